Source: an optimization exercise on an open RTL-to-GDS flow (aim: small area and few clock cycles). Production flows keep margins and buffers that such runs may drop. Where RTL was checked, it was by simulation tests only, not by an equivalence proof against the original. The runs stand in the order in which they began. Some may have run side by side, so a run need not build on the results above it, and the first need not be the original design. Some runs may be left out. An edit can pass the tests and still lose a function that they never use. No functional check of the RTL was part of runs 1 to 8, 13, 14 and 18.

==> flow/design.v <==
`timescale 1ns/10ps
module ELA(clk, rst, ready, in_data, data_rd, req, wen, addr, data_wr, done);
	input				clk;
	input				rst;
	input				ready;
	input		[7:0]	in_data;
	input		[7:0]	data_rd;
	output				req;
	output				wen;
	output		[12:0]	addr;
	output		[7:0]	data_wr;
	output	reg			done;
reg				mode;		 
reg		[1:0]	ph;
reg		[6:0]	cnt;
reg		[4:0]	n;
reg				fin;
reg		[7:0]	U0, U1, U2;	 
reg		[7:0]	D0, D1;		 
wire	[6:0]	cnt_inc = cnt + 7'd1;
wire			cnt_last = (cnt == 7'd127);
assign req     = ~mode & ~done & cnt_last & (ph != 2'd3);
assign wen     = ~done & (mode ? (ph != 2'd0) : (ph != 2'd3));
assign addr    = {n + {4'd0, ph[1]}, ph[0], ph[0] ? cnt : cnt_inc};
wire	[8:0]	e1 = {1'b0, U0} - {1'b0, data_rd};
wire	[8:0]	e2 = {1'b0, U1} - {1'b0, D1};
wire	[8:0]	e3 = {1'b0, U2} - {1'b0, D0};
wire	[7:0]	d1 = e1[8] ? -e1[7:0] : e1[7:0];
wire	[7:0]	d2 = e2[8] ? -e2[7:0] : e2[7:0];
wire	[7:0]	d3 = e3[8] ? -e3[7:0] : e3[7:0];
wire	[8:0]	s1 = U0 + data_rd;
wire	[8:0]	s2 = U1 + D1;
wire	[8:0]	s3 = U2 + D0;
wire	[10:0]	st = s1 + s3 + {s2, 1'b0};
wire			edge_x = (cnt == 7'd0) | cnt_last;
reg		[7:0]	res;
always @(*) begin
	if (edge_x)
		res = s2[8:1];
	else if (d1 == d2 && d2 == d3)
		res = st[10:3];
	else if (d1 <= d3)
		res = (d2 <= d1) ? s2[8:1] : s1[8:1];
	else
		res = (d2 <= d3) ? s2[8:1] : s3[8:1];
end
assign data_wr = ~mode ? in_data : (ph[1] ? D1 : res);
always @(posedge clk) begin
	if (mode && ph == 2'd0) begin
		U0 <= U1;
		U1 <= U2;
		U2 <= data_rd;
	end
	if (mode && ph == 2'd1) begin
		D0 <= D1;
		D1 <= data_rd;
	end
end
always @(posedge clk or posedge rst) begin
	if (rst) begin
		mode <= 1'b0;
		ph   <= 2'd3;
		cnt  <= 7'd127;
		n    <= 5'd0;
		fin  <= 1'b0;
		done <= 1'b0;
	end
	else if (!done) begin
		if (!mode) begin
			if (ph == 2'd3) begin
				if (ready)
					ph <= 2'd0;
			end
			else begin
				cnt <= cnt_inc;
				if (cnt == 7'd126) begin
					if (ph == 2'd0)
						ph <= 2'd1;
					else begin
						mode <= 1'b1;
						ph   <= 2'd0;
					end
				end
			end
		end
		else begin
			case (ph)
			2'd0: ph <= 2'd1;
			2'd1: begin
				if (fin) begin
					fin <= 1'b0;
					if (n == 5'd30)
						done <= 1'b1;
					else begin
						mode <= 1'b0;
						n    <= n + 5'd1;
					end
				end
				else
					ph <= 2'd2;
			end
			default: begin
				ph  <= 2'd0;
				cnt <= cnt_inc;
				if (cnt == 7'd126)
					fin <= 1'b1;
			end
			endcase
		end
	end
end
endmodule
==> flow/run.sh <==
#!/bin/bash
# synth_recipe.tcl (not shown) runs the flow's synth.tcl, then flattens the netlist and writes it again
# the make line also repeats each setting of config.mk as NAME=value (left out here)
make -C /OpenROAD-flow-scripts/flow DESIGN_CONFIG=/design/flow/config.mk WORK_HOME=/design/flow/orfs CLKGATE_MAP_FILE= SYNTH_SCRIPT=/design/flow/synth_recipe.tcl finish
==> flow/config.mk <==
export PLATFORM = sky130hd
export DESIGN_NAME = ELA
export DESIGN_NICKNAME = ELA
export VERILOG_FILES = /design/flow/design.v
export SDC_FILE = /design/flow/constraint.sdc
export NUM_CORES = 4
export LEC_CHECK = 0
export CAP_MARGIN = 20
export CORE_MARGIN = 2
export CORE_UTILIZATION = 40
export SLEW_MARGIN = 20
==> flow/constraint.sdc <==
create_clock -name core_clock -period 10.0 [get_ports {clk}]
set_input_delay 2.0000 -clock core_clock [delete_from_list [all_inputs] [get_ports {clk}]]
set_output_delay 2.0000 -clock core_clock [all_outputs]
set_load 0.01 [all_outputs]
==> run_summary.xml, run 1 <==
<?xml version="1.0" encoding="UTF-8"?>
<metrics>
  <group name="cts">
    <metric name="tritoncts_clock_tree" unit="">built</metric>
    <metric name="clock_path_buffers" unit="">2</metric>
    <metric name="cts_resized" unit="">0</metric>
    <metric name="post_cts.repair.setup_buffers" unit="">0</metric>
    <metric name="cts-htree-levels" unit="">3</metric>
    <metric name="cts-buffers-inserted" unit="">9</metric>
    <metric name="clkSinkCount" unit="">57</metric>
    <metric name="ctsRootBufferMaster" unit="">sky130_fd_sc_hd__clkbuf_16</metric>
    <metric name="clk_pin_slew" unit="ps">50</metric>
    <metric name="cts.hold.buffers_added" unit="">0</metric>
    <metric name="clk-insertion-delay-late" unit="ps">330</metric>
  </group>
  <group name="sta">
    <metric name="final_cycle_utilization_of_the_critical_path" unit="">0.9351</metric>
    <metric name="tightestPinTransition" unit="ps">1025</metric>
    <metric name="fin_tns_setup" unit="ps">0</metric>
    <metric name="setup_viol" unit="">0</metric>
    <metric name="post-route-worst-setup-slack" unit="ps">649.1</metric>
    <metric name="timing.fmax" unit="GHz">0.1069</metric>
    <metric name="finalClockSkew" unit="ps">5.794</metric>
    <metric name="min_period" unit="ps">9351</metric>
    <metric name="slew_viol_final" unit="">0</metric>
    <metric name="finalHoldViolations" unit="">0</metric>
    <metric name="slew_headroom" unit="">0.3167</metric>
    <metric name="grt_setup_unrepaired" unit="">no</metric>
  </group>
  <group name="layout">
    <metric name="num_antenna_cells" unit="">0</metric>
    <metric name="layout.cells.most_common" unit="">sky130_fd_sc_hd__ha_1</metric>
    <metric name="layout_common_cells" unit="">sky130_fd_sc_hd__ha_1, sky130_fd_sc_hd__inv_1, sky130_fd_sc_hd__nor2_1</metric>
    <metric name="area_growth_syn_to_layout" unit="%">14.17</metric>
    <metric name="drive_gt1_frac" unit="">0.06640</metric>
    <metric name="layout.core_utilization" unit="">0.4694</metric>
    <metric name="final_net_count" unit="">870</metric>
  </group>
  <group name="synth">
    <metric name="syn_area_per_cell" unit="µm²">8.820</metric>
    <metric name="synth_async_sr_flop_share" unit="">0.2982</metric>
    <metric name="yosys.cell_types.count" unit="">68</metric>
    <metric name="syn-instance-count" unit="">714</metric>
    <metric name="ys_warn_count" unit="">1</metric>
    <metric name="synth-main-ff-cell" unit="">sky130_fd_sc_hd__edfxtp_1</metric>
    <metric name="yosys_register_bits" unit="">57</metric>
    <metric name="synth_top_area_frac" unit="">0.1907</metric>
    <metric name="yosysSeqAreaShare" unit="">0.2601</metric>
    <metric name="synth.area.top_cells" unit="">sky130_fd_sc_hd__edfxtp_1, sky130_fd_sc_hd__ha_1, sky130_fd_sc_hd__xnor2_1</metric>
    <metric name="yosysTopAreaCell" unit="">sky130_fd_sc_hd__edfxtp_1</metric>
    <metric name="netlist_area" unit="mm²">0.006297</metric>
    <metric name="syn-num-nets" unit="">836</metric>
    <metric name="synth-edff-count" unit="">40</metric>
  </group>
  <group name="detailed_routing">
    <metric name="drtPass1Iterations" unit="">5</metric>
    <metric name="wire_per_inst" unit="µm">17.41</metric>
    <metric name="route.final.wire_length" unit="mm">16.78</metric>
    <metric name="avgViaCountPerCell" unit="">5.425</metric>
    <metric name="initialDrtViolationCount" unit="">286</metric>
    <metric name="drc_errors" unit="">0</metric>
    <metric name="via_count" unit="">5230</metric>
    <metric name="remaining_antenna_violation_count" unit="">0</metric>
  </group>
  <group name="die">
    <metric name="floorplan.initialDensity" unit="">0.4112</metric>
    <metric name="fp.dieArea" unit="mm²">0.01676</metric>
    <metric name="rows" unit="">45</metric>
    <metric name="num_io_pins" unit="">43</metric>
    <metric name="fp.dieW" unit="µm">129.5</metric>
    <metric name="core_region_area" unit="mm²">0.01531</metric>
    <metric name="die_y" unit="µm">129.5</metric>
  </group>
  <group name="worst_hold_path">
    <metric name="worstHoldEndpoint" unit="">U0[7]</metric>
    <metric name="hold_class" unit="">reg2reg</metric>
    <metric name="hold_path_startpoint" unit="">U1[7]</metric>
    <metric name="hold_depth" unit="">0</metric>
  </group>
  <group name="run_status">
    <metric name="outcome" unit="">timing/DRC/antenna clean</metric>
  </group>
  <group name="worst_setup_path">
    <metric name="critical_path_depth" unit="">18</metric>
    <metric name="crit_required" unit="ps">8000</metric>
    <metric name="worst-r2r-setup-slack" unit="ps">7290</metric>
    <metric name="setup.worst_path.class" unit="">in2out</metric>
    <metric name="critPathMaxFanout" unit="">7</metric>
    <metric name="crit_path_start_kind" unit="">input pin</metric>
    <metric name="cp.arrival" unit="ps">7350</metric>
    <metric name="worst_path_largest_cell_delay" unit="ps">530</metric>
    <metric name="r2r_cells" unit="">2</metric>
    <metric name="critical-path-top-delay-family" unit="">simple AND/OR/NAND/NOR gates</metric>
    <metric name="worst_r2r_startpoint" unit="">mode</metric>
    <metric name="endpoint_kind" unit="">output pin</metric>
    <metric name="critical_path_cell_list" unit="">clkdlybuf4s50_1 &gt; ha_1 &gt; fa_1 &gt; nand2b_1 &gt; a211oi_1 &gt; mux2_2 &gt; or4_1 &gt; o21ai_0 &gt; or2_2 &gt; inv_1 &gt; ha_1 &gt; nand4_1 &gt; or2_2 &gt; or3_1 &gt; and2_4 &gt; a221oi_1 &gt; a21o_1 &gt; clkdlybuf4s50_1</metric>
    <metric name="cp_slowest_cell" unit="">sky130_fd_sc_hd__clkdlybuf4s50_1</metric>
    <metric name="worst_reg2reg_endpoint" unit="">D1[4]</metric>
    <metric name="worst-path-buf-inv" unit="">3</metric>
  </group>
  <group name="placement">
    <metric name="io_buffer_count" unit="">42</metric>
    <metric name="gp_routability_congestion" unit="">0.9635</metric>
    <metric name="dpl.hpwl" unit="mm">13.52</metric>
    <metric name="dpl_worst_slack" unit="ps">639.4</metric>
  </group>
  <group name="global_route">
    <metric name="groute.usage.overall" unit="">0.2055</metric>
    <metric name="grt-ovfl-total" unit="">0</metric>
    <metric name="grt_antenna_before_repair" unit="">0</metric>
    <metric name="grt_max_degree" unit="">27</metric>
    <metric name="vias_in_the_first_global_route" unit="">5160</metric>
    <metric name="grt_first_pass_wirelength" unit="mm">26.58</metric>
  </group>
  <group name="flow_run">
    <metric name="timing.max_cap.violations" unit="">0</metric>
  </group>
</metrics>
## cell usage after synthesis, drive strengths merged (11+ instances only)
cell type  number
nand2          39
xor2           23
nor2           66
nand3          16
xnor2          49
nor3           21
inv            80
nor2b          12
nand2b         16
o21ai          27
fa             14
a21oi          48
edfxtp         40
ha             89
o21bai         11
clkbuf         14
## state kept, by name, summed over array words and instances, names as in the netlist
signal and flops:
D0 8, D1 8, U0 8, U1 8, U2 8, cnt 7, done 1, fin 1
mode 1, n 5, ph 2
## per-layer routing
| metal | part of all wire | wire length [µm] | GRT usage |
|---|---|---|---|
| met1 | 0.46 | 7687 | 0.2724 |
| met2 | 0.48 | 8106 | 0.3557 |
| met3 | 0.042 | 711 | 0.02395 |
| met4 | 0.017 | 279 | 0.05693 |
| met5 | 0 | 0 | 0 |
## cells by family (layout without fill, tap and decap cells)
logic type                 after synthesis  count (layout)  share of synthesized area
AOI/OAI and AO/OA                      159             159                     0.1711
xor gates and xnor gates                72              72                     0.1001
adders and majority gates              103             103                     0.2213
buffers and inverters                  103             142                    0.06636
DFF                                     57              57                     0.2601
muxes                                   11              11                    0.01868
and+or+nand+nor                        209             209                     0.1623
## area by class of cell
cell class                 instances  area (µm²)
clock inverter                     4       25.02
tap                              211       264.0
clock buffer                      12       267.8
fill                            1483        8125
timing repair buffer              46       450.4
sequential                        57        1638
inverter                          80       300.3
multi-input combinational        554        4244
## how the worst max path moves through the flow
stage | end | startpoint | slack (ps)
floorplan | data_wr[1] | data_rd[0] | 2060
global route | data_wr[1] | data_rd[0] | 320
detailed placement | data_wr[1] | data_rd[0] | 640
finish | data_wr[1] | data_rd[0] | 650
global placement | data_wr[1] | data_rd[0] | 740
CTS | data_wr[1] | data_rd[0] | 630
## stage by stage
step,area (µm²),std cells,hold slack (ps)
6_report,7189,964,497.4
5_1_grt,7189,964,522.4
4_1_cts,7189,964,505.5
3_5_place_dp,6897,948,483.5
3_3_place_gp,6897,948,479.8
2_1_floorplan,6297,714,454.3
Power of run 1 is not shown: the default activity estimate is doubtful for this run.
==> run 2: changes to the inputs <==
--- a/flow/design.v
+++ b/flow/design.v
@@ -12,36 +12,39 @@
 	output	reg			done;
 reg				mode;		 
-reg		[1:0]	ph;
+reg		[1:0]	ph;			 
 reg		[6:0]	cnt;
 reg		[4:0]	n;
 reg				fin;
-reg		[7:0]	U0, U1, U2;	 
-reg		[7:0]	D0, D1;		 
+reg		[7:0]	U0, U1, U2;
+reg		[7:0]	D0, D1;
+reg		[7:0]	best_d;		 
+reg		[7:0]	best_v;		 
+reg				is3;		 
+reg				eq;			 
+reg		[10:0]	tot;		 
 wire	[6:0]	cnt_inc = cnt + 7'd1;
 wire			cnt_last = (cnt == 7'd127);
+wire			edge_x = (cnt == 7'd0) | cnt_last;
 assign req     = ~mode & ~done & cnt_last & (ph != 2'd3);
 assign wen     = ~done & (mode ? (ph != 2'd0) : (ph != 2'd3));
 assign addr    = {n + {4'd0, ph[1]}, ph[0], ph[0] ? cnt : cnt_inc};
-wire	[8:0]	e1 = {1'b0, U0} - {1'b0, data_rd};
-wire	[8:0]	e2 = {1'b0, U1} - {1'b0, D1};
-wire	[8:0]	e3 = {1'b0, U2} - {1'b0, D0};
-wire	[7:0]	d1 = e1[8] ? -e1[7:0] : e1[7:0];
-wire	[7:0]	d2 = e2[8] ? -e2[7:0] : e2[7:0];
-wire	[7:0]	d3 = e3[8] ? -e3[7:0] : e3[7:0];
-wire	[8:0]	s1 = U0 + data_rd;
-wire	[8:0]	s2 = U1 + D1;
-wire	[8:0]	s3 = U2 + D0;
-wire	[10:0]	st = s1 + s3 + {s2, 1'b0};
-wire			edge_x = (cnt == 7'd0) | cnt_last;
+wire	[7:0]	opa = ph[1] ? U2 : (ph[0] ? U0 : D0);
+wire	[7:0]	opb = ph[1] ? D1 : data_rd;
+wire	[8:0]	e   = {1'b0, opa} - {1'b0, opb};
+wire	[7:0]	d   = e[8] ? -e[7:0] : e[7:0];
+wire	[8:0]	s   = opa + opb;
+wire			lt  = d < best_d;
+wire			eqd = d == best_d;
+wire	[10:0]	tsum = tot + {2'b00, s};
 reg		[7:0]	res;
 always @(*) begin
 	if (edge_x)
-		res = s2[8:1];
-	else if (d1 == d2 && d2 == d3)
-		res = st[10:3];
-	else if (d1 <= d3)
-		res = (d2 <= d1) ? s2[8:1] : s1[8:1];
+		res = best_v;
+	else if (eq & eqd)
+		res = tsum[10:3];
+	else if (lt | (eqd & is3))
+		res = s[8:1];
 	else
-		res = (d2 <= d3) ? s2[8:1] : s3[8:1];
+		res = best_v;
 end
 assign data_wr = ~mode ? in_data : (ph[1] ? D1 : res);
@@ -56,4 +59,13 @@
 		D1 <= data_rd;
 	end
+end
+always @(posedge clk) begin
+	if (ph[1] || (!edge_x && lt)) begin
+		best_d <= d;
+		best_v <= s[8:1];
+		is3    <= ~ph[1];
+	end
+	eq  <= eqd;
+	tot <= ph[1] ? {1'b0, s, 1'b0} : tsum;
 end
 always @(posedge clk or posedge rst) begin
@@ -101,8 +113,11 @@
 			end
 			default: begin
-				ph  <= 2'd0;
 				cnt <= cnt_inc;
-				if (cnt == 7'd126)
+				if (cnt == 7'd126) begin
 					fin <= 1'b1;
+					ph  <= 2'd1;
+				end
+				else
+					ph <= 2'd0;
 			end
 			endcase
==> run 2 against run 1 <==
Net effect: still clean; die area down 16%; first-iteration DRC count up 5.9%; count of clock-buffer cells in the layout up 2; via count down 26%; sequential share of layout area up 16 points; flip-flop and latch count up 29; critical path type unchanged.
==> run_summary.xml, run 2 <==
<?xml version="1.0" encoding="UTF-8"?>
<metrics>
  <group name="cts">
    <metric name="ctsRootBufferMaster" unit="">sky130_fd_sc_hd__clkbuf_16</metric>
    <metric name="cts-htree-levels" unit="">3</metric>
    <metric name="clk_pin_slew" unit="ps">60</metric>
    <metric name="post_cts.repair.setup_buffers" unit="">0</metric>
    <metric name="cts-buffers-inserted" unit="">9</metric>
    <metric name="clk-insertion-delay-late" unit="ps">350</metric>
    <metric name="tritoncts_clock_tree" unit="">built</metric>
    <metric name="clock_path_buffers" unit="">2</metric>
    <metric name="cts.hold.buffers_added" unit="">0</metric>
    <metric name="clkSinkCount" unit="">86</metric>
    <metric name="cts_resized" unit="">0</metric>
  </group>
  <group name="detailed_routing">
    <metric name="via_count" unit="">3874</metric>
    <metric name="wl_met1" unit="mm">5.378</metric>
    <metric name="drc_errors" unit="">0</metric>
    <metric name="met3_routed_wl" unit="µm">515</metric>
    <metric name="avgViaCountPerCell" unit="">5.321</metric>
    <metric name="route.top_layer_used" unit="">met4</metric>
    <metric name="wire_per_inst" unit="µm">16.21</metric>
    <metric name="remaining_antenna_violation_count" unit="">0</metric>
    <metric name="initialDrtViolationCount" unit="">303</metric>
    <metric name="routed-wl-met2" unit="mm">5.678</metric>
    <metric name="route.final.wire_length" unit="mm">11.80</metric>
    <metric name="drtPass1Iterations" unit="">5</metric>
  </group>
  <group name="layout">
    <metric name="area_growth_syn_to_layout" unit="%">15.73</metric>
    <metric name="layout_common_cells" unit="">sky130_fd_sc_hd__edfxtp_1, sky130_fd_sc_hd__nand2_1, sky130_fd_sc_hd__clkdlybuf4s50_1</metric>
    <metric name="largest_register_ff_count" unit="">11</metric>
    <metric name="num_antenna_cells" unit="">0</metric>
    <metric name="final_cell_count_no_fill" unit="">728</metric>
    <metric name="layout.cells.most_common" unit="">sky130_fd_sc_hd__edfxtp_1</metric>
    <metric name="max_flop_register" unit="">tot</metric>
    <metric name="drive_gt1_frac" unit="">0.07014</metric>
    <metric name="final_net_count" unit="">614</metric>
  </group>
  <group name="global_route">
    <metric name="grt_max_degree" unit="">30</metric>
    <metric name="grt-ovfl-total" unit="">0</metric>
    <metric name="grt_antenna_before_repair" unit="">0</metric>
    <metric name="vias_in_the_first_global_route" unit="">3786</metric>
    <metric name="grt_first_pass_wirelength" unit="mm">19.33</metric>
    <metric name="groute.usage.overall" unit="">0.1749</metric>
  </group>
  <group name="synth">
    <metric name="netlist_area" unit="mm²">0.005259</metric>
    <metric name="syn-num-nets" unit="">578</metric>
    <metric name="synth_async_sr_flop_share" unit="">0.1977</metric>
    <metric name="yosysSeqAreaShare" unit="">0.4542</metric>
    <metric name="yosysTopAreaCell" unit="">sky130_fd_sc_hd__edfxtp_1</metric>
    <metric name="syn_area_per_cell" unit="µm²">10.21</metric>
    <metric name="synth_top_area_frac" unit="">0.3255</metric>
    <metric name="yosys.cell_types.count" unit="">55</metric>
    <metric name="synth-edff-count" unit="">57</metric>
    <metric name="yosys_register_bits" unit="">86</metric>
    <metric name="syn-instance-count" unit="">515</metric>
    <metric name="yosys-top-cells-count" unit="">sky130_fd_sc_hd__edfxtp_1, sky130_fd_sc_hd__nand2_1, sky130_fd_sc_hd__ha_1</metric>
    <metric name="synth.area.top_cells" unit="">sky130_fd_sc_hd__edfxtp_1, sky130_fd_sc_hd__ha_1, sky130_fd_sc_hd__xnor2_1</metric>
    <metric name="synth-main-ff-cell" unit="">sky130_fd_sc_hd__edfxtp_1</metric>
    <metric name="synthMostInstantiatedCell" unit="">sky130_fd_sc_hd__edfxtp_1</metric>
    <metric name="ys_warn_count" unit="">1</metric>
  </group>
  <group name="run_status">
    <metric name="outcome" unit="">timing/DRC/antenna clean</metric>
  </group>
  <group name="placement">
    <metric name="gp_routability_congestion" unit="">0.8544</metric>
    <metric name="dpl.hpwl" unit="mm">8.832</metric>
    <metric name="io_buffer_count" unit="">42</metric>
    <metric name="post-place-cells" unit="">712</metric>
  </group>
  <group name="worst_setup_path">
    <metric name="crit_required" unit="ps">8000</metric>
    <metric name="crit_path_start_kind" unit="">input pin</metric>
    <metric name="endpoint_kind" unit="">output pin</metric>
    <metric name="cp.arrival" unit="ps">6920</metric>
    <metric name="critPathMaxFanout" unit="">11</metric>
    <metric name="setup.worst_path.class" unit="">in2out</metric>
  </group>
  <group name="sta">
    <metric name="finalHoldViolations" unit="">0</metric>
    <metric name="slew_headroom" unit="">0.4262</metric>
    <metric name="grt_setup_unrepaired" unit="">no</metric>
    <metric name="tightestPinTransition" unit="ps">839.0</metric>
    <metric name="fin_tns_setup" unit="ps">0</metric>
    <metric name="slew_viol_final" unit="">0</metric>
    <metric name="final_cycle_utilization_of_the_critical_path" unit="">0.8916</metric>
    <metric name="finalClockSkew" unit="ps">8.563</metric>
    <metric name="timing.fmax" unit="GHz">0.1122</metric>
    <metric name="min_period" unit="ps">8916</metric>
    <metric name="setup_viol" unit="">0</metric>
  </group>
  <group name="die">
    <metric name="core_region_area" unit="mm²">0.01272</metric>
    <metric name="rows" unit="">41</metric>
    <metric name="num_io_pins" unit="">43</metric>
    <metric name="floorplan.initialDensity" unit="">0.4134</metric>
    <metric name="die_y" unit="µm">118.7</metric>
    <metric name="fp.dieW" unit="µm">118.7</metric>
    <metric name="fp.dieArea" unit="mm²">0.01408</metric>
  </group>
  <group name="worst_hold_path">
    <metric name="hold_class" unit="">reg2reg</metric>
  </group>
  <group name="flow_run">
    <metric name="timing.max_cap.violations" unit="">0</metric>
  </group>
</metrics>
run 2: cell types whose count changed in the layout (fill, tap and decap cells not counted), moves of 15 or more:
cell and change:
sky130_fd_sc_hd__a21oi_1 -26, sky130_fd_sc_hd__edfxtp_1 +17, sky130_fd_sc_hd__ha_1 -48, sky130_fd_sc_hd__inv_1 -41, sky130_fd_sc_hd__nand2_1 +15, sky130_fd_sc_hd__nor2_1 -37
sky130_fd_sc_hd__nor3_1 -17, sky130_fd_sc_hd__xnor2_1 -21
run 2: cell type report:
type | instances | area, µm²
Timing Repair Buffer | 46 | 450.4
Fill cell | 1233 | 6636
Sequential cell | 86 | 2389
Multi-Input combinational cell | 369 | 2631
Clock buffer | 14 | 244.0
Inverter | 39 | 146.4
Tap cell | 172 | 215.2
Clock inverter | 2 | 10.01
run 2: routing by layer:
layer  up-vias  global-route usage
met1      1854              0.2195
met2        83              0.2902
li1       1922                   -
met3        15             0.03958
met5         -                   0
met4         0             0.07217
run 2: final timing paths:
check                            from          to  slack (ps)  cells after the start
max reg2reg                     ph[1]   best_v[5]        5050                     14
min in group asynchronous         rst        n[0]        2050                      2
max in group asynchronous         rst         fin        7520                      2
min reg2reg                     U1[3]       U0[3]         420                      0
max                        data_rd[0]  data_wr[3]        1080                     20
min                             U1[3]       U0[3]         420                      0
run 2: kinds of logic (layout without fill, tap and decap cells):
| logic type | after synthesis | after routing | share of synthesized area |
|---|---|---|---|
| mux | 20 | 20 | 0.03973 |
| buf+inv | 60 | 101 | 0.04592 |
| compound gates | 126 | 126 | 0.1561 |
| xor+xnor | 42 | 42 | 0.07352 |
| flops | 86 | 86 | 0.4542 |
| simple gates | 137 | 137 | 0.1216 |
| fa+ha+maj | 44 | 44 | 0.1090 |
run 2: per-stage QoR:
step	util	setup WS, ps	instance area, µm²	hold slack (ps)
floorplan	-	2434	5259	400.3
global placement	0.4584	1134	5832	400.5
detailed placement	0.4584	1094	5832	404.5
CTS	0.4784	1084	6086	418.5
global route	0.4784	576.5	6086	422.7
finish	0.4784	1084	6086	417.1
run 2: worst max-delay path, stage by stage:
cell and delay [ps]:
sky130_fd_sc_hd__clkdlybuf4s50_1 430, sky130_fd_sc_hd__inv_1 60, sky130_fd_sc_hd__o21ai_0 90, sky130_fd_sc_hd__ha_1 250, sky130_fd_sc_hd__fa_1 400, sky130_fd_sc_hd__or3_4 400
sky130_fd_sc_hd__and3_4 200, sky130_fd_sc_hd__xnor2_4 150, sky130_fd_sc_hd__nand2_1 60, sky130_fd_sc_hd__or2_1 240, sky130_fd_sc_hd__o31ai_2 240, sky130_fd_sc_hd__xnor2_1 120
sky130_fd_sc_hd__ha_1 300, sky130_fd_sc_hd__nand4_1 120, sky130_fd_sc_hd__a21o_1 190, sky130_fd_sc_hd__a22o_1 360, sky130_fd_sc_hd__o21ai_0 340, sky130_fd_sc_hd__nand2_1 90
sky130_fd_sc_hd__a31oi_1 270, sky130_fd_sc_hd__clkdlybuf4s50_1 600
Power of run 2 is not shown: the default activity estimate is doubtful for this run.
==> run 3: changes to the inputs <==
==> flow/design.v (replaced) <==
`timescale 1ns/10ps
module ELA(clk, rst, ready, in_data, data_rd, req, wen, addr, data_wr, done);
	input				clk;
	input				rst;
	input				ready;
	input		[7:0]	in_data;
	input		[7:0]	data_rd;
	output				req;
	output				wen;
	output		[12:0]	addr;
	output		[7:0]	data_wr;
	output				done;
reg				mode;
reg		[1:0]	ph;
reg		[6:0]	cnt;
reg		[4:0]	n;
reg		[7:0]	U0, U1, U2;
reg		[7:0]	D0, D1;
reg		[7:0]	best_d;		 
reg		[7:0]	best_v;		 
reg				is3;		 
reg				eq;			 
reg		[10:0]	tot;		 
function [8:0] add8;			 
	input	[7:0]	a;
	input	[7:0]	b;
	input			ci;
	integer			k;
	reg				c;
	begin
		c = ci;
		for (k = 0; k < 8; k = k + 1) begin
			add8[k] = a[k] ^ b[k] ^ c;
			c = (a[k] & b[k]) | (c & (a[k] ^ b[k]));
		end
		add8[8] = c;
	end
endfunction
function [7:0] inc8;			 
	input	[7:0]	a;
	input			ci;
	integer			k;
	reg				c;
	begin
		c = ci;
		for (k = 0; k < 8; k = k + 1) begin
			inc8[k] = a[k] ^ c;
			c = a[k] & c;
		end
	end
endfunction
function [10:0] add11;			 
	input	[10:0]	a;
	input	[10:0]	b;
	integer			k;
	reg				c;
	begin
		c = 1'b0;
		for (k = 0; k < 11; k = k + 1) begin
			add11[k] = a[k] ^ b[k] ^ c;
			c = (a[k] & b[k]) | (c & (a[k] ^ b[k]));
		end
	end
endfunction
wire	[7:0]	cnt_i8 = inc8({1'b0, cnt}, 1'b1);
wire	[6:0]	cnt_inc = cnt_i8[6:0];
wire	[7:0]	row_i8 = inc8({3'b000, n}, ph[1]);
wire			cnt_last = (cnt == 7'd127);
wire			cnt_end = (cnt == 7'd126);
wire			edge_x = (cnt == 7'd0) | cnt_last;
assign done    = mode & ph[1] & ph[0];
assign req     = ~mode & ph[1] & cnt_last;
assign wen     = (ph != 2'd0) & ~done;
assign addr    = {row_i8[4:0], ph[0], ph[0] ? cnt : cnt_inc};
wire	[7:0]	opa = ph[1] ? U2 : (ph[0] ? U0 : D0);
wire	[7:0]	opb = ph[1] ? D1 : data_rd;
wire	[8:0]	e   = add8(opa, ~opb, 1'b1);		 
wire	[7:0]	d   = inc8(e[7:0] ^ {8{~e[8]}}, ~e[8]);
wire	[8:0]	s   = add8(opa, opb, 1'b0);
wire	[8:0]	cmp = add8(d, ~best_d, 1'b1);		 
wire			lt  = ~cmp[8];
wire			eqd = ~|cmp[7:0];
wire	[10:0]	tsum = add11(tot, {2'b00, s});
reg		[7:0]	res;
always @(*) begin
	if (edge_x)
		res = best_v;
	else if (eq & eqd)
		res = tsum[10:3];
	else if (lt | (eqd & is3))
		res = s[8:1];
	else
		res = best_v;
end
assign data_wr = ph[1] ? (mode ? D1 : in_data) : res;
always @(posedge clk) begin
	if (mode && ph == 2'd0) begin
		U0 <= U1;
		U1 <= U2;
		U2 <= data_rd;
	end
	if (mode && ph == 2'd1) begin
		D0 <= D1;
		D1 <= data_rd;
	end
end
always @(posedge clk) begin
	if (ph[1] || (!edge_x && lt)) begin
		best_d <= d;
		best_v <= s[8:1];
		is3    <= ~ph[1];
	end
	eq  <= eqd;
	tot <= ph[1] ? {1'b0, s, 1'b0} : tsum;
end
always @(posedge clk or posedge rst) begin
	if (rst) begin
		mode <= 1'b0;
		ph   <= 2'd0;
		cnt  <= 7'd127;
		n    <= 5'd31;
	end
	else if (!mode) begin
		case (ph)
		2'd0: if (ready) ph <= 2'd2;
		2'd1: if (n == 5'd30) begin
				mode <= 1'b1;
				ph   <= 2'd3;
			end
			else
				ph <= 2'd3;
		default: begin
			cnt <= cnt_inc;
			if (cnt_end) begin
				if (!ph[0])
					ph <= 2'd3;
				else begin
					mode <= 1'b1;
					ph   <= 2'd0;
					n    <= row_i8[4:0];
				end
			end
		end
		endcase
	end
	else begin
		case (ph)
		2'd0: ph <= 2'd1;
		2'd1: ph <= 2'd2;
		2'd2: begin
			cnt <= cnt_inc;
			if (cnt_end) begin
				mode <= 1'b0;
				ph   <= 2'd1;
			end
			else
				ph <= 2'd0;
		end
		default: ;
		endcase
	end
end
endmodule
==> run 3 against run 2 <==
Net effect: sequential share of layout area down 1.2 points; global-route usage is 0.23 points higher; synthesized cell count is 23% lower; now fails the layout checks on negative setup slack; via count fell by 17%; worst hold slack gained 1.1 ps; die area down 6.6%.
==> run_summary.xml, run 3 <==
<?xml version="1.0" encoding="UTF-8"?>
<metrics>
  <group name="sta">
    <metric name="finalHoldViolations" unit="">0</metric>
    <metric name="grt_setup_unrepaired" unit="">yes</metric>
    <metric name="hold-worst-slack" unit="ps">418.3</metric>
    <metric name="timing.fmax" unit="GHz">0.09186</metric>
    <metric name="post-route-worst-setup-slack" unit="ps">-886.2</metric>
    <metric name="min_period" unit="ps">10890</metric>
    <metric name="slew_viol_final" unit="">0</metric>
    <metric name="finalClockSkew" unit="ps">6.867</metric>
    <metric name="final_cycle_utilization_of_the_critical_path" unit="">1.089</metric>
    <metric name="slew_headroom" unit="">0.4248</metric>
    <metric name="tightestPinTransition" unit="ps">862.8</metric>
    <metric name="setup_viol" unit="">8</metric>
  </group>
  <group name="placement">
    <metric name="dpl.hpwl" unit="mm">7.919</metric>
    <metric name="io_buffer_count" unit="">42</metric>
    <metric name="gp_routability_congestion" unit="">0.8548</metric>
    <metric name="post-place-cells" unit="">597</metric>
  </group>
  <group name="run_status">
    <metric name="outcome" unit="">complete, but fails checks</metric>
    <metric name="so_faults" unit="">negative setup slack</metric>
  </group>
  <group name="synth">
    <metric name="yosys_register_bits" unit="">84</metric>
    <metric name="synthMostInstantiatedCell" unit="">sky130_fd_sc_hd__edfxtp_1</metric>
    <metric name="yosysSeqAreaShare" unit="">0.4780</metric>
    <metric name="synth-main-ff-cell" unit="">sky130_fd_sc_hd__edfxtp_1</metric>
    <metric name="synth-edff-count" unit="">57</metric>
    <metric name="syn-num-nets" unit="">470</metric>
    <metric name="synth.area.top_cells" unit="">sky130_fd_sc_hd__edfxtp_1, sky130_fd_sc_hd__fa_1, sky130_fd_sc_hd__dfstp_2</metric>
    <metric name="yosysTopAreaCell" unit="">sky130_fd_sc_hd__edfxtp_1</metric>
    <metric name="yosys-top-cells-count" unit="">sky130_fd_sc_hd__edfxtp_1, sky130_fd_sc_hd__inv_1, sky130_fd_sc_hd__nand2_1</metric>
    <metric name="synth_async_sr_flop_share" unit="">0.1786</metric>
    <metric name="netlist_area" unit="mm²">0.004900</metric>
    <metric name="ys_warn_count" unit="">1</metric>
    <metric name="syn-instance-count" unit="">397</metric>
    <metric name="yosys.cell_types.count" unit="">46</metric>
    <metric name="synth_top_area_frac" unit="">0.3493</metric>
    <metric name="syn_area_per_cell" unit="µm²">12.34</metric>
  </group>
  <group name="worst_setup_path">
    <metric name="crit_path_start_kind" unit="">input pin</metric>
    <metric name="critPathMaxFanout" unit="">4</metric>
    <metric name="worst_path_most_repeated_cell" unit="">sky130_fd_sc_hd__fa_2</metric>
    <metric name="worst_path_largest_cell_delay" unit="ps">400</metric>
    <metric name="crit_required" unit="ps">8000</metric>
    <metric name="setup.worst_path.class" unit="">in2out</metric>
    <metric name="cp_slowest_cell" unit="">sky130_fd_sc_hd__fa_2</metric>
    <metric name="endpoint_kind" unit="">output pin</metric>
    <metric name="cp.arrival" unit="ps">8890</metric>
  </group>
  <group name="layout">
    <metric name="max_flop_register" unit="">tot</metric>
    <metric name="num_antenna_cells" unit="">0</metric>
    <metric name="layout.cells.most_common" unit="">sky130_fd_sc_hd__edfxtp_1</metric>
    <metric name="largest_register_ff_count" unit="">11</metric>
    <metric name="final_net_count" unit="">544</metric>
    <metric name="final_cell_count_no_fill" unit="">623</metric>
    <metric name="layout_common_cells" unit="">sky130_fd_sc_hd__edfxtp_1, sky130_fd_sc_hd__inv_1, sky130_fd_sc_hd__clkdlybuf4s50_1, sky130_fd_sc_hd__buf_4, sky130_fd_sc_hd__nand2_1</metric>
    <metric name="area_growth_syn_to_layout" unit="%">25.56</metric>
    <metric name="drive_gt1_frac" unit="">0.2878</metric>
  </group>
  <group name="worst_hold_path">
    <metric name="hold_class" unit="">reg2reg</metric>
  </group>
  <group name="cts">
    <metric name="tritoncts_clock_tree" unit="">built</metric>
    <metric name="clock_path_buffers" unit="">2</metric>
    <metric name="clk_pin_slew" unit="ps">60</metric>
    <metric name="clkSinkCount" unit="">84</metric>
    <metric name="cts.hold.buffers_added" unit="">0</metric>
    <metric name="cts-buffers-inserted" unit="">9</metric>
    <metric name="cts-htree-levels" unit="">3</metric>
    <metric name="clk-insertion-delay-late" unit="ps">350</metric>
    <metric name="ctsRootBufferMaster" unit="">sky130_fd_sc_hd__clkbuf_16</metric>
  </group>
  <group name="die">
    <metric name="fp.dieArea" unit="mm²">0.01315</metric>
    <metric name="fp.dieW" unit="µm">114.7</metric>
    <metric name="core_region_area" unit="mm²">0.01196</metric>
    <metric name="num_io_pins" unit="">43</metric>
    <metric name="die_y" unit="µm">114.7</metric>
    <metric name="floorplan.initialDensity" unit="">0.4096</metric>
    <metric name="rows" unit="">40</metric>
  </group>
  <group name="detailed_routing">
    <metric name="drc_errors" unit="">0</metric>
    <metric name="route.final.wire_length" unit="mm">10.77</metric>
    <metric name="initialDrtViolationCount" unit="">145</metric>
    <metric name="wire_per_inst" unit="µm">17.28</metric>
    <metric name="avgViaCountPerCell" unit="">5.167</metric>
    <metric name="via_count" unit="">3219</metric>
    <metric name="drtPass1Iterations" unit="">5</metric>
    <metric name="remaining_antenna_violation_count" unit="">0</metric>
  </group>
  <group name="global_route">
    <metric name="grt_first_pass_wirelength" unit="mm">17.39</metric>
    <metric name="groute.usage.overall" unit="">0.1772</metric>
    <metric name="busiest_layer" unit="">met2</metric>
    <metric name="gr-usage-met3" unit="">0.02965</metric>
    <metric name="grt_antenna_before_repair" unit="">0</metric>
    <metric name="grtUsageMet2" unit="">0.2852</metric>
    <metric name="grt_max_degree" unit="">41</metric>
    <metric name="vias_in_the_first_global_route" unit="">3286</metric>
    <metric name="grt-ovfl-total" unit="">0</metric>
    <metric name="global_route.usage.met1" unit="">0.2380</metric>
  </group>
  <group name="flow_run">
    <metric name="timing.max_cap.violations" unit="">0</metric>
  </group>
</metrics>
[run 3: path summary, 6_finish.rpt]
path,start,to,slack [ps],cells past startpoint
setup / recovery,data_rd[0],data_wr[7],-890,35
hold / removal,U1[4],U0[4],420,0
setup reg to reg,ph[0],best_v[0],2720,32
hold reg to reg,U1[4],U0[4],420,0
max in group asynchronous,rst,ph[1],7530,2
min in group asynchronous,rst,ph[1],2030,2
[run 3: worst max-delay path: cells and delay by family]
kind                     cells  cell delay (ps)
XOR/XNOR                     1              150
adder cells (fa/ha/maj)     16             4940
AO/OA/AOI/OAI                3              530
multiplexers                 1              160
buffers and inverters       12              880
AND/OR/NAND/NOR              2              210
[run 3: logic make-up (layout without fill, tap and decap cells)]
family                     Yosys count  after routing  synth area share
and+or+nand+nor                     58             58           0.05720
DFF                                 84             84            0.4780
muxes                               45             45           0.09627
AOI/OAI and AO/OA                   66             66           0.09755
adders and majority gates           54             54            0.1823
xor gates and xnor gates            15             15           0.02681
buffers and inverters               75            154           0.06180
[run 3: final cells by class]
type	instances	area, µm²
Clock buffer	9	225.2
Clock inverter	7	66.31
Fill cell	1039	5809
Inverter	56	210.2
Multi-Input combinational cell	238	2411
Sequential cell	84	2344
Tap cell	147	183.9
Timing Repair Buffer	82	711.9
[run 3: metrics by stage]
step           TNS (ps)  setup slack (ps)  instance area, µm²    util
6_report          -6731            -886.2                6152  0.5143
5_1_grt           -8595             -1117                6152  0.5143
4_1_cts           -6396            -869.6                6110  0.5108
3_5_place_dp     -14030             -1806                5707  0.4771
3_3_place_gp     -13250             -1710                5705  0.4770
2_1_floorplan     -3630            -480.8                4975       -
[run 3: timing repair]
action                                  CTS  global route
pin swaps                                13             2
endpoints found under the setup margin    8             8
setup buffers                             9             2
resized for setup                        60             6
[run 3: layer usage]
layer / wire (µm) / part of all wire
met5: 0 / 0
met4: 211 / 0.020
met2: 5251 / 0.49
met1: 4908 / 0.46
met3: 397 / 0.037
Power of run 3 is not shown: the default activity estimate is doubtful for this run.
==> run 4: changes to the inputs <==
--- a/flow/config.mk
+++ b/flow/config.mk
@@ -9,3 +9,6 @@
 export CORE_MARGIN = 2
 export CORE_UTILIZATION = 40
+export CTS_BUF_LIST = sky130_fd_sc_hd__clkbuf_8
+export CTS_CLUSTER_DIAMETER = 500
+export CTS_CLUSTER_SIZE = 100
 export SLEW_MARGIN = 20
==> run 4 against run 3 <==
Net effect: the layout still fails its checks (negative setup slack); wire length shrank 0.56%; clock skew grew 3.6 ps; setup slack improved by 54 ps; design area is 1.7% lower; sequential share of layout area is 0.66 points higher; non-clock buffer count unchanged; critical endpoint is now data_wr[1].
==> run_summary.xml, run 4 <==
<?xml version="1.0" encoding="UTF-8"?>
<metrics>
  <group name="global_route">
    <metric name="grt_first_pass_wirelength" unit="mm">17.24</metric>
    <metric name="groute.usage.overall" unit="">0.1765</metric>
    <metric name="vias_in_the_first_global_route" unit="">3266</metric>
    <metric name="grt_antenna_before_repair" unit="">0</metric>
    <metric name="grt-ovfl-total" unit="">0</metric>
    <metric name="grt_max_degree" unit="">41</metric>
  </group>
  <group name="worst_setup_path">
    <metric name="crit_required" unit="ps">8000</metric>
    <metric name="r2r_cells" unit="">32</metric>
    <metric name="worst_path_largest_cell_delay" unit="ps">400</metric>
    <metric name="worst_reg2reg_endpoint" unit="">best_v[0]</metric>
    <metric name="worst_r2r_startpoint" unit="">ph[0]</metric>
    <metric name="cp.arrival" unit="ps">8830</metric>
    <metric name="endpoint_kind" unit="">output pin</metric>
    <metric name="critPathMaxFanout" unit="">4</metric>
    <metric name="worst-r2r-setup-slack" unit="ps">2750</metric>
    <metric name="crit_path_start_kind" unit="">input pin</metric>
    <metric name="worst_path_most_repeated_cell" unit="">sky130_fd_sc_hd__fa_2</metric>
    <metric name="setup.worst_path.class" unit="">in2out</metric>
    <metric name="cp_slowest_cell" unit="">sky130_fd_sc_hd__fa_1</metric>
  </group>
  <group name="flow_run">
    <metric name="timing.max_cap.violations" unit="">0</metric>
  </group>
  <group name="layout">
    <metric name="largest_register_ff_count" unit="">11</metric>
    <metric name="layout.cells.most_common" unit="">sky130_fd_sc_hd__edfxtp_1</metric>
    <metric name="final_net_count" unit="">544</metric>
    <metric name="max_flop_register" unit="">tot</metric>
    <metric name="area_growth_syn_to_layout" unit="%">23.42</metric>
    <metric name="num_antenna_cells" unit="">0</metric>
    <metric name="layout_common_cells" unit="">sky130_fd_sc_hd__edfxtp_1, sky130_fd_sc_hd__inv_1, sky130_fd_sc_hd__clkdlybuf4s50_1</metric>
    <metric name="drive_gt1_frac" unit="">0.2857</metric>
    <metric name="layout.core_utilization" unit="">0.5055</metric>
    <metric name="final_cell_count_no_fill" unit="">623</metric>
  </group>
  <group name="synth">
    <metric name="synth_async_sr_flop_share" unit="">0.1786</metric>
    <metric name="ys_warn_count" unit="">1</metric>
    <metric name="synth-main-ff-cell" unit="">sky130_fd_sc_hd__edfxtp_1</metric>
    <metric name="syn_area_per_cell" unit="µm²">12.34</metric>
    <metric name="netlist_area" unit="mm²">0.004900</metric>
    <metric name="synth.area.top_cells" unit="">sky130_fd_sc_hd__edfxtp_1, sky130_fd_sc_hd__fa_1, sky130_fd_sc_hd__dfstp_2</metric>
    <metric name="synthMostInstantiatedCell" unit="">sky130_fd_sc_hd__edfxtp_1</metric>
    <metric name="synth_top_area_frac" unit="">0.3493</metric>
    <metric name="yosys-top-cells-count" unit="">sky130_fd_sc_hd__edfxtp_1, sky130_fd_sc_hd__inv_1, sky130_fd_sc_hd__nand2_1</metric>
    <metric name="yosysTopAreaCell" unit="">sky130_fd_sc_hd__edfxtp_1</metric>
    <metric name="syn-instance-count" unit="">397</metric>
    <metric name="yosys.cell_types.count" unit="">46</metric>
    <metric name="synth-edff-count" unit="">57</metric>
    <metric name="syn-num-nets" unit="">470</metric>
    <metric name="yosysSeqAreaShare" unit="">0.4780</metric>
    <metric name="yosys_register_bits" unit="">84</metric>
  </group>
  <group name="placement">
    <metric name="dpl.hpwl" unit="mm">7.919</metric>
    <metric name="gp_routability_congestion" unit="">0.8548</metric>
    <metric name="post-place-cells" unit="">597</metric>
    <metric name="io_buffer_count" unit="">42</metric>
  </group>
  <group name="sta">
    <metric name="slew_viol_final" unit="">0</metric>
    <metric name="post-route-worst-setup-slack" unit="ps">-831.9</metric>
    <metric name="grt_setup_unrepaired" unit="">yes</metric>
    <metric name="setup_viol" unit="">8</metric>
    <metric name="min_period" unit="ps">10830</metric>
    <metric name="finalClockSkew" unit="ps">10.45</metric>
    <metric name="final_cycle_utilization_of_the_critical_path" unit="">1.083</metric>
    <metric name="finalHoldViolations" unit="">0</metric>
    <metric name="hold-worst-slack" unit="ps">424.7</metric>
    <metric name="fin_tns_setup" unit="ps">-6341</metric>
    <metric name="slew_headroom" unit="">0.4274</metric>
    <metric name="tightestPinTransition" unit="ps">859.0</metric>
    <metric name="timing.fmax" unit="GHz">0.09232</metric>
  </group>
  <group name="worst_hold_path">
    <metric name="hold_path_startpoint" unit="">U1[4]</metric>
    <metric name="hold_depth" unit="">0</metric>
    <metric name="hold_class" unit="">reg2reg</metric>
    <metric name="worstHoldEndpoint" unit="">U0[4]</metric>
  </group>
  <group name="detailed_routing">
    <metric name="drc_errors" unit="">0</metric>
    <metric name="avgViaCountPerCell" unit="">5.133</metric>
    <metric name="wire_per_inst" unit="µm">17.19</metric>
    <metric name="via_count" unit="">3198</metric>
    <metric name="route.final.wire_length" unit="mm">10.71</metric>
    <metric name="initialDrtViolationCount" unit="">142</metric>
    <metric name="remaining_antenna_violation_count" unit="">0</metric>
    <metric name="drtPass1Iterations" unit="">4</metric>
  </group>
  <group name="run_status">
    <metric name="outcome" unit="">complete, but fails checks</metric>
    <metric name="so_faults" unit="">negative setup slack</metric>
  </group>
  <group name="cts">
    <metric name="ctsRootBufferMaster" unit="">sky130_fd_sc_hd__clkbuf_8</metric>
    <metric name="tritoncts_clock_tree" unit="">built</metric>
    <metric name="clk_pin_slew" unit="ps">90</metric>
    <metric name="cts-htree-levels" unit="">3</metric>
    <metric name="clkSinkCount" unit="">84</metric>
    <metric name="clk-insertion-delay-late" unit="ps">380</metric>
    <metric name="cts.hold.buffers_added" unit="">0</metric>
    <metric name="cts-buffers-inserted" unit="">9</metric>
    <metric name="clock_path_buffers" unit="">2</metric>
  </group>
  <group name="die">
    <metric name="die_y" unit="µm">114.7</metric>
    <metric name="fp.dieArea" unit="mm²">0.01315</metric>
    <metric name="num_io_pins" unit="">43</metric>
    <metric name="floorplan.initialDensity" unit="">0.4096</metric>
    <metric name="fp.dieW" unit="µm">114.7</metric>
    <metric name="rows" unit="">40</metric>
    <metric name="core_region_area" unit="mm²">0.01196</metric>
  </group>
</metrics>
run 4: cell counts after synthesis:
No cell type changed its count.
run 4: logic make-up (layout without fill, tap and decap cells):
group / after synthesis / after routing / synth area share
buffers and inverters: 75 / 154 / 0.06180
adder cells (fa/ha/maj): 54 / 54 / 0.1823
XOR/XNOR: 15 / 15 / 0.02681
flip-flops: 84 / 84 / 0.4780
multiplexers: 45 / 45 / 0.09627
AND/OR/NAND/NOR: 58 / 58 / 0.05720
AO/OA/AOI/OAI: 66 / 66 / 0.09755
run 4: metal layers:
layer  share of wire  track usage
met5               0            0
met4           0.023      0.07642
met3           0.040      0.03123
met2            0.48       0.2828
met1            0.46       0.2359
run 4: critical path, delay by kind of cell:
kind,cells,cell delay [ps]
multiplexers,1,160
XOR/XNOR,1,160
buffers and inverters,12,860
AO/OA/AOI/OAI,3,550
AND/OR/NAND/NOR,2,210
adder cells (fa/ha/maj),16,4900
run 4: worst max-delay path by stage:
| stage | slack [ps] | startpoint | to |
|---|---|---|---|
| final | -830 | data_rd[0] | data_wr[1] |
| after global placement | -1710 | data_rd[0] | data_wr[7] |
| after floorplan | -480 | data_rd[0] | data_wr[2] |
| after global routing | -1100 | data_rd[0] | data_wr[5] |
| after detailed placement | -1810 | data_rd[0] | data_wr[7] |
| after CTS | -840 | data_rd[0] | data_wr[2] |
run 4: final cells by class:
class | count | area (µm²)
sequential | 84 | 2344
clock inverter | 7 | 66.31
timing repair buffer | 82 | 715.7
tap | 147 | 183.9
inverter | 56 | 210.2
clock buffer | 9 | 123.9
fill | 1049 | 5914
multi-input combinational | 238 | 2404
run 4: per-stage QoR:
step,setup WS (ps),area (µm²)
2_1_floorplan,-480.8,4975
3_3_place_gp,-1710,5705
3_5_place_dp,-1806,5707
4_1_cts,-836.3,6018
5_1_grt,-1101,6047
6_report,-831.9,6047
run 4: what timing repair did:
action                                  in CTS  in global routing
gates cloned                                 0                  0
pin swaps                                   10                  1
endpoints found under the setup margin       8                  8
resized for setup                           60                  6
setup buffers                                9                  1
Power of run 4 is not shown: the default activity estimate is doubtful for this run.
==> run 5: changes to the inputs <==
--- a/flow/design.v
+++ b/flow/design.v
@@ -17,5 +17,6 @@
 reg		[7:0]	U0, U1, U2;
 reg		[7:0]	D0, D1;
-reg		[7:0]	best_d;		 
+reg		[7:0]	best_q;		 
+reg				best_c;
 reg		[7:0]	best_v;		 
 reg				is3;		 
@@ -75,10 +76,13 @@
 wire	[7:0]	opa = ph[1] ? U2 : (ph[0] ? U0 : D0);
 wire	[7:0]	opb = ph[1] ? D1 : data_rd;
-wire	[8:0]	e   = add8(opa, ~opb, 1'b1);		 
-wire	[7:0]	d   = inc8(e[7:0] ^ {8{~e[8]}}, ~e[8]);
+wire	[8:0]	t   = add8(opa, ~opb, 1'b0);
+wire			c   = t[8];
+wire	[7:0]	q   = t[7:0] ^ {8{~c}};
 wire	[8:0]	s   = add8(opa, opb, 1'b0);
-wire	[8:0]	cmp = add8(d, ~best_d, 1'b1);		 
-wire			lt  = ~cmp[8];
-wire			eqd = ~|cmp[7:0];
+wire	[8:0]	y   = add8(q, ~best_q, c);
+wire			y1s = &y[7:0];
+wire			y0s = ~|y[7:0];
+wire			lt  = best_c ? ~y[8] : (~y[8] & ~y1s);
+wire			eqd = best_c ? (y[8] & y0s) : (~y[8] & y1s);
 wire	[10:0]	tsum = add11(tot, {2'b00, s});
 reg		[7:0]	res;
@@ -107,5 +111,6 @@
 always @(posedge clk) begin
 	if (ph[1] || (!edge_x && lt)) begin
-		best_d <= d;
+		best_q <= q;
+		best_c <= c;
 		best_v <= s[8:1];
 		is3    <= ~ph[1];
--- a/flow/config.mk
+++ b/flow/config.mk
@@ -9,6 +9,3 @@
 export CORE_MARGIN = 2
 export CORE_UTILIZATION = 40
-export CTS_BUF_LIST = sky130_fd_sc_hd__clkbuf_8
-export CTS_CLUSTER_DIAMETER = 500
-export CTS_CLUSTER_SIZE = 100
 export SLEW_MARGIN = 20
==> run 5 against run 4 <==
Net effect: still fails the layout checks on negative setup slack; first-iteration DRC count decreased by 2.1%; sequential share of layout area decreased by 0.19 points; final cell count decreased by 4.0%; largest cell class is now sequential cells; die area decreased by 2.7%; count of clock-buffer cells in the layout increased by 5; design area increased by 1.8%; setup slack improved by 99 ps.
==> run_summary.xml, run 5 <==
<?xml version="1.0" encoding="UTF-8"?>
<metrics>
  <group name="synth">
    <metric name="synth_top_area_frac" unit="">0.3657</metric>
    <metric name="yosysTopAreaCell" unit="">sky130_fd_sc_hd__edfxtp_1</metric>
    <metric name="synth.area.top_cells" unit="">sky130_fd_sc_hd__edfxtp_1, sky130_fd_sc_hd__fa_1, sky130_fd_sc_hd__dfstp_2</metric>
    <metric name="netlist_area" unit="mm²">0.004762</metric>
    <metric name="synth-main-ff-cell" unit="">sky130_fd_sc_hd__edfxtp_1</metric>
    <metric name="syn-num-nets" unit="">434</metric>
    <metric name="yosysSeqAreaShare" unit="">0.4982</metric>
    <metric name="synthMostInstantiatedCell" unit="">sky130_fd_sc_hd__edfxtp_1</metric>
    <metric name="syn-instance-count" unit="">368</metric>
    <metric name="yosys_register_bits" unit="">85</metric>
    <metric name="ys_warn_count" unit="">1</metric>
    <metric name="synth-edff-count" unit="">58</metric>
    <metric name="syn_area_per_cell" unit="µm²">12.94</metric>
    <metric name="synth_async_sr_flop_share" unit="">0.1765</metric>
    <metric name="yosys.cell_types.count" unit="">48</metric>
    <metric name="yosys-top-cells-count" unit="">sky130_fd_sc_hd__edfxtp_1, sky130_fd_sc_hd__inv_1, sky130_fd_sc_hd__mux2i_1</metric>
  </group>
  <group name="cts">
    <metric name="clkSinkCount" unit="">85</metric>
    <metric name="cts-buffers-inserted" unit="">9</metric>
    <metric name="cts-htree-levels" unit="">3</metric>
    <metric name="ctsRootBufferMaster" unit="">sky130_fd_sc_hd__clkbuf_16</metric>
    <metric name="clk-insertion-delay-late" unit="ps">330</metric>
    <metric name="clk_pin_slew" unit="ps">60</metric>
    <metric name="clock_path_buffers" unit="">2</metric>
    <metric name="tritoncts_clock_tree" unit="">built</metric>
  </group>
  <group name="worst_setup_path">
    <metric name="critical_path_depth" unit="">30</metric>
    <metric name="r2r_cells" unit="">27</metric>
    <metric name="cp.arrival" unit="ps">8730</metric>
    <metric name="critical-path-top-delay-family" unit="">adder cells</metric>
    <metric name="endpoint_kind" unit="">output pin</metric>
    <metric name="setup.worst_path.class" unit="">in2out</metric>
    <metric name="worst_path_largest_cell_delay" unit="ps">490</metric>
    <metric name="worst_r2r_startpoint" unit="">ph[0]</metric>
    <metric name="crit_path_start_kind" unit="">input pin</metric>
    <metric name="worst_reg2reg_endpoint" unit="">best_v[0]</metric>
    <metric name="worst-r2r-setup-slack" unit="ps">2370</metric>
    <metric name="worst_path_most_repeated_cell" unit="">sky130_fd_sc_hd__fa_2</metric>
    <metric name="worstSetupStartpoint" unit="">data_rd[0]</metric>
    <metric name="cp_slowest_cell" unit="">sky130_fd_sc_hd__fa_1</metric>
    <metric name="worst-path-buf-inv" unit="">8</metric>
    <metric name="worst_setup_path_endpoint" unit="">data_wr[4]</metric>
    <metric name="crit_required" unit="ps">8000</metric>
    <metric name="critPathMaxFanout" unit="">5</metric>
  </group>
  <group name="detailed_routing">
    <metric name="route.final.wire_length" unit="mm">10.04</metric>
    <metric name="avgViaCountPerCell" unit="">5.018</metric>
    <metric name="wire_per_inst" unit="µm">16.79</metric>
    <metric name="initialDrtViolationCount" unit="">139</metric>
    <metric name="via_count" unit="">3001</metric>
    <metric name="drc_errors" unit="">0</metric>
    <metric name="remaining_antenna_violation_count" unit="">0</metric>
    <metric name="drtPass1Iterations" unit="">15</metric>
  </group>
  <group name="global_route">
    <metric name="grt_max_degree" unit="">25</metric>
    <metric name="groute.usage.overall" unit="">0.1720</metric>
    <metric name="grt_first_pass_wirelength" unit="mm">16.84</metric>
    <metric name="vias_in_the_first_global_route" unit="">3184</metric>
    <metric name="grt-ovfl-total" unit="">0</metric>
    <metric name="grt_antenna_before_repair" unit="">0</metric>
  </group>
  <group name="sta">
    <metric name="timing.fmax" unit="GHz">0.09317</metric>
    <metric name="hold-worst-slack" unit="ps">420.0</metric>
    <metric name="grt_setup_unrepaired" unit="">yes</metric>
    <metric name="post-route-worst-setup-slack" unit="ps">-733.1</metric>
    <metric name="slew_headroom" unit="">0.3372</metric>
    <metric name="final_cycle_utilization_of_the_critical_path" unit="">1.073</metric>
    <metric name="fin_tns_setup" unit="ps">-5565</metric>
    <metric name="min_period" unit="ps">10730</metric>
    <metric name="tightestPinTransition" unit="ps">994.2</metric>
    <metric name="setup_viol" unit="">8</metric>
    <metric name="finalHoldViolations" unit="">0</metric>
    <metric name="finalClockSkew" unit="ps">4.331</metric>
    <metric name="slew_viol_final" unit="">0</metric>
  </group>
  <group name="die">
    <metric name="fp.dieArea" unit="mm²">0.01279</metric>
    <metric name="floorplan.initialDensity" unit="">0.4135</metric>
    <metric name="die_y" unit="µm">113.1</metric>
    <metric name="num_io_pins" unit="">43</metric>
    <metric name="core_region_area" unit="mm²">0.01152</metric>
    <metric name="fp.dieW" unit="µm">113.1</metric>
    <metric name="rows" unit="">39</metric>
  </group>
  <group name="flow_run">
    <metric name="timing.max_cap.violations" unit="">0</metric>
  </group>
  <group name="layout">
    <metric name="multi_input_combinational_cell_area" unit="mm²">0.002332</metric>
    <metric name="final_net_count" unit="">516</metric>
    <metric name="final_area" unit="mm²">0.006155</metric>
    <metric name="layout.cells.most_common" unit="">sky130_fd_sc_hd__edfxtp_1</metric>
    <metric name="fillCellCount" unit="">988</metric>
    <metric name="ff_latch_area" unit="mm²">0.002374</metric>
    <metric name="layout_common_cells" unit="">sky130_fd_sc_hd__edfxtp_1, sky130_fd_sc_hd__inv_1, sky130_fd_sc_hd__buf_4</metric>
    <metric name="area_growth_syn_to_layout" unit="%">29.24</metric>
    <metric name="max_flop_register" unit="">tot</metric>
    <metric name="largest_register_ff_count" unit="">11</metric>
    <metric name="num_antenna_cells" unit="">0</metric>
    <metric name="drive_gt1_frac" unit="">0.3143</metric>
  </group>
  <group name="placement">
    <metric name="gp_routability_congestion" unit="">0.8578</metric>
    <metric name="dpl.hpwl" unit="mm">7.272</metric>
    <metric name="dpl-instance-area" unit="mm²">0.005634</metric>
    <metric name="io_buffer_count" unit="">42</metric>
  </group>
  <group name="worst_hold_path">
    <metric name="hold_depth" unit="">0</metric>
    <metric name="hold_class" unit="">reg2reg</metric>
  </group>
  <group name="run_status">
    <metric name="so_faults" unit="">negative setup slack</metric>
    <metric name="outcome" unit="">complete, but fails checks</metric>
  </group>
</metrics>
-- run 5: routing by layer --
layer,routed length [µm],part of all wire,vias up,GRT usage
met5,0,0,-,0
met1,4824,0.48,1489,0.2394
met2,4734,0.47,49,0.2683
li1,-,-,1447,-
met3,256,0.026,16,0.02892
met4,223,0.022,0,0.07236
-- run 5: logic make-up (layout without fill, tap and decap cells) --
kind of cell	after synthesis	count (layout)	share of synthesized area
muxes	50	50	0.1127
DFF	85	85	0.4982
AOI/OAI and AO/OA	44	44	0.06175
buffers and inverters	60	147	0.04913
adders and majority gates	47	47	0.1692
and+or+nand+nor	66	66	0.07804
xor gates and xnor gates	16	16	0.03101
-- run 5: stage by stage --
stage	instances	setup slack, ps	utilization
after floorplan	368	-388.3	-
after global placement	568	-1488	0.4892
after detailed placement	568	-1568	0.4892
after CTS	594	-987.4	0.5287
after global routing	598	-1010	0.5344
final	598	-733.1	0.5344
-- run 5: worst min-delay path by stage --
| stage | slack [ps] | to | start |
|---|---|---|---|
| global placement | 400 | U0[3] | U1[3] |
| global route | 430 | U0[5] | U1[5] |
| CTS | 420 | U0[5] | U1[5] |
| detailed placement | 410 | U0[5] | U1[5] |
| finish | 420 | U0[0] | U1[0] |
| floorplan | 400 | U0[0] | U1[0] |
-- run 5: cell type report --
type,count,share of cell area
Clock inverter,2,0.005692
Multi-Input combinational cell,223,0.3789
Clock buffer,14,0.04818
Sequential cell,85,0.3856
Tap cell,143,0.02907
Timing Repair Buffer,84,0.1238
Inverter,47,0.02866
-- run 5: worst register-to-register path, cell delays in order, from the launching register on --
cell and delay [ps]:
sky130_fd_sc_hd__dfrtp_1 390, sky130_fd_sc_hd__mux2i_1 220, sky130_fd_sc_hd__o21ai_0 140, sky130_fd_sc_hd__ha_2 220, sky130_fd_sc_hd__fa_2 360, sky130_fd_sc_hd__fa_2 370, sky130_fd_sc_hd__fa_2 340, sky130_fd_sc_hd__fa_2 350
sky130_fd_sc_hd__fa_2 350, sky130_fd_sc_hd__inv_2 60, sky130_fd_sc_hd__fa_2 210, sky130_fd_sc_hd__fa_2 240, sky130_fd_sc_hd__xor2_2 200, sky130_fd_sc_hd__inv_2 50, sky130_fd_sc_hd__fa_2 350, sky130_fd_sc_hd__fa_2 380
sky130_fd_sc_hd__fa_2 370, sky130_fd_sc_hd__fa_2 340, sky130_fd_sc_hd__inv_2 70, sky130_fd_sc_hd__fa_2 200, sky130_fd_sc_hd__fa_2 200, sky130_fd_sc_hd__inv_2 40, sky130_fd_sc_hd__fa_1 490, sky130_fd_sc_hd__and4bb_2 280
sky130_fd_sc_hd__buf_4 140, sky130_fd_sc_hd__a31oi_1 240, sky130_fd_sc_hd__buf_4 170, sky130_fd_sc_hd__a31o_2 510
-- run 5: repair_timing --
action / in CTS / in global routing
gates resized for setup: 51 / 12
setup endpoints to repair: 8 / 8
buffers inserted: 10 / 5
pin swaps: 21 / 20
hold buffers: 0 / 0
Power of run 5 is not shown: the default activity estimate is doubtful for this run.
==> run 6: changes to the inputs <==
==> flow/design.v (replaced) <==
`timescale 1ns/10ps
module ELA(clk, rst, ready, in_data, data_rd, req, wen, addr, data_wr, done);
	input				clk;
	input				rst;
	input				ready;
	input		[7:0]	in_data;
	input		[7:0]	data_rd;
	output				req;
	output				wen;
	output		[12:0]	addr;
	output		[7:0]	data_wr;
	output				done;
reg				mode;
reg		[1:0]	ph;
reg		[6:0]	cnt;
reg		[4:0]	n;
reg				fin;
reg		[7:0]	UA, UB;			 
reg		[7:0]	R0, R1, R2;		 
reg		[7:0]	best_q;			 
reg				best_c;
reg		[7:0]	best_v;			 
reg				eq;				 
reg		[8:0]	tot;			 
function [8:0] add8;			 
	input	[7:0]	a;
	input	[7:0]	b;
	input			ci;
	integer			k;
	reg				c;
	begin
		c = ci;
		for (k = 0; k < 8; k = k + 1) begin
			add8[k] = a[k] ^ b[k] ^ c;
			c = (a[k] & b[k]) | (c & (a[k] ^ b[k]));
		end
		add8[8] = c;
	end
endfunction
function [9:0] add9;			 
	input	[8:0]	a;
	input	[8:0]	b;
	integer			k;
	reg				c;
	begin
		c = 1'b0;
		for (k = 0; k < 9; k = k + 1) begin
			add9[k] = a[k] ^ b[k] ^ c;
			c = (a[k] & b[k]) | (c & (a[k] ^ b[k]));
		end
		add9[9] = c;
	end
endfunction
function [7:0] inc8;			 
	input	[7:0]	a;
	input			ci;
	integer			k;
	reg				c;
	begin
		c = ci;
		for (k = 0; k < 8; k = k + 1) begin
			inc8[k] = a[k] ^ c;
			c = a[k] & c;
		end
	end
endfunction
wire	[7:0]	cnt_i8 = inc8({1'b0, cnt}, 1'b1);
wire	[6:0]	cnt_inc = cnt_i8[6:0];
wire	[7:0]	row_i8 = inc8({3'b000, n}, ph[1]);
wire			cnt_hi = &cnt[6:1];
wire			cnt_last = cnt_hi & cnt[0];		 
wire			cnt_126 = cnt_hi & ~cnt[0];
wire			cnt_125 = (cnt == 7'd125);
wire			edge_x = (cnt == 7'd0) | cnt_last;
assign done    = mode & ph[1] & ph[0];
assign req     = ~mode & ph[1] & cnt_hi & (cnt[0] ^ ph[0]);
assign wen     = (ph != 2'd0) & ~done;
assign addr    = {row_i8[4:0], ph[0], ph[0] ? cnt : cnt_inc};
wire	[7:0]	opa = (ph == 2'd0) ? data_rd : UA;
wire	[7:0]	opb = R0;
wire	[8:0]	t   = add8(opa, ~opb, 1'b0);
wire			c   = t[8];
wire	[7:0]	q   = t[7:0] ^ {8{~c}};
wire	[8:0]	s   = add8(opa, opb, 1'b0);
wire	[8:0]	y   = add8(q, ~best_q, c);
wire			y1s = &y[7:0];
wire			y0s = ~|y[7:0];
wire			lt  = best_c ? ~y[8] : (~y[8] & ~y1s);
wire			eqd = best_c ? (y[8] & y0s) : (~y[8] & y1s);
wire	[9:0]	ts  = add9(tot, s);
wire			tie = eq & eqd & ~edge_x;
wire	[7:0]	res = tie ? ts[9:2] : ((edge_x | lt | eqd) ? s[8:1] : best_v);
assign data_wr = ph[1] ? (mode ? R2 : in_data) : res;
always @(posedge clk) begin
	if (ph == 2'd0) begin
		UA <= UB;
		UB <= data_rd;
	end
	if (ph == 2'd1) begin
		R0 <= data_rd;
		R1 <= R0;
		R2 <= R1;
	end
	else begin
		R0 <= R1;
		R1 <= R2;
		R2 <= R0;
	end
end
always @(posedge clk) begin
	if (ph[1] || lt) begin
		best_q <= q;
		best_c <= c;
		best_v <= s[8:1];
	end
	eq  <= eqd;
	tot <= ph[1] ? s : ts[9:1];
end
always @(posedge clk or posedge rst) begin
	if (rst) begin
		mode <= 1'b0;
		ph   <= 2'd0;
		cnt  <= 7'd127;
		n    <= 5'd31;
		fin  <= 1'b0;
	end
	else if (!mode) begin
		case (ph)
		2'd0: if (ready) ph <= 2'd2;
		2'd2: begin
			if (cnt_126)
				ph <= 2'd3;
			else
				cnt <= cnt_inc;
		end
		2'd3: begin
			cnt <= cnt_inc;
			if (cnt_125) begin
				mode <= 1'b1;
				ph   <= 2'd1;
				n    <= row_i8[4:0];
				fin  <= 1'b1;
			end
		end
		default: ;
		endcase
	end
	else begin
		case (ph)
		2'd0: ph <= 2'd1;
		2'd1: begin
			if (fin && cnt_last) begin
				fin <= 1'b0;
				cnt <= 7'd126;
				if (n == 5'd30)
					ph <= 2'd3;
				else begin
					mode <= 1'b0;
					ph   <= 2'd3;
				end
			end
			else
				ph <= 2'd2;
		end
		2'd2: begin
			cnt <= cnt_inc;
			ph  <= 2'd0;
			if (cnt_126)
				fin <= ~fin;
		end
		default: ;
		endcase
	end
end
endmodule
==> run 6 against run 5 <==
Net effect: core utilization shrank 2.3 points; via count grew 2.5%; wire length shrank 3.8%; design area shrank 5.1%; die area shrank 1.3%; synthesized cell count grew 6.3%; register-to-register slack gained 280 ps; sequential share of layout area shrank 2.8 points; fmax shrank 0.54%; setup slack lost 58 ps; clock skew grew 0.64 ps; the layout still fails its checks (negative setup slack).
==> run_summary.xml, run 6 <==
<?xml version="1.0" encoding="UTF-8"?>
<metrics>
  <group name="run_status">
    <metric name="outcome" unit="">complete, but fails checks</metric>
    <metric name="so_faults" unit="">negative setup slack</metric>
  </group>
  <group name="die">
    <metric name="num_io_pins" unit="">43</metric>
    <metric name="fp.dieArea" unit="mm²">0.01262</metric>
    <metric name="die_y" unit="µm">112.4</metric>
    <metric name="floorplan.initialDensity" unit="">0.4112</metric>
    <metric name="fp.dieW" unit="µm">112.4</metric>
    <metric name="rows" unit="">39</metric>
    <metric name="core_region_area" unit="mm²">0.01142</metric>
  </group>
  <group name="worst_setup_path">
    <metric name="crit_required" unit="ps">8000</metric>
    <metric name="cp_slowest_cell" unit="">sky130_fd_sc_hd__fa_2</metric>
    <metric name="crit_path_start_kind" unit="">input pin</metric>
    <metric name="worst_path_most_repeated_cell" unit="">sky130_fd_sc_hd__fa_2</metric>
    <metric name="critPathMaxFanout" unit="">4</metric>
    <metric name="worst_path_largest_cell_delay" unit="ps">440</metric>
    <metric name="cp.arrival" unit="ps">8790</metric>
    <metric name="setup.worst_path.class" unit="">in2out</metric>
    <metric name="endpoint_kind" unit="">output pin</metric>
  </group>
  <group name="sta">
    <metric name="grt_setup_unrepaired" unit="">yes</metric>
    <metric name="slew_viol_final" unit="">0</metric>
    <metric name="setup_viol" unit="">8</metric>
    <metric name="post-route-worst-setup-slack" unit="ps">-791.4</metric>
    <metric name="min_period" unit="ps">10790</metric>
    <metric name="final_cycle_utilization_of_the_critical_path" unit="">1.079</metric>
    <metric name="timing.fmax" unit="GHz">0.09267</metric>
    <metric name="finalHoldViolations" unit="">0</metric>
    <metric name="slew_headroom" unit="">0.4820</metric>
    <metric name="hold-worst-slack" unit="ps">417.4</metric>
    <metric name="finalClockSkew" unit="ps">4.972</metric>
    <metric name="tightestPinTransition" unit="ps">777.0</metric>
  </group>
  <group name="layout">
    <metric name="fillCellCount" unit="">1051</metric>
    <metric name="max_flop_register" unit="">tot</metric>
    <metric name="area_growth_syn_to_layout" unit="%">24.38</metric>
    <metric name="layout_common_cells" unit="">sky130_fd_sc_hd__inv_1, sky130_fd_sc_hd__dfxtp_1, sky130_fd_sc_hd__edfxtp_1, sky130_fd_sc_hd__mux2_2, sky130_fd_sc_hd__clkdlybuf4s50_1</metric>
    <metric name="final_cell_count_no_fill" unit="">609</metric>
    <metric name="multi_input_combinational_cell_area" unit="mm²">0.002462</metric>
    <metric name="final_area" unit="mm²">0.005841</metric>
    <metric name="ff_latch_area" unit="mm²">0.002087</metric>
    <metric name="largest_register_ff_count" unit="">9</metric>
    <metric name="final_net_count" unit="">526</metric>
    <metric name="layout.core_utilization" unit="">0.5115</metric>
    <metric name="num_antenna_cells" unit="">0</metric>
    <metric name="drive_gt1_frac" unit="">0.3133</metric>
    <metric name="layout.cells.most_common" unit="">sky130_fd_sc_hd__inv_1</metric>
  </group>
  <group name="global_route">
    <metric name="vias_in_the_first_global_route" unit="">3141</metric>
    <metric name="groute.usage.overall" unit="">0.1657</metric>
    <metric name="grt-ovfl-total" unit="">0</metric>
    <metric name="grt_antenna_before_repair" unit="">0</metric>
    <metric name="grt_max_degree" unit="">31</metric>
    <metric name="grt_first_pass_wirelength" unit="mm">16.15</metric>
  </group>
  <group name="synth">
    <metric name="synthMostInstantiatedCell" unit="">sky130_fd_sc_hd__inv_1</metric>
    <metric name="yosysSeqAreaShare" unit="">0.4444</metric>
    <metric name="syn_area_per_cell" unit="µm²">12.01</metric>
    <metric name="synth_async_sr_flop_share" unit="">0.1928</metric>
    <metric name="syn-num-nets" unit="">456</metric>
    <metric name="synth-edff-count" unit="">33</metric>
    <metric name="netlist_area" unit="mm²">0.004696</metric>
    <metric name="yosys_register_bits" unit="">83</metric>
    <metric name="syn-instance-count" unit="">391</metric>
    <metric name="synth_top_area_frac" unit="">0.2110</metric>
    <metric name="synth.area.top_cells" unit="">sky130_fd_sc_hd__edfxtp_1, sky130_fd_sc_hd__dfxtp_1, sky130_fd_sc_hd__fa_1</metric>
    <metric name="synth-main-ff-cell" unit="">sky130_fd_sc_hd__dfxtp_1</metric>
    <metric name="yosys.cell_types.count" unit="">59</metric>
    <metric name="yosys-top-cells-count" unit="">sky130_fd_sc_hd__inv_1, sky130_fd_sc_hd__mux2_2, sky130_fd_sc_hd__dfxtp_1</metric>
    <metric name="ys_warn_count" unit="">1</metric>
    <metric name="yosysTopAreaCell" unit="">sky130_fd_sc_hd__edfxtp_1</metric>
  </group>
  <group name="detailed_routing">
    <metric name="drtPass1Iterations" unit="">4</metric>
    <metric name="remaining_antenna_violation_count" unit="">0</metric>
    <metric name="via_count" unit="">3076</metric>
    <metric name="wire_per_inst" unit="µm">15.86</metric>
    <metric name="drc_errors" unit="">0</metric>
    <metric name="initialDrtViolationCount" unit="">153</metric>
    <metric name="avgViaCountPerCell" unit="">5.051</metric>
    <metric name="route.final.wire_length" unit="mm">9.657</metric>
  </group>
  <group name="placement">
    <metric name="gp_routability_congestion" unit="">0.7755</metric>
    <metric name="io_buffer_count" unit="">42</metric>
    <metric name="dpl-instance-area" unit="mm²">0.005512</metric>
    <metric name="post-place-cells" unit="">586</metric>
    <metric name="dpl.hpwl" unit="mm">6.986</metric>
  </group>
  <group name="cts">
    <metric name="clkSinkCount" unit="">83</metric>
    <metric name="clock_path_buffers" unit="">2</metric>
    <metric name="cts-htree-levels" unit="">3</metric>
    <metric name="clk_pin_slew" unit="ps">60</metric>
    <metric name="clk-insertion-delay-late" unit="ps">340</metric>
    <metric name="ctsRootBufferMaster" unit="">sky130_fd_sc_hd__clkbuf_16</metric>
    <metric name="cts-buffers-inserted" unit="">9</metric>
    <metric name="tritoncts_clock_tree" unit="">built</metric>
  </group>
  <group name="worst_hold_path">
    <metric name="hold_class" unit="">reg2reg</metric>
  </group>
  <group name="flow_run">
    <metric name="timing.max_cap.violations" unit="">0</metric>
  </group>
</metrics>
-- run 6: cell types whose count changed after synthesis, moves of 6 or more --
| cell | before | now |
|---|---|---|
| sky130_fd_sc_hd__mux2_2 | 19 | 36 |
| sky130_fd_sc_hd__nand2_1 | 22 | 28 |
| sky130_fd_sc_hd__a21oi_1 | 8 | 20 |
| sky130_fd_sc_hd__a22o_1 | 0 | 7 |
| sky130_fd_sc_hd__edfxtp_1 | 58 | 33 |
| sky130_fd_sc_hd__dfxtp_1 | 12 | 34 |
| sky130_fd_sc_hd__mux2i_1 | 30 | 18 |
| sky130_fd_sc_hd__a221oi_1 | 7 | 0 |
| sky130_fd_sc_hd__o21ai_0 | 16 | 6 |
-- run 6: layout make-up --
class                   count  share of cell area
repair buffers             74              0.1123
flip-flops and latches     83              0.3573
multi-input cells         248              0.4216
clock buffers              13             0.04284
inverters                  45             0.02892
clock inverters             3            0.006427
well taps                 143             0.03063
-- run 6: worst max-delay path: cells and delay by family --
kind,cells,cell delay [ps]
adder cells (fa/ha/maj),15,4660
buffers and inverters,9,760
AO/OA/AOI/OAI,3,520
AND/OR/NAND/NOR,2,500
XOR/XNOR,1,180
multiplexers,1,150
-- run 6: worst paths after layout --
| check | from | to | slack [ps] | depth (start not counted) |
|---|---|---|---|---|
| worst max-delay path | data_rd[0] | data_wr[7] | -790 | 31 |
| worst min-delay path | UB[6] | UA[6] | 420 | 0 |
| worst max register to register | ph[0] | best_v[7] | 2650 | 27 |
| worst min register to register | UB[6] | UA[6] | 420 | 0 |
| max in group asynchronous | rst | mode | 7540 | 2 |
| min in group asynchronous | rst | ph[1] | 2050 | 2 |
-- run 6: layer usage --
metal | share of wire | track usage | vias to the layer above
met5 | 0 | 0 | -
met4 | 0.015 | 0.05610 | 0
met3 | 0.027 | 0.03564 | 11
met2 | 0.46 | 0.2514 | 38
met1 | 0.50 | 0.2373 | 1523
li1 | - | - | 1504
-- run 6: what timing repair did --
item,4_1_cts,5_1_grt
gates resized for setup,46,5
cloned,0,0
setup endpoints to repair,8,8
endpoints found under the hold margin,0,0
hold buffers,0,0
pin swaps,27,20
setup buffers,6,1
-- run 6: logic make-up after synthesis --
| family | synth area share |
|---|---|
| muxes | 0.1271 |
| adders and majority gates | 0.1689 |
| buffers and inverters | 0.05329 |
| xor gates and xnor gates | 0.02771 |
| and+or+nand+nor | 0.1018 |
| DFF | 0.4444 |
| AOI/OAI and AO/OA | 0.07674 |
-- run 6: per-stage QoR --
stage	TNS [ps]	worst slack, ps
2_1_floorplan	-5008	-646.9
3_5_place_dp	-13310	-1689
6_report	-6252	-791.4
5_1_grt	-8252	-1050
4_1_cts	-9165	-1156
3_3_place_gp	-12490	-1587
Power of run 6 is not shown: the default activity estimate is doubtful for this run.
==> run 7: changes to the inputs <==
--- a/flow/config.mk
+++ b/flow/config.mk
@@ -9,3 +9,6 @@
 export CORE_MARGIN = 2
 export CORE_UTILIZATION = 40
+export CTS_BUF_LIST = sky130_fd_sc_hd__clkbuf_8
+export CTS_CLUSTER_DIAMETER = 500
+export CTS_CLUSTER_SIZE = 100
 export SLEW_MARGIN = 20
==> run 7 against run 6 <==
Net effect: the layout still fails its checks (negative setup slack); critical endpoint unchanged; setup slack better by 14 ps; flip-flop and latch count stayed put; die area stayed put; non-clock buffer count stayed put; critical path depth stayed put; clock skew is 2.5 ps higher; core utilization is 0.89 points lower; synthesized cell count stayed put; via count is 1.8% lower.
==> run_summary.xml, run 7 <==
<?xml version="1.0" encoding="UTF-8"?>
<metrics>
  <group name="detailed_routing">
    <metric name="initialDrtViolationCount" unit="">123</metric>
    <metric name="via_count" unit="">3022</metric>
    <metric name="remaining_antenna_violation_count" unit="">0</metric>
    <metric name="drtPass1Iterations" unit="">4</metric>
    <metric name="avgViaCountPerCell" unit="">4.962</metric>
    <metric name="wire_per_inst" unit="µm">15.71</metric>
    <metric name="route.final.wire_length" unit="mm">9.569</metric>
    <metric name="drc_errors" unit="">0</metric>
  </group>
  <group name="synth">
    <metric name="synth-main-ff-cell" unit="">sky130_fd_sc_hd__dfxtp_1</metric>
    <metric name="synth-edff-count" unit="">33</metric>
    <metric name="yosysTopAreaCell" unit="">sky130_fd_sc_hd__edfxtp_1</metric>
    <metric name="synth.area.top_cells" unit="">sky130_fd_sc_hd__edfxtp_1, sky130_fd_sc_hd__dfxtp_1, sky130_fd_sc_hd__fa_1</metric>
    <metric name="synthMostInstantiatedCell" unit="">sky130_fd_sc_hd__inv_1</metric>
    <metric name="synth_async_sr_flop_share" unit="">0.1928</metric>
    <metric name="ys_warn_count" unit="">1</metric>
    <metric name="netlist_area" unit="mm²">0.004696</metric>
    <metric name="yosysSeqAreaShare" unit="">0.4444</metric>
    <metric name="syn-instance-count" unit="">391</metric>
    <metric name="syn-num-nets" unit="">456</metric>
    <metric name="yosys.cell_types.count" unit="">59</metric>
    <metric name="yosys-top-cells-count" unit="">sky130_fd_sc_hd__inv_1, sky130_fd_sc_hd__mux2_2, sky130_fd_sc_hd__dfxtp_1</metric>
    <metric name="yosys_register_bits" unit="">83</metric>
    <metric name="synth_top_area_frac" unit="">0.2110</metric>
    <metric name="syn_area_per_cell" unit="µm²">12.01</metric>
  </group>
  <group name="global_route">
    <metric name="grt-ovfl-total" unit="">0</metric>
    <metric name="grt_antenna_before_repair" unit="">0</metric>
    <metric name="grt_first_pass_wirelength" unit="mm">16.08</metric>
    <metric name="vias_in_the_first_global_route" unit="">3119</metric>
    <metric name="groute.usage.overall" unit="">0.1650</metric>
    <metric name="grt_max_degree" unit="">31</metric>
  </group>
  <group name="sta">
    <metric name="min_period" unit="ps">10780</metric>
    <metric name="final_cycle_utilization_of_the_critical_path" unit="">1.078</metric>
    <metric name="setup_viol" unit="">8</metric>
    <metric name="tightestPinTransition" unit="ps">767.9</metric>
    <metric name="slew_headroom" unit="">0.4881</metric>
    <metric name="timing.fmax" unit="GHz">0.09278</metric>
    <metric name="slew_viol_final" unit="">0</metric>
    <metric name="finalClockSkew" unit="ps">7.436</metric>
    <metric name="finalHoldViolations" unit="">0</metric>
    <metric name="grt_setup_unrepaired" unit="">yes</metric>
    <metric name="post-route-worst-setup-slack" unit="ps">-777.6</metric>
  </group>
  <group name="layout">
    <metric name="layout.core_utilization" unit="">0.5026</metric>
    <metric name="area_growth_syn_to_layout" unit="%">22.22</metric>
    <metric name="max_flop_register" unit="">tot</metric>
    <metric name="final_net_count" unit="">526</metric>
    <metric name="num_antenna_cells" unit="">0</metric>
    <metric name="drive_gt1_frac" unit="">0.3133</metric>
    <metric name="layout.cells.most_common" unit="">sky130_fd_sc_hd__inv_1</metric>
    <metric name="layout_common_cells" unit="">sky130_fd_sc_hd__inv_1, sky130_fd_sc_hd__dfxtp_1, sky130_fd_sc_hd__edfxtp_1, sky130_fd_sc_hd__mux2_2, sky130_fd_sc_hd__clkdlybuf4s50_1</metric>
    <metric name="largest_register_ff_count" unit="">9</metric>
  </group>
  <group name="cts">
    <metric name="clkSinkCount" unit="">83</metric>
    <metric name="tritoncts_clock_tree" unit="">built</metric>
    <metric name="cts.hold.buffers_added" unit="">0</metric>
    <metric name="clk-insertion-delay-late" unit="ps">360</metric>
    <metric name="ctsRootBufferMaster" unit="">sky130_fd_sc_hd__clkbuf_8</metric>
    <metric name="cts-buffers-inserted" unit="">9</metric>
    <metric name="clk_pin_slew" unit="ps">80</metric>
    <metric name="cts-htree-levels" unit="">3</metric>
    <metric name="clock_path_buffers" unit="">2</metric>
  </group>
  <group name="placement">
    <metric name="dpl.hpwl" unit="mm">6.986</metric>
    <metric name="io_buffer_count" unit="">42</metric>
    <metric name="gp_routability_congestion" unit="">0.7755</metric>
  </group>
  <group name="flow_run">
    <metric name="timing.max_cap.violations" unit="">0</metric>
  </group>
  <group name="die">
    <metric name="fp.dieArea" unit="mm²">0.01262</metric>
    <metric name="fp.dieW" unit="µm">112.4</metric>
    <metric name="rows" unit="">39</metric>
    <metric name="num_io_pins" unit="">43</metric>
    <metric name="die_y" unit="µm">112.4</metric>
    <metric name="core_region_area" unit="mm²">0.01142</metric>
    <metric name="floorplan.initialDensity" unit="">0.4112</metric>
  </group>
  <group name="run_status">
    <metric name="so_faults" unit="">negative setup slack</metric>
    <metric name="outcome" unit="">complete, but fails checks</metric>
  </group>
  <group name="worst_setup_path">
    <metric name="crit_required" unit="ps">8000</metric>
    <metric name="cp_slowest_cell" unit="">sky130_fd_sc_hd__fa_2</metric>
    <metric name="setup.worst_path.class" unit="">in2out</metric>
    <metric name="critPathMaxFanout" unit="">4</metric>
    <metric name="crit_path_start_kind" unit="">input pin</metric>
    <metric name="endpoint_kind" unit="">output pin</metric>
    <metric name="worst_path_largest_cell_delay" unit="ps">440</metric>
    <metric name="worst_path_most_repeated_cell" unit="">sky130_fd_sc_hd__fa_2</metric>
    <metric name="cp.arrival" unit="ps">8780</metric>
  </group>
  <group name="worst_hold_path">
    <metric name="hold_class" unit="">reg2reg</metric>
  </group>
</metrics>
run 7: changes by cell type in the layout (fill, tap and decap cells not counted), sizes merged:
| cell | change |
|---|---|
| clkbuf | -3 |
| inv | +3 |
run 7: worst paths after layout:
path                         endpoint  cells after the start  slack (ps)        from
min in group asynchronous        mode                      2        2020         rst
min reg2reg                     UA[6]                      0         420       UB[6]
max in group asynchronous       ph[0]                      2        7570         rst
max reg2reg                 best_v[2]                     27        2670       ph[0]
min                             UA[6]                      0         420       UB[6]
max                        data_wr[7]                     31        -780  data_rd[0]
run 7: cell families after synthesis:
group | after synthesis | share of synthesized area
AOI/OAI and AO/OA | 52 | 0.07674
buffers and inverters | 60 | 0.05329
adders and majority gates | 46 | 0.1689
and+or+nand+nor | 81 | 0.1018
xor gates and xnor gates | 14 | 0.02771
muxes | 55 | 0.1271
DFF | 83 | 0.4444
run 7: timing repair:
action | in CTS | in global routing
setup buffers | 5 | 2
setup endpoints to repair | 8 | 8
pin swaps | 27 | 20
gates resized for setup | 46 | 5
run 7: per-layer routing:
layer	part of all wire	GRT usage	vias up
met5	0	0	-
li1	-	-	1488
met4	0.013	0.05854	0
met2	0.45	0.2450	32
met1	0.51	0.2409	1492
met3	0.024	0.03402	10
run 7: cell type report:
type,instances,area [µm²]
fillers,1069,5679
flip-flops and latches,83,2087
repair buffers,74,655.6
clock buffers,10,137.6
multi-input cells,248,2462
clock inverters,6,48.80
inverters,45,168.9
well taps,143,178.9
run 7: worst max-delay path: cells and delay by family:
| kind | cells | cell delay, ps |
|---|---|---|
| xor+xnor | 1 | 180 |
| fa+ha+maj | 15 | 4640 |
| compound gates | 3 | 520 |
| mux | 1 | 150 |
| simple gates | 2 | 500 |
| buf+inv | 9 | 770 |
run 7: metrics by stage:
stage | worst slack [ps] | TNS [ps] | cell area [µm²] | hold WS (ps) | cells
after floorplan | -646.9 | -5008 | 4791 | 400.3 | 391
after detailed placement | -1689 | -13310 | 5512 | 405.2 | 586
final | -777.6 | -6139 | 5739 | 422.8 | 609
after CTS | -1146 | -9088 | 5724 | 424.9 | 607
after global routing | -1034 | -8123 | 5739 | 446.7 | 609
after global placement | -1587 | -12490 | 5512 | 402.3 | 586
Power of run 7 is not shown: the default activity estimate is doubtful for this run.
==> run 8: changes to the inputs <==
--- a/flow/design.v
+++ b/flow/design.v
@@ -22,5 +22,5 @@
 reg		[7:0]	best_v;			 
 reg				eq;				 
-reg		[8:0]	tot;			 
+reg		[10:0]	tot;			 
 function [8:0] add8;			 
 	input	[7:0]	a;
@@ -38,16 +38,15 @@
 	end
 endfunction
-function [9:0] add9;			 
-	input	[8:0]	a;
-	input	[8:0]	b;
+function [10:0] add11;			 
+	input	[10:0]	a;
+	input	[10:0]	b;
 	integer			k;
 	reg				c;
 	begin
 		c = 1'b0;
-		for (k = 0; k < 9; k = k + 1) begin
-			add9[k] = a[k] ^ b[k] ^ c;
+		for (k = 0; k < 11; k = k + 1) begin
+			add11[k] = a[k] ^ b[k] ^ c;
 			c = (a[k] & b[k]) | (c & (a[k] ^ b[k]));
 		end
-		add9[9] = c;
 	end
 endfunction
@@ -77,5 +76,5 @@
 assign wen     = (ph != 2'd0) & ~done;
 assign addr    = {row_i8[4:0], ph[0], ph[0] ? cnt : cnt_inc};
-wire	[7:0]	opa = (ph == 2'd0) ? data_rd : UA;
+wire	[7:0]	opa = (ph == 2'd0) ? UA : UB;
 wire	[7:0]	opb = R0;
 wire	[8:0]	t   = add8(opa, ~opb, 1'b0);
@@ -88,8 +87,8 @@
 wire			lt  = best_c ? ~y[8] : (~y[8] & ~y1s);
 wire			eqd = best_c ? (y[8] & y0s) : (~y[8] & y1s);
-wire	[9:0]	ts  = add9(tot, s);
+wire	[10:0]	ts  = add11(tot, {2'b00, s});
 wire			tie = eq & eqd & ~edge_x;
-wire	[7:0]	res = tie ? ts[9:2] : ((edge_x | lt | eqd) ? s[8:1] : best_v);
-assign data_wr = ph[1] ? (mode ? R2 : in_data) : res;
+wire	[7:0]	res = tie ? ts[10:3] : ((~edge_x & lt) ? s[8:1] : best_v);
+assign data_wr = ph[1] ? (mode ? R0 : in_data) : res;
 always @(posedge clk) begin
 	if (ph == 2'd0) begin
@@ -98,6 +97,6 @@
 	end
 	if (ph == 2'd1) begin
-		R0 <= data_rd;
-		R1 <= R0;
+		R0 <= R2;
+		R1 <= data_rd;
 		R2 <= R1;
 	end
@@ -109,5 +108,5 @@
 end
 always @(posedge clk) begin
-	if (ph[1] || lt) begin
+	if (ph[1] || (!edge_x && lt)) begin
 		best_q <= q;
 		best_c <= c;
@@ -115,5 +114,5 @@
 	end
 	eq  <= eqd;
-	tot <= ph[1] ? s : ts[9:1];
+	tot <= ph[1] ? {1'b0, s, 1'b0} : ts;
 end
 always @(posedge clk or posedge rst) begin
--- a/flow/config.mk
+++ b/flow/config.mk
@@ -9,6 +9,3 @@
 export CORE_MARGIN = 2
 export CORE_UTILIZATION = 40
-export CTS_BUF_LIST = sky130_fd_sc_hd__clkbuf_8
-export CTS_CLUSTER_DIAMETER = 500
-export CTS_CLUSTER_SIZE = 100
 export SLEW_MARGIN = 20
==> run 8 against run 7 <==
Net effect: setup slack improved by 740 ps; first-iteration DRC count increased by 28%; still fails the layout checks on negative setup slack; die area down 0.46%; final cell count shrank 3.0%; via count is 0.36% higher; count of clock-buffer cells in the layout is 1 lower; largest cell class unchanged; design area barely moved.
==> run_summary.xml, run 8 <==
<?xml version="1.0" encoding="UTF-8"?>
<metrics>
  <group name="run_status">
    <metric name="outcome" unit="">complete, but fails checks</metric>
    <metric name="so_faults" unit="">negative setup slack</metric>
  </group>
  <group name="layout">
    <metric name="layout.cells.most_common" unit="">sky130_fd_sc_hd__inv_1</metric>
    <metric name="final_net_count" unit="">510</metric>
    <metric name="multi_input_combinational_cell_area" unit="mm²">0.002396</metric>
    <metric name="max_flop_register" unit="">tot</metric>
    <metric name="area_growth_syn_to_layout" unit="%">22.70</metric>
    <metric name="largest_register_ff_count" unit="">11</metric>
    <metric name="fillCellCount" unit="">1047</metric>
    <metric name="num_antenna_cells" unit="">0</metric>
    <metric name="final_cell_count_no_fill" unit="">591</metric>
    <metric name="final_area" unit="mm²">0.005734</metric>
    <metric name="ff_latch_area" unit="mm²">0.002127</metric>
    <metric name="layout_common_cells" unit="">sky130_fd_sc_hd__inv_1, sky130_fd_sc_hd__mux2_2, sky130_fd_sc_hd__dfxtp_1</metric>
    <metric name="drive_gt1_frac" unit="">0.2924</metric>
  </group>
  <group name="detailed_routing">
    <metric name="avgViaCountPerCell" unit="">5.132</metric>
    <metric name="via_count" unit="">3033</metric>
    <metric name="remaining_antenna_violation_count" unit="">0</metric>
    <metric name="drtPass1Iterations" unit="">4</metric>
    <metric name="wire_per_inst" unit="µm">15.85</metric>
    <metric name="route.final.wire_length" unit="mm">9.369</metric>
    <metric name="initialDrtViolationCount" unit="">157</metric>
    <metric name="drc_errors" unit="">0</metric>
  </group>
  <group name="worst_setup_path">
    <metric name="cp_slowest_cell" unit="">sky130_fd_sc_hd__or4b_1</metric>
    <metric name="critPathMaxFanout" unit="">4</metric>
    <metric name="worst_path_largest_cell_delay" unit="ps">490</metric>
    <metric name="crit_required" unit="ps">8000</metric>
    <metric name="endpoint_kind" unit="">output pin</metric>
    <metric name="worst_path_most_repeated_cell" unit="">sky130_fd_sc_hd__fa_2</metric>
    <metric name="cp.arrival" unit="ps">8040</metric>
    <metric name="crit_path_start_kind" unit="">flip-flop</metric>
    <metric name="setup.worst_path.class" unit="">reg2out</metric>
    <metric name="worst-r2r-setup-slack" unit="ps">2210</metric>
  </group>
  <group name="cts">
    <metric name="cts-htree-levels" unit="">3</metric>
    <metric name="clock_path_buffers" unit="">2</metric>
    <metric name="cts-buffers-inserted" unit="">9</metric>
    <metric name="ctsRootBufferMaster" unit="">sky130_fd_sc_hd__clkbuf_16</metric>
    <metric name="cts.hold.buffers_added" unit="">0</metric>
    <metric name="clk_pin_slew" unit="ps">60</metric>
    <metric name="clkSinkCount" unit="">85</metric>
    <metric name="tritoncts_clock_tree" unit="">built</metric>
    <metric name="clk-insertion-delay-late" unit="ps">340</metric>
  </group>
  <group name="synth">
    <metric name="yosys.area_share.simple" unit="">0.08353</metric>
    <metric name="synthMostInstantiatedCell" unit="">sky130_fd_sc_hd__inv_1</metric>
    <metric name="syn-instance-count" unit="">392</metric>
    <metric name="synth_compound_gate_area_share" unit="">0.07764</metric>
    <metric name="muxShareOfSynthArea" unit="">0.1282</metric>
    <metric name="yosysTopAreaCell" unit="">sky130_fd_sc_hd__edfxtp_1</metric>
    <metric name="netlist_area" unit="mm²">0.004673</metric>
    <metric name="synth_xor_xnor_area_share" unit="">0.02624</metric>
    <metric name="syn_area_per_cell" unit="µm²">11.92</metric>
    <metric name="synth_async_sr_flop_share" unit="">0.1882</metric>
    <metric name="synth_top_family_by_area" unit="">adder cells</metric>
    <metric name="synth_top_area_frac" unit="">0.2120</metric>
    <metric name="yosysSeqAreaShare" unit="">0.4552</metric>
    <metric name="ys_warn_count" unit="">1</metric>
    <metric name="synth-main-ff-cell" unit="">sky130_fd_sc_hd__dfxtp_1</metric>
    <metric name="syn-num-nets" unit="">459</metric>
    <metric name="synth.area.top_cells" unit="">sky130_fd_sc_hd__edfxtp_1, sky130_fd_sc_hd__dfxtp_1, sky130_fd_sc_hd__fa_1</metric>
    <metric name="yosys-top-cells-count" unit="">sky130_fd_sc_hd__inv_1, sky130_fd_sc_hd__mux2_2, sky130_fd_sc_hd__dfxtp_1</metric>
    <metric name="adder_cell_area_share_of_the_yosys_netlist" unit="">0.1751</metric>
    <metric name="synth-edff-count" unit="">33</metric>
    <metric name="yosys_register_bits" unit="">85</metric>
    <metric name="yosys.cell_types.count" unit="">52</metric>
  </group>
  <group name="global_route">
    <metric name="grt_first_pass_wirelength" unit="mm">15.75</metric>
    <metric name="groute.usage.overall" unit="">0.1594</metric>
    <metric name="grt_max_degree" unit="">33</metric>
    <metric name="grt_antenna_before_repair" unit="">0</metric>
    <metric name="grt-ovfl-total" unit="">0</metric>
    <metric name="vias_in_the_first_global_route" unit="">3153</metric>
  </group>
  <group name="die">
    <metric name="fp.dieW" unit="µm">112.1</metric>
    <metric name="floorplan.initialDensity" unit="">0.4093</metric>
    <metric name="core_region_area" unit="mm²">0.01142</metric>
    <metric name="num_io_pins" unit="">43</metric>
    <metric name="fp.dieArea" unit="mm²">0.01256</metric>
    <metric name="die_y" unit="µm">112.1</metric>
    <metric name="rows" unit="">39</metric>
  </group>
  <group name="sta">
    <metric name="finalHoldViolations" unit="">0</metric>
    <metric name="hold-worst-slack" unit="ps">447.4</metric>
    <metric name="final_cycle_utilization_of_the_critical_path" unit="">1.004</metric>
    <metric name="finalClockSkew" unit="ps">9.815</metric>
    <metric name="post-route-worst-setup-slack" unit="ps">-35.91</metric>
    <metric name="grt_setup_unrepaired" unit="">yes</metric>
    <metric name="timing.fmax" unit="GHz">0.09964</metric>
    <metric name="tightestPinTransition" unit="ps">850.5</metric>
    <metric name="min_period" unit="ps">10040</metric>
    <metric name="setup_viol" unit="">7</metric>
    <metric name="slew_headroom" unit="">0.4330</metric>
    <metric name="slew_viol_final" unit="">0</metric>
  </group>
  <group name="placement">
    <metric name="gp_routability_congestion" unit="">0.8201</metric>
    <metric name="dpl.hpwl" unit="mm">6.953</metric>
    <metric name="io_buffer_count" unit="">42</metric>
    <metric name="dpl-instance-area" unit="mm²">0.005356</metric>
    <metric name="post-place-cells" unit="">568</metric>
    <metric name="dpl_worst_slack" unit="ps">8.971</metric>
  </group>
  <group name="flow_run">
    <metric name="timing.max_cap.violations" unit="">0</metric>
  </group>
  <group name="worst_hold_path">
    <metric name="hold_class" unit="">reg2reg</metric>
  </group>
</metrics>
==> run 8: final timing paths <==
| path | end | cells past startpoint | from |
|---|---|---|---|
| max | data_wr[2] | 31 | ph[1] |
| min | UA[5] | 0 | UB[5] |
| max reg2reg | best_q[0] | 27 | ph[1] |
| min reg2reg | UA[5] | 0 | UB[5] |
| max in group asynchronous | ph[1] | 2 | rst |
| min in group asynchronous | mode | 2 | rst |
==> run 8: stage by stage <==
step / TNS [ps] / utilization
2_1_floorplan: -4.640 / -
3_3_place_gp: 0 / 0.4691
3_5_place_dp: 0 / 0.4691
4_1_cts: -1364 / 0.5007
5_1_grt: -2040 / 0.5022
6_report: -191.4 / 0.5022
==> run 8: kinds of logic (layout without fill, tap and decap cells) <==
logic type / count (synthesis) / after routing
multiplexers: 55 / 55
flip-flops: 85 / 85
AND/OR/NAND/NOR: 70 / 70
buffers and inverters: 66 / 122
XOR/XNOR: 14 / 14
adder cells (fa/ha/maj): 48 / 48
AO/OA/AOI/OAI: 54 / 54
==> run 8: worst max-delay path, delay by kind of cell (launching register included) <==
| family | cells | cell delay [ps] |
|---|---|---|
| flip-flops | 1 | 360 |
| AO/OA/AOI/OAI | 3 | 530 |
| buffers and inverters | 8 | 800 |
| multiplexers | 1 | 220 |
| adder cells (fa/ha/maj) | 16 | 4680 |
| AND/OR/NAND/NOR | 2 | 940 |
| XOR/XNOR | 1 | 180 |
==> run 8: what timing repair did <==
item                                    CTS  global route
pin swaps                                 4             3
endpoints found under the setup margin    8             8
resized for setup                        35             0
setup buffers                             5             2
hold endpoints to repair                  0             0
==> run 8: area by class of cell <==
cell class,instances,share of cell area
multi-input combinational,241,0.4178
sequential,85,0.3709
timing repair buffer,57,0.08728
clock buffer,9,0.03928
inverter,49,0.03229
tap,143,0.03120
clock inverter,7,0.02117
==> run 8: routing by layer <==
metal | up-vias | wire length, µm | global-route usage
li1 | 1453 | - | -
met1 | 1509 | 4439 | 0.2200
met2 | 58 | 4449 | 0.2502
met3 | 13 | 264 | 0.02430
met4 | 0 | 216 | 0.07236
met5 | - | 0 | 0
Power of run 8 is not shown: the default activity estimate is doubtful for this run.
==> run 9: changes to the inputs <==
--- a/flow/design.v
+++ b/flow/design.v
@@ -76,5 +76,5 @@
 assign wen     = (ph != 2'd0) & ~done;
 assign addr    = {row_i8[4:0], ph[0], ph[0] ? cnt : cnt_inc};
-wire	[7:0]	opa = (ph == 2'd0) ? UA : UB;
+wire	[7:0]	opa = UA;
 wire	[7:0]	opb = R0;
 wire	[8:0]	t   = add8(opa, ~opb, 1'b0);
@@ -92,7 +92,9 @@
 assign data_wr = ph[1] ? (mode ? R0 : in_data) : res;
 always @(posedge clk) begin
-	if (ph == 2'd0) begin
+	if (ph == 2'd0)
+		UA <= data_rd;
+	else if (ph == 2'd2) begin
 		UA <= UB;
-		UB <= data_rd;
+		UB <= UA;
 	end
 	if (ph == 2'd1) begin
--- a/flow/config.mk
+++ b/flow/config.mk
@@ -9,3 +9,6 @@
 export CORE_MARGIN = 2
 export CORE_UTILIZATION = 40
+export CTS_BUF_LIST = sky130_fd_sc_hd__clkbuf_8
+export CTS_CLUSTER_DIAMETER = 500
+export CTS_CLUSTER_SIZE = 100
 export SLEW_MARGIN = 20
==> run 9 against run 8 <==
Net effect: the run now finishes clean; synthesized cell count down 1.5%; non-clock buffer count is 3 higher; via count decreased by 2.0%; area after synthesis is essentially flat; flip-flop and latch count unchanged; clock skew grew 4.3 ps; design area shrank 3.1%; core utilization fell by 1.5 points; critical path depth fell by 4; worst hold slack better by 18 ps; count of clock-buffer cells in the layout unchanged; sequential share of layout area up 1.2 points.
==> run_summary.xml, run 9 <==
<?xml version="1.0" encoding="UTF-8"?>
<metrics>
  <group name="worst_setup_path">
    <metric name="cp.arrival" unit="ps">7770</metric>
    <metric name="cp_slowest_cell" unit="">sky130_fd_sc_hd__or4b_4</metric>
    <metric name="setup.worst_path.class" unit="">reg2out</metric>
    <metric name="critical_path_depth" unit="">27</metric>
    <metric name="worst_path_largest_cell_delay" unit="ps">500</metric>
    <metric name="worst-r2r-setup-slack" unit="ps">2610</metric>
    <metric name="critPathMaxFanout" unit="">5</metric>
    <metric name="endpoint_kind" unit="">output pin</metric>
    <metric name="worst_reg2reg_endpoint" unit="">best_q[4]</metric>
    <metric name="r2r_cells" unit="">25</metric>
    <metric name="worst-path-buf-inv" unit="">6</metric>
    <metric name="worst_r2r_startpoint" unit="">UA[0]</metric>
    <metric name="worst_setup_path_endpoint" unit="">data_wr[6]</metric>
    <metric name="critical-path-top-delay-family" unit="">adder cells</metric>
    <metric name="worstSetupStartpoint" unit="">UA[0]</metric>
    <metric name="crit_path_start_kind" unit="">flip-flop</metric>
    <metric name="worst_path_most_repeated_cell" unit="">sky130_fd_sc_hd__fa_2</metric>
    <metric name="crit_required" unit="ps">8000</metric>
  </group>
  <group name="sta">
    <metric name="hold-worst-slack" unit="ps">465.1</metric>
    <metric name="min_period" unit="ps">9768</metric>
    <metric name="finalClockSkew" unit="ps">14.07</metric>
    <metric name="tightestPinTransition" unit="ps">869.6</metric>
    <metric name="timing.fmax" unit="GHz">0.1024</metric>
    <metric name="slew_viol_final" unit="">0</metric>
    <metric name="finalHoldViolations" unit="">0</metric>
    <metric name="setup_viol" unit="">0</metric>
    <metric name="grt_setup_unrepaired" unit="">yes</metric>
    <metric name="slew_headroom" unit="">0.4202</metric>
    <metric name="final_cycle_utilization_of_the_critical_path" unit="">0.9768</metric>
  </group>
  <group name="layout">
    <metric name="num_antenna_cells" unit="">0</metric>
    <metric name="largest_register_ff_count" unit="">11</metric>
    <metric name="layout.cells.most_common" unit="">sky130_fd_sc_hd__inv_1</metric>
    <metric name="drive_gt1_frac" unit="">0.2944</metric>
    <metric name="layout_common_cells" unit="">sky130_fd_sc_hd__inv_1, sky130_fd_sc_hd__mux2_2, sky130_fd_sc_hd__dfxtp_1</metric>
    <metric name="max_flop_register" unit="">tot</metric>
    <metric name="final_net_count" unit="">507</metric>
    <metric name="area_growth_syn_to_layout" unit="%">19.02</metric>
    <metric name="fillCellCount" unit="">1089</metric>
  </group>
  <group name="synth">
    <metric name="syn-num-nets" unit="">453</metric>
    <metric name="yosys_register_bits" unit="">85</metric>
    <metric name="synth_async_sr_flop_share" unit="">0.1882</metric>
    <metric name="yosys-top-cells-count" unit="">sky130_fd_sc_hd__inv_1, sky130_fd_sc_hd__mux2_2, sky130_fd_sc_hd__dfxtp_1</metric>
    <metric name="synth.area.top_cells" unit="">sky130_fd_sc_hd__edfxtp_1, sky130_fd_sc_hd__dfxtp_1, sky130_fd_sc_hd__fa_1</metric>
    <metric name="synth-main-ff-cell" unit="">sky130_fd_sc_hd__dfxtp_1</metric>
    <metric name="synthMostInstantiatedCell" unit="">sky130_fd_sc_hd__inv_1</metric>
    <metric name="netlist_area" unit="mm²">0.004671</metric>
    <metric name="ys_warn_count" unit="">1</metric>
    <metric name="yosys.cell_types.count" unit="">50</metric>
    <metric name="yosysSeqAreaShare" unit="">0.4554</metric>
    <metric name="syn-instance-count" unit="">386</metric>
    <metric name="yosysTopAreaCell" unit="">sky130_fd_sc_hd__edfxtp_1</metric>
    <metric name="synth_top_area_frac" unit="">0.2122</metric>
    <metric name="syn_area_per_cell" unit="µm²">12.10</metric>
    <metric name="synth-edff-count" unit="">33</metric>
  </group>
  <group name="die">
    <metric name="core_region_area" unit="mm²">0.01142</metric>
    <metric name="fp.dieArea" unit="mm²">0.01256</metric>
    <metric name="fp.dieW" unit="µm">112.1</metric>
    <metric name="die_y" unit="µm">112.1</metric>
    <metric name="num_io_pins" unit="">43</metric>
    <metric name="rows" unit="">39</metric>
    <metric name="floorplan.initialDensity" unit="">0.4091</metric>
  </group>
  <group name="cts">
    <metric name="clkSinkCount" unit="">85</metric>
    <metric name="tritoncts_clock_tree" unit="">built</metric>
    <metric name="cts-buffers-inserted" unit="">9</metric>
    <metric name="clock_path_buffers" unit="">2</metric>
    <metric name="cts-htree-levels" unit="">3</metric>
    <metric name="clk-insertion-delay-late" unit="ps">370</metric>
    <metric name="clk_pin_slew" unit="ps">90</metric>
    <metric name="ctsRootBufferMaster" unit="">sky130_fd_sc_hd__clkbuf_8</metric>
  </group>
  <group name="global_route">
    <metric name="grt_antenna_before_repair" unit="">0</metric>
    <metric name="grt_max_degree" unit="">27</metric>
    <metric name="grt-ovfl-total" unit="">0</metric>
    <metric name="vias_in_the_first_global_route" unit="">3147</metric>
    <metric name="groute.usage.overall" unit="">0.1620</metric>
    <metric name="grt_first_pass_wirelength" unit="mm">15.87</metric>
  </group>
  <group name="detailed_routing">
    <metric name="wire_per_inst" unit="µm">16.11</metric>
    <metric name="drc_errors" unit="">0</metric>
    <metric name="initialDrtViolationCount" unit="">119</metric>
    <metric name="route.final.wire_length" unit="mm">9.474</metric>
    <metric name="via_count" unit="">2973</metric>
    <metric name="drtPass1Iterations" unit="">4</metric>
    <metric name="remaining_antenna_violation_count" unit="">0</metric>
    <metric name="avgViaCountPerCell" unit="">5.056</metric>
  </group>
  <group name="placement">
    <metric name="gp_routability_congestion" unit="">0.8072</metric>
    <metric name="dpl.hpwl" unit="mm">7.115</metric>
    <metric name="io_buffer_count" unit="">42</metric>
  </group>
  <group name="flow_run">
    <metric name="timing.max_cap.violations" unit="">0</metric>
  </group>
  <group name="run_status">
    <metric name="outcome" unit="">timing/DRC/antenna clean</metric>
  </group>
  <group name="worst_hold_path">
    <metric name="hold_class" unit="">reg2reg</metric>
  </group>
</metrics>
-- run 9: cells by family (layout without fill, tap and decap cells) --
kind of cell	Yosys count	count (layout)	synth area share
DFF	85	85	0.4554
buffers and inverters	66	125	0.05545
and+or+nand+nor	61	61	0.07367
AOI/OAI and AO/OA	57	57	0.08412
muxes	55	55	0.1299
adders and majority gates	48	48	0.1752
xor gates and xnor gates	14	14	0.02625
-- run 9: per-stage QoR --
| stage | setup TNS [ps] | util | cell area, µm² | worst slack, ps | cells |
|---|---|---|---|---|---|
| 2_1_floorplan | 0 | - | 4671 | 165.5 | 386 |
| 3_3_place_gp | -62.43 | 0.4609 | 5263 | -62.43 | 563 |
| 3_5_place_dp | -895.4 | 0.4609 | 5263 | -204.5 | 563 |
| 4_1_cts | 0 | 0.4822 | 5507 | 34.65 | 583 |
| 5_1_grt | -180.6 | 0.4869 | 5559 | -73.01 | 588 |
| 6_report | 0 | 0.4869 | 5559 | 231.6 | 588 |
-- run 9: layout make-up --
type                            instances  area [µm²]  area share
Tap cell                              143       178.9     0.03219
Sequential cell                        85        2128      0.3828
Clock buffer                            9       123.9     0.02228
Clock inverter                          7       73.82     0.01328
Timing Repair Buffer                   60       519.2     0.09341
Multi-Input combinational cell        235        2351      0.4229
Inverter                               49       183.9     0.03309
-- run 9: how the worst min path moves through the flow --
stage,startpoint,endpoint,depth (start not counted)
final,R1[4],R2[4],2
after CTS,R1[4],R2[4],2
after detailed placement,R1[4],R2[4],2
after global routing,R1[5],R2[5],2
after global placement,R1[3],R2[3],2
after floorplan,R1[4],R2[4],2
-- run 9: per-layer routing --
metal / GRT usage / part of all wire / vias to the layer above
met1: 0.2039 / 0.45 / 1474
met3: 0.04050 / 0.037 / 13
met4: 0.05285 / 0.017 / 0
met5: 0 / 0 / -
met2: 0.2760 / 0.49 / 47
li1: - / - / 1439
-- run 9: timing repair --
item	4_1_cts	5_1_grt
setup endpoints to repair	8	8
buffers inserted	4	5
hold buffers	0	0
pin swaps	3	12
resized for setup	15	32
-- run 9: worst register-to-register path, cell delays in order (launching register included) --
cell and delay (ps):
sky130_fd_sc_hd__edfxtp_1 400, sky130_fd_sc_hd__ha_2 190, sky130_fd_sc_hd__fa_2 340, sky130_fd_sc_hd__fa_2 350
sky130_fd_sc_hd__fa_2 350, sky130_fd_sc_hd__fa_2 340, sky130_fd_sc_hd__fa_1 350, sky130_fd_sc_hd__inv_1 80
sky130_fd_sc_hd__fa_2 170, sky130_fd_sc_hd__inv_1 50, sky130_fd_sc_hd__fa_2 420, sky130_fd_sc_hd__buf_4 210
sky130_fd_sc_hd__a21oi_2 180, sky130_fd_sc_hd__fa_2 230, sky130_fd_sc_hd__fa_2 210, sky130_fd_sc_hd__fa_2 210
sky130_fd_sc_hd__fa_2 200, sky130_fd_sc_hd__inv_2 40, sky130_fd_sc_hd__fa_2 390, sky130_fd_sc_hd__fa_2 400
sky130_fd_sc_hd__fa_1 550, sky130_fd_sc_hd__nor4bb_1 340, sky130_fd_sc_hd__a31oi_1 140, sky130_fd_sc_hd__nand3_1 150
sky130_fd_sc_hd__buf_4 210, sky130_fd_sc_hd__nand2_1 480
Testbench counts for the RTL of run 9, summed over its fixed seeds: cycles 258,016.
Power of run 9 is not shown: the default activity estimate is doubtful for this run.
==> run 10: changes to the inputs <==
==> flow/flow/run.sh (new file) <==
#!/bin/bash
# The standard layout (standard.sh, standard synthesis included), with
# the port buffers made from the smallest buffer cell instead of the one
# buffer_ports picks by default.  Each tool's output goes to orfs/logs; this
# script's own output goes to flow_standard.log.
set -euo pipefail
cd "$(dirname "$0")/.."
bash standard.sh "BUFFER_PORTS_ARGS=-buffer_cell sky130_fd_sc_hd__buf_1" finish > flow_standard.log 2>&1
==> flow/standard.sh (new file) <==
#!/bin/bash
# synth_recipe.tcl (not shown) runs the flow's synth.tcl, then flattens the netlist and writes it again
# the make line also repeats each setting of config.mk as NAME=value (left out here)
make -C /OpenROAD-flow-scripts/flow DESIGN_CONFIG=/design/flow/config.mk WORK_HOME=/design/flow/orfs CLKGATE_MAP_FILE= SYNTH_SCRIPT=/design/flow/synth_recipe.tcl "${@:-finish}"
removed: flow/run.sh
==> run 10 against run 9 <==
Net effect: first-iteration DRC count decreased by 37%; synthesized cell count unchanged; clock skew increased by 1.9 ps; design area decreased by 6.3%; sequential share of layout area increased by 2.6 points; core utilization decreased by 3.1 points; worst hold slack got worse by 12 ps; final cell count decreased by 2.0%; die area unchanged; fmax increased by 0.71%; setup slack improved by 68 ps; critical path depth decreased by 1; critical path type unchanged.
==> run_summary.xml, run 10 <==
<?xml version="1.0" encoding="UTF-8"?>
<metrics>
  <group name="synth">
    <metric name="synth.area.top_cells" unit="">sky130_fd_sc_hd__edfxtp_1, sky130_fd_sc_hd__dfxtp_1, sky130_fd_sc_hd__fa_1</metric>
    <metric name="synth_async_sr_flop_share" unit="">0.1882</metric>
    <metric name="yosysTopAreaCell" unit="">sky130_fd_sc_hd__edfxtp_1</metric>
    <metric name="synth-edff-count" unit="">33</metric>
    <metric name="syn_area_per_cell" unit="µm²">12.10</metric>
    <metric name="syn-num-nets" unit="">453</metric>
    <metric name="yosys.cell_types.count" unit="">50</metric>
    <metric name="yosys-top-cells-count" unit="">sky130_fd_sc_hd__inv_1, sky130_fd_sc_hd__mux2_2, sky130_fd_sc_hd__dfxtp_1</metric>
    <metric name="synth_top_area_frac" unit="">0.2122</metric>
    <metric name="syn-instance-count" unit="">386</metric>
    <metric name="yosys_register_bits" unit="">85</metric>
    <metric name="netlist_area" unit="mm²">0.004671</metric>
    <metric name="synth-main-ff-cell" unit="">sky130_fd_sc_hd__dfxtp_1</metric>
    <metric name="ys_warn_count" unit="">1</metric>
    <metric name="synthMostInstantiatedCell" unit="">sky130_fd_sc_hd__inv_1</metric>
    <metric name="yosysSeqAreaShare" unit="">0.4554</metric>
  </group>
  <group name="global_route">
    <metric name="grt-ovfl-total" unit="">0</metric>
    <metric name="busiest_layer" unit="">met2</metric>
    <metric name="grtUsageMet2" unit="">0.2853</metric>
    <metric name="vias_in_the_first_global_route" unit="">3132</metric>
    <metric name="grt_first_pass_wirelength" unit="mm">15.90</metric>
    <metric name="grt_antenna_before_repair" unit="">0</metric>
    <metric name="grt_max_degree" unit="">37</metric>
    <metric name="gr-usage-met3" unit="">0.04428</metric>
    <metric name="global_route.usage.met1" unit="">0.2058</metric>
    <metric name="groute.usage.overall" unit="">0.1644</metric>
  </group>
  <group name="sta">
    <metric name="timing.fmax" unit="GHz">0.1031</metric>
    <metric name="setup_viol" unit="">0</metric>
    <metric name="hold-worst-slack" unit="ps">453.0</metric>
    <metric name="fin_tns_setup" unit="ps">0</metric>
    <metric name="tightestPinTransition" unit="ps">850.5</metric>
    <metric name="finalClockSkew" unit="ps">15.94</metric>
    <metric name="min_period" unit="ps">9700</metric>
    <metric name="final_cycle_utilization_of_the_critical_path" unit="">0.9700</metric>
    <metric name="slew_viol_final" unit="">0</metric>
    <metric name="grt_setup_unrepaired" unit="">no</metric>
    <metric name="finalHoldViolations" unit="">0</metric>
    <metric name="slew_headroom" unit="">0.4283</metric>
  </group>
  <group name="layout">
    <metric name="area_growth_syn_to_layout" unit="%">11.52</metric>
    <metric name="num_antenna_cells" unit="">0</metric>
    <metric name="ff_latch_area" unit="mm²">0.002128</metric>
    <metric name="largest_register_ff_count" unit="">11</metric>
    <metric name="layout_common_cells" unit="">sky130_fd_sc_hd__inv_1, sky130_fd_sc_hd__mux2_2, sky130_fd_sc_hd__buf_1</metric>
    <metric name="layout.cells.most_common" unit="">sky130_fd_sc_hd__inv_1</metric>
    <metric name="layout.core_utilization" unit="">0.4562</metric>
    <metric name="final_net_count" unit="">495</metric>
    <metric name="fillCellCount" unit="">1110</metric>
    <metric name="multi_input_combinational_cell_area" unit="mm²">0.002336</metric>
    <metric name="drive_gt1_frac" unit="">0.2379</metric>
    <metric name="max_flop_register" unit="">tot</metric>
  </group>
  <group name="cts">
    <metric name="clock_path_buffers" unit="">2</metric>
    <metric name="cts-htree-levels" unit="">3</metric>
    <metric name="clkSinkCount" unit="">85</metric>
    <metric name="tritoncts_clock_tree" unit="">built</metric>
    <metric name="ctsRootBufferMaster" unit="">sky130_fd_sc_hd__clkbuf_8</metric>
    <metric name="clk_pin_slew" unit="ps">90</metric>
    <metric name="clk-insertion-delay-late" unit="ps">370</metric>
    <metric name="cts.hold.buffers_added" unit="">0</metric>
    <metric name="cts-buffers-inserted" unit="">9</metric>
  </group>
  <group name="placement">
    <metric name="dpl.hpwl" unit="mm">7.222</metric>
    <metric name="io_buffer_count" unit="">42</metric>
    <metric name="gp_routability_congestion" unit="">0.8027</metric>
  </group>
  <group name="die">
    <metric name="die_y" unit="µm">112.1</metric>
    <metric name="floorplan.initialDensity" unit="">0.4091</metric>
    <metric name="rows" unit="">39</metric>
    <metric name="num_io_pins" unit="">43</metric>
    <metric name="fp.dieArea" unit="mm²">0.01256</metric>
    <metric name="fp.dieW" unit="µm">112.1</metric>
    <metric name="core_region_area" unit="mm²">0.01142</metric>
  </group>
  <group name="worst_setup_path">
    <metric name="crit_required" unit="ps">8000</metric>
    <metric name="setup.worst_path.class" unit="">reg2out</metric>
    <metric name="crit_path_start_kind" unit="">flip-flop</metric>
    <metric name="endpoint_kind" unit="">output pin</metric>
    <metric name="r2r_cells" unit="">25</metric>
    <metric name="cp.arrival" unit="ps">7700</metric>
    <metric name="critPathMaxFanout" unit="">8</metric>
  </group>
  <group name="detailed_routing">
    <metric name="drtPass1Iterations" unit="">4</metric>
    <metric name="drc_errors" unit="">0</metric>
    <metric name="via_count" unit="">2940</metric>
    <metric name="initialDrtViolationCount" unit="">75</metric>
    <metric name="remaining_antenna_violation_count" unit="">0</metric>
    <metric name="avgViaCountPerCell" unit="">5.104</metric>
    <metric name="route.final.wire_length" unit="mm">9.619</metric>
    <metric name="wire_per_inst" unit="µm">16.70</metric>
  </group>
  <group name="worst_hold_path">
    <metric name="hold_class" unit="">reg2reg</metric>
    <metric name="hold_depth" unit="">2</metric>
  </group>
  <group name="flow_run">
    <metric name="timing.max_cap.violations" unit="">0</metric>
  </group>
  <group name="run_status">
    <metric name="outcome" unit="">timing/DRC/antenna clean</metric>
  </group>
</metrics>
[run 10: changes by cell type in the layout (fill, tap and decap cells not counted), sizes merged]
cell           previous run  this run
buf                      20        47
clkinvlp                  1         0
clkbuf                   14        10
inv                      51        52
clkdlybuf4s50            34         0
dlygate4sd2               1         0
[run 10: worst max-delay path, stage by stage, from the launching register on]
cell	delay, ps
sky130_fd_sc_hd__edfxtp_1	410
sky130_fd_sc_hd__ha_2	210
sky130_fd_sc_hd__fa_2	340
sky130_fd_sc_hd__fa_2	340
sky130_fd_sc_hd__fa_2	350
sky130_fd_sc_hd__fa_2	350
sky130_fd_sc_hd__fa_1	360
sky130_fd_sc_hd__inv_1	70
sky130_fd_sc_hd__fa_1	170
sky130_fd_sc_hd__inv_1	60
sky130_fd_sc_hd__fa_2	400
sky130_fd_sc_hd__xnor2_2	200
sky130_fd_sc_hd__inv_1	70
sky130_fd_sc_hd__fa_2	340
sky130_fd_sc_hd__fa_2	340
sky130_fd_sc_hd__fa_2	350
sky130_fd_sc_hd__fa_2	360
sky130_fd_sc_hd__inv_2	70
sky130_fd_sc_hd__fa_2	200
sky130_fd_sc_hd__fa_2	200
sky130_fd_sc_hd__fa_1	410
sky130_fd_sc_hd__or4b_4	520
sky130_fd_sc_hd__nor4_4	350
sky130_fd_sc_hd__o2111ai_4	160
sky130_fd_sc_hd__and2_4	230
sky130_fd_sc_hd__a221o_1	310
sky130_fd_sc_hd__clkbuf_2	130
[run 10: cell type report]
cell class / instances / share of cell area
clock inverter: 7 / 0.01033
inverter: 49 / 0.03531
clock buffer: 9 / 0.02378
timing repair buffer: 48 / 0.03915
tap: 143 / 0.03435
sequential: 85 / 0.4086
multi-input combinational: 235 / 0.4485
[run 10: repair_timing]
action	in CTS	in global routing
setup endpoints to repair	8	8
pin swaps	2	9
buffers inserted	1	1
endpoints found under the hold margin	0	0
resized for setup	4	15
[run 10: final timing paths]
check	start	to	slack (ps)
setup / recovery	UA[0]	data_wr[7]	300
hold / removal	R1[0]	R2[0]	450
setup reg to reg	UA[0]	best_q[3]	2630
hold reg to reg	R1[0]	R2[0]	450
max in group asynchronous	rst	mode	7930
min in group asynchronous	rst	ph[1]	1670
[run 10: cells by family (layout without fill, tap and decap cells)]
kind of cell | after synthesis | in the layout | share of synthesized area
fa+ha+maj | 48 | 48 | 0.1752
buf+inv | 66 | 113 | 0.05545
compound gates | 57 | 57 | 0.08412
xor+xnor | 14 | 14 | 0.02625
mux | 55 | 55 | 0.1299
flops | 85 | 85 | 0.4554
simple gates | 61 | 61 | 0.07367
[run 10: metrics by stage]
step / setup WS, ps / cells / cell area [µm²]
after floorplan: 165.5 / 386 / 4671
after global placement: 300.2 / 558 / 4962
after detailed placement: 70.43 / 558 / 4962
after CTS: 22.62 / 575 / 5162
after global routing: 23.89 / 576 / 5209
final: 300.1 / 576 / 5209
[run 10: routing by layer]
| metal | wire (µm) | part of all wire |
|---|---|---|
| met5 | 0 | 0 |
| met4 | 99 | 0.010 |
| met3 | 361 | 0.038 |
| met2 | 4776 | 0.50 |
| met1 | 4382 | 0.46 |
Power of run 10 is not shown: the default activity estimate is doubtful for this run.
==> run 11: changes to the inputs <==
--- a/flow/design.v
+++ b/flow/design.v
@@ -22,5 +22,5 @@
 reg		[7:0]	best_v;			 
 reg				eq;				 
-reg		[10:0]	tot;			 
+reg		[9:0]	tot;			 
 function [8:0] add8;			 
 	input	[7:0]	a;
@@ -38,13 +38,14 @@
 	end
 endfunction
-function [10:0] add11;			 
-	input	[10:0]	a;
-	input	[10:0]	b;
+function [9:0] add10;			 
+	input	[9:0]	a;
+	input	[9:0]	b;
+	input			ci;
 	integer			k;
 	reg				c;
 	begin
-		c = 1'b0;
-		for (k = 0; k < 11; k = k + 1) begin
-			add11[k] = a[k] ^ b[k] ^ c;
+		c = ci;
+		for (k = 0; k < 10; k = k + 1) begin
+			add10[k] = a[k] ^ b[k] ^ c;
 			c = (a[k] & b[k]) | (c & (a[k] ^ b[k]));
 		end
@@ -87,7 +88,7 @@
 wire			lt  = best_c ? ~y[8] : (~y[8] & ~y1s);
 wire			eqd = best_c ? (y[8] & y0s) : (~y[8] & y1s);
-wire	[10:0]	ts  = add11(tot, {2'b00, s});
+wire	[9:0]	ts  = add10(tot, {2'b00, s[8:1]}, ph[0] & s[0]);
 wire			tie = eq & eqd & ~edge_x;
-wire	[7:0]	res = tie ? ts[10:3] : ((~edge_x & lt) ? s[8:1] : best_v);
+wire	[7:0]	res = tie ? ts[9:2] : ((~edge_x & lt) ? s[8:1] : best_v);
 assign data_wr = ph[1] ? (mode ? R0 : in_data) : res;
 always @(posedge clk) begin
@@ -116,5 +117,5 @@
 	end
 	eq  <= eqd;
-	tot <= ph[1] ? {1'b0, s, 1'b0} : ts;
+	tot <= ph[1] ? {1'b0, s} : ts;
 end
 always @(posedge clk or posedge rst) begin
@@ -166,5 +167,8 @@
 		2'd2: begin
 			cnt <= cnt_inc;
-			ph  <= 2'd0;
+			if (cnt_126 && !fin)
+				ph <= 2'd1;
+			else
+				ph <= 2'd0;
 			if (cnt_126)
 				fin <= ~fin;
==> flow/flow/run.sh (replaced) <==
#!/bin/bash
# The standard layout (standard.sh, standard synthesis included) with
# two changes that only affect buffering:
#  - the port buffers use the smallest buffer cell instead of the one
#    buffer_ports picks by default;
#  - clock tree synthesis inserts no dummy loads.
# Each tool's output goes to orfs/logs; this script's own output goes to
# flow_standard.log.
set -euo pipefail
cd "$(dirname "$0")/.."
bash standard.sh \
  "BUFFER_PORTS_ARGS=-buffer_cell sky130_fd_sc_hd__buf_1" \
  "CTS_ARGS=-sink_clustering_enable -repair_clock_nets -dont_use_dummy_load -buf_list sky130_fd_sc_hd__clkbuf_8 -sink_clustering_size 100 -sink_clustering_max_diameter 500" \
  finish > flow_standard.log 2>&1
==> run 11 against run 10 <==
Net effect: still clean; via count up 1.3%; wire length down 4.7%; worst hold slack better by 9.6 ps; design area down 0.65%; synthesized cell count up 4.4%; first-iteration DRC count up 95%; core utilization down 0.49 points; die area up 0.67%; critical path type unchanged.
==> run_summary.xml, run 11 <==
<?xml version="1.0" encoding="UTF-8"?>
<metrics>
  <group name="synth">
    <metric name="synthMostInstantiatedCell" unit="">sky130_fd_sc_hd__inv_1</metric>
    <metric name="synth_top_area_frac" unit="">0.2107</metric>
    <metric name="yosys.cell_types.count" unit="">53</metric>
    <metric name="syn-instance-count" unit="">403</metric>
    <metric name="synth-main-ff-cell" unit="">sky130_fd_sc_hd__dfxtp_1</metric>
    <metric name="syn-num-nets" unit="">469</metric>
    <metric name="synth_async_sr_flop_share" unit="">0.1905</metric>
    <metric name="synth-edff-count" unit="">33</metric>
    <metric name="yosysTopAreaCell" unit="">sky130_fd_sc_hd__edfxtp_1</metric>
    <metric name="syn_area_per_cell" unit="µm²">11.67</metric>
    <metric name="yosys-top-cells-count" unit="">sky130_fd_sc_hd__inv_1, sky130_fd_sc_hd__dfxtp_1, sky130_fd_sc_hd__mux2_2</metric>
    <metric name="netlist_area" unit="mm²">0.004703</metric>
    <metric name="yosysSeqAreaShare" unit="">0.4480</metric>
    <metric name="synth.area.top_cells" unit="">sky130_fd_sc_hd__edfxtp_1, sky130_fd_sc_hd__dfxtp_1, sky130_fd_sc_hd__fa_1</metric>
    <metric name="ys_warn_count" unit="">1</metric>
    <metric name="yosys_register_bits" unit="">84</metric>
  </group>
  <group name="layout">
    <metric name="drive_gt1_frac" unit="">0.1919</metric>
    <metric name="layout.cells.most_common" unit="">sky130_fd_sc_hd__inv_1</metric>
    <metric name="final_cell_count_no_fill" unit="">586</metric>
    <metric name="num_antenna_cells" unit="">0</metric>
    <metric name="max_flop_register" unit="">tot</metric>
    <metric name="largest_register_ff_count" unit="">10</metric>
    <metric name="final_area" unit="mm²">0.005175</metric>
    <metric name="final_net_count" unit="">511</metric>
    <metric name="fillCellCount" unit="">1065</metric>
    <metric name="layout_common_cells" unit="">sky130_fd_sc_hd__inv_1, sky130_fd_sc_hd__buf_1, sky130_fd_sc_hd__dfxtp_1, sky130_fd_sc_hd__mux2_2, sky130_fd_sc_hd__edfxtp_1</metric>
    <metric name="area_growth_syn_to_layout" unit="%">10.03</metric>
  </group>
  <group name="global_route">
    <metric name="vias_in_the_first_global_route" unit="">3013</metric>
    <metric name="grt_first_pass_wirelength" unit="mm">15.04</metric>
    <metric name="grt_max_degree" unit="">37</metric>
    <metric name="grt-ovfl-total" unit="">0</metric>
    <metric name="groute.usage.overall" unit="">0.1530</metric>
    <metric name="grt_antenna_before_repair" unit="">0</metric>
  </group>
  <group name="sta">
    <metric name="finalClockSkew" unit="ps">18.66</metric>
    <metric name="grt_setup_unrepaired" unit="">no</metric>
    <metric name="setup_viol" unit="">0</metric>
    <metric name="post-route-worst-setup-slack" unit="ps">329.4</metric>
    <metric name="finalHoldViolations" unit="">0</metric>
    <metric name="slew_headroom" unit="">0.4268</metric>
    <metric name="fin_tns_setup" unit="ps">0</metric>
    <metric name="final_cycle_utilization_of_the_critical_path" unit="">0.9671</metric>
    <metric name="tightestPinTransition" unit="ps">859.8</metric>
    <metric name="slew_viol_final" unit="">0</metric>
    <metric name="timing.fmax" unit="GHz">0.1034</metric>
    <metric name="min_period" unit="ps">9671</metric>
  </group>
  <group name="placement">
    <metric name="dpl-instance-area" unit="mm²">0.004969</metric>
    <metric name="dpl_worst_slack" unit="ps">160.4</metric>
    <metric name="gp_routability_congestion" unit="">0.7947</metric>
    <metric name="dpl.hpwl" unit="mm">6.871</metric>
    <metric name="io_buffer_count" unit="">42</metric>
    <metric name="post-place-cells" unit="">573</metric>
  </group>
  <group name="worst_setup_path">
    <metric name="worst_r2r_startpoint" unit="">UA[0]</metric>
    <metric name="r2r_cells" unit="">25</metric>
    <metric name="worst_reg2reg_endpoint" unit="">best_q[7]</metric>
    <metric name="endpoint_kind" unit="">output pin</metric>
    <metric name="critPathMaxFanout" unit="">13</metric>
    <metric name="worst-r2r-setup-slack" unit="ps">2600</metric>
    <metric name="crit_path_start_kind" unit="">flip-flop</metric>
    <metric name="crit_required" unit="ps">8000</metric>
    <metric name="setup.worst_path.class" unit="">reg2out</metric>
    <metric name="cp.arrival" unit="ps">7670</metric>
  </group>
  <group name="die">
    <metric name="num_io_pins" unit="">43</metric>
    <metric name="fp.dieW" unit="µm">112.4</metric>
    <metric name="core_region_area" unit="mm²">0.01147</metric>
    <metric name="rows" unit="">39</metric>
    <metric name="floorplan.initialDensity" unit="">0.4101</metric>
    <metric name="die_y" unit="µm">112.4</metric>
    <metric name="fp.dieArea" unit="mm²">0.01264</metric>
  </group>
  <group name="worst_hold_path">
    <metric name="hold_class" unit="">reg2reg</metric>
    <metric name="hold_path_startpoint" unit="">R1[5]</metric>
    <metric name="hold_depth" unit="">2</metric>
    <metric name="worstHoldEndpoint" unit="">R2[5]</metric>
  </group>
  <group name="detailed_routing">
    <metric name="avgViaCountPerCell" unit="">5.084</metric>
    <metric name="via_count" unit="">2979</metric>
    <metric name="drtPass1Iterations" unit="">4</metric>
    <metric name="route.final.wire_length" unit="mm">9.167</metric>
    <metric name="wire_per_inst" unit="µm">15.64</metric>
    <metric name="remaining_antenna_violation_count" unit="">0</metric>
    <metric name="drc_errors" unit="">0</metric>
    <metric name="initialDrtViolationCount" unit="">146</metric>
  </group>
  <group name="cts">
    <metric name="clk_pin_slew" unit="ps">80</metric>
    <metric name="tritoncts_clock_tree" unit="">built</metric>
    <metric name="clock_path_buffers" unit="">2</metric>
    <metric name="cts.hold.buffers_added" unit="">0</metric>
    <metric name="clkSinkCount" unit="">84</metric>
    <metric name="ctsRootBufferMaster" unit="">sky130_fd_sc_hd__clkbuf_8</metric>
    <metric name="cts-htree-levels" unit="">3</metric>
    <metric name="cts-buffers-inserted" unit="">9</metric>
    <metric name="clk-insertion-delay-late" unit="ps">360</metric>
  </group>
  <group name="flow_run">
    <metric name="timing.max_cap.violations" unit="">0</metric>
  </group>
  <group name="run_status">
    <metric name="outcome" unit="">timing/DRC/antenna clean</metric>
  </group>
</metrics>
run 11: cell types whose count changed after synthesis, sizes merged, moves of 4 or more:
cell    change
mux2       -11
nor2       +16
o22ai       -5
a21boi      -4
a21oi       +5
mux2i       +8
a211oi      +6
nand2       -4
o22a        -5
buf         +4
o21ai       +6
run 11: cell families (layout without fill, tap and decap cells):
family | Yosys count | after routing | share of synthesized area
AOI/OAI and AO/OA | 60 | 60 | 0.08247
xor gates and xnor gates | 14 | 14 | 0.02607
adders and majority gates | 47 | 47 | 0.1713
buffers and inverters | 67 | 107 | 0.05985
DFF | 84 | 84 | 0.4480
muxes | 52 | 52 | 0.1197
and+or+nand+nor | 79 | 79 | 0.09258
run 11: how the worst max path moves through the flow:
stage	endpoint	slack, ps	cells after the start	startpoint
after global routing	data_wr[3]	20	27	UA[0]
after global placement	data_wr[3]	350	26	UA[0]
after detailed placement	data_wr[3]	160	26	UA[0]
after floorplan	data_wr[1]	500	27	UA[0]
final	data_wr[3]	330	27	UA[0]
after CTS	data_wr[3]	30	28	R0[0]
run 11: layer usage:
metal | vias to the layer above | share of wire | routed length (µm) | track usage
met5 | - | 0 | 0 | 0
met4 | 0 | 0.016 | 146 | 0.06098
met3 | 12 | 0.032 | 293 | 0.02862
met2 | 47 | 0.47 | 4317 | 0.2390
met1 | 1455 | 0.48 | 4409 | 0.2120
li1 | 1465 | - | - | -
run 11: repair_timing:
item	in CTS	in global routing
setup endpoints to repair	8	8
resized for setup	3	10
setup buffers	2	2
pin swaps	2	6
run 11: per-stage QoR:
stage / hold slack [ps] / util
2_1_floorplan: 424.4 / -
3_3_place_gp: 434.8 / 0.4333
3_5_place_dp: 444.8 / 0.4333
4_1_cts: 470.7 / 0.4476
5_1_grt: 486.5 / 0.4513
6_report: 462.6 / 0.4513
run 11: layout make-up:
type | count | area (µm²) | share of cell area
multi-input cells | 252 | 2352 | 0.4545
flip-flops and latches | 84 | 2108 | 0.4074
repair buffers | 50 | 231.5 | 0.04473
inverters | 48 | 180.2 | 0.03482
well taps | 143 | 178.9 | 0.03457
clock buffers | 9 | 123.9 | 0.02394
run 11: worst max-delay path, cell delays in order (launching register included):
cell and delay [ps]:
sky130_fd_sc_hd__edfxtp_1 400, sky130_fd_sc_hd__ha_1 230, sky130_fd_sc_hd__fa_2 340, sky130_fd_sc_hd__fa_1 390, sky130_fd_sc_hd__fa_1 400, sky130_fd_sc_hd__fa_2 350
sky130_fd_sc_hd__fa_1 360, sky130_fd_sc_hd__inv_1 70, sky130_fd_sc_hd__fa_1 160, sky130_fd_sc_hd__inv_1 50, sky130_fd_sc_hd__fa_2 370, sky130_fd_sc_hd__xnor2_2 180
sky130_fd_sc_hd__inv_1 70, sky130_fd_sc_hd__fa_1 380, sky130_fd_sc_hd__fa_2 360, sky130_fd_sc_hd__fa_2 360, sky130_fd_sc_hd__fa_1 400, sky130_fd_sc_hd__inv_1 90
sky130_fd_sc_hd__fa_2 210, sky130_fd_sc_hd__fa_2 210, sky130_fd_sc_hd__fa_1 430, sky130_fd_sc_hd__or4b_4 540, sky130_fd_sc_hd__nor4_4 160, sky130_fd_sc_hd__o2111a_2 240
sky130_fd_sc_hd__buf_12 140, sky130_fd_sc_hd__a21oi_1 80, sky130_fd_sc_hd__o2bb2ai_1 180, sky130_fd_sc_hd__buf_2 170
Testbench counts for the RTL of run 11, summed over its fixed seeds: cycles 257,520.
Power of run 11 is not shown: the default activity estimate is doubtful for this run.
==> run 12: changes to the inputs <==
--- a/flow/design.v
+++ b/flow/design.v
@@ -17,10 +17,10 @@
 reg				fin;
 reg		[7:0]	UA, UB;			 
-reg		[7:0]	R0, R1, R2;		 
+reg		[7:0]	R0, R1, R2, R3;	 
 reg		[7:0]	best_q;			 
 reg				best_c;
 reg		[7:0]	best_v;			 
 reg				eq;				 
-reg		[9:0]	tot;			 
+reg		[10:0]	tot;			 
 function [8:0] add8;			 
 	input	[7:0]	a;
@@ -38,7 +38,7 @@
 	end
 endfunction
-function [9:0] add10;			 
-	input	[9:0]	a;
-	input	[9:0]	b;
+function [10:0] add11;			 
+	input	[10:0]	a;
+	input	[10:0]	b;
 	input			ci;
 	integer			k;
@@ -46,6 +46,6 @@
 	begin
 		c = ci;
-		for (k = 0; k < 10; k = k + 1) begin
-			add10[k] = a[k] ^ b[k] ^ c;
+		for (k = 0; k < 11; k = k + 1) begin
+			add11[k] = a[k] ^ b[k] ^ c;
 			c = (a[k] & b[k]) | (c & (a[k] ^ b[k]));
 		end
@@ -88,28 +88,18 @@
 wire			lt  = best_c ? ~y[8] : (~y[8] & ~y1s);
 wire			eqd = best_c ? (y[8] & y0s) : (~y[8] & y1s);
-wire	[9:0]	ts  = add10(tot, {2'b00, s[8:1]}, ph[0] & s[0]);
+wire	[10:0]	ts  = add11(tot, {2'b00, s}, ph[0] & s[0]);
 wire			tie = eq & eqd & ~edge_x;
-wire	[7:0]	res = tie ? ts[9:2] : ((~edge_x & lt) ? s[8:1] : best_v);
-assign data_wr = ph[1] ? (mode ? R0 : in_data) : res;
+wire	[7:0]	res = tie ? ts[10:3] : ((~edge_x & lt) ? s[8:1] : best_v);
+assign data_wr = ph[1] ? (mode ? R3 : in_data) : res;
 always @(posedge clk) begin
-	if (ph == 2'd0)
-		UA <= data_rd;
-	else if (ph == 2'd2) begin
-		UA <= UB;
-		UB <= UA;
-	end
-	if (ph == 2'd1) begin
-		R0 <= R2;
-		R1 <= data_rd;
-		R2 <= R1;
-	end
-	else begin
-		R0 <= R1;
-		R1 <= R2;
-		R2 <= R0;
-	end
+	UA <= (ph == 2'd0) ? data_rd : UB;
+	UB <= UA;
+	R0 <= (ph == 2'd1) ? data_rd : R3;
+	R1 <= R0;
+	R2 <= R1;
+	R3 <= R2;
 end
 always @(posedge clk) begin
-	if (ph[1] || (!edge_x && lt)) begin
+	if (ph[1] || lt || eqd || edge_x) begin
 		best_q <= q;
 		best_c <= c;
@@ -117,5 +107,5 @@
 	end
 	eq  <= eqd;
-	tot <= ph[1] ? {1'b0, s} : ts;
+	tot <= ph[1] ? {3'b000, s[8:1]} : {ts[9:0], 1'b0};
 end
 always @(posedge clk or posedge rst) begin
@@ -167,8 +157,5 @@
 		2'd2: begin
 			cnt <= cnt_inc;
-			if (cnt_126 && !fin)
-				ph <= 2'd1;
-			else
-				ph <= 2'd0;
+			ph  <= 2'd0;
 			if (cnt_126)
 				fin <= ~fin;
==> run 12 against run 11 <==
Net effect: still clean; core utilization rose by 0.84 points; flip-flop and latch count is 9 higher; sequential share of layout area is 1.6 points higher; fmax decreased by 0.75%; via count fell by 2.1%; synthesized cell count down 4.0%; area after synthesis decreased by 3.9%; clock skew rose by 5.7 ps; worst hold slack got worse by 130 ps; final cell count decreased by 3.1%; wire length increased by 2.8%; critical endpoint is now data_wr[1]; largest cell class unchanged.
==> run_summary.xml, run 12 <==
<?xml version="1.0" encoding="UTF-8"?>
<metrics>
  <group name="global_route">
    <metric name="grt-ovfl-total" unit="">0</metric>
    <metric name="grt_first_pass_wirelength" unit="mm">15.12</metric>
    <metric name="grt_antenna_before_repair" unit="">0</metric>
    <metric name="vias_in_the_first_global_route" unit="">2951</metric>
    <metric name="grt_max_degree" unit="">25</metric>
    <metric name="groute.usage.overall" unit="">0.1692</metric>
  </group>
  <group name="detailed_routing">
    <metric name="remaining_antenna_violation_count" unit="">0</metric>
    <metric name="avgViaCountPerCell" unit="">5.134</metric>
    <metric name="via_count" unit="">2916</metric>
    <metric name="route.final.wire_length" unit="mm">9.428</metric>
    <metric name="drtPass1Iterations" unit="">4</metric>
    <metric name="drc_errors" unit="">0</metric>
    <metric name="initialDrtViolationCount" unit="">197</metric>
    <metric name="wire_per_inst" unit="µm">16.60</metric>
  </group>
  <group name="worst_setup_path">
    <metric name="worstSetupStartpoint" unit="">R0[0]</metric>
    <metric name="cp_slowest_cell" unit="">sky130_fd_sc_hd__or4_4</metric>
    <metric name="worst_r2r_startpoint" unit="">R0[0]</metric>
    <metric name="worst_path_most_repeated_cell" unit="">sky130_fd_sc_hd__fa_2</metric>
    <metric name="worst_path_largest_cell_delay" unit="ps">560</metric>
    <metric name="critPathMaxFanout" unit="">6</metric>
    <metric name="endpoint_kind" unit="">output pin</metric>
    <metric name="cp.arrival" unit="ps">7740</metric>
    <metric name="crit_path_start_kind" unit="">flip-flop</metric>
    <metric name="crit_required" unit="ps">8000</metric>
    <metric name="setup.worst_path.class" unit="">reg2out</metric>
  </group>
  <group name="sta">
    <metric name="slew_viol_final" unit="">0</metric>
    <metric name="grt_setup_unrepaired" unit="">yes</metric>
    <metric name="final_cycle_utilization_of_the_critical_path" unit="">0.9744</metric>
    <metric name="setup_viol" unit="">0</metric>
    <metric name="finalClockSkew" unit="ps">24.36</metric>
    <metric name="min_period" unit="ps">9744</metric>
    <metric name="finalHoldViolations" unit="">0</metric>
    <metric name="post-route-worst-setup-slack" unit="ps">255.9</metric>
    <metric name="slew_headroom" unit="">0.2914</metric>
    <metric name="timing.fmax" unit="GHz">0.1026</metric>
    <metric name="tightestPinTransition" unit="ps">1063</metric>
    <metric name="fin_tns_setup" unit="ps">0</metric>
  </group>
  <group name="flow_run">
    <metric name="timing.max_cap.violations" unit="">0</metric>
  </group>
  <group name="synth">
    <metric name="yosysSeqAreaShare" unit="">0.4705</metric>
    <metric name="yosys.area_share.simple" unit="">0.08497</metric>
    <metric name="yosys-top-cells-count" unit="">sky130_fd_sc_hd__dfxtp_1, sky130_fd_sc_hd__inv_1, sky130_fd_sc_hd__fa_1</metric>
    <metric name="muxShareOfSynthArea" unit="">0.08608</metric>
    <metric name="synth_async_sr_flop_share" unit="">0.1720</metric>
    <metric name="yosys.cell_types.count" unit="">47</metric>
    <metric name="ys_warn_count" unit="">1</metric>
    <metric name="synth-edff-count" unit="">17</metric>
    <metric name="syn-instance-count" unit="">387</metric>
    <metric name="syn-num-nets" unit="">454</metric>
    <metric name="netlist_area" unit="mm²">0.004521</metric>
    <metric name="syn_area_per_cell" unit="µm²">11.68</metric>
    <metric name="synth_xor_xnor_area_share" unit="">0.02878</metric>
    <metric name="synthMostInstantiatedCell" unit="">sky130_fd_sc_hd__dfxtp_1</metric>
    <metric name="synth-main-ff-cell" unit="">sky130_fd_sc_hd__dfxtp_1</metric>
    <metric name="yosys_register_bits" unit="">93</metric>
    <metric name="synth_compound_gate_area_share" unit="">0.08635</metric>
    <metric name="adder_cell_area_share_of_the_yosys_netlist" unit="">0.1827</metric>
    <metric name="synth_top_area_frac" unit="">0.2657</metric>
    <metric name="yosysTopAreaCell" unit="">sky130_fd_sc_hd__dfxtp_1</metric>
    <metric name="synth_top_family_by_area" unit="">adder cells</metric>
    <metric name="synth.area.top_cells" unit="">sky130_fd_sc_hd__dfxtp_1, sky130_fd_sc_hd__fa_1, sky130_fd_sc_hd__edfxtp_1</metric>
  </group>
  <group name="die">
    <metric name="num_io_pins" unit="">43</metric>
    <metric name="core_region_area" unit="mm²">0.01094</metric>
    <metric name="die_y" unit="µm">110.3</metric>
    <metric name="fp.dieW" unit="µm">110.3</metric>
    <metric name="fp.dieArea" unit="mm²">0.01217</metric>
    <metric name="rows" unit="">38</metric>
    <metric name="floorplan.initialDensity" unit="">0.4134</metric>
  </group>
  <group name="layout">
    <metric name="layout.cells.most_common" unit="">sky130_fd_sc_hd__dfxtp_1</metric>
    <metric name="area_growth_syn_to_layout" unit="%">11.21</metric>
    <metric name="largest_register_ff_count" unit="">11</metric>
    <metric name="final_net_count" unit="">497</metric>
    <metric name="num_antenna_cells" unit="">0</metric>
    <metric name="layout_common_cells" unit="">sky130_fd_sc_hd__dfxtp_1, sky130_fd_sc_hd__inv_1, sky130_fd_sc_hd__buf_1</metric>
    <metric name="max_flop_register" unit="">tot</metric>
    <metric name="layout.core_utilization" unit="">0.4597</metric>
    <metric name="drive_gt1_frac" unit="">0.1939</metric>
    <metric name="final_cell_count_no_fill" unit="">568</metric>
    <metric name="fillCellCount" unit="">1048</metric>
  </group>
  <group name="placement">
    <metric name="gp_routability_congestion" unit="">0.7771</metric>
    <metric name="dpl.hpwl" unit="mm">6.753</metric>
    <metric name="post-place-cells" unit="">559</metric>
    <metric name="io_buffer_count" unit="">42</metric>
    <metric name="dpl_worst_slack" unit="ps">131.3</metric>
  </group>
  <group name="cts">
    <metric name="cts-buffers-inserted" unit="">9</metric>
    <metric name="clk-insertion-delay-late" unit="ps">370</metric>
    <metric name="ctsRootBufferMaster" unit="">sky130_fd_sc_hd__clkbuf_8</metric>
    <metric name="tritoncts_clock_tree" unit="">built</metric>
    <metric name="cts-htree-levels" unit="">3</metric>
    <metric name="clkSinkCount" unit="">93</metric>
    <metric name="clk_pin_slew" unit="ps">80</metric>
    <metric name="cts.hold.buffers_added" unit="">0</metric>
    <metric name="clock_path_buffers" unit="">2</metric>
  </group>
  <group name="worst_hold_path">
    <metric name="hold_path_startpoint" unit="">R2[7]</metric>
    <metric name="hold_class" unit="">reg2reg</metric>
  </group>
  <group name="run_status">
    <metric name="outcome" unit="">timing/DRC/antenna clean</metric>
  </group>
</metrics>
run 12: final timing paths:
| kind | end | slack, ps | depth (start not counted) |
|---|---|---|---|
| worst max-delay path | data_wr[1] | 260 | 29 |
| worst min-delay path | R3[7] | 330 | 0 |
| worst max register to register | best_q[1] | 2840 | 26 |
| worst min register to register | R3[7] | 330 | 0 |
| max in group asynchronous | fin | 7900 | 2 |
| min in group asynchronous | mode | 1690 | 2 |
run 12: worst max-delay path: cells and delay by family, from the launching register on:
family	cells	cell delay (ps)
and+or+nand+nor	2	700
DFF	1	350
xor gates and xnor gates	1	170
adders and majority gates	15	4800
buffers and inverters	8	740
AOI/OAI and AO/OA	3	630
run 12: stage by stage:
stage	hold slack (ps)	cell area, µm²
final	334.0	5027
after global routing	338.6	5027
after CTS	335.2	4964
after detailed placement	313.5	4820
after global placement	310.2	4820
after floorplan	309.6	4521
run 12: cells by family after synthesis:
kind of cell | count (synthesis)
fa+ha+maj | 48
xor+xnor | 14
buf+inv | 69
flops | 93
mux | 36
compound gates | 55
simple gates | 72
run 12: timing repair:
| item | in CTS | in global routing |
|---|---|---|
| buffers inserted | 0 | 0 |
| endpoints found under the hold margin | 0 | 0 |
| setup endpoints to repair | 8 | 8 |
| resized for setup | 7 | 24 |
| pin swaps | 1 | 11 |
run 12: area by class of cell:
| class | instances | area (µm²) | share of cell area |
|---|---|---|---|
| Timing Repair Buffer | 47 | 197.7 | 0.03932 |
| Tap cell | 140 | 175.2 | 0.03484 |
| Inverter | 54 | 202.7 | 0.04032 |
| Multi-Input combinational cell | 225 | 2197 | 0.4370 |
| Sequential cell | 93 | 2131 | 0.4238 |
| Clock buffer | 9 | 123.9 | 0.02464 |
run 12: per-layer routing:
layer / track usage / routed length (µm) / part of all wire
met5: 0 / 0 / 0
met4: 0.05089 / 157 / 0.017
met3: 0.04409 / 482 / 0.051
met2: 0.2778 / 4420 / 0.47
met1: 0.2200 / 4367 / 0.46
Testbench counts for the RTL of run 12, summed over its fixed seeds: cycles 258,016.
Power of run 12 is not shown: the default activity estimate is doubtful for this run.
==> run 13: changes to the inputs <==
--- a/flow/design.v
+++ b/flow/design.v
@@ -90,5 +90,5 @@
 wire	[10:0]	ts  = add11(tot, {2'b00, s}, ph[0] & s[0]);
 wire			tie = eq & eqd & ~edge_x;
-wire	[7:0]	res = tie ? ts[10:3] : ((~edge_x & lt) ? s[8:1] : best_v);
+wire	[7:0]	res = tie ? ts[10:3] : ((edge_x ? cnt[0] : lt) ? s[8:1] : best_v);
 assign data_wr = ph[1] ? (mode ? R3 : in_data) : res;
 always @(posedge clk) begin
@@ -157,5 +157,5 @@
 		2'd2: begin
 			cnt <= cnt_inc;
-			ph  <= 2'd0;
+			ph  <= (cnt_126 && !fin) ? 2'd1 : 2'd0;
 			if (cnt_126)
 				fin <= ~fin;
==> run 13 against run 12 <==
Net effect: critical path depth did not move; area after synthesis rose by 2.2%; fmax rose by 0.77%; first-iteration DRC count fell by 44%; global-route usage fell by 0.68 points; sequential share of layout area fell by 0.92 points; final cell count rose by 2.3%; core utilization fell by 0.66 points; non-clock buffer count rose by 3; worst hold slack got worse by 4.7 ps; clock skew rose by 4.9 ps; die area rose by 2.1%; largest cell class unchanged.
==> run_summary.xml, run 13 <==
<?xml version="1.0" encoding="UTF-8"?>
<metrics>
  <group name="worst_setup_path">
    <metric name="worst-r2r-setup-slack" unit="ps">2550</metric>
    <metric name="setup.worst_path.class" unit="">reg2out</metric>
    <metric name="cp_slowest_cell" unit="">sky130_fd_sc_hd__fa_1</metric>
    <metric name="critPathMaxFanout" unit="">5</metric>
    <metric name="cp.arrival" unit="ps">7670</metric>
    <metric name="worst_path_most_repeated_cell" unit="">sky130_fd_sc_hd__fa_1</metric>
    <metric name="crit_path_start_kind" unit="">flip-flop</metric>
    <metric name="crit_required" unit="ps">8000</metric>
    <metric name="endpoint_kind" unit="">output pin</metric>
    <metric name="worst_path_largest_cell_delay" unit="ps">440</metric>
  </group>
  <group name="layout">
    <metric name="max_flop_register" unit="">tot</metric>
    <metric name="largest_register_ff_count" unit="">11</metric>
    <metric name="final_net_count" unit="">507</metric>
    <metric name="fillCellCount" unit="">1070</metric>
    <metric name="multi_input_combinational_cell_area" unit="mm²">0.002283</metric>
    <metric name="layout_common_cells" unit="">sky130_fd_sc_hd__dfxtp_1, sky130_fd_sc_hd__inv_1, sky130_fd_sc_hd__buf_1</metric>
    <metric name="num_antenna_cells" unit="">0</metric>
    <metric name="ff_latch_area" unit="mm²">0.002127</metric>
    <metric name="layout.cells.most_common" unit="">sky130_fd_sc_hd__dfxtp_1</metric>
    <metric name="area_growth_syn_to_layout" unit="%">11.05</metric>
    <metric name="drive_gt1_frac" unit="">0.1918</metric>
  </group>
  <group name="synth">
    <metric name="yosysTopAreaCell" unit="">sky130_fd_sc_hd__dfxtp_1</metric>
    <metric name="yosysSeqAreaShare" unit="">0.4605</metric>
    <metric name="syn-instance-count" unit="">395</metric>
    <metric name="synth_async_sr_flop_share" unit="">0.1720</metric>
    <metric name="synthMostInstantiatedCell" unit="">sky130_fd_sc_hd__dfxtp_1</metric>
    <metric name="syn_area_per_cell" unit="µm²">11.69</metric>
    <metric name="yosys.cell_types.count" unit="">60</metric>
    <metric name="synth-main-ff-cell" unit="">sky130_fd_sc_hd__dfxtp_1</metric>
    <metric name="yosys-top-cells-count" unit="">sky130_fd_sc_hd__dfxtp_1, sky130_fd_sc_hd__inv_1, sky130_fd_sc_hd__fa_1</metric>
    <metric name="synth-edff-count" unit="">17</metric>
    <metric name="ys_warn_count" unit="">1</metric>
    <metric name="synth_top_area_frac" unit="">0.2600</metric>
    <metric name="netlist_area" unit="mm²">0.004619</metric>
    <metric name="synth.area.top_cells" unit="">sky130_fd_sc_hd__dfxtp_1, sky130_fd_sc_hd__fa_1, sky130_fd_sc_hd__edfxtp_1</metric>
    <metric name="syn-num-nets" unit="">462</metric>
    <metric name="yosys_register_bits" unit="">93</metric>
  </group>
  <group name="sta">
    <metric name="slew_headroom" unit="">0.4566</metric>
    <metric name="fin_tns_setup" unit="ps">0</metric>
    <metric name="setup_viol" unit="">0</metric>
    <metric name="timing.fmax" unit="GHz">0.1034</metric>
    <metric name="slew_viol_final" unit="">0</metric>
    <metric name="min_period" unit="ps">9669</metric>
    <metric name="grt_setup_unrepaired" unit="">no</metric>
    <metric name="final_cycle_utilization_of_the_critical_path" unit="">0.9669</metric>
    <metric name="finalHoldViolations" unit="">0</metric>
    <metric name="tightestPinTransition" unit="ps">815.2</metric>
    <metric name="finalClockSkew" unit="ps">29.23</metric>
  </group>
  <group name="placement">
    <metric name="io_buffer_count" unit="">42</metric>
    <metric name="dpl.hpwl" unit="mm">7.094</metric>
    <metric name="gp_routability_congestion" unit="">0.8827</metric>
  </group>
  <group name="global_route">
    <metric name="groute.usage.overall" unit="">0.1624</metric>
    <metric name="grt-ovfl-total" unit="">0</metric>
    <metric name="grt_antenna_before_repair" unit="">0</metric>
    <metric name="grt_first_pass_wirelength" unit="mm">15.56</metric>
    <metric name="grt_max_degree" unit="">29</metric>
    <metric name="vias_in_the_first_global_route" unit="">3060</metric>
  </group>
  <group name="die">
    <metric name="rows" unit="">39</metric>
    <metric name="core_region_area" unit="mm²">0.01132</metric>
    <metric name="die_y" unit="µm">111.5</metric>
    <metric name="fp.dieArea" unit="mm²">0.01242</metric>
    <metric name="num_io_pins" unit="">43</metric>
    <metric name="floorplan.initialDensity" unit="">0.4080</metric>
    <metric name="fp.dieW" unit="µm">111.5</metric>
  </group>
  <group name="worst_hold_path">
    <metric name="hold_class" unit="">reg2reg</metric>
  </group>
  <group name="cts">
    <metric name="clk_pin_slew" unit="ps">70</metric>
    <metric name="clk-insertion-delay-late" unit="ps">370</metric>
    <metric name="tritoncts_clock_tree" unit="">built</metric>
    <metric name="clkSinkCount" unit="">93</metric>
    <metric name="ctsRootBufferMaster" unit="">sky130_fd_sc_hd__clkbuf_8</metric>
    <metric name="cts-htree-levels" unit="">3</metric>
    <metric name="cts-buffers-inserted" unit="">9</metric>
    <metric name="clock_path_buffers" unit="">2</metric>
  </group>
  <group name="detailed_routing">
    <metric name="drtPass1Iterations" unit="">5</metric>
    <metric name="drc_errors" unit="">0</metric>
    <metric name="route.final.wire_length" unit="mm">9.681</metric>
    <metric name="wire_per_inst" unit="µm">16.66</metric>
    <metric name="initialDrtViolationCount" unit="">111</metric>
    <metric name="avgViaCountPerCell" unit="">5.040</metric>
    <metric name="remaining_antenna_violation_count" unit="">0</metric>
    <metric name="via_count" unit="">2928</metric>
  </group>
  <group name="flow_run">
    <metric name="timing.max_cap.violations" unit="">0</metric>
  </group>
  <group name="run_status">
    <metric name="outcome" unit="">timing/DRC/antenna clean</metric>
  </group>
</metrics>
-- run 13: changes by cell type after synthesis, sizes merged, moves of 4 or more --
| cell | previous run | this run |
|---|---|---|
| o31ai | 2 | 6 |
| o22ai | 8 | 2 |
| or2 | 0 | 5 |
| nand2 | 24 | 20 |
| a221o | 8 | 0 |
| mux2 | 23 | 28 |
| o211ai | 0 | 7 |
| a21oi | 18 | 11 |
| inv | 54 | 48 |
-- run 13: logic make-up (layout without fill, tap and decap cells) --
group / after synthesis / after routing / share of synthesized area
flip-flops: 93 / 93 / 0.4605
AND/OR/NAND/NOR: 79 / 79 / 0.09372
buffers and inverters: 64 / 107 / 0.05688
AO/OA/AOI/OAI: 55 / 55 / 0.08342
adder cells (fa/ha/maj): 48 / 48 / 0.1788
multiplexers: 42 / 42 / 0.09859
XOR/XNOR: 14 / 14 / 0.02817
-- run 13: timing repair --
item                       CTS  global route
setup buffers                0             4
setup endpoints to repair    3             8
hold buffers                 0             0
pin swaps                    0             4
gates resized for setup      2            12
-- run 13: layer usage --
layer  up-vias  part of all wire  track usage
li1       1425                 -            -
met1      1418              0.45       0.2063
met2        70              0.49       0.2683
met3        15             0.044      0.03484
met4         0             0.020      0.07160
met5         -                 0            0
-- run 13: metrics by stage --
step	std cells	area [µm²]	setup WS [ps]	hold WS, ps	utilization
finish	581	5130	330.9	329.3	0.4531
global route	581	5130	27.29	336.3	0.4531
CTS	576	5034	25.53	331.9	0.4446
detailed placement	567	4896	271.9	312.1	0.4325
global placement	567	4896	485.6	311.1	0.4325
floorplan	395	4619	731.1	309.6	-
-- run 13: cell type report --
| class | count | share of cell area |
|---|---|---|
| Clock buffer | 9 | 0.02415 |
| Inverter | 48 | 0.03512 |
| Multi-Input combinational cell | 238 | 0.4451 |
| Sequential cell | 93 | 0.4146 |
| Tap cell | 143 | 0.03488 |
| Timing Repair Buffer | 50 | 0.04610 |
-- run 13: worst max-delay path, delay by kind of cell (launching register included) --
kind | cells | cell delay [ps]
adders and majority gates | 15 | 5020
buffers and inverters | 7 | 680
and+or+nand+nor | 3 | 670
AOI/OAI and AO/OA | 3 | 420
DFF | 1 | 350
xor gates and xnor gates | 1 | 180
-- run 13: worst paths after layout --
check                       from          to  cells past startpoint
setup reg to reg           R0[0]   best_q[3]                     26
hold / removal             R1[7]       R2[7]                      0
min in group asynchronous    rst        mode                      2
max in group asynchronous    rst       ph[0]                      2
hold reg to reg            R1[7]       R2[7]                      0
setup / recovery           R0[0]  data_wr[7]                     29
Power of run 13 is not shown: default switching activity piles up to over one toggle a cycle in this logic, so the estimate is an artifact.
==> run 14: changes to the inputs <==
--- a/flow/config.mk
+++ b/flow/config.mk
@@ -8,5 +8,5 @@
 export CAP_MARGIN = 20
 export CORE_MARGIN = 2
-export CORE_UTILIZATION = 40
+export CORE_UTILIZATION = 60
 export CTS_BUF_LIST = sky130_fd_sc_hd__clkbuf_8
 export CTS_CLUSTER_DIAMETER = 500
==> run 14 against run 13 <==
Net effect: worst hold slack worse by 14 ps; final cell count is 8.1% lower; register-to-register slack worse by 180 ps; global-route usage is 7.4 points higher; via count is 0.58% higher; core utilization is 23 points higher; count of clock-buffer cells in the layout stayed put; first-iteration DRC count is 15% higher; critical endpoint is now data_wr[3]; largest cell class unchanged.
==> run_summary.xml, run 14 <==
<?xml version="1.0" encoding="UTF-8"?>
<metrics>
  <group name="run_status">
    <metric name="outcome" unit="">timing/DRC/antenna clean</metric>
  </group>
  <group name="synth">
    <metric name="yosys-top-cells-count" unit="">sky130_fd_sc_hd__dfxtp_1, sky130_fd_sc_hd__inv_1, sky130_fd_sc_hd__fa_1</metric>
    <metric name="synth_async_sr_flop_share" unit="">0.1720</metric>
    <metric name="ys_warn_count" unit="">1</metric>
    <metric name="synthMostInstantiatedCell" unit="">sky130_fd_sc_hd__dfxtp_1</metric>
    <metric name="netlist_area" unit="mm²">0.004619</metric>
    <metric name="synth_top_area_frac" unit="">0.2600</metric>
    <metric name="synth.area.top_cells" unit="">sky130_fd_sc_hd__dfxtp_1, sky130_fd_sc_hd__fa_1, sky130_fd_sc_hd__edfxtp_1</metric>
    <metric name="yosysSeqAreaShare" unit="">0.4605</metric>
    <metric name="yosys_register_bits" unit="">93</metric>
    <metric name="synth-main-ff-cell" unit="">sky130_fd_sc_hd__dfxtp_1</metric>
    <metric name="synth-edff-count" unit="">17</metric>
    <metric name="syn-instance-count" unit="">395</metric>
    <metric name="yosys.cell_types.count" unit="">60</metric>
    <metric name="syn-num-nets" unit="">462</metric>
    <metric name="syn_area_per_cell" unit="µm²">11.69</metric>
    <metric name="yosysTopAreaCell" unit="">sky130_fd_sc_hd__dfxtp_1</metric>
  </group>
  <group name="layout">
    <metric name="largest_register_ff_count" unit="">11</metric>
    <metric name="layout.cells.most_common" unit="">sky130_fd_sc_hd__dfxtp_1</metric>
    <metric name="fillCellCount" unit="">586</metric>
    <metric name="max_flop_register" unit="">tot</metric>
    <metric name="final_area" unit="mm²">0.005030</metric>
    <metric name="final_net_count" unit="">504</metric>
    <metric name="drive_gt1_frac" unit="">0.1908</metric>
    <metric name="layout_common_cells" unit="">sky130_fd_sc_hd__dfxtp_1, sky130_fd_sc_hd__inv_1, sky130_fd_sc_hd__buf_1</metric>
    <metric name="num_antenna_cells" unit="">0</metric>
    <metric name="area_growth_syn_to_layout" unit="%">8.884</metric>
    <metric name="layout.core_utilization" unit="">0.6825</metric>
  </group>
  <group name="die">
    <metric name="num_io_pins" unit="">43</metric>
    <metric name="fp.dieArea" unit="mm²">0.008417</metric>
    <metric name="rows" unit="">31</metric>
    <metric name="die_y" unit="µm">91.75</metric>
    <metric name="floorplan.initialDensity" unit="">0.6268</metric>
    <metric name="fp.dieW" unit="µm">91.75</metric>
    <metric name="core_region_area" unit="mm²">0.007370</metric>
  </group>
  <group name="cts">
    <metric name="ctsRootBufferMaster" unit="">sky130_fd_sc_hd__clkbuf_8</metric>
    <metric name="cts.hold.buffers_added" unit="">0</metric>
    <metric name="clk_pin_slew" unit="ps">100</metric>
    <metric name="clkSinkCount" unit="">93</metric>
    <metric name="clock_path_buffers" unit="">2</metric>
    <metric name="tritoncts_clock_tree" unit="">built</metric>
    <metric name="cts-buffers-inserted" unit="">9</metric>
    <metric name="clk-insertion-delay-late" unit="ps">370</metric>
    <metric name="cts-htree-levels" unit="">3</metric>
  </group>
  <group name="global_route">
    <metric name="grt_first_pass_wirelength" unit="mm">14.94</metric>
    <metric name="grt_max_degree" unit="">29</metric>
    <metric name="groute.usage.overall" unit="">0.2367</metric>
    <metric name="grt-ovfl-total" unit="">0</metric>
    <metric name="grt_antenna_before_repair" unit="">0</metric>
    <metric name="vias_in_the_first_global_route" unit="">2903</metric>
  </group>
  <group name="worst_setup_path">
    <metric name="worst-r2r-setup-slack" unit="ps">2370</metric>
    <metric name="worst_path_largest_cell_delay" unit="ps">470</metric>
    <metric name="endpoint_kind" unit="">output pin</metric>
    <metric name="cp_slowest_cell" unit="">sky130_fd_sc_hd__fa_1</metric>
    <metric name="setup.worst_path.class" unit="">reg2out</metric>
    <metric name="crit_required" unit="ps">8000</metric>
    <metric name="critPathMaxFanout" unit="">8</metric>
    <metric name="worst_path_most_repeated_cell" unit="">sky130_fd_sc_hd__fa_1</metric>
    <metric name="crit_path_start_kind" unit="">flip-flop</metric>
    <metric name="cp.arrival" unit="ps">7790</metric>
  </group>
  <group name="sta">
    <metric name="tightestPinTransition" unit="ps">1010</metric>
    <metric name="grt_setup_unrepaired" unit="">no</metric>
    <metric name="fin_tns_setup" unit="ps">0</metric>
    <metric name="finalClockSkew" unit="ps">39.13</metric>
    <metric name="timing.fmax" unit="GHz">0.1022</metric>
    <metric name="hold-worst-slack" unit="ps">315.2</metric>
    <metric name="slew_viol_final" unit="">0</metric>
    <metric name="min_period" unit="ps">9785</metric>
    <metric name="finalHoldViolations" unit="">0</metric>
    <metric name="final_cycle_utilization_of_the_critical_path" unit="">0.9785</metric>
    <metric name="setup_viol" unit="">0</metric>
    <metric name="slew_headroom" unit="">0.3249</metric>
  </group>
  <group name="detailed_routing">
    <metric name="route.final.wire_length" unit="mm">9.244</metric>
    <metric name="via_count" unit="">2945</metric>
    <metric name="wire_per_inst" unit="µm">17.31</metric>
    <metric name="drc_errors" unit="">0</metric>
    <metric name="remaining_antenna_violation_count" unit="">0</metric>
    <metric name="avgViaCountPerCell" unit="">5.515</metric>
    <metric name="initialDrtViolationCount" unit="">128</metric>
    <metric name="drtPass1Iterations" unit="">5</metric>
  </group>
  <group name="placement">
    <metric name="dpl.hpwl" unit="mm">6.757</metric>
    <metric name="io_buffer_count" unit="">42</metric>
    <metric name="dpl-instance-area" unit="mm²">0.004833</metric>
    <metric name="gp_routability_congestion" unit="">0.8505</metric>
  </group>
  <group name="worst_hold_path">
    <metric name="hold_class" unit="">reg2reg</metric>
  </group>
  <group name="flow_run">
    <metric name="timing.max_cap.violations" unit="">0</metric>
  </group>
</metrics>
run 14: cell count changes in the layout (fill, tap and decap cells not counted), sizes merged:
cell / delta
clkbuf: -1
buf: -2
run 14: cell type report:
class | instances | area [µm²] | share of cell area
clock buffer | 9 | 123.9 | 0.02463
inverter | 48 | 180.2 | 0.03582
multi-input combinational | 238 | 2275 | 0.4522
sequential | 93 | 2128 | 0.4231
tap | 99 | 123.9 | 0.02463
timing repair buffer | 47 | 198.9 | 0.03955
run 14: metal layers:
metal	track usage	share of wire	wire, µm	vias up
li1	-	-	-	1419
met1	0.3441	0.47	4364	1441
met4	0.06219	0.014	134	0
met2	0.3597	0.46	4231	73
met5	0	0	0	-
met3	0.05670	0.055	513	12
run 14: worst paths after layout:
| path | from | end | cells after the start |
|---|---|---|---|
| min in group asynchronous | rst | mode | 2 |
| worst min-delay path | R1[3] | R2[3] | 0 |
| worst min register to register | R1[3] | R2[3] | 0 |
| worst max-delay path | R0[0] | data_wr[3] | 28 |
| max in group asynchronous | rst | fin | 2 |
| worst max register to register | R0[0] | best_v[6] | 24 |
run 14: repair_timing:
action / CTS / global route
hold endpoints to repair: 0 / 0
setup buffers: 1 / 2
pin swaps: 4 / 3
setup endpoints to repair: 8 / 8
gates resized for setup: 7 / 8
gates cloned: 0 / 0
run 14: metrics by stage:
| stage | setup slack, ps | cells |
|---|---|---|
| detailed placement | 249.0 | 522 |
| global route | 14.93 | 534 |
| CTS | 51.43 | 532 |
| global placement | 498.5 | 522 |
| floorplan | 731.1 | 395 |
| finish | 214.9 | 534 |
run 14: cells by family (layout without fill, tap and decap cells):
logic type	count (synthesis)	after routing	share of synthesized area
AOI/OAI and AO/OA	55	55	0.08342
xor gates and xnor gates	14	14	0.02817
adders and majority gates	48	48	0.1788
buffers and inverters	64	104	0.05688
DFF	93	93	0.4605
muxes	42	42	0.09859
and+or+nand+nor	79	79	0.09372
run 14: worst max-delay path: cells and delay by family, from the launching register on:
kind	cells	cell delay [ps]
AND/OR/NAND/NOR	4	1040
adder cells (fa/ha/maj)	15	5150
AO/OA/AOI/OAI	2	230
buffers and inverters	6	480
flip-flops	1	350
XOR/XNOR	1	160
Power of run 14 is left out for the same reason.
==> run 15: changes to the inputs <==
--- a/flow/design.v
+++ b/flow/design.v
@@ -90,5 +90,5 @@
 wire	[10:0]	ts  = add11(tot, {2'b00, s}, ph[0] & s[0]);
 wire			tie = eq & eqd & ~edge_x;
-wire	[7:0]	res = tie ? ts[10:3] : ((edge_x ? cnt[0] : lt) ? s[8:1] : best_v);
+wire	[7:0]	res = tie ? ts[10:3] : ((~edge_x & lt) ? s[8:1] : best_v);
 assign data_wr = ph[1] ? (mode ? R3 : in_data) : res;
 always @(posedge clk) begin
@@ -157,5 +157,5 @@
 		2'd2: begin
 			cnt <= cnt_inc;
-			ph  <= (cnt_126 && !fin) ? 2'd1 : 2'd0;
+			ph  <= 2'd0;
 			if (cnt_126)
 				fin <= ~fin;
--- a/flow/config.mk
+++ b/flow/config.mk
@@ -8,7 +8,8 @@
 export CAP_MARGIN = 20
 export CORE_MARGIN = 2
-export CORE_UTILIZATION = 60
+export CORE_UTILIZATION = 75
 export CTS_BUF_LIST = sky130_fd_sc_hd__clkbuf_8
 export CTS_CLUSTER_DIAMETER = 500
 export CTS_CLUSTER_SIZE = 100
+export PLACE_DENSITY = 0.85
 export SLEW_MARGIN = 20
==> run 15 against run 14 <==
Net effect: via count increased by 2.9%; synthesized cell count decreased by 2.0%; worst hold slack got worse by 4.1 ps; still clean; critical endpoint is now data_wr[0]; flip-flop and latch count unchanged; largest cell class unchanged; clock skew decreased by 11 ps.
==> run_summary.xml, run 15 <==
<?xml version="1.0" encoding="UTF-8"?>
<metrics>
  <group name="run_status">
    <metric name="outcome" unit="">timing/DRC/antenna clean</metric>
  </group>
  <group name="die">
    <metric name="core_region_area" unit="mm²">0.005886</metric>
    <metric name="rows" unit="">28</metric>
    <metric name="floorplan.initialDensity" unit="">0.7681</metric>
    <metric name="fp.dieW" unit="µm">81.64</metric>
    <metric name="num_io_pins" unit="">43</metric>
    <metric name="fp.dieArea" unit="mm²">0.006664</metric>
    <metric name="die_y" unit="µm">81.64</metric>
  </group>
  <group name="cts">
    <metric name="cts-htree-levels" unit="">3</metric>
    <metric name="clock_path_buffers" unit="">2</metric>
    <metric name="clk_pin_slew" unit="ps">80</metric>
    <metric name="cts-buffers-inserted" unit="">9</metric>
    <metric name="clk-insertion-delay-late" unit="ps">350</metric>
    <metric name="tritoncts_clock_tree" unit="">built</metric>
    <metric name="clkSinkCount" unit="">93</metric>
    <metric name="ctsRootBufferMaster" unit="">sky130_fd_sc_hd__clkbuf_8</metric>
    <metric name="cts.hold.buffers_added" unit="">0</metric>
  </group>
  <group name="worst_setup_path">
    <metric name="cp_slowest_cell" unit="">sky130_fd_sc_hd__or4_4</metric>
    <metric name="worst_reg2reg_endpoint" unit="">best_v[1]</metric>
    <metric name="crit_required" unit="ps">8000</metric>
    <metric name="cp.arrival" unit="ps">7920</metric>
    <metric name="worst_r2r_startpoint" unit="">R0[0]</metric>
    <metric name="worst-r2r-setup-slack" unit="ps">2610</metric>
    <metric name="worst_path_most_repeated_cell" unit="">sky130_fd_sc_hd__fa_2</metric>
    <metric name="r2r_cells" unit="">26</metric>
    <metric name="critPathMaxFanout" unit="">8</metric>
    <metric name="setup.worst_path.class" unit="">reg2out</metric>
    <metric name="worst_path_largest_cell_delay" unit="ps">580</metric>
    <metric name="endpoint_kind" unit="">output pin</metric>
    <metric name="crit_path_start_kind" unit="">flip-flop</metric>
  </group>
  <group name="sta">
    <metric name="finalClockSkew" unit="ps">28.12</metric>
    <metric name="setup_viol" unit="">0</metric>
    <metric name="final_cycle_utilization_of_the_critical_path" unit="">0.9916</metric>
    <metric name="slew_viol_final" unit="">0</metric>
    <metric name="slew_headroom" unit="">0.3457</metric>
    <metric name="fin_tns_setup" unit="ps">0</metric>
    <metric name="timing.fmax" unit="GHz">0.1008</metric>
    <metric name="min_period" unit="ps">9916</metric>
    <metric name="tightestPinTransition" unit="ps">981.4</metric>
    <metric name="finalHoldViolations" unit="">0</metric>
    <metric name="post-route-worst-setup-slack" unit="ps">84.11</metric>
  </group>
  <group name="worst_hold_path">
    <metric name="hold_depth" unit="">0</metric>
    <metric name="worstHoldEndpoint" unit="">R2[2]</metric>
    <metric name="hold_path_startpoint" unit="">R1[2]</metric>
    <metric name="hold_class" unit="">reg2reg</metric>
  </group>
  <group name="synth">
    <metric name="synth.area.top_cells" unit="">sky130_fd_sc_hd__dfxtp_1, sky130_fd_sc_hd__fa_1, sky130_fd_sc_hd__edfxtp_1</metric>
    <metric name="muxShareOfSynthArea" unit="">0.08608</metric>
    <metric name="synth_async_sr_flop_share" unit="">0.1720</metric>
    <metric name="syn-num-nets" unit="">454</metric>
    <metric name="synth_compound_gate_area_share" unit="">0.08635</metric>
    <metric name="syn_area_per_cell" unit="µm²">11.68</metric>
    <metric name="ys_warn_count" unit="">1</metric>
    <metric name="adder_cell_area_share_of_the_yosys_netlist" unit="">0.1827</metric>
    <metric name="synth_top_family_by_area" unit="">adder cells</metric>
    <metric name="yosys-top-cells-count" unit="">sky130_fd_sc_hd__dfxtp_1, sky130_fd_sc_hd__inv_1, sky130_fd_sc_hd__fa_1</metric>
    <metric name="synth_xor_xnor_area_share" unit="">0.02878</metric>
    <metric name="syn-instance-count" unit="">387</metric>
    <metric name="yosys.area_share.simple" unit="">0.08497</metric>
    <metric name="netlist_area" unit="mm²">0.004521</metric>
    <metric name="synth-main-ff-cell" unit="">sky130_fd_sc_hd__dfxtp_1</metric>
    <metric name="yosys_register_bits" unit="">93</metric>
    <metric name="yosysSeqAreaShare" unit="">0.4705</metric>
    <metric name="synth-edff-count" unit="">17</metric>
    <metric name="yosys.cell_types.count" unit="">47</metric>
    <metric name="synth_top_area_frac" unit="">0.2657</metric>
    <metric name="yosysTopAreaCell" unit="">sky130_fd_sc_hd__dfxtp_1</metric>
    <metric name="synthMostInstantiatedCell" unit="">sky130_fd_sc_hd__dfxtp_1</metric>
  </group>
  <group name="detailed_routing">
    <metric name="initialDrtViolationCount" unit="">245</metric>
    <metric name="avgViaCountPerCell" unit="">6.024</metric>
    <metric name="remaining_antenna_violation_count" unit="">0</metric>
    <metric name="wire_per_inst" unit="µm">19.10</metric>
    <metric name="route.final.wire_length" unit="mm">9.606</metric>
    <metric name="via_count" unit="">3030</metric>
    <metric name="drc_errors" unit="">0</metric>
    <metric name="drtPass1Iterations" unit="">5</metric>
  </group>
  <group name="placement">
    <metric name="gp_routability_congestion" unit="">0.8599</metric>
    <metric name="io_buffer_count" unit="">42</metric>
    <metric name="post-place-cells" unit="">492</metric>
    <metric name="dpl.hpwl" unit="mm">6.582</metric>
    <metric name="dpl_worst_slack" unit="ps">96.87</metric>
  </group>
  <group name="layout">
    <metric name="area_growth_syn_to_layout" unit="%">8.912</metric>
    <metric name="max_flop_register" unit="">tot</metric>
    <metric name="final_net_count" unit="">497</metric>
    <metric name="fillCellCount" unit="">340</metric>
    <metric name="ff_latch_area" unit="mm²">0.002128</metric>
    <metric name="layout.cells.most_common" unit="">sky130_fd_sc_hd__dfxtp_1</metric>
    <metric name="final_cell_count_no_fill" unit="">503</metric>
    <metric name="num_antenna_cells" unit="">0</metric>
    <metric name="multi_input_combinational_cell_area" unit="mm²">0.002175</metric>
    <metric name="drive_gt1_frac" unit="">0.1729</metric>
    <metric name="largest_register_ff_count" unit="">11</metric>
    <metric name="layout_common_cells" unit="">sky130_fd_sc_hd__dfxtp_1, sky130_fd_sc_hd__inv_1, sky130_fd_sc_hd__buf_1</metric>
  </group>
  <group name="flow_run">
    <metric name="timing.max_cap.violations" unit="">0</metric>
  </group>
  <group name="global_route">
    <metric name="grt_first_pass_wirelength" unit="mm">14.76</metric>
    <metric name="grt-ovfl-total" unit="">0</metric>
    <metric name="grt_max_degree" unit="">28</metric>
    <metric name="groute.usage.overall" unit="">0.3057</metric>
    <metric name="grt_antenna_before_repair" unit="">0</metric>
    <metric name="vias_in_the_first_global_route" unit="">2973</metric>
  </group>
</metrics>
[run 15: changes by cell type after synthesis, sizes merged, moves of 4 or more]
| cell | before | now |
|---|---|---|
| inv | 48 | 54 |
| mux2 | 28 | 23 |
| nand2 | 20 | 24 |
| o211ai | 7 | 0 |
| o31ai | 6 | 2 |
| or2 | 5 | 0 |
| a221o | 0 | 8 |
| o22ai | 2 | 8 |
| a21oi | 11 | 18 |
[run 15: what timing repair did]
item / 4_1_cts / 5_1_grt
buffers inserted: 0 / 2
resized for setup: 7 / 14
setup endpoints to repair: 8 / 8
endpoints found under the hold margin: 0 / 0
pin swaps: 2 / 13
[run 15: final cells by class]
class,count,area share
multi-input combinational,225,0.4417
timing repair buffer,47,0.04066
inverter,54,0.04117
sequential,93,0.4323
tap,75,0.01906
clock buffer,9,0.02516
[run 15: metal layers]
layer  up-vias  track usage  wire, µm
li1       1381            -         -
met2       136       0.4836      4746
met3        19      0.07473       633
met5         -            0         0
met1      1494       0.4104      3995
met4         0       0.1217       231
[run 15: worst max-delay path by stage]
| stage | startpoint | to | cells after the start |
|---|---|---|---|
| 3_3_place_gp | R0[0] | data_wr[0] | 29 |
| 4_1_cts | R0[0] | data_wr[0] | 29 |
| 6_report | R0[0] | data_wr[0] | 29 |
| 5_1_grt | R0[0] | data_wr[0] | 29 |
| 2_1_floorplan | R0[0] | data_wr[0] | 28 |
| 3_5_place_dp | R0[0] | data_wr[0] | 29 |
[run 15: logic make-up (layout without fill, tap and decap cells)]
| logic type | Yosys count | count (layout) |
|---|---|---|
| AOI/OAI and AO/OA | 55 | 55 |
| buffers and inverters | 69 | 110 |
| muxes | 36 | 36 |
| xor gates and xnor gates | 14 | 14 |
| adders and majority gates | 48 | 48 |
| DFF | 93 | 93 |
| and+or+nand+nor | 72 | 72 |
[run 15: per-stage QoR]
stage	instance area, µm²	utilization	hold slack, ps
2_1_floorplan	4521	-	309.6
3_3_place_gp	4723	0.8025	310.1
3_5_place_dp	4723	0.8025	312.1
4_1_cts	4880	0.8291	318.7
5_1_grt	4923	0.8365	324.0
6_report	4923	0.8365	311.1
[run 15: critical path: cells and delay by family (launching register included)]
family / cells / cell delay, ps
XOR/XNOR: 1 / 210
adder cells (fa/ha/maj): 15 / 4860
buffers and inverters: 8 / 760
flip-flops: 1 / 340
AO/OA/AOI/OAI: 3 / 670
AND/OR/NAND/NOR: 2 / 730
Testbench counts for the RTL of run 15, summed over its fixed seeds: cycles 258,016.
Power of run 15 is not shown: the default activity estimate is doubtful for this run.
==> run 16: changes to the inputs <==
--- a/flow/config.mk
+++ b/flow/config.mk
@@ -8,8 +8,7 @@
 export CAP_MARGIN = 20
 export CORE_MARGIN = 2
-export CORE_UTILIZATION = 75
+export CORE_UTILIZATION = 60
 export CTS_BUF_LIST = sky130_fd_sc_hd__clkbuf_8
 export CTS_CLUSTER_DIAMETER = 500
 export CTS_CLUSTER_SIZE = 100
-export PLACE_DENSITY = 0.85
 export SLEW_MARGIN = 20
==> run 16 against run 15 <==
Net effect: via count decreased by 5.8%; flip-flop and latch count stayed put; critical path depth is the same; non-clock buffer count is 1 lower; sequential share of layout area shrank 0.24 points; final cell count increased by 4.6%; highest routed layer unchanged; critical endpoint is now data_wr[7]; critical path type unchanged; worst hold slack improved by 20 ps.
==> run_summary.xml, run 16 <==
<?xml version="1.0" encoding="UTF-8"?>
<metrics>
  <group name="run_status">
    <metric name="outcome" unit="">timing/DRC/antenna clean</metric>
  </group>
  <group name="die">
    <metric name="floorplan.initialDensity" unit="">0.6199</metric>
    <metric name="fp.dieArea" unit="mm²">0.008245</metric>
    <metric name="die_y" unit="µm">90.80</metric>
    <metric name="rows" unit="">31</metric>
    <metric name="core_region_area" unit="mm²">0.007292</metric>
    <metric name="fp.dieW" unit="µm">90.80</metric>
    <metric name="num_io_pins" unit="">43</metric>
  </group>
  <group name="worst_setup_path">
    <metric name="setup.worst_path.class" unit="">reg2out</metric>
    <metric name="crit_required" unit="ps">8000</metric>
    <metric name="endpoint_kind" unit="">output pin</metric>
    <metric name="cp.arrival" unit="ps">7750</metric>
    <metric name="worst_reg2reg_endpoint" unit="">best_q[6]</metric>
    <metric name="worst_path_most_repeated_cell" unit="">sky130_fd_sc_hd__fa_2</metric>
    <metric name="cp_slowest_cell" unit="">sky130_fd_sc_hd__or4_4</metric>
    <metric name="worstSetupStartpoint" unit="">R0[0]</metric>
    <metric name="r2r_cells" unit="">26</metric>
    <metric name="critPathMaxFanout" unit="">8</metric>
    <metric name="worst_path_largest_cell_delay" unit="ps">580</metric>
    <metric name="worst_r2r_startpoint" unit="">R0[0]</metric>
    <metric name="crit_path_start_kind" unit="">flip-flop</metric>
    <metric name="worst-r2r-setup-slack" unit="ps">2770</metric>
    <metric name="worst_setup_path_endpoint" unit="">data_wr[7]</metric>
  </group>
  <group name="synth">
    <metric name="synthMostInstantiatedCell" unit="">sky130_fd_sc_hd__dfxtp_1</metric>
    <metric name="syn_area_per_cell" unit="µm²">11.68</metric>
    <metric name="synth.area.top_cells" unit="">sky130_fd_sc_hd__dfxtp_1, sky130_fd_sc_hd__fa_1, sky130_fd_sc_hd__edfxtp_1</metric>
    <metric name="yosys-top-cells-count" unit="">sky130_fd_sc_hd__dfxtp_1, sky130_fd_sc_hd__inv_1, sky130_fd_sc_hd__fa_1</metric>
    <metric name="synth-main-ff-cell" unit="">sky130_fd_sc_hd__dfxtp_1</metric>
    <metric name="yosysTopAreaCell" unit="">sky130_fd_sc_hd__dfxtp_1</metric>
    <metric name="synth-edff-count" unit="">17</metric>
    <metric name="netlist_area" unit="mm²">0.004521</metric>
    <metric name="yosys_register_bits" unit="">93</metric>
    <metric name="syn-num-nets" unit="">454</metric>
    <metric name="ys_warn_count" unit="">1</metric>
    <metric name="synth_async_sr_flop_share" unit="">0.1720</metric>
    <metric name="yosysSeqAreaShare" unit="">0.4705</metric>
    <metric name="yosys.cell_types.count" unit="">47</metric>
    <metric name="syn-instance-count" unit="">387</metric>
    <metric name="synth_top_area_frac" unit="">0.2657</metric>
  </group>
  <group name="global_route">
    <metric name="grt_max_degree" unit="">28</metric>
    <metric name="vias_in_the_first_global_route" unit="">2788</metric>
    <metric name="grt-ovfl-total" unit="">0</metric>
    <metric name="grt_first_pass_wirelength" unit="mm">14.66</metric>
    <metric name="groute.usage.overall" unit="">0.2343</metric>
    <metric name="grt_antenna_before_repair" unit="">0</metric>
  </group>
  <group name="layout">
    <metric name="final_area" unit="mm²">0.004951</metric>
    <metric name="final_net_count" unit="">496</metric>
    <metric name="area_growth_syn_to_layout" unit="%">9.521</metric>
    <metric name="max_flop_register" unit="">tot</metric>
    <metric name="largest_register_ff_count" unit="">11</metric>
    <metric name="drive_gt1_frac" unit="">0.1756</metric>
    <metric name="layout.cells.most_common" unit="">sky130_fd_sc_hd__dfxtp_1</metric>
    <metric name="layout_common_cells" unit="">sky130_fd_sc_hd__dfxtp_1, sky130_fd_sc_hd__inv_1, sky130_fd_sc_hd__buf_1</metric>
    <metric name="num_antenna_cells" unit="">0</metric>
  </group>
  <group name="sta">
    <metric name="final_cycle_utilization_of_the_critical_path" unit="">0.9754</metric>
    <metric name="timing.fmax" unit="GHz">0.1025</metric>
    <metric name="finalClockSkew" unit="ps">37.79</metric>
    <metric name="slew_headroom" unit="">0.3532</metric>
    <metric name="slew_viol_final" unit="">0</metric>
    <metric name="finalHoldViolations" unit="">0</metric>
    <metric name="setup_viol" unit="">0</metric>
    <metric name="min_period" unit="ps">9754</metric>
    <metric name="tightestPinTransition" unit="ps">970.3</metric>
  </group>
  <group name="detailed_routing">
    <metric name="drc_errors" unit="">0</metric>
    <metric name="wire_per_inst" unit="µm">17.17</metric>
    <metric name="route.final.wire_length" unit="mm">9.032</metric>
    <metric name="drtPass1Iterations" unit="">4</metric>
    <metric name="remaining_antenna_violation_count" unit="">0</metric>
    <metric name="via_count" unit="">2853</metric>
    <metric name="avgViaCountPerCell" unit="">5.424</metric>
    <metric name="initialDrtViolationCount" unit="">130</metric>
  </group>
  <group name="cts">
    <metric name="tritoncts_clock_tree" unit="">built</metric>
    <metric name="cts-buffers-inserted" unit="">9</metric>
    <metric name="ctsRootBufferMaster" unit="">sky130_fd_sc_hd__clkbuf_8</metric>
    <metric name="clk_pin_slew" unit="ps">80</metric>
    <metric name="clk-insertion-delay-late" unit="ps">380</metric>
    <metric name="clkSinkCount" unit="">93</metric>
    <metric name="cts.hold.buffers_added" unit="">0</metric>
    <metric name="clock_path_buffers" unit="">2</metric>
    <metric name="cts-htree-levels" unit="">3</metric>
  </group>
  <group name="flow_run">
    <metric name="timing.max_cap.violations" unit="">0</metric>
  </group>
  <group name="placement">
    <metric name="dpl-instance-area" unit="mm²">0.004753</metric>
    <metric name="io_buffer_count" unit="">42</metric>
    <metric name="gp_routability_congestion" unit="">0.8707</metric>
    <metric name="dpl.hpwl" unit="mm">6.577</metric>
  </group>
  <group name="worst_hold_path">
    <metric name="hold_class" unit="">reg2reg</metric>
    <metric name="hold_depth" unit="">0</metric>
  </group>
</metrics>
[run 16: cell count changes in the layout (fill, tap and decap cells not counted)]
| cell | previous run | this run |
|---|---|---|
| sky130_fd_sc_hd__fa_1 | 18 | 16 |
| sky130_fd_sc_hd__fa_2 | 12 | 14 |
| sky130_fd_sc_hd__buf_4 | 4 | 3 |
[run 16: worst max-delay path: cells and delay by family, from the launching register on]
| kind | cells | cell delay (ps) |
|---|---|---|
| simple gates | 2 | 690 |
| buf+inv | 8 | 720 |
| compound gates | 3 | 610 |
| xor+xnor | 1 | 210 |
| flops | 1 | 340 |
| fa+ha+maj | 15 | 4790 |
[run 16: metal layers]
| layer | vias to the layer above | GRT usage | wire [µm] |
|---|---|---|---|
| li1 | 1379 | - | - |
| met5 | - | 0 | 0 |
| met3 | 14 | 0.04174 | 195 |
| met4 | 0 | 0.07576 | 153 |
| met1 | 1431 | 0.3417 | 4466 |
| met2 | 29 | 0.3588 | 4217 |
[run 16: timing repair]
| action | in CTS | in global routing |
|---|---|---|
| gates resized for setup | 6 | 17 |
| setup endpoints to repair | 8 | 8 |
| pin swaps | 1 | 11 |
| buffers inserted | 0 | 1 |
[run 16: worst min-delay path by stage]
stage | startpoint | slack [ps] | end
2_1_floorplan | R1[0] | 310 | R2[0]
4_1_cts | R2[2] | 330 | R3[2]
5_1_grt | R2[2] | 340 | R3[2]
6_report | R2[0] | 330 | R3[0]
3_3_place_gp | R2[2] | 310 | R3[2]
3_5_place_dp | R2[2] | 310 | R3[2]
[run 16: kinds of logic (layout without fill, tap and decap cells)]
| kind of cell | after synthesis | count (layout) | share of synthesized area |
|---|---|---|---|
| flops | 93 | 93 | 0.4705 |
| xor+xnor | 14 | 14 | 0.02879 |
| fa+ha+maj | 48 | 48 | 0.1827 |
| mux | 36 | 36 | 0.08608 |
| compound gates | 55 | 55 | 0.08636 |
| buf+inv | 69 | 109 | 0.06061 |
| simple gates | 72 | 72 | 0.08497 |
[run 16: metrics by stage]
step                      TNS, ps  setup slack, ps  instances  hold slack, ps    util
after floorplan                 0            431.0        387           309.6       -
after global placement          0            378.7        516           309.5  0.6519
after detailed placement        0            113.2        516           312.8  0.6519
after CTS                       0            7.290        525           331.0  0.6721
after global routing       -2.164           -2.164        526           336.9  0.6790
final                           0            245.8        526           330.8  0.6790
[run 16: final cells by class]
type	instances	area (µm²)
timing repair buffer	46	192.7
tap	99	123.9
clock buffer	9	123.9
multi-input combinational	225	2180
sequential	93	2128
inverter	54	202.7
fill	611	2341
Power of run 16 is not shown: the default activity estimate is doubtful for this run.
==> run 17: changes to the inputs <==
--- a/flow/design.v
+++ b/flow/design.v
@@ -75,5 +75,6 @@
 assign done    = mode & ph[1] & ph[0];
 assign req     = ~mode & ph[1] & cnt_hi & (cnt[0] ^ ph[0]);
-assign wen     = (ph != 2'd0) & ~done;
+wire			lead = mode & (fin ? cnt_126 : (cnt_last & ph == 2'd1));
+assign wen     = (ph != 2'd0) & ~done & ~lead;
 assign addr    = {row_i8[4:0], ph[0], ph[0] ? cnt : cnt_inc};
 wire	[7:0]	opa = UA;
==> run 17 against run 16 <==
Net effect: global-route usage fell by 1.0 points; design area grew 0.13%; count of clock-buffer cells in the layout is the same; register-to-register slack got worse by 250 ps; clock skew fell by 1.3 ps; setup slack gained 63 ps; die area decreased by 1.0%; fmax is 0.66% higher; flip-flop and latch count did not move; critical path depth up 1; critical path type unchanged.
==> run_summary.xml, run 17 <==
<?xml version="1.0" encoding="UTF-8"?>
<metrics>
  <group name="detailed_routing">
    <metric name="remaining_antenna_violation_count" unit="">0</metric>
    <metric name="via_count" unit="">2749</metric>
    <metric name="avgViaCountPerCell" unit="">5.390</metric>
    <metric name="drc_errors" unit="">0</metric>
    <metric name="wire_per_inst" unit="µm">16.62</metric>
    <metric name="initialDrtViolationCount" unit="">197</metric>
    <metric name="route.final.wire_length" unit="mm">8.476</metric>
    <metric name="drtPass1Iterations" unit="">4</metric>
  </group>
  <group name="synth">
    <metric name="yosysTopAreaCell" unit="">sky130_fd_sc_hd__dfxtp_1</metric>
    <metric name="yosys.cell_types.count" unit="">46</metric>
    <metric name="synthMostInstantiatedCell" unit="">sky130_fd_sc_hd__dfxtp_1</metric>
    <metric name="synth_top_area_frac" unit="">0.2686</metric>
    <metric name="yosysSeqAreaShare" unit="">0.4757</metric>
    <metric name="syn_area_per_cell" unit="µm²">12.29</metric>
    <metric name="ys_warn_count" unit="">1</metric>
    <metric name="yosys_register_bits" unit="">93</metric>
    <metric name="synth-main-ff-cell" unit="">sky130_fd_sc_hd__dfxtp_1</metric>
    <metric name="netlist_area" unit="mm²">0.004472</metric>
    <metric name="synth.area.top_cells" unit="">sky130_fd_sc_hd__dfxtp_1, sky130_fd_sc_hd__fa_1, sky130_fd_sc_hd__edfxtp_1</metric>
    <metric name="synth-edff-count" unit="">17</metric>
    <metric name="syn-num-nets" unit="">427</metric>
    <metric name="synth_async_sr_flop_share" unit="">0.1720</metric>
    <metric name="yosys-top-cells-count" unit="">sky130_fd_sc_hd__dfxtp_1, sky130_fd_sc_hd__inv_1, sky130_fd_sc_hd__fa_1</metric>
    <metric name="syn-instance-count" unit="">364</metric>
  </group>
  <group name="sta">
    <metric name="min_period" unit="ps">9691</metric>
    <metric name="slew_headroom" unit="">0.3133</metric>
    <metric name="finalClockSkew" unit="ps">36.50</metric>
    <metric name="timing.fmax" unit="GHz">0.1032</metric>
    <metric name="grt_setup_unrepaired" unit="">no</metric>
    <metric name="hold-worst-slack" unit="ps">326.1</metric>
    <metric name="slew_viol_final" unit="">0</metric>
    <metric name="fin_tns_setup" unit="ps">0</metric>
    <metric name="finalHoldViolations" unit="">0</metric>
    <metric name="setup_viol" unit="">0</metric>
    <metric name="tightestPinTransition" unit="ps">1026</metric>
    <metric name="final_cycle_utilization_of_the_critical_path" unit="">0.9691</metric>
  </group>
  <group name="cts">
    <metric name="cts.hold.buffers_added" unit="">0</metric>
    <metric name="clkSinkCount" unit="">93</metric>
    <metric name="clk_pin_slew" unit="ps">100</metric>
    <metric name="clk-insertion-delay-late" unit="ps">370</metric>
    <metric name="cts-buffers-inserted" unit="">9</metric>
    <metric name="cts-htree-levels" unit="">3</metric>
    <metric name="ctsRootBufferMaster" unit="">sky130_fd_sc_hd__clkbuf_8</metric>
    <metric name="clock_path_buffers" unit="">2</metric>
    <metric name="tritoncts_clock_tree" unit="">built</metric>
  </group>
  <group name="worst_hold_path">
    <metric name="hold_path_startpoint" unit="">R1[5]</metric>
    <metric name="hold_class" unit="">reg2reg</metric>
  </group>
  <group name="die">
    <metric name="fp.dieArea" unit="mm²">0.008160</metric>
    <metric name="floorplan.initialDensity" unit="">0.6165</metric>
    <metric name="fp.dieW" unit="µm">90.33</metric>
    <metric name="rows" unit="">31</metric>
    <metric name="die_y" unit="µm">90.33</metric>
    <metric name="core_region_area" unit="mm²">0.007253</metric>
    <metric name="num_io_pins" unit="">43</metric>
  </group>
  <group name="layout">
    <metric name="layout_common_cells" unit="">sky130_fd_sc_hd__dfxtp_1, sky130_fd_sc_hd__inv_1, sky130_fd_sc_hd__buf_1</metric>
    <metric name="layout.cells.most_common" unit="">sky130_fd_sc_hd__dfxtp_1</metric>
    <metric name="final_net_count" unit="">476</metric>
    <metric name="layout.core_utilization" unit="">0.6835</metric>
    <metric name="area_growth_syn_to_layout" unit="%">10.86</metric>
    <metric name="max_flop_register" unit="">tot</metric>
    <metric name="drive_gt1_frac" unit="">0.2311</metric>
    <metric name="largest_register_ff_count" unit="">11</metric>
    <metric name="final_area" unit="mm²">0.004957</metric>
    <metric name="num_antenna_cells" unit="">0</metric>
  </group>
  <group name="placement">
    <metric name="dpl-instance-area" unit="mm²">0.004731</metric>
    <metric name="gp_routability_congestion" unit="">0.7591</metric>
    <metric name="dpl.hpwl" unit="mm">6.180</metric>
    <metric name="io_buffer_count" unit="">42</metric>
  </group>
  <group name="worst_setup_path">
    <metric name="critical-path-top-delay-family" unit="">adder cells</metric>
    <metric name="worst_r2r_startpoint" unit="">R0[0]</metric>
    <metric name="cp.arrival" unit="ps">7690</metric>
    <metric name="worstSetupStartpoint" unit="">R0[0]</metric>
    <metric name="setup.worst_path.class" unit="">reg2out</metric>
    <metric name="worst_path_most_repeated_cell" unit="">sky130_fd_sc_hd__fa_2</metric>
    <metric name="crit_required" unit="ps">8000</metric>
    <metric name="worst_path_largest_cell_delay" unit="ps">470</metric>
    <metric name="cp_slowest_cell" unit="">sky130_fd_sc_hd__or4b_1</metric>
    <metric name="worst-path-buf-inv" unit="">9</metric>
    <metric name="crit_path_start_kind" unit="">flip-flop</metric>
    <metric name="endpoint_kind" unit="">output pin</metric>
    <metric name="critPathMaxFanout" unit="">6</metric>
  </group>
  <group name="global_route">
    <metric name="vias_in_the_first_global_route" unit="">2741</metric>
    <metric name="grt_antenna_before_repair" unit="">0</metric>
    <metric name="grt_max_degree" unit="">47</metric>
    <metric name="grt_first_pass_wirelength" unit="mm">14.00</metric>
    <metric name="grt-ovfl-total" unit="">0</metric>
    <metric name="groute.usage.overall" unit="">0.2242</metric>
  </group>
  <group name="flow_run">
    <metric name="timing.max_cap.violations" unit="">0</metric>
  </group>
  <group name="run_status">
    <metric name="outcome" unit="">timing/DRC/antenna clean</metric>
  </group>
</metrics>
==> run 17: layout make-up <==
class,instances,area [µm²]
Clock buffer,9,123.9
Inverter,48,180.2
Sequential cell,93,2128
Fill cell,592,2296
Timing Repair Buffer,52,242.7
Multi-Input combinational cell,209,2158
Tap cell,99,123.9
==> run 17: per-stage QoR <==
step / cells / worst slack [ps]
3_3_place_gp: 496 / 130.0
4_1_cts: 506 / 34.88
2_1_floorplan: 364 / 172.1
6_report: 510 / 309.3
3_5_place_dp: 496 / -96.59
5_1_grt: 510 / 12.09
==> run 17: cells by family after synthesis <==
kind of cell / synth area share
adder cells (fa/ha/maj): 0.1735
XOR/XNOR: 0.02742
AO/OA/AOI/OAI: 0.08086
multiplexers: 0.1108
buffers and inverters: 0.05540
flip-flops: 0.4757
AND/OR/NAND/NOR: 0.07639
==> run 17: per-layer routing <==
layer	vias to the layer above	GRT usage	routed length [µm]
met4	0	0.07949	147
met1	1355	0.3174	4074
met2	57	0.3459	3977
met3	11	0.04758	277
li1	1326	-	-
met5	-	0	0
==> run 17: timing repair <==
action | 4_1_cts | 5_1_grt
pin swaps | 5 | 9
resized for setup | 18 | 9
endpoints found under the hold margin | 0 | 0
endpoints found under the setup margin | 8 | 8
gates cloned | 1 | 0
setup buffers | 0 | 4
==> run 17: final timing paths <==
kind	end	slack, ps	depth (start not counted)
worst min register to register	R2[5]	330	0
max in group asynchronous	ph[0]	7830	2
worst max register to register	best_v[1]	2520	26
worst max-delay path	data_wr[7]	310	30
min in group asynchronous	ph[1]	1730	2
worst min-delay path	R2[5]	330	0
Testbench counts for the RTL of run 17, summed over its fixed seeds: cycles 258,016.
Power of run 17 is not shown: the default activity estimate is doubtful for this run.
==> run 18: changes to the inputs <==
--- a/flow/design.v
+++ b/flow/design.v
@@ -91,5 +91,5 @@
 wire	[10:0]	ts  = add11(tot, {2'b00, s}, ph[0] & s[0]);
 wire			tie = eq & eqd & ~edge_x;
-wire	[7:0]	res = tie ? ts[10:3] : ((~edge_x & lt) ? s[8:1] : best_v);
+wire	[7:0]	res = tie ? ts[10:3] : ((edge_x ? cnt[0] : lt) ? s[8:1] : best_v);
 assign data_wr = ph[1] ? (mode ? R3 : in_data) : res;
 always @(posedge clk) begin
@@ -158,5 +158,5 @@
 		2'd2: begin
 			cnt <= cnt_inc;
-			ph  <= 2'd0;
+			ph  <= (cnt_126 && !fin) ? 2'd1 : 2'd0;
 			if (cnt_126)
 				fin <= ~fin;
==> run 18 against run 17 <==
Net effect: still clean; worst hold slack about the same; final cell count increased by 4.9%; flip-flop and latch count unchanged; global-route usage decreased by 0.30 points; clock skew decreased by 5.8 ps; non-clock buffer count decreased by 5; area after synthesis increased by 3.0%; design area increased by 1.7%; via count increased by 5.5%; register-to-register slack got worse by 60 ps; fmax about the same.
==> run_summary.xml, run 18 <==
<?xml version="1.0" encoding="UTF-8"?>
<metrics>
  <group name="layout">
    <metric name="max_flop_register" unit="">tot</metric>
    <metric name="final_net_count" unit="">505</metric>
    <metric name="area_growth_syn_to_layout" unit="%">9.484</metric>
    <metric name="num_antenna_cells" unit="">0</metric>
    <metric name="largest_register_ff_count" unit="">11</metric>
    <metric name="layout_common_cells" unit="">sky130_fd_sc_hd__dfxtp_1, sky130_fd_sc_hd__inv_1, sky130_fd_sc_hd__buf_1</metric>
    <metric name="drive_gt1_frac" unit="">0.1651</metric>
    <metric name="layout.cells.most_common" unit="">sky130_fd_sc_hd__dfxtp_1</metric>
  </group>
  <group name="cts">
    <metric name="clk_pin_slew" unit="ps">100</metric>
    <metric name="ctsRootBufferMaster" unit="">sky130_fd_sc_hd__clkbuf_8</metric>
    <metric name="cts-htree-levels" unit="">3</metric>
    <metric name="cts.hold.buffers_added" unit="">0</metric>
    <metric name="clk-insertion-delay-late" unit="ps">360</metric>
    <metric name="cts-buffers-inserted" unit="">9</metric>
    <metric name="clkSinkCount" unit="">93</metric>
    <metric name="clock_path_buffers" unit="">2</metric>
    <metric name="tritoncts_clock_tree" unit="">built</metric>
  </group>
  <group name="synth">
    <metric name="ys_warn_count" unit="">1</metric>
    <metric name="synth.area.top_cells" unit="">sky130_fd_sc_hd__dfxtp_1, sky130_fd_sc_hd__fa_1, sky130_fd_sc_hd__edfxtp_1</metric>
    <metric name="synth-main-ff-cell" unit="">sky130_fd_sc_hd__dfxtp_1</metric>
    <metric name="yosys-top-cells-count" unit="">sky130_fd_sc_hd__dfxtp_1, sky130_fd_sc_hd__inv_1, sky130_fd_sc_hd__fa_1</metric>
    <metric name="syn-num-nets" unit="">462</metric>
    <metric name="yosys.cell_types.count" unit="">55</metric>
    <metric name="syn_area_per_cell" unit="µm²">11.66</metric>
    <metric name="syn-instance-count" unit="">395</metric>
    <metric name="synthMostInstantiatedCell" unit="">sky130_fd_sc_hd__dfxtp_1</metric>
    <metric name="yosysTopAreaCell" unit="">sky130_fd_sc_hd__dfxtp_1</metric>
    <metric name="synth_top_area_frac" unit="">0.2609</metric>
    <metric name="yosysSeqAreaShare" unit="">0.4620</metric>
    <metric name="synth_async_sr_flop_share" unit="">0.1720</metric>
    <metric name="netlist_area" unit="mm²">0.004604</metric>
    <metric name="synth-edff-count" unit="">17</metric>
    <metric name="yosys_register_bits" unit="">93</metric>
  </group>
  <group name="sta">
    <metric name="fin_tns_setup" unit="ps">0</metric>
    <metric name="finalHoldViolations" unit="">0</metric>
    <metric name="final_cycle_utilization_of_the_critical_path" unit="">0.9694</metric>
    <metric name="tightestPinTransition" unit="ps">1012</metric>
    <metric name="min_period" unit="ps">9694</metric>
    <metric name="slew_viol_final" unit="">0</metric>
    <metric name="setup_viol" unit="">0</metric>
    <metric name="slew_headroom" unit="">0.3212</metric>
    <metric name="timing.fmax" unit="GHz">0.1032</metric>
    <metric name="finalClockSkew" unit="ps">30.69</metric>
    <metric name="grt_setup_unrepaired" unit="">no</metric>
  </group>
  <group name="die">
    <metric name="die_y" unit="µm">91.60</metric>
    <metric name="num_io_pins" unit="">43</metric>
    <metric name="fp.dieW" unit="µm">91.60</metric>
    <metric name="core_region_area" unit="mm²">0.007331</metric>
    <metric name="rows" unit="">31</metric>
    <metric name="fp.dieArea" unit="mm²">0.008391</metric>
    <metric name="floorplan.initialDensity" unit="">0.6281</metric>
  </group>
  <group name="flow_run">
    <metric name="timing.max_cap.violations" unit="">0</metric>
  </group>
  <group name="global_route">
    <metric name="vias_in_the_first_global_route" unit="">2947</metric>
    <metric name="grt_antenna_before_repair" unit="">0</metric>
    <metric name="grt_first_pass_wirelength" unit="mm">14.21</metric>
    <metric name="grt-ovfl-total" unit="">0</metric>
    <metric name="grt_max_degree" unit="">29</metric>
    <metric name="groute.usage.overall" unit="">0.2212</metric>
  </group>
  <group name="detailed_routing">
    <metric name="route.final.wire_length" unit="mm">8.770</metric>
    <metric name="initialDrtViolationCount" unit="">95</metric>
    <metric name="remaining_antenna_violation_count" unit="">0</metric>
    <metric name="avgViaCountPerCell" unit="">5.419</metric>
    <metric name="via_count" unit="">2899</metric>
    <metric name="wire_per_inst" unit="µm">16.39</metric>
    <metric name="drc_errors" unit="">0</metric>
    <metric name="drtPass1Iterations" unit="">4</metric>
  </group>
  <group name="placement">
    <metric name="gp_routability_congestion" unit="">0.8975</metric>
    <metric name="dpl.hpwl" unit="mm">6.560</metric>
    <metric name="io_buffer_count" unit="">42</metric>
  </group>
  <group name="worst_hold_path">
    <metric name="hold_class" unit="">reg2reg</metric>
  </group>
  <group name="worst_setup_path">
    <metric name="setup.worst_path.class" unit="">reg2out</metric>
    <metric name="endpoint_kind" unit="">output pin</metric>
    <metric name="worst_path_largest_cell_delay" unit="ps">450</metric>
    <metric name="crit_path_start_kind" unit="">flip-flop</metric>
    <metric name="critPathMaxFanout" unit="">3</metric>
    <metric name="cp.arrival" unit="ps">7690</metric>
    <metric name="cp_slowest_cell" unit="">sky130_fd_sc_hd__fa_1</metric>
    <metric name="crit_required" unit="ps">8000</metric>
    <metric name="worst_path_most_repeated_cell" unit="">sky130_fd_sc_hd__fa_1</metric>
  </group>
  <group name="run_status">
    <metric name="outcome" unit="">timing/DRC/antenna clean</metric>
  </group>
</metrics>
run 18: cell count changes after synthesis, sizes merged, moves of 4 or more:
cell,previous run,this run
nand2,6,21
a22o,8,0
nor2,13,21
nor2b,11,3
nor3,1,9
o21ai,3,9
mux2i,18,13
nand4,7,2
o22a,5,0
ha,14,18
mux2,28,32
run 18: final timing paths:
kind	cells after the start	start	end	slack, ps
worst max-delay path	29	R0[0]	data_wr[2]	310
worst min-delay path	0	R0[3]	R1[3]	330
worst max register to register	25	R0[0]	best_q[0]	2460
worst min register to register	0	R0[3]	R1[3]	330
max in group asynchronous	2	rst	fin	7880
min in group asynchronous	2	rst	ph[0]	1720
run 18: routing by layer:
| metal | vias up | share of wire | GRT usage | wire length, µm |
|---|---|---|---|---|
| met1 | 1412 | 0.47 | 0.2950 | 4120 |
| met4 | 0 | 0.022 | 0.08965 | 193 |
| met3 | 15 | 0.030 | 0.03817 | 266 |
| met5 | - | 0 | 0 | 0 |
| met2 | 54 | 0.48 | 0.3597 | 4189 |
| li1 | 1418 | - | - | - |
run 18: layout make-up:
type	count	area (µm²)
fillers	561	2290
multi-input cells	239	2287
flip-flops and latches	93	2127
repair buffers	47	198.9
inverters	48	180.2
clock buffers	9	123.9
well taps	99	123.9
run 18: cell families after synthesis:
family,count (synthesis),synth area share
AOI/OAI and AO/OA,54,0.08179
xor gates and xnor gates,15,0.02853
adders and majority gates,48,0.1793
buffers and inverters,63,0.05244
DFF,93,0.4620
muxes,45,0.1082
and+or+nand+nor,77,0.08778
run 18: worst max-delay path, delay by kind of cell, from the launching register on:
| kind | cells | cell delay, ps |
|---|---|---|
| adders and majority gates | 15 | 5040 |
| buffers and inverters | 7 | 660 |
| AOI/OAI and AO/OA | 2 | 500 |
| DFF | 1 | 350 |
| and+or+nand+nor | 3 | 310 |
| muxes | 1 | 290 |
| xor gates and xnor gates | 1 | 150 |
run 18: what timing repair did:
action	CTS	global route
hold endpoints to repair	0	0
setup buffers	0	1
resized for setup	0	11
endpoints found under the setup margin	0	8
run 18: stage by stage:
step | area [µm²] | util | setup slack [ps] | hold WS (ps) | cells
6_report | 5041 | 0.6877 | 305.8 | 326.2 | 535
5_1_grt | 5041 | 0.6877 | 0.2123 | 324.5 | 535
4_1_cts | 4979 | 0.6791 | 38.55 | 331.5 | 534
3_5_place_dp | 4855 | 0.6622 | 420.9 | 312.1 | 525
3_3_place_gp | 4855 | 0.6622 | 588.0 | 310.0 | 525
2_1_floorplan | 4604 | - | 571.4 | 309.6 | 395
Power of run 18 is left out: the tool's default activity adds up to more than one toggle a clock period on the data nets, which glitch-free logic cannot reach.
==> run 19: changes to the inputs <==
--- a/flow/design.v
+++ b/flow/design.v
@@ -91,5 +91,5 @@
 wire	[10:0]	ts  = add11(tot, {2'b00, s}, ph[0] & s[0]);
 wire			tie = eq & eqd & ~edge_x;
-wire	[7:0]	res = tie ? ts[10:3] : ((edge_x ? cnt[0] : lt) ? s[8:1] : best_v);
+wire	[7:0]	res = tie ? ts[10:3] : ((~edge_x & lt) ? s[8:1] : best_v);
 assign data_wr = ph[1] ? (mode ? R3 : in_data) : res;
 always @(posedge clk) begin
@@ -158,5 +158,5 @@
 		2'd2: begin
 			cnt <= cnt_inc;
-			ph  <= (cnt_126 && !fin) ? 2'd1 : 2'd0;
+			ph  <= 2'd0;
 			if (cnt_126)
 				fin <= ~fin;
--- a/flow/config.mk
+++ b/flow/config.mk
@@ -6,5 +6,5 @@
 export NUM_CORES = 4
 export LEC_CHECK = 0
-export CAP_MARGIN = 20
+export CAP_MARGIN = 0
 export CORE_MARGIN = 2
 export CORE_UTILIZATION = 60
@@ -12,3 +12,3 @@
 export CTS_CLUSTER_DIAMETER = 500
 export CTS_CLUSTER_SIZE = 100
-export SLEW_MARGIN = 20
+export SLEW_MARGIN = 0
==> run 19 against run 18 <==
Net effect: final cell count is 4.7% lower; synthesized cell count is 7.8% lower; wire length is 4.3% lower; non-clock buffer count is 5 higher; via count is 4.1% lower; area after synthesis is 2.9% lower; critical path depth stayed put; global-route usage is 0.41 points higher; critical endpoint is now data_wr[1].
==> run_summary.xml, run 19 <==
<?xml version="1.0" encoding="UTF-8"?>
<metrics>
  <group name="layout">
    <metric name="final_net_count" unit="">476</metric>
    <metric name="largest_register_ff_count" unit="">11</metric>
    <metric name="area_growth_syn_to_layout" unit="%">10.55</metric>
    <metric name="layout_common_cells" unit="">sky130_fd_sc_hd__dfxtp_1, sky130_fd_sc_hd__inv_1, sky130_fd_sc_hd__buf_1</metric>
    <metric name="drive_gt1_frac" unit="">0.2263</metric>
    <metric name="max_flop_register" unit="">tot</metric>
    <metric name="fillCellCount" unit="">586</metric>
    <metric name="num_antenna_cells" unit="">0</metric>
    <metric name="layout.cells.most_common" unit="">sky130_fd_sc_hd__dfxtp_1</metric>
  </group>
  <group name="die">
    <metric name="num_io_pins" unit="">43</metric>
    <metric name="fp.dieW" unit="µm">90.33</metric>
    <metric name="fp.dieArea" unit="mm²">0.008160</metric>
    <metric name="die_y" unit="µm">90.33</metric>
    <metric name="core_region_area" unit="mm²">0.007253</metric>
    <metric name="rows" unit="">31</metric>
    <metric name="floorplan.initialDensity" unit="">0.6165</metric>
  </group>
  <group name="cts">
    <metric name="cts-htree-levels" unit="">3</metric>
    <metric name="cts-buffers-inserted" unit="">9</metric>
    <metric name="cts.hold.buffers_added" unit="">0</metric>
    <metric name="clock_path_buffers" unit="">2</metric>
    <metric name="tritoncts_clock_tree" unit="">built</metric>
    <metric name="ctsRootBufferMaster" unit="">sky130_fd_sc_hd__clkbuf_8</metric>
    <metric name="clkSinkCount" unit="">93</metric>
    <metric name="clk-insertion-delay-late" unit="ps">370</metric>
    <metric name="clk_pin_slew" unit="ps">90</metric>
  </group>
  <group name="sta">
    <metric name="fin_tns_setup" unit="ps">0</metric>
    <metric name="grt_setup_unrepaired" unit="">no</metric>
    <metric name="finalHoldViolations" unit="">0</metric>
    <metric name="min_period" unit="ps">9673</metric>
    <metric name="finalClockSkew" unit="ps">31.17</metric>
    <metric name="tightestPinTransition" unit="ps">1158</metric>
    <metric name="setup_viol" unit="">0</metric>
    <metric name="timing.fmax" unit="GHz">0.1034</metric>
    <metric name="final_cycle_utilization_of_the_critical_path" unit="">0.9673</metric>
    <metric name="slew_headroom" unit="">0.2181</metric>
    <metric name="slew_viol_final" unit="">0</metric>
  </group>
  <group name="detailed_routing">
    <metric name="drc_errors" unit="">0</metric>
    <metric name="wire_per_inst" unit="µm">16.45</metric>
    <metric name="avgViaCountPerCell" unit="">5.449</metric>
    <metric name="route.final.wire_length" unit="mm">8.389</metric>
    <metric name="remaining_antenna_violation_count" unit="">0</metric>
    <metric name="drtPass1Iterations" unit="">5</metric>
    <metric name="initialDrtViolationCount" unit="">165</metric>
    <metric name="via_count" unit="">2779</metric>
  </group>
  <group name="placement">
    <metric name="io_buffer_count" unit="">42</metric>
    <metric name="gp_routability_congestion" unit="">0.7591</metric>
    <metric name="dpl.hpwl" unit="mm">6.215</metric>
  </group>
  <group name="synth">
    <metric name="synth_top_area_frac" unit="">0.2686</metric>
    <metric name="synthMostInstantiatedCell" unit="">sky130_fd_sc_hd__dfxtp_1</metric>
    <metric name="synth.area.top_cells" unit="">sky130_fd_sc_hd__dfxtp_1, sky130_fd_sc_hd__fa_1, sky130_fd_sc_hd__edfxtp_1</metric>
    <metric name="yosys-top-cells-count" unit="">sky130_fd_sc_hd__dfxtp_1, sky130_fd_sc_hd__inv_1, sky130_fd_sc_hd__fa_1</metric>
    <metric name="synth-edff-count" unit="">17</metric>
    <metric name="yosys.cell_types.count" unit="">46</metric>
    <metric name="yosys_register_bits" unit="">93</metric>
    <metric name="netlist_area" unit="mm²">0.004472</metric>
    <metric name="synth-main-ff-cell" unit="">sky130_fd_sc_hd__dfxtp_1</metric>
    <metric name="yosysSeqAreaShare" unit="">0.4757</metric>
    <metric name="syn-num-nets" unit="">427</metric>
    <metric name="yosysTopAreaCell" unit="">sky130_fd_sc_hd__dfxtp_1</metric>
    <metric name="syn_area_per_cell" unit="µm²">12.29</metric>
    <metric name="ys_warn_count" unit="">1</metric>
    <metric name="synth_async_sr_flop_share" unit="">0.1720</metric>
    <metric name="syn-instance-count" unit="">364</metric>
  </group>
  <group name="global_route">
    <metric name="grt_antenna_before_repair" unit="">0</metric>
    <metric name="groute.usage.overall" unit="">0.2253</metric>
    <metric name="grt_max_degree" unit="">47</metric>
    <metric name="grt_first_pass_wirelength" unit="mm">14.09</metric>
    <metric name="vias_in_the_first_global_route" unit="">2800</metric>
    <metric name="grt-ovfl-total" unit="">0</metric>
  </group>
  <group name="worst_setup_path">
    <metric name="cp.arrival" unit="ps">7670</metric>
    <metric name="worst_path_largest_cell_delay" unit="ps">470</metric>
    <metric name="critPathMaxFanout" unit="">6</metric>
    <metric name="setup.worst_path.class" unit="">reg2out</metric>
    <metric name="crit_path_start_kind" unit="">flip-flop</metric>
    <metric name="cp_slowest_cell" unit="">sky130_fd_sc_hd__or4b_1</metric>
    <metric name="crit_required" unit="ps">8000</metric>
    <metric name="endpoint_kind" unit="">output pin</metric>
    <metric name="worst_path_most_repeated_cell" unit="">sky130_fd_sc_hd__fa_2</metric>
  </group>
  <group name="flow_run">
    <metric name="timing.max_cap.violations" unit="">0</metric>
  </group>
  <group name="worst_hold_path">
    <metric name="hold_class" unit="">reg2reg</metric>
  </group>
  <group name="run_status">
    <metric name="outcome" unit="">timing/DRC/antenna clean</metric>
  </group>
</metrics>
run 19: cell types whose count changed in the layout (fill, tap and decap cells not counted), moves of 8 or more:
cell	delta
sky130_fd_sc_hd__nand2_1	-15
sky130_fd_sc_hd__fa_1	-9
sky130_fd_sc_hd__a22o_1	+8
sky130_fd_sc_hd__nor2b_1	+8
sky130_fd_sc_hd__nor2_1	-8
sky130_fd_sc_hd__fa_2	+9
run 19: layout make-up:
type                    instances  area (µm²)  area share
inverters                      48       180.2     0.03645
multi-input cells             209        2143      0.4336
flip-flops and latches         93        2128      0.4305
well taps                      99       123.9     0.02506
repair buffers                 52       244.0     0.04935
clock buffers                   9       123.9     0.02506
run 19: worst max-delay path: cells and delay by family (launching register included):
kind,cells,cell delay (ps)
simple gates,3,1000
buf+inv,8,700
flops,1,330
compound gates,2,560
fa+ha+maj,15,4550
xor+xnor,1,180
run 19: final timing paths:
path	start	end	slack, ps	depth (start not counted)
max in group asynchronous	rst	ph[0]	7850	2
max reg2reg	R0[0]	best_v[2]	2490	26
min in group asynchronous	rst	ph[1]	1710	2
max	R0[0]	data_wr[1]	330	29
min	R2[7]	R3[7]	330	0
min reg2reg	R2[7]	R3[7]	330	0
run 19: metrics by stage:
stage                 util  cells  cell area, µm²  setup WS, ps  hold WS (ps)
floorplan                -    364            4472         172.1         309.6
global placement    0.6512    496            4723         130.0         310.7
detailed placement  0.6512    496            4723        -112.2         312.1
CTS                 0.6767    507            4908         32.79         327.8
global route        0.6816    510            4943         11.60         339.9
finish              0.6816    510            4943         327.1         325.1
run 19: cell families after synthesis:
group           count (synthesis)  share of synthesized area
buf+inv                        62                    0.05540
flops                          93                     0.4757
fa+ha+maj                      44                     0.1735
simple gates                   59                    0.07639
compound gates                 46                    0.08086
xor+xnor                       14                    0.02742
mux                            46                     0.1108
run 19: layer usage:
layer | vias to the layer above | wire length, µm | global-route usage
met4 | 0 | 117 | 0.06538
met2 | 54 | 3988 | 0.3471
met1 | 1382 | 3979 | 0.3215
li1 | 1331 | - | -
met5 | - | 0 | 0
met3 | 12 | 303 | 0.05426
run 19: repair_timing:
| item | CTS | global route |
|---|---|---|
| gates cloned | 1 | 0 |
| resized for setup | 21 | 4 |
| endpoints found under the setup margin | 8 | 8 |
| pin swaps | 5 | 8 |
| buffers inserted | 1 | 3 |
| endpoints found under the hold margin | 0 | 0 |
Testbench counts for the RTL of run 19, summed over its fixed seeds: cycles 258,016.
Power of run 19 is not shown: the default activity estimate is doubtful for this run.
==> run 20: changes to the inputs <==
--- a/flow/config.mk
+++ b/flow/config.mk
@@ -6,5 +6,5 @@
 export NUM_CORES = 4
 export LEC_CHECK = 0
-export CAP_MARGIN = 0
+export CAP_MARGIN = 20
 export CORE_MARGIN = 2
 export CORE_UTILIZATION = 60
@@ -12,3 +12,5 @@
 export CTS_CLUSTER_DIAMETER = 500
 export CTS_CLUSTER_SIZE = 100
-export SLEW_MARGIN = 0
+export GPL_ROUTABILITY_DRIVEN = 0
+export GPL_TIMING_DRIVEN = 0
+export SLEW_MARGIN = 20
==> run 20 against run 19 <==
Net effect: still clean on timing, DRC and antenna; wire length rose by 6.4%; first-iteration DRC count decreased by 32%; die area is the same; via count increased by 1.3%; area after synthesis unchanged; register-to-register slack worse by 180 ps; worst hold slack lost 16 ps; clock skew is 16 ps higher; critical path type unchanged; largest cell class unchanged.
==> run_summary.xml, run 20 <==
<?xml version="1.0" encoding="UTF-8"?>
<metrics>
  <group name="synth">
    <metric name="synth_async_sr_flop_share" unit="">0.1720</metric>
    <metric name="yosysTopAreaCell" unit="">sky130_fd_sc_hd__dfxtp_1</metric>
    <metric name="ys_warn_count" unit="">1</metric>
    <metric name="yosys.cell_types.count" unit="">46</metric>
    <metric name="synth-edff-count" unit="">17</metric>
    <metric name="syn-instance-count" unit="">364</metric>
    <metric name="netlist_area" unit="mm²">0.004472</metric>
    <metric name="yosys_register_bits" unit="">93</metric>
    <metric name="synth-main-ff-cell" unit="">sky130_fd_sc_hd__dfxtp_1</metric>
    <metric name="syn_area_per_cell" unit="µm²">12.29</metric>
    <metric name="yosys-top-cells-count" unit="">sky130_fd_sc_hd__dfxtp_1, sky130_fd_sc_hd__inv_1, sky130_fd_sc_hd__fa_1</metric>
    <metric name="yosysSeqAreaShare" unit="">0.4757</metric>
    <metric name="synthMostInstantiatedCell" unit="">sky130_fd_sc_hd__dfxtp_1</metric>
    <metric name="synth_top_area_frac" unit="">0.2686</metric>
    <metric name="syn-num-nets" unit="">427</metric>
    <metric name="synth.area.top_cells" unit="">sky130_fd_sc_hd__dfxtp_1, sky130_fd_sc_hd__fa_1, sky130_fd_sc_hd__edfxtp_1</metric>
  </group>
  <group name="sta">
    <metric name="tightestPinTransition" unit="ps">1027</metric>
    <metric name="timing.fmax" unit="GHz">0.1013</metric>
    <metric name="finalClockSkew" unit="ps">47.07</metric>
    <metric name="slew_viol_final" unit="">0</metric>
    <metric name="grt_setup_unrepaired" unit="">yes</metric>
    <metric name="slew_headroom" unit="">0.3135</metric>
    <metric name="fin_tns_setup" unit="ps">0</metric>
    <metric name="finalHoldViolations" unit="">0</metric>
    <metric name="min_period" unit="ps">9872</metric>
    <metric name="final_cycle_utilization_of_the_critical_path" unit="">0.9872</metric>
    <metric name="setup_viol" unit="">0</metric>
  </group>
  <group name="detailed_routing">
    <metric name="drtPass1Iterations" unit="">6</metric>
    <metric name="initialDrtViolationCount" unit="">112</metric>
    <metric name="wire_per_inst" unit="µm">17.21</metric>
    <metric name="remaining_antenna_violation_count" unit="">0</metric>
    <metric name="route.final.wire_length" unit="mm">8.930</metric>
    <metric name="via_count" unit="">2815</metric>
    <metric name="drc_errors" unit="">0</metric>
    <metric name="avgViaCountPerCell" unit="">5.424</metric>
  </group>
  <group name="layout">
    <metric name="drive_gt1_frac" unit="">0.2333</metric>
    <metric name="final_cell_count_no_fill" unit="">519</metric>
    <metric name="final_net_count" unit="">485</metric>
    <metric name="max_flop_register" unit="">tot</metric>
    <metric name="layout.cells.most_common" unit="">sky130_fd_sc_hd__dfxtp_1</metric>
    <metric name="largest_register_ff_count" unit="">11</metric>
    <metric name="num_antenna_cells" unit="">0</metric>
    <metric name="fillCellCount" unit="">586</metric>
    <metric name="layout_common_cells" unit="">sky130_fd_sc_hd__dfxtp_1, sky130_fd_sc_hd__inv_1, sky130_fd_sc_hd__buf_1</metric>
    <metric name="area_growth_syn_to_layout" unit="%">11.67</metric>
  </group>
  <group name="cts">
    <metric name="tritoncts_clock_tree" unit="">built</metric>
    <metric name="cts-buffers-inserted" unit="">9</metric>
    <metric name="clk_pin_slew" unit="ps">100</metric>
    <metric name="clk-insertion-delay-late" unit="ps">380</metric>
    <metric name="clkSinkCount" unit="">93</metric>
    <metric name="cts.hold.buffers_added" unit="">0</metric>
    <metric name="cts-htree-levels" unit="">3</metric>
    <metric name="ctsRootBufferMaster" unit="">sky130_fd_sc_hd__clkbuf_8</metric>
    <metric name="clock_path_buffers" unit="">2</metric>
  </group>
  <group name="die">
    <metric name="fp.dieArea" unit="mm²">0.008160</metric>
    <metric name="die_y" unit="µm">90.33</metric>
    <metric name="floorplan.initialDensity" unit="">0.6165</metric>
    <metric name="core_region_area" unit="mm²">0.007253</metric>
    <metric name="num_io_pins" unit="">43</metric>
    <metric name="rows" unit="">31</metric>
    <metric name="fp.dieW" unit="µm">90.33</metric>
  </group>
  <group name="worst_setup_path">
    <metric name="setup.worst_path.class" unit="">reg2out</metric>
    <metric name="critPathMaxFanout" unit="">5</metric>
    <metric name="worst_path_largest_cell_delay" unit="ps">550</metric>
    <metric name="crit_path_start_kind" unit="">flip-flop</metric>
    <metric name="endpoint_kind" unit="">output pin</metric>
    <metric name="cp_slowest_cell" unit="">sky130_fd_sc_hd__or4_4</metric>
    <metric name="crit_required" unit="ps">8000</metric>
    <metric name="worst_path_most_repeated_cell" unit="">sky130_fd_sc_hd__fa_2</metric>
    <metric name="cp.arrival" unit="ps">7870</metric>
  </group>
  <group name="placement">
    <metric name="dpl.hpwl" unit="mm">6.354</metric>
    <metric name="post-place-cells" unit="">505</metric>
    <metric name="io_buffer_count" unit="">42</metric>
  </group>
  <group name="global_route">
    <metric name="grt_max_degree" unit="">20</metric>
    <metric name="grt_antenna_before_repair" unit="">0</metric>
    <metric name="grt_first_pass_wirelength" unit="mm">14.46</metric>
    <metric name="vias_in_the_first_global_route" unit="">2908</metric>
    <metric name="groute.usage.overall" unit="">0.2329</metric>
    <metric name="grt-ovfl-total" unit="">0</metric>
  </group>
  <group name="run_status">
    <metric name="outcome" unit="">timing/DRC/antenna clean</metric>
  </group>
  <group name="flow_run">
    <metric name="timing.max_cap.violations" unit="">0</metric>
  </group>
  <group name="worst_hold_path">
    <metric name="hold_class" unit="">reg2reg</metric>
  </group>
</metrics>
==> run 20: cell counts after synthesis <==
No cell type changed its count.
==> run 20: routing by layer <==
layer,vias to the layer above,share of wire,global-route usage
li1,1337,-,-
met1,1394,0.46,0.3090
met2,75,0.49,0.3866
met3,9,0.037,0.05092
met4,0,0.012,0.07179
met5,-,0,0
==> run 20: stage by stage <==
stage                     worst slack (ps)  hold slack (ps)  instance area (µm²)  utilization
after floorplan                      172.1            309.6                 4472            -
after global placement              -514.3            310.6                 4753       0.6553
after detailed placement            -557.1            314.3                 4761       0.6564
after CTS                           -9.700            309.2                 4967       0.6848
after global routing                -136.6            306.7                 4994       0.6885
final                                128.4            308.9                 4994       0.6885
==> run 20: worst paths after layout <==
| check | start | endpoint | slack [ps] | cells after the start |
|---|---|---|---|---|
| max in group asynchronous | rst | ph[0] | 7840 | 2 |
| setup / recovery | R0[0] | data_wr[2] | 130 | 29 |
| hold / removal | R1[3] | R2[3] | 310 | 0 |
| setup reg to reg | R0[0] | best_v[1] | 2310 | 26 |
| min in group asynchronous | rst | ph[1] | 1720 | 2 |
| hold reg to reg | R1[3] | R2[3] | 310 | 0 |
==> run 20: layout make-up <==
cell class                 count  area [µm²]  share of cell area
timing repair buffer          48       212.7             0.04260
inverter                      48       180.2             0.03608
sequential                    93        2128              0.4262
clock buffer                   9       123.9             0.02481
buffer                        13       63.81             0.01278
multi-input combinational    209        2161              0.4327
tap                           99       123.9             0.02481
==> run 20: timing repair <==
item	4_1_cts	5_1_grt
pin swaps	9	10
gates cloned	1	0
endpoints found under the setup margin	8	8
setup buffers	4	1
gates resized for setup	24	8
==> run 20: worst max-delay path, delay by kind of cell (launching register included) <==
kind | cells | cell delay (ps)
adders and majority gates | 15 | 4570
and+or+nand+nor | 2 | 1030
buffers and inverters | 8 | 740
AOI/OAI and AO/OA | 3 | 630
DFF | 1 | 350
xor gates and xnor gates | 1 | 180
==> run 20: logic make-up after synthesis <==
group	after synthesis	synth area share
compound gates	46	0.08086
xor+xnor	14	0.02742
flops	93	0.4757
fa+ha+maj	44	0.1735
buf+inv	62	0.05540
simple gates	59	0.07639
mux	46	0.1108
Power of run 20 is not shown: the default activity estimate is doubtful for this run.

==> static timing again, ports no longer ideal <==
The flow's constraints put no driver on any port. The routed layouts listed below were extracted and timed again, unchanged, in two steps.
Step 1, drivers: a clkbuf_16 drives clk and a buf_2 each remaining input, both assumed.
Step 2 moves the port delays by t, midway between the first and last clock arrival at a register: inputs arrive t later, outputs are due t later. That takes back most of the time a late clock gives input paths.
a / b / c = no drivers / after step 1 / after step 2; a / b = the first two.
run | t (ns) | setup WS [ns] | latest minus earliest clock arrival (ns) | worst register clock-pin slew, ns | worst data-port slew with drivers (ns)
run 1 | 0.367 | 0.649 / 0.627 / 0.627 | 0.006 / 0.006 | 0.05 / 0.05 | 0.04
run 2 | 0.382 | 1.084 / 1.061 / 1.061 | 0.008 / 0.008 | 0.06 / 0.06 | 0.05
run 3 | 0.379 | -0.886 / -0.923 / -0.923 | 0.007 / 0.007 | 0.06 / 0.06 | 0.05
run 4 | 0.409 | -0.832 / -0.869 / -0.869 | 0.011 / 0.010 | 0.09 / 0.09 | 0.05
run 5 | 0.369 | -0.733 / -0.784 / -0.784 | 0.004 / 0.004 | 0.06 / 0.06 | 0.05
run 6 | 0.372 | -0.791 / -0.828 / -0.828 | 0.006 / 0.005 | 0.06 / 0.06 | 0.04
run 7 | 0.391 | -0.778 / -0.815 / -0.815 | 0.007 / 0.007 | 0.08 / 0.08 | 0.04
run 8 | 0.374 | -0.036 / -0.073 / 0.301 | 0.009 / 0.010 | 0.07 / 0.07 | 0.03
run 9 | 0.400 | 0.232 / 0.199 / 0.600 | 0.014 / 0.015 | 0.09 / 0.09 | 0.04
run 10 | 0.396 | 0.300 / 0.267 / 0.663 | 0.016 / 0.016 | 0.09 / 0.09 | 0.04
run 11 | 0.379 | 0.329 / 0.299 / 0.677 | 0.019 / 0.019 | 0.08 / 0.08 | 0.03
run 12 | 0.388 | 0.256 / 0.224 / 0.612 | 0.024 / 0.024 | 0.09 / 0.09 | 0.03
run 13 | 0.392 | 0.331 / 0.299 / 0.690 | 0.029 / 0.029 | 0.10 / 0.10 | 0.04
run 14 | 0.380 | 0.215 / 0.183 / 0.563 | 0.039 / 0.039 | 0.11 / 0.11 | 0.03
run 15 | 0.372 | 0.084 / 0.052 / 0.425 | 0.029 / 0.029 | 0.09 / 0.09 | 0.03
run 16 | 0.393 | 0.246 / 0.213 / 0.606 | 0.038 / 0.038 | 0.10 / 0.10 | 0.04
run 17 | 0.384 | 0.309 / 0.277 / 0.661 | 0.036 / 0.037 | 0.10 / 0.10 | 0.03
run 18 | 0.374 | 0.306 / 0.273 / 0.648 | 0.031 / 0.031 | 0.10 / 0.10 | 0.03
run 19 | 0.383 | 0.327 / 0.295 / 0.678 | 0.031 / 0.031 | 0.09 / 0.09 | 0.03
run 20 | 0.384 | 0.128 / 0.096 / 0.481 | 0.047 / 0.047 | 0.10 / 0.10 | 0.04
The setup slack of run 5, which loses most, moves by -0.051 ns with the drivers and by -0.051 ns with both steps.
